This design comes from an exercise in tuning for small area, a short achievable clock period and few clock cycles on the open sky130 flow, not from production work. Where RTL was checked, it was by simulation tests only, not by an equivalence proof against the original. Runs are listed by start time; runs that overlapped did not see each other's results, and the first one shown may already differ from the original design. Some runs may be left out. An edit can pass the tests and still lose a function that they never use. Function not checked in runs 4, 9, 17 to 19 and 21: the RTL went through the layout flow alone. Power and IR drop assume default switching activity.

==> flow/design.v <==
module fixed_point_add #(parameter BITSIZE = 16) (
    input [BITSIZE-1:0] A,   
    input [BITSIZE-1:0] B,   
    output [BITSIZE-1:0] C   
);
    wire sign_A = A[BITSIZE-1];          
    wire sign_B = B[BITSIZE-1];          
    wire [BITSIZE-2:0] value_A = A[BITSIZE-2:0];  
    wire [BITSIZE-2:0] value_B = B[BITSIZE-2:0];  
    wire [BITSIZE-1:0] sum;
    wire result_sign;
    wire [BITSIZE-2:0] result_value;
    assign sum = (sign_A == sign_B) ? (value_A + value_B) : 
                 (value_A > value_B ? (value_A - value_B) : (value_B - value_A));
    assign result_sign = (sign_A == sign_B) ? sign_A : (value_A > value_B ? sign_A : sign_B);
    wire overflow = (sign_A == sign_B) && ((sum[BITSIZE-1]));
    assign result_value = overflow ? {BITSIZE-1{1'b1}} : sum[BITSIZE-2:0];
    assign C = {result_sign, result_value};
endmodule
module fixed_point_multiply #(parameter BITSIZE = 16, parameter FRAC = 11 ) (
    input  [BITSIZE-1:0] A,   
    input  [BITSIZE-1:0] B,   
    output [BITSIZE-1:0] C    
);
    wire sign_A = A[BITSIZE-1];
    wire sign_B = B[BITSIZE-1];
    wire [BITSIZE-2:0] mag_A = A[BITSIZE-2:0];
    wire [BITSIZE-2:0] mag_B = B[BITSIZE-2:0];
    wire [(2*BITSIZE)-3:0] product_unsigned = mag_A * mag_B;
    wire [BITSIZE-2:0] normalized_product = product_unsigned[25:11];
    wire result_sign = sign_A ^ sign_B;  
    wire [6:0] overflow = 7'b1111111 & product_unsigned[(2*BITSIZE)-3:26];
    assign C = overflow ? {result_sign, 15'b111_1111_1111_1111} : {result_sign, normalized_product[BITSIZE-2:0]};  
endmodule
module compare_8float (
    input wire [15:0] data, x1, x2, x3, x4, x5, x6, x7, x8,  
    input wire [15:0] m1, m2, m3, m4, m5, m6, m7, m8, m9,
    input wire [15:0] c1, c2, c3, c4, c5, c6, c7, c8, c9,
    input wire clk,
    input wire reset,
    output reg [15:0] m, c
);
    reg [7:0] flag;
    wire data_sign = data[15];
    wire [14:0] data_mag = data[14:0];
    wire x1_sign = x1[15];
    wire [14:0] x1_mag = x1[14:0];
    wire x2_sign = x2[15];
    wire [14:0] x2_mag = x2[14:0];
    wire x3_sign = x3[15];
    wire [14:0] x3_mag = x3[14:0];
    wire x4_sign = x4[15];
    wire [14:0] x4_mag = x4[14:0];
    wire x5_sign = x5[15];
    wire [14:0] x5_mag = x5[14:0];
    wire x6_sign = x6[15];
    wire [14:0] x6_mag = x6[14:0];
    wire x7_sign = x7[15];
    wire [14:0] x7_mag = x7[14:0];
    wire x8_sign = x8[15];
    wire [14:0] x8_mag = x8[14:0];
    function compare_sign_mag;
        input sign_a, sign_b;
        input [14:0] mag_a, mag_b;
        begin
            if (sign_a != sign_b) begin
                compare_sign_mag = (sign_a > sign_b);   
            end else begin
                if (sign_a == 1'b1) begin
                    compare_sign_mag = (mag_a > mag_b);
                end else begin
                    compare_sign_mag = (mag_a < mag_b);
                end
            end
        end
    endfunction
    always @(posedge clk or posedge reset) begin
        if (reset) begin
            flag <= 8'b0;
        end else begin
            flag[0] <= compare_sign_mag(data_sign, x1_sign, data_mag, x1_mag);  
            flag[1] <= compare_sign_mag(data_sign, x2_sign, data_mag, x2_mag);  
            flag[2] <= compare_sign_mag(data_sign, x3_sign, data_mag, x3_mag);  
            flag[3] <= compare_sign_mag(data_sign, x4_sign, data_mag, x4_mag);  
            flag[4] <= compare_sign_mag(data_sign, x5_sign, data_mag, x5_mag);  
            flag[5] <= compare_sign_mag(data_sign, x6_sign, data_mag, x6_mag);  
            flag[6] <= compare_sign_mag(data_sign, x7_sign, data_mag, x7_mag);  
            flag[7] <= compare_sign_mag(data_sign, x8_sign, data_mag, x8_mag);  
        end
    end
    always @(posedge clk or posedge reset) begin
        if (reset) begin
            m <= 16'h0000;
            c <= 16'h0000;
        end else begin
            if (flag[3]) begin
                if (flag[1]) begin
                    if (flag[0]) begin
                        m <= m1;
                        c <= c1;
                    end else begin
                        m <= m2;
                        c <= c2;
                    end
                end else begin
                    if (flag[2]) begin
                        m <= m3;
                        c <= c3;
                    end else begin
                        m <= m4;
                        c <= c4;
                    end
                end
            end else begin
                if (flag[5]) begin
                    if(flag[4]) begin
                        m <= m5;
                        c <= c5;
                    end else begin
                        m <= m6;
                        c <= c6;
                    end
                end else begin
                    if(flag[6]) begin
                        m <= m7;
                        c <= c7;
                    end else begin
                        if (flag[7]) begin
                            m <= m8;
                            c <= c8;
                        end else begin
                            m <= m9;
                            c <= c9;
                        end
                    end
                end
            end
        end
    end
endmodule
module enc_1 #(parameter BITSIZE = 16) (
    input wire  clk,
    input wire  reset,
    input wire  [BITSIZE*10-1:0]   x,   
    input wire  [BITSIZE*6*10-1:0] w,   
    input wire  [BITSIZE*6-1:0]    b,   
    output wire [BITSIZE*6-1:0]    y    
);
wire [BITSIZE-1:0] in_mul_1    [5:0];
wire [BITSIZE-1:0] in_mul_2    [5:0];
wire [BITSIZE-1:0] out_mul     [5:0];  
reg  [BITSIZE-1:0] out_mul_reg [5:0];
wire [BITSIZE-1:0] in_add      [5:0];  
reg  [BITSIZE-1:0] in_add_reg  [5:0];
wire [BITSIZE-1:0] out_add     [5:0];  
reg  [3:0] j;                          
reg  done;
always @(posedge clk or posedge reset) begin
    if (reset) begin
        j <= 0;
        done <= 0;
        out_mul_reg[0] <= 0; out_mul_reg[1] <= 0; out_mul_reg[2] <= 0; out_mul_reg[3] <= 0; out_mul_reg[4] <= 0; out_mul_reg[5] <= 0;  
        in_add_reg[0]  <= 0; in_add_reg[1]  <= 0; in_add_reg[2]  <= 0; in_add_reg[3]  <= 0; in_add_reg[4]  <= 0; in_add_reg[5]  <= 0;
    end else begin
        if (!done) begin
            out_mul_reg[0] <= out_mul[0];
            out_mul_reg[1] <= out_mul[1];
            out_mul_reg[2] <= out_mul[2];
            out_mul_reg[3] <= out_mul[3];
            out_mul_reg[4] <= out_mul[4];
            out_mul_reg[5] <= out_mul[5];
            in_add_reg[0] <= in_add[0];
            in_add_reg[1] <= in_add[1];
            in_add_reg[2] <= in_add[2];
            in_add_reg[3] <= in_add[3];
            in_add_reg[4] <= in_add[4];
            in_add_reg[5] <= in_add[5];
            if (j < 10) begin
                j <= j + 1;
            end else begin
                done <= 1;
            end
        end
    end
end
genvar idx;
generate
    for (idx = 0; idx < 6; idx = idx + 1) begin : multiplier
        assign in_mul_1 [idx] = (j == 0) ? x[(BITSIZE*0) +: BITSIZE] :
                                (j == 1) ? x[(BITSIZE*1) +: BITSIZE] :
                                (j == 2) ? x[(BITSIZE*2) +: BITSIZE] :
                                (j == 3) ? x[(BITSIZE*3) +: BITSIZE] :
                                (j == 4) ? x[(BITSIZE*4) +: BITSIZE] :
                                (j == 5) ? x[(BITSIZE*5) +: BITSIZE] :
                                (j == 6) ? x[(BITSIZE*6) +: BITSIZE] :
                                (j == 7) ? x[(BITSIZE*7) +: BITSIZE] :
                                (j == 8) ? x[(BITSIZE*8) +: BITSIZE] : x[(BITSIZE*9) +: BITSIZE];
        assign in_mul_2 [idx] = (j == 0) ? w[(BITSIZE*6*9) + (BITSIZE*idx) +: BITSIZE] :
                                (j == 1) ? w[(BITSIZE*6*8) + (BITSIZE*idx) +: BITSIZE] :
                                (j == 2) ? w[(BITSIZE*6*7) + (BITSIZE*idx) +: BITSIZE] :
                                (j == 3) ? w[(BITSIZE*6*6) + (BITSIZE*idx) +: BITSIZE] :
                                (j == 4) ? w[(BITSIZE*6*5) + (BITSIZE*idx) +: BITSIZE] :
                                (j == 5) ? w[(BITSIZE*6*4) + (BITSIZE*idx) +: BITSIZE] :
                                (j == 6) ? w[(BITSIZE*6*3) + (BITSIZE*idx) +: BITSIZE] :
                                (j == 7) ? w[(BITSIZE*6*2) + (BITSIZE*idx) +: BITSIZE] :
                                (j == 8) ? w[(BITSIZE*6*1) + (BITSIZE*idx) +: BITSIZE] : w[(BITSIZE*6*0) + (BITSIZE*idx) +: BITSIZE];
        fixed_point_multiply mul (
            .A(in_mul_1[idx]),  
            .B(in_mul_2[idx]),  
            .C(out_mul [idx])
        );
    end
endgenerate
generate
    for (idx = 0; idx < 6; idx = idx + 1) begin : adder
        assign in_add[idx] = (j == 0) ? b[BITSIZE*idx +: BITSIZE] : out_add[idx];
        fixed_point_add add (
            .A(out_mul_reg[idx]),
            .B(in_add_reg [idx]),
            .C(out_add    [idx])
        );
        assign y[BITSIZE*idx +: BITSIZE] = in_add_reg[idx];
    end
endgenerate
endmodule
module enc_2 #(parameter BITSIZE = 16) (
    input wire  clk,
    input wire  reset,
    input wire  [BITSIZE*6-1:0]   x,   
    input wire  [BITSIZE*1*6-1:0] w,   
    input wire  [BITSIZE*1-1:0]    b,   
    output wire [BITSIZE*1-1:0]    y    
);
wire [BITSIZE-1:0] in_mul_1;
wire [BITSIZE-1:0] in_mul_2;
wire [BITSIZE-1:0] out_mul;    
reg  [BITSIZE-1:0] out_mul_reg;
wire [BITSIZE-1:0] in_add;     
reg  [BITSIZE-1:0] in_add_reg;
wire [BITSIZE-1:0] out_add;    
reg  [2:0] j;                  
reg  done;                     
assign  in_add =   (j == 0) ? b : out_add;
assign  in_mul_1 = (j == 0) ? x[(BITSIZE*1*0) +: BITSIZE] :
                   (j == 1) ? x[(BITSIZE*1*1) +: BITSIZE] :
                   (j == 2) ? x[(BITSIZE*1*2) +: BITSIZE] :
                   (j == 3) ? x[(BITSIZE*1*3) +: BITSIZE] :
                   (j == 4) ? x[(BITSIZE*1*4) +: BITSIZE] : x[(BITSIZE*1*5) +: BITSIZE];
assign  in_mul_2 = (j == 0) ? w[(BITSIZE*1*0) +: BITSIZE] :
                   (j == 1) ? w[(BITSIZE*1*1) +: BITSIZE] :
                   (j == 2) ? w[(BITSIZE*1*2) +: BITSIZE] :
                   (j == 3) ? w[(BITSIZE*1*3) +: BITSIZE] :
                   (j == 4) ? w[(BITSIZE*1*4) +: BITSIZE] : w[(BITSIZE*1*5) +: BITSIZE];
always @(posedge clk or posedge reset) begin
    if (reset) begin
        j <= 0;
        done <= 0;
        in_add_reg <= 0;
        out_mul_reg <= 0;
    end else begin
        if (!done) begin
            out_mul_reg <= out_mul;
            in_add_reg <= in_add;
            if (j < 6) begin
                j <= j + 1;
            end else begin
                done <= 1;
            end
        end
    end
end
fixed_point_multiply mul (
    .A(in_mul_1),  
    .B(in_mul_2),  
    .C(out_mul)
);
fixed_point_add add (
    .A(out_mul_reg),
    .B(in_add_reg),
    .C(out_add)
);
assign y = in_add_reg;
endmodule
module lambda_layer_v2 (
    input  wire clk,                                   
    input  wire reset,                                 
    input  wire [15:0] mean,                           
    input  wire [15:0] vare,                            
    output wire [15:0] lambda_out                      
);
    wire [15:0] sigma_sqrt;                            
    wire [15:0] prng_out;                              
    wire [15:0] product_var;                           
    wire [15:0] delayed_mean;                          
    wire [15:0] delayed_mean_2;                          
    wire [15:0] softplus_var;                          
    wire [15:0] lambda_result;                         
    wire [4:0] seedprng = 5'b11010;
    delay_3_cycle_v2 delay (
        .clk(clk),
        .in_data(mean),
        .out_data(delayed_mean)
    );
    delay_3_cycle_v2 delay2 (
        .clk(clk),
        .in_data(delayed_mean),
        .out_data(delayed_mean_2)
    );
    softplus_8slice_piped_v2 softplus_lambda (
        .clk(clk),
        .reset(reset),
        .data_in(vare),
        .data_out(softplus_var)
    );
    squareroot_piped_v2 sqrt (
        .clk(clk),
        .reset(reset),
        .data_in(softplus_var),
        .data_out(sigma_sqrt)
    );
    PRNG prng_instance (
        .clk(clk),
        .rst(reset),
        .seed(seedprng),
        .random_out(prng_out),
        .statee()
    );
    reg [15:0] prng_out_reg;
    reg [15:0] sigma_sqrt_reg;
    reg [15:0] delayed_mean_2ke3;
    always @(posedge clk) begin
        if (reset) begin
            prng_out_reg <= 16'b0;
            sigma_sqrt_reg <= 16'b0;
            delayed_mean_2ke3 <= 16'b0;
        end else begin
            prng_out_reg <= prng_out;
            sigma_sqrt_reg <= sigma_sqrt;
            delayed_mean_2ke3 <= delayed_mean_2;        
        end
    end
    fixed_point_multiply mult (
        .A(sigma_sqrt_reg),
        .B(prng_out_reg),
        .C(product_var)
    );
    reg [15:0] product_var_reg;
    reg [15:0] delayed_mean_3;
    always @(posedge clk) begin
        if (reset) begin
            product_var_reg <= 16'b0;
            delayed_mean_3 <= 16'b0;
        end else begin
            product_var_reg <= product_var;
            delayed_mean_3 <= delayed_mean_2ke3;
        end
    end
    fixed_point_add add (
        .A(delayed_mean_3),
        .B(product_var_reg),
        .C(lambda_result)
    );
    reg [15:0] output_reg;
    always @(posedge clk) begin
        if (reset) begin
            output_reg <= 16'b0;
        end else begin
            output_reg <= lambda_result;
        end
    end
    assign lambda_out = output_reg;
endmodule
module delay_3_cycle_v2 (
    input  wire clk,                      
    input  wire [15:0] in_data,           
    output reg  [15:0] out_data           
);
    reg [15:0] shift_reg [0:2];
    always @(posedge clk) begin
        shift_reg[0] <= in_data;
        shift_reg[1] <= shift_reg[0];
        out_data <= shift_reg[1];
    end
endmodule
module squareroot_piped_v2 #(
    parameter BITSIZE = 16         
)(
    input wire clk,                               
    input wire reset,                               
    input wire [BITSIZE-1:0] data_in,             
    output wire [BITSIZE-1:0] data_out            
);
wire [BITSIZE-1:0] m1 = 16'b0101001110001101;  
wire [BITSIZE-1:0] c1 = 16'b0000000000000000;  
wire [BITSIZE-1:0] m2 = 16'b0001001111100011;  
wire [BITSIZE-1:0] c2 = 16'b0000000010010101;  
wire [BITSIZE-1:0] m3 = 16'b0000100011001001;  
wire [BITSIZE-1:0] c3 = 16'b0000000110100000;  
wire [BITSIZE-1:0] m4 = 16'b0000010100110111;  
wire [BITSIZE-1:0] c4 = 16'b0000001011101101;  
wire [BITSIZE-1:0] m5 = 16'b0000001110001101;  
wire [BITSIZE-1:0] c5 = 16'b0000010001011101;  
wire [BITSIZE-1:0] m6 = 16'b0000001010101001;  
wire [BITSIZE-1:0] c6 = 16'b0000010111101101;  
wire [BITSIZE-1:0] m7 = 16'b0000001000011111;  
wire [BITSIZE-1:0] c7 = 16'b0000011101110011;  
wire [BITSIZE-1:0] m8 = 16'b0000000110111111;  
wire [BITSIZE-1:0] c8 = 16'b0000100100010100;  
wire [BITSIZE-1:0] m9 = 16'b0000000110000000;  
wire [BITSIZE-1:0] c9 = 16'b0000101010011011;  
wire [BITSIZE-1:0] x1 = 16'b0000000000010010;  
wire [BITSIZE-1:0] x2 = 16'b0000000011000000;  
wire [BITSIZE-1:0] x3 = 16'b0000001011101011;  
wire [BITSIZE-1:0] x4 = 16'b0000011011100111;  
wire [BITSIZE-1:0] x5 = 16'b0000110111111000;  
wire [BITSIZE-1:0] x6 = 16'b0001011010111001;  
wire [BITSIZE-1:0] x7 = 16'b0010001010110011;  
wire [BITSIZE-1:0] x8 = 16'b0011000111001110;  
wire signed [BITSIZE-1:0] m_out;
wire signed [BITSIZE-1:0] c_out;
compare_8float custom_mux (
    .data  (data_in),
    .x1    (x1),
    .x2    (x2),
    .x3    (x3),
    .x4    (x4),
    .x5    (x5),
    .x6    (x6),
    .x7    (x7),
    .x8    (x8),
    .m1    (m1),
    .m2    (m2),
    .m3    (m3),
    .m4    (m4),
    .m5    (m5),
    .m6    (m6),
    .m7    (m7),
    .m8    (m8),
    .m9    (m9),
    .c1    (c1),
    .c2    (c2),
    .c3    (c3),
    .c4    (c4),
    .c5    (c5),
    .c6    (c6),
    .c7    (c7),
    .c8    (c8),
    .c9    (c9),
    .clk(clk),
    .reset(reset),
    .m     (m_out),
    .c     (c_out)
);
reg [BITSIZE-1:0] data_in_2;
reg [BITSIZE-1:0] data_in_3;
always @(posedge clk or posedge reset) begin
    if (reset) begin
        data_in_2 <= {BITSIZE{1'b0}};   
        data_in_3 <= {BITSIZE{1'b0}};   
    end else begin
        data_in_2 <= data_in;   
        data_in_3 <= data_in_2;   
    end
end
wire signed [BITSIZE-1:0] out_mul;
fixed_point_multiply #(
    .BITSIZE(BITSIZE)   
) custom_mul (
    .A  (data_in_3),  
    .B  (m_out),      
    .C  (out_mul)     
);
 reg [BITSIZE-1:0] c_out2;  
 reg [BITSIZE-1:0] out_mul_reg;  
 always @(posedge clk or posedge reset) begin
     if (reset) begin
         out_mul_reg <= {BITSIZE{1'b0}};   
         c_out2 <= {BITSIZE{1'b0}};        
     end else begin
         out_mul_reg <= out_mul;   
         c_out2 <= c_out;
     end
 end
fixed_point_add #(
    .BITSIZE(BITSIZE)   
) custom_add (
    .A (out_mul_reg),    
    .B (c_out2),         
    .C (data_out)        
);
endmodule
module PRNG
(
    input wire clk,           
    input wire rst,           
    input wire [4:0] seed,   
    output reg [15:0] random_out,  
    output reg [4:0] statee
);
reg [4:0] state;
wire [32*16-1:0] epsilon_LUT;
    assign epsilon_LUT = {
        16'b0000000000000000,  
        16'b0000000000000000,  
        16'b0000000001110001,  
        16'b0000000001110001,  
        16'b0000000011100011,  
        16'b0000000011100011,  
        16'b0000000011100011,  
        16'b0000000101010101,  
        16'b0000000101010101,  
        16'b0000000101010101,  
        16'b0000000101010101,  
        16'b0000000111000111,  
        16'b0000000111000111,  
        16'b0000000111000111,  
        16'b0000000111000111,  
        16'b0000000111000111,  
        16'b0000001000111000,  
        16'b0000001000111000,  
        16'b0000001000111000,  
        16'b0000001000111000,  
        16'b0000001000111000,  
        16'b0000001010101010,  
        16'b0000001010101010,  
        16'b0000001010101010,  
        16'b0000001010101010,  
        16'b0000001100011100,  
        16'b0000001100011100,  
        16'b0000001100011100,  
        16'b0000001110001110,  
        16'b0000001110001110,  
        16'b0000010000000000,  
        16'b0000010000000000   
    };
always @(posedge clk or posedge rst) begin
    if (rst) begin
        random_out <= 0;
    end else begin
        random_out <= epsilon_LUT[state*16 +: 16];
    end
end
always @(posedge clk or posedge rst) begin
    if (rst) begin
        state <= seed;  
    end else begin
        state <= (state ^ (state << 4)) + 3;
    end
end
always @(*) statee = state;
endmodule
module enc_3 #(parameter BITSIZE = 16) (
    input wire  clk,
    input wire  reset,
    input wire  [BITSIZE*1-1:0]    x,   
    input wire  [BITSIZE*6*1-1:0]  w,   
    input wire  [BITSIZE*6-1:0]    b,   
    output wire [BITSIZE*6-1:0]    y    
);
wire [BITSIZE-1:0] in_mul_1    [5:0];
wire [BITSIZE-1:0] in_mul_2    [5:0];
wire [BITSIZE-1:0] out_mul     [5:0];  
reg  [BITSIZE-1:0] out_mul_reg [5:0];
wire [BITSIZE-1:0] in_add      [5:0];  
reg  [BITSIZE-1:0] in_add_reg  [5:0];
wire [BITSIZE-1:0] out_add     [5:0];  
reg  [3:0] j;
reg  done;
always @(posedge clk or posedge reset) begin
    if (reset) begin
        j <= 0;
        done <= 0;
        out_mul_reg[0] <= 0; out_mul_reg[1] <= 0; out_mul_reg[2] <= 0; out_mul_reg[3] <= 0; out_mul_reg[4] <= 0; out_mul_reg[5] <= 0;  
        in_add_reg[0]  <= 0; in_add_reg[1]  <= 0; in_add_reg[2]  <= 0; in_add_reg[3]  <= 0; in_add_reg[4]  <= 0; in_add_reg[5]  <= 0;
    end else begin
        if (!done) begin
            out_mul_reg[0] <= out_mul[0];
            out_mul_reg[1] <= out_mul[1];
            out_mul_reg[2] <= out_mul[2];
            out_mul_reg[3] <= out_mul[3];
            out_mul_reg[4] <= out_mul[4];
            out_mul_reg[5] <= out_mul[5];
            in_add_reg[0] <= in_add[0];
            in_add_reg[1] <= in_add[1];
            in_add_reg[2] <= in_add[2];
            in_add_reg[3] <= in_add[3];
            in_add_reg[4] <= in_add[4];
            in_add_reg[5] <= in_add[5];
            if (j < 1) begin
                j <= j + 1;
            end else begin
                done <= 1;
            end
        end
    end
end
genvar idx;
generate
    for (idx = 0; idx < 6; idx = idx + 1) begin : multiplier
        assign in_mul_1 [idx] = x[(BITSIZE*0) +: BITSIZE];
        assign in_mul_2 [idx] = w[(BITSIZE*idx) +: BITSIZE];
        fixed_point_multiply mul (
            .A(in_mul_1[idx]),
            .B(in_mul_2[idx]),
            .C(out_mul [idx])
        );
    end
endgenerate
generate
    for (idx = 0; idx < 6; idx = idx + 1) begin : adder
        assign in_add[idx] = (j == 0) ? b[BITSIZE*idx +: BITSIZE] : out_add[idx];
        fixed_point_add add (
            .A(out_mul_reg[idx]),
            .B(in_add_reg [idx]),
            .C(out_add    [idx])
        );
        assign y[BITSIZE*idx +: BITSIZE] = in_add_reg[idx];
    end
endgenerate
endmodule
module enc_4 #(parameter BITSIZE = 16) (
    input wire  clk,
    input wire  reset,
    input wire  [BITSIZE*6-1:0]   x,   
    input wire  [BITSIZE*2*6-1:0] w,   
    input wire  [BITSIZE*2-1:0]    b,   
    output wire [BITSIZE*2-1:0]    y    
);
wire [BITSIZE-1:0] in_mul_1    [1:0];
wire [BITSIZE-1:0] in_mul_2    [1:0];
wire [BITSIZE-1:0] out_mul     [1:0];  
reg  [BITSIZE-1:0] out_mul_reg [1:0];
wire [BITSIZE-1:0] in_add      [1:0];  
reg  [BITSIZE-1:0] in_add_reg  [1:0];
wire [BITSIZE-1:0] out_add     [1:0];  
reg  [3:0] j;                          
reg  done;
always @(posedge clk or posedge reset) begin
    if (reset) begin
        j <= 0;
        done <= 0;
        out_mul_reg[0] <= 0; out_mul_reg[1] <= 0;  
        in_add_reg[0]  <= 0; in_add_reg[1]  <= 0;
    end else begin
        if (!done) begin
            out_mul_reg[0] <= out_mul[0];
            out_mul_reg[1] <= out_mul[1];
            in_add_reg[0] <= in_add[0];
            in_add_reg[1] <= in_add[1];
            if (j < 6) begin
                j <= j + 1;
            end else begin
                done <= 1;
            end
        end
    end
end
genvar idx;
generate
    for (idx = 0; idx < 2; idx = idx + 1) begin : multiplier
        assign in_mul_1 [idx] = (j == 0) ? x[(BITSIZE*0) +: BITSIZE] :
                                (j == 1) ? x[(BITSIZE*1) +: BITSIZE] :
                                (j == 2) ? x[(BITSIZE*2) +: BITSIZE] :
                                (j == 3) ? x[(BITSIZE*3) +: BITSIZE] :
                                (j == 4) ? x[(BITSIZE*4) +: BITSIZE] : x[(BITSIZE*5) +: BITSIZE];
        assign in_mul_2 [idx] = (j == 0) ? w[(BITSIZE*2*5) + (BITSIZE*idx) +: BITSIZE] :
                                (j == 1) ? w[(BITSIZE*2*4) + (BITSIZE*idx) +: BITSIZE] :
                                (j == 2) ? w[(BITSIZE*2*3) + (BITSIZE*idx) +: BITSIZE] :
                                (j == 3) ? w[(BITSIZE*2*2) + (BITSIZE*idx) +: BITSIZE] :
                                (j == 4) ? w[(BITSIZE*2*1) + (BITSIZE*idx) +: BITSIZE] : w[(BITSIZE*2*0) + (BITSIZE*idx) +: BITSIZE];
        fixed_point_multiply mul (
            .A(in_mul_1[idx]),
            .B(in_mul_2[idx]),
            .C(out_mul [idx])
        );
    end
endgenerate
generate
    for (idx = 0; idx < 2; idx = idx + 1) begin : adder
        assign in_add[idx] = (j == 0) ? b[BITSIZE*idx +: BITSIZE] : out_add[idx];
        fixed_point_add add (
            .A(out_mul_reg[idx]),
            .B(in_add_reg [idx]),
            .C(out_add    [idx])
        );
        assign y[BITSIZE*idx +: BITSIZE] = in_add_reg[idx];
    end
endgenerate
endmodule
module enc_control (
    input  wire clk,
    input  wire reset,
    output wire [5:0] debug_cc,
    output reg  enc1_start,
    output reg  enc2_start,
    output reg  lambda_start,
    output reg  enc3_start,
    output reg  enc4_start,
    output reg  done_flag
);
    localparam offset    = 2;
    localparam enc1_cc   = 12;
    localparam softplus1 = 3;
    localparam enc2_cc   = 8;
    localparam softplus2 = 3;
    localparam lambda    = 8;
    localparam enc3_cc   = 3;
    localparam softplus3 = 3;
    localparam enc4_cc   = 8;
    localparam sigmoid   = 3;
    reg [6:0] cc;
    assign debug_cc = cc;
    always @(posedge clk or posedge reset) begin
        if (reset) begin
            cc          <= 0;
            enc1_start  <= 1;
            enc2_start  <= 1;
            lambda_start <= 1;
            enc3_start  <= 1;
            enc4_start  <= 1;
            done_flag   <= 0;
        end else begin
            if (!done_flag) begin
                cc <= cc + 1;
                case (cc)
                    offset: 
                        enc1_start <= 0;
                    offset + enc1_cc + softplus1:
                        enc2_start <= 0;
                    offset + enc1_cc + softplus1 + enc2_cc:
                        lambda_start <= 0;
                    offset + enc1_cc + softplus1 + enc2_cc + softplus2 + lambda:
                        enc3_start <= 0;
                    offset + enc1_cc + softplus1 + enc2_cc + softplus2 + lambda + enc3_cc + softplus3:
                        enc4_start <= 0;
                    offset + enc1_cc + softplus1 + enc2_cc + softplus2 + lambda + enc3_cc + softplus3 + enc4_cc + sigmoid:
                        done_flag <= 1;
                    default: begin
                        enc1_start   <= enc1_start;
                        enc2_start   <= enc2_start;
                        lambda_start <= lambda_start;
                        enc3_start   <= enc3_start;
                        enc4_start   <= enc4_start;
                        done_flag    <= done_flag;
                    end
                endcase
            end
        end
    end
endmodule
module sigmoid8_piped 
#(
    parameter BITSIZE = 16  
)
(
    input clk, reset,
    input wire signed [BITSIZE-1:0] data_in,  
    output wire signed [BITSIZE-1:0] data_out
);
wire [15:0] m1 = 16'b0000000000000110;  
wire [15:0] c1 = 16'b0000000000110100;  
wire [15:0] m2 = 16'b0000000000110100;  
wire [15:0] c2 = 16'b0000000100000010;  
wire [15:0] m3 = 16'b0000000010011100;  
wire [15:0] c3 = 16'b0000001000110011;  
wire [15:0] m4 = 16'b0000000100110110;  
wire [15:0] c4 = 16'b0000001101011001;  
wire [15:0] m5 = 16'b0000000111010110;  
wire [15:0] c5 = 16'b0000001111111111;  
wire [15:0] m6 = 16'b0000000100110110;  
wire [15:0] c6 = 16'b0000010010100110;  
wire [15:0] m7 = 16'b0000000010011100;  
wire [15:0] c7 = 16'b0000010111001100;  
wire [15:0] m8 = 16'b0000000000110100;  
wire [15:0] c8 = 16'b0000011011111101;  
wire [15:0] m9 = 16'b0000000000000110;  
wire [15:0] c9 = 16'b0000011111001011;  
wire [15:0] x1 = 16'b1010001110001010;  
wire [15:0] x2 = 16'b1001011101111001;  
wire [15:0] x3 = 16'b1000111101001101;  
wire [15:0] x4 = 16'b1000100001011001;  
wire [15:0] x5 = 16'b0000100001011001;  
wire [15:0] x6 = 16'b0000111101001101;  
wire [15:0] x7 = 16'b0001011101111001;  
wire [15:0] x8 = 16'b0010001110001010;  
wire signed [BITSIZE-1:0] m_out;
wire signed [BITSIZE-1:0] c_out;
compare_8float custom_mux (
    .data  (data_in),
    .x1    (x1),
    .x2    (x2),
    .x3    (x3),
    .x4    (x4),
    .x5    (x5),
    .x6    (x6),
    .x7    (x7),
    .x8    (x8),
    .m1    (m1),
    .m2    (m2),
    .m3    (m3),
    .m4    (m4),
    .m5    (m5),
    .m6    (m6),
    .m7    (m7),
    .m8    (m8),
    .m9    (m9),
    .c1    (c1),
    .c2    (c2),
    .c3    (c3),
    .c4    (c4),
    .c5    (c5),
    .c6    (c6),
    .c7    (c7),
    .c8    (c8),
    .c9    (c9),
    .clk(clk),
    .reset(reset),
    .m     (m_out),
    .c     (c_out)
);
reg [BITSIZE-1:0] data_in_2;
reg [BITSIZE-1:0] data_in_3;
always @(posedge clk or posedge reset) begin
    if (reset) begin
        data_in_2 <= {BITSIZE{1'b0}};   
        data_in_3 <= {BITSIZE{1'b0}};   
    end else begin
        data_in_2 <= data_in;   
        data_in_3 <= data_in_2;   
    end
end
wire signed [BITSIZE-1:0] out_mul;
fixed_point_multiply #(
    .BITSIZE(BITSIZE)   
) custom_mul (
    .A  (data_in_3),  
    .B  (m_out),      
    .C  (out_mul)     
);
 reg [BITSIZE-1:0] c_out2;  
 reg [BITSIZE-1:0] out_mul_reg;  
 always @(posedge clk or posedge reset) begin
     if (reset) begin
         out_mul_reg <= {BITSIZE{1'b0}};   
         c_out2 <= {BITSIZE{1'b0}};        
     end else begin
         out_mul_reg <= out_mul;   
         c_out2 <= c_out;
     end
 end
fixed_point_add #(
    .BITSIZE(BITSIZE)   
) custom_add (
    .A (out_mul_reg),    
    .B (c_out2),         
    .C (data_out)        
);
endmodule
module softplus_8slice_piped_v2
#(parameter BITSIZE = 16)
(
    input clk,
    input reset,
    input wire  [15:0] data_in,
    output wire [15:0] data_out
);
    wire [15:0] m1 = 16'b0000000000000001;
    wire [15:0] m2 = 16'b0000000001100011;
    wire [15:0] m3 = 16'b0000000100111000;
    wire [15:0] m4 = 16'b0000001001111110;
    wire [15:0] m5 = 16'b0000001111111111;
    wire [15:0] m6 = 16'b0000010110000001;
    wire [15:0] m7 = 16'b0000001110001110;
    wire [15:0] m8 = 16'b0000000110101001;
    wire [15:0] m9 = 16'b0000011111110101;
    wire [15:0] c1 = 16'b0000000000011000;
    wire [15:0] c2 = 16'b0000000110101010;
    wire [15:0] c3 = 16'b0000001110001111;
    wire [15:0] c4 = 16'b0000010100011100;
    wire [15:0] c5 = 16'b0000010110110001;
    wire [15:0] c6 = 16'b0000010100011100;
    wire [15:0] c7 = 16'b0000101010100111;
    wire [15:0] c8 = 16'b0000110001111011;
    wire [15:0] c9 = 16'b0000000001010001;
    wire [15:0] x1 = 16'b1001111100000000;
    wire [15:0] x2 = 16'b1001001000101001;
    wire [15:0] x3 = 16'b1000100110111111;
    wire [15:0] x4 = 16'b1000001100011011;
    wire [15:0] x5 = 16'b0000001100010100;
    wire [15:0] x6 = 16'b0000100111000101;
    wire [15:0] x7 = 16'b0001001000110101;
    wire [15:0] x8 = 16'b0001111011111000;
    wire signed [BITSIZE-1:0] m_out;
    wire signed [BITSIZE-1:0] c_out;
compare_8float custom_mux (
    .data  (data_in),
    .x1    (x1),
    .x2    (x2),
    .x3    (x3),
    .x4    (x4),
    .x5    (x5),
    .x6    (x6),
    .x7    (x7),
    .x8    (x8),
    .m1    (m1),
    .m2    (m2),
    .m3    (m3),
    .m4    (m4),
    .m5    (m5),
    .m6    (m6),
    .m7    (m7),
    .m8    (m8),
    .m9    (m9),
    .c1    (c1),
    .c2    (c2),
    .c3    (c3),
    .c4    (c4),
    .c5    (c5),
    .c6    (c6),
    .c7    (c7),
    .c8    (c8),
    .c9    (c9),
    .clk(clk),
    .reset(reset),
    .m     (m_out),
    .c     (c_out)
);
reg [BITSIZE-1:0] data_in_2;
reg [BITSIZE-1:0] data_in_3;
always @(posedge clk or posedge reset) begin
    if (reset) begin
        data_in_2 <= {BITSIZE{1'b0}};   
        data_in_3 <= {BITSIZE{1'b0}};   
    end else begin
        data_in_2 <= data_in;   
        data_in_3 <= data_in_2;   
    end
end
wire signed [BITSIZE-1:0] out_mul;
fixed_point_multiply #(
    .BITSIZE(BITSIZE)   
) custom_mul (
    .A  (data_in_3),  
    .B  (m_out),      
    .C  (out_mul)     
);
 reg [BITSIZE-1:0] c_out2;  
 reg [BITSIZE-1:0] out_mul_reg;  
 always @(posedge clk or posedge reset) begin
     if (reset) begin
         out_mul_reg <= {BITSIZE{1'b0}};   
         c_out2 <= {BITSIZE{1'b0}};        
     end else begin
         out_mul_reg <= out_mul;   
         c_out2 <= c_out;
     end
 end
fixed_point_add #(
    .BITSIZE(BITSIZE)   
) custom_add (
    .A (out_mul_reg),    
    .B (c_out2),         
    .C (data_out)        
);
endmodule
module top_arrhythmia #(parameter BITSIZE = 16) (
    input wire  clk,
    input wire  reset,
    input wire  [BITSIZE*10-1:0]   x,   
    output wire [BITSIZE*6-1:0]    out_intermediate,
    output wire [BITSIZE*1-1:0] out_zvar,
    output wire [BITSIZE*1-1:0] out_zmean,
    output wire [BITSIZE*1-1:0] out_sampling,
    output wire [BITSIZE*6-1:0]    out_hidden_classifier,
    output wire [BITSIZE*2-1:0]    y,    
    output wire done_flag_out
);
    wire signed[BITSIZE*10*6-1:0] w_enc_1;
    wire signed[BITSIZE*6-1:0] b_enc_1;
    wire signed[BITSIZE*6-1:0] w_enc_2_mean;
    wire signed[BITSIZE*1-1:0] b_enc_2_mean;
    wire signed[BITSIZE*6-1:0] w_enc_2_var;
    wire signed[BITSIZE*1-1:0] b_enc_2_var;
    wire signed[BITSIZE*6-1:0] w_enc_3;
    wire signed[BITSIZE*6-1:0] b_enc_3;
    wire signed[BITSIZE*2*6-1:0] w_enc_4;
    wire signed[BITSIZE*2-1:0] b_enc_4;
        assign w_enc_1 = {
16'b1000000101101100,
16'b0000000000000111,
16'b0000000110011111,
16'b0000001110000100,
16'b0000001000001000,
16'b0000011000110101,
16'b0000011100011111,
16'b0000000101111011,
16'b1000010000110101,
16'b0000001100000011,
16'b1000001001011001,
16'b0000001010101000,
16'b1000011011110001,
16'b1000001110100011,
16'b0000011000000111,
16'b0000001000011001,
16'b0000000001010010,
16'b0000010000110011,
16'b0000001110100011,
16'b0000001000011100,
16'b1000010101111011,
16'b0000001110010000,
16'b0000001111000011,
16'b0000000101110000,
16'b0000001001110001,
16'b1000000000000110,
16'b0000010101110111,
16'b1000000000110000,
16'b1000100011000110,
16'b0000000000110100,
16'b1000010100111011,
16'b0000001011000111,
16'b1000010010001000,
16'b0000000110111001,
16'b0000000100011010,
16'b0000011100100101,
16'b0000001110001101,
16'b1000011011011110,
16'b0000001011011010,
16'b0000001101101110,
16'b0000001111101011,
16'b0000001110011111,
16'b1000011001100000,
16'b0000100010001011,
16'b1000000000000010,
16'b0000100001011110,
16'b1000000011001011,
16'b0000001100000100,
16'b0000001001110111,
16'b1000100100111100,
16'b1000000010011110,
16'b1000011001110011,
16'b1000001100011000,
16'b0000011110101000,
16'b0000001101010111,
16'b0000010100001101,
16'b0000000010001000,
16'b0000011001001011,
16'b0000010000001111,
16'b1000001001110110
};
assign b_enc_1 = {
16'b1000001000001011,
16'b1000000001001000,
16'b1000000100111010,
16'b1000000010001011,
16'b1000000001110111,
16'b0000010111100100
};
assign w_enc_2_mean = {
16'b1000101101001101,
16'b1001000101000010,
16'b1001010010010011,
16'b0000011111001111,
16'b1001000000000011,
16'b1000010000100000
};
assign b_enc_2_mean = {
16'b1000000001000101
};
assign w_enc_2_var = {
16'b0000000001100111,
16'b1000100101101101,
16'b1000001110001000,
16'b1001010101110010,
16'b1000110110110110,
16'b1010001101000001
};
assign b_enc_2_var = {
16'b1001100101001010
};
assign w_enc_3 = {
16'b1000011110110001,
16'b1000110000001011,
16'b0000001110011110,
16'b0000101111001101,
16'b0001001100000110,
16'b1000100110011001
};
assign b_enc_3 = {
16'b0000000101001100,
16'b0000001000000101,
16'b1000000111011001,
16'b0000001110110110,
16'b0000010100010001,
16'b0000000110011101
};
assign w_enc_4 = {
16'b0000011011101011,
16'b1000100001010010,
16'b0000000101101011,
16'b1000011100111010,
16'b1000000110001000,
16'b1000010000101101,
16'b1000011110001010,
16'b0000111000010011,
16'b1000001110110000,
16'b0000110111010000,
16'b0000011111001110,
16'b1000001110001010
};
assign b_enc_4 = {
16'b1000010011110011,
16'b0000010011110011
};
    wire  enc1_start;
    wire  enc2_start;
    wire  lambda_start;
    wire  enc3_start;
    wire  enc4_start;
    wire  done_flag;
    assign done_flag_out = done_flag;
    enc_control enc_control_1(
    .clk(clk),
    .reset(reset),
    .debug_cc(),
    .enc1_start(enc1_start),
    .enc2_start(enc2_start),
    .lambda_start(lambda_start),
    .enc3_start(enc3_start),
    .enc4_start(enc4_start),
    .done_flag(done_flag)
    );
    wire [BITSIZE*6-1:0] enc_1_out;
    enc_1 #(.BITSIZE(BITSIZE)) 
    intermediate_layer(
        .clk(clk),
        .reset(enc1_start),
        .x(x),
        .w(w_enc_1),
        .b(b_enc_1),
        .y(enc_1_out)
    );
    wire [BITSIZE*6-1:0] softplus_enc_1_out;
    genvar i;
    generate
        for (i = 0; i < 6; i = i + 1) begin : relu_layer_enc_1
            assign softplus_enc_1_out[BITSIZE*i +: BITSIZE] = enc_1_out[BITSIZE*(i+1)-1] ? {BITSIZE{1'b0}} : enc_1_out[BITSIZE*i +: BITSIZE];
        end
    endgenerate
    assign out_intermediate = softplus_enc_1_out;                    
    reg [BITSIZE*6-1:0] softplus_enc_1_out_reg;
    always @(posedge clk or posedge reset) begin
     if (reset) begin
         softplus_enc_1_out_reg <= {BITSIZE*6{1'b0}};   
     end else begin
         softplus_enc_1_out_reg <= softplus_enc_1_out;   
     end
    end
    wire [BITSIZE*1-1:0] enc_2_mean_out;
    wire [BITSIZE*1-1:0] enc_2_var_out;
    enc_2 #(.BITSIZE(BITSIZE)) 
    mean (
        .clk(clk),
        .reset(enc2_start),
        .x(softplus_enc_1_out_reg),
        .w(w_enc_2_mean),
        .b(b_enc_2_mean),
        .y(enc_2_mean_out)
    );
    assign out_zmean = enc_2_mean_out;                               
    enc_2 #(.BITSIZE(BITSIZE)) 
    ivar (
        .clk(clk),
        .reset(enc2_start),
        .x(softplus_enc_1_out_reg),
        .w(w_enc_2_var),
        .b(b_enc_2_var),
        .y(enc_2_var_out)
    );
    assign out_zvar = enc_2_var_out;                                 
    wire [BITSIZE*1-1:0] lambda_out;
    lambda_layer_v2
    lambda (
    .clk(clk),
    .reset(lambda_start),
    .mean(enc_2_mean_out),
    .vare(enc_2_var_out),
    .lambda_out(lambda_out)
    );
    reg enc3_start_d;
    reg [BITSIZE-1:0] z_sample_reg;
    always @(posedge clk or posedge reset) begin
     if (reset) begin
         enc3_start_d <= 1'b1;
         z_sample_reg <= {BITSIZE{1'b0}};
     end else begin
         enc3_start_d <= enc3_start;
         if (enc3_start_d && !enc3_start)
             z_sample_reg <= lambda_out;
     end
    end
    assign out_sampling = z_sample_reg;                               
    wire [BITSIZE*6-1:0] enc_3_out;
    enc_3 #(.BITSIZE(BITSIZE))
    hidden_classifier(
        .clk(clk),
        .reset(enc3_start),
        .x(lambda_out),
        .w(w_enc_3),
        .b(b_enc_3),
        .y(enc_3_out)
    );
    wire [BITSIZE*6-1:0] softplus_enc_3_out;
    generate
        for (i = 0; i < 6; i = i + 1) begin : relu_layer_enc_3
            assign softplus_enc_3_out[BITSIZE*i +: BITSIZE] = enc_3_out[BITSIZE*(i+1)-1] ? {BITSIZE-1{1'b0}} : enc_3_out[BITSIZE*i +: BITSIZE];
        end
    endgenerate
    assign out_hidden_classifier = softplus_enc_3_out;                                 
    reg [BITSIZE*6-1:0] softplus_enc_3_out_reg;
    always @(posedge clk or posedge reset) begin
     if (reset) begin
         softplus_enc_3_out_reg <= {BITSIZE*6{1'b0}};   
     end else begin
         softplus_enc_3_out_reg [BITSIZE*0 +: BITSIZE] <= softplus_enc_3_out [BITSIZE*5 +: BITSIZE];
         softplus_enc_3_out_reg [BITSIZE*1 +: BITSIZE] <= softplus_enc_3_out [BITSIZE*4 +: BITSIZE];
         softplus_enc_3_out_reg [BITSIZE*2 +: BITSIZE] <= softplus_enc_3_out [BITSIZE*3 +: BITSIZE];
         softplus_enc_3_out_reg [BITSIZE*3 +: BITSIZE] <= softplus_enc_3_out [BITSIZE*2 +: BITSIZE];
         softplus_enc_3_out_reg [BITSIZE*4 +: BITSIZE] <= softplus_enc_3_out [BITSIZE*1 +: BITSIZE];
         softplus_enc_3_out_reg [BITSIZE*5 +: BITSIZE] <= softplus_enc_3_out [BITSIZE*0 +: BITSIZE];
     end
    end
    wire [BITSIZE*2-1:0] enc_4_out;
    enc_4 #(.BITSIZE(BITSIZE))
    classifier_output (
        .clk(clk),
        .reset(enc4_start),
        .x(softplus_enc_3_out_reg),
        .w(w_enc_4),
        .b(b_enc_4),
        .y(enc_4_out)
    );
    wire [BITSIZE*2-1:0] enc_4_out_reverse; 
    assign enc_4_out_reverse[BITSIZE*0 +: BITSIZE] = enc_4_out[BITSIZE*1 +: BITSIZE];
    assign enc_4_out_reverse[BITSIZE*1 +: BITSIZE] = enc_4_out[BITSIZE*0 +: BITSIZE];
    wire [BITSIZE*2-1:0] sigmoid_enc_4_out;
    generate
        for (i = 0; i < 2; i = i + 1) begin : sigmoid_layer_enc_4
            sigmoid8_piped sigmoid_enc_4 (
                .clk(clk),
                .reset(reset),
                .data_in(enc_4_out[BITSIZE*i +: BITSIZE]),
                .data_out(sigmoid_enc_4_out[BITSIZE*i +: BITSIZE])
            );
        end
    endgenerate
    assign y = enc_4_out_reverse;
endmodule
==> flow/run.sh <==
#!/bin/bash
# synth_recipe.tcl (not shown) runs the flow's synth.tcl, then flattens the netlist and writes it again
# the make line also repeats each setting of config.mk as NAME=value (left out here)
make -C /OpenROAD-flow-scripts/flow DESIGN_CONFIG=/design/flow/config.mk WORK_HOME=/design/flow/orfs CLKGATE_MAP_FILE= SYNTH_SCRIPT=/design/flow/synth_recipe.tcl finish
==> flow/config.mk <==
export PLATFORM = sky130hd
export DESIGN_NAME = top_arrhythmia
export DESIGN_NICKNAME = top_arrhythmia
export VERILOG_FILES = /design/flow/design.v
export SDC_FILE = /design/flow/constraint.sdc
export NUM_CORES = 4
export LEC_CHECK = 0
export CAP_MARGIN = 20
export CORE_MARGIN = 2
export CORE_UTILIZATION = 40
export PLACE_DENSITY = 0.6
export SLEW_MARGIN = 20
==> flow/constraint.sdc <==
create_clock -name core_clock -period 12.0 [get_ports {clk}]
set_input_delay 2.4000 -clock core_clock [delete_from_list [all_inputs] [get_ports {clk}]]
set_output_delay 2.4000 -clock core_clock [all_outputs]
set_load 0.01 [all_outputs]
==> impl_metrics.py, run 1 <==
metrics = {
    "die": {
        "core-area_mm2": 0.413,
        "fp.dieW_um": 648,
        "die_h_um": 648,
        "die_area_mm2": 0.420,
        "core.rowCount": 236,
        "start_util_pct": 40.2,
        "io_pins": 435,
    },
    "clock_tree": {
        "clkLatencyLatePin_ns": 0.87,
        "cts_setup_buffers": 0,
        "cts_sinks": 1119,
        "clkTransAtPathRegs_ns": 0.06,
        "cts_buffer_depth": 4,
        "cts_resized": 0,
        "ctsHoldBuffers": 0,
        "htree_levels": 4,
        "cts_tree": "done",
        "cts.root.buffer_cell": "clkbuf_16",
        "cts_buffers": 147,
    },
    "place": {
        "port_buffers": 422,
        "dp_hpwl_um": 463000,
        "post_dp_cell_area_mm2": 0.177,
        "gp_congestion": 1.02,
    },
    "synth": {
        "syn_area_mm2": 0.166,
        "ys_dominant_reg_cell": "dfrtp_1",
        "synth_edf_count": 0,
        "async_flop_share_pct": 83.6,
        "yosysTopAreaCellShare_pct": 23.4,
        "synth_top_area_cell": "fa_1",
        "avgSynthCellArea_um2": 8.64,
        "ys_seq_elements": 1119,
        "synth_area_leaders": "fa_1 (23%), ha_1 (18%), dfrtp_1 (14%)",
        "netlist_instances": 19200,
        "yosysSeqAreaShare_pct": 16.3,
        "ys_warn_count": 27,
        "synth_cell_types": 100,
    },
    "timing": {
        "setup_tns_ns": 0,
        "hold_violations": 0,
        "tightest_slew_ns": 1.30,
        "min_period_over_period_pct": 92.6,
        "slew-limit-headroom_pct": 13.3,
        "rsz0062_at_grt": "no",
        "slew_viol_final": 0,
        "setup_viol": 0,
        "min_period_ns": 11.11,
        "fmax_ghz": 0.0900,
        "skew_ns": 0.0812,
    },
    "grt": {
        "grt_overflow_total": 0,
        "grt.total_usage_pct": 26.9,
        "grt_pass1_wl_um": 865000,
        "grt_max_degree": 140,
        "grt_pass1_vias": 139000,
        "antenna_found_initial": 22,
    },
    "cells_and_area": {
        "drive_above_1_share_pct": 4.49,
        "nFillCells": 40900,
        "syn_to_final_growth_pct": 9.54,
        "nNetsFinal": 23800,
        "final_common_cell": "inv_1",
        "final_cell_mix": "inv_1 (3455), ha_1 (2439), fa_1 (1938)",
        "final_area_mm2": 0.182,
    },
    "detailed_routing": {
        "drt_wl_total_um": 570000,
        "wl_per_cell_um": 22.9,
        "via_per_inst": 5.48,
        "firstDrtPassIters": 8,
        "post-route-drc-count": 0,
        "route.vias.total": 136000,
        "first_iter_violations": 11300,
        "ant_nets": 0,
    },
    "setup_path": {
        "cp_common_cell": "fa_1",
        "max_stage_delay_ns": 0.86,
        "cpMaxStageDelayCell": "a21oi_1",
        "crit_fanout": 14,
        "cp-end-kind": "flip-flop",
        "worst_ep_required_time_ns": 12.64,
        "crit_type": "reg2reg",
        "cp-start-kind": "flip-flop",
        "critPathArrivalTime_ns": 11.75,
        "critical_path.top_delay_family": "adder cells",
        "crit_buf_inv": 8,
    },
    "min_path": {
        "hold_class": "reg2async",
    },
    "status": {
        "run_status": "no timing/DRC/antenna violations",
    },
    "run": {
        "drv_cap": 0,
    },
}
==> path summary, 6_finish.rpt <==
path	startpoint	to	slack [ns]	cells after the start
worst max-delay path	intermediate_layer.j[1]$_DFFE_PP0P_	intermediate_layer.out_mul_reg[0][10]$_DFFE_PP0N_	0.89	32
worst min-delay path	enc_control_1.enc4_start$_DFFE_PP1P_	classifier_output.j[2]$_DFFE_PP0P_	0.26	1
worst max register to register	intermediate_layer.j[1]$_DFFE_PP0P_	intermediate_layer.out_mul_reg[0][10]$_DFFE_PP0N_	0.89	32
worst min register to register	enc_control_1.enc4_start$_DFFE_PP1P_	classifier_output.j[2]$_DFFE_PP0P_	0.26	1
max in group asynchronous	reset	softplus_enc_3_out_reg[28]$_DFF_PP0_	8.65	3
min in group core_clock	lambda.delay.shift_reg[1][2]$_DFF_P_	lambda.delay.out_data[2]$_DFF_P_	0.31	0
==> per-layer routing <==
layer / track usage (%) / share of wire (%) / vias up
met5: 0 / 0.013 / -
met4: 12.5 / 5.6 / 10
met3: 4.07 / 6.9 / 1205
met2: 44.3 / 46 / 5065
met1: 34.8 / 41 / 67600
li1: - / - / 62600
==> cell type report <==
type	count	area, µm²	area share [%]
multi-input cells	13800	123000	67.7
flip-flops and latches	1119	27100	14.9
inverters	3470	13100	7.18
well taps	5474	6850	3.77
repair buffers	741	6650	3.65
clock buffers	184	4080	2.25
clock inverters	80	905	0.498
diodes	14	35.0	0.0193
==> worst reg2reg max path, delay by kind of cell (launching register included) <==
| family | cells | cell delay (ns) |
|---|---|---|
| compound gates | 11 | 3.42 |
| buf+inv | 8 | 1.31 |
| fa+ha+maj | 8 | 4.11 |
| flops | 1 | 0.45 |
| simple gates | 5 | 1.61 |
==> synth_stat cells, drive strengths merged, types with 46 or more instances <==
master   number
mux2i       177
nor3        222
nand2      1607
ha         2439
buf          93
nor2b       234
a21o        284
o31ai        68
o41ai        46
dfxtp       183
xnor2       308
a211oi       99
nand4       111
a2bb2oi      48
and3         67
or2          66
nor4         55
a21oi      1058
xor2        196
o22ai        68
and2        304
o21bai      194
clkbuf      714
mux2         91
o21ai       769
a31oi       103
a221oi       76
nand2b      174
a22oi       208
dfrtp       927
inv        3465
or3          77
o211ai      116
nand3       160
nor2       1819
o21a         99
fa         1938
==> stage by stage <==
step                instances  hold WS (ns)  setup WS (ns)  util [%]
global route            24900         0.284          0.639      44.0
global placement        24600         0.199          0.688      42.8
CTS                     24900         0.271           1.13      44.0
finish                  24900         0.262          0.888      44.0
detailed placement      24600         0.201          0.652      42.8
floorplan               19200         0.310           2.25         -
==> cell families (layout without fill, tap and decap cells) <==
group           count (synthesis)  count (layout)  share of synthesized area (%)
simple gates                 5004            5004                           13.5
fa+ha+maj                    4377            4377                           41.8
buf+inv                      4277            4475                           9.73
compound gates               3664            3664                           14.3
flops                        1119            1119                           16.3
xor+xnor                      504             504                           2.66
mux                           268             268                           1.68
other cells                     1              26                        0.00226
Testbench counts, summed over its fixed seeds: cycles 66,000.
Power of run 1 is left out: the tool's default activity adds up to more than one toggle a clock period on the data nets, which glitch-free logic cannot reach.
==> run 2: changes to the inputs <==
==> flow/design.v (replaced) <==
module top_arrhythmia #(parameter BITSIZE = 16) (
    input wire  clk,
    input wire  reset,
    input wire  [BITSIZE*10-1:0]   x,
    output wire [BITSIZE*6-1:0]    out_intermediate,
    output wire [BITSIZE*1-1:0] out_zvar,
    output wire [BITSIZE*1-1:0] out_zmean,
    output wire [BITSIZE*1-1:0] out_sampling,
    output wire [BITSIZE*6-1:0]    out_hidden_classifier,
    output wire [BITSIZE*2-1:0]    y,
    output wire done_flag_out
);
    reg [5:0] tr;
    reg       done;
    reg [22:0] osel;
    function [22:0] srcdec(input [5:0] t);
        begin
            srcdec = 23'd0;
            case (t)
                6'd0: srcdec[0] = 1'b1;
                6'd1: srcdec[1] = 1'b1;
                6'd2: srcdec[2] = 1'b1;
                6'd3: srcdec[3] = 1'b1;
                6'd4: srcdec[4] = 1'b1;
                6'd5: srcdec[5] = 1'b1;
                6'd6: srcdec[6] = 1'b1;
                6'd7: srcdec[7] = 1'b1;
                6'd8: srcdec[8] = 1'b1;
                6'd9: srcdec[9] = 1'b1;
                6'd10: srcdec[0] = 1'b1;
                6'd11: srcdec[1] = 1'b1;
                6'd12: srcdec[2] = 1'b1;
                6'd13: srcdec[3] = 1'b1;
                6'd14: srcdec[4] = 1'b1;
                6'd15: srcdec[5] = 1'b1;
                6'd16: srcdec[6] = 1'b1;
                6'd17: srcdec[7] = 1'b1;
                6'd18: srcdec[8] = 1'b1;
                6'd19: srcdec[9] = 1'b1;
                6'd20: srcdec[0] = 1'b1;
                6'd21: srcdec[1] = 1'b1;
                6'd22: srcdec[2] = 1'b1;
                6'd23: srcdec[3] = 1'b1;
                6'd24: srcdec[4] = 1'b1;
                6'd25: srcdec[5] = 1'b1;
                6'd26: srcdec[6] = 1'b1;
                6'd27: srcdec[7] = 1'b1;
                6'd28: srcdec[8] = 1'b1;
                6'd29: srcdec[9] = 1'b1;
                6'd30: srcdec[10] = 1'b1;
                6'd31: srcdec[11] = 1'b1;
                6'd32: srcdec[12] = 1'b1;
                6'd33: srcdec[13] = 1'b1;
                6'd34: srcdec[14] = 1'b1;
                6'd35: srcdec[15] = 1'b1;
                6'd39: srcdec[22] = 1'b1;
                6'd40: srcdec[22] = 1'b1;
                6'd41: srcdec[22] = 1'b1;
                6'd43: srcdec[21] = 1'b1;
                6'd44: srcdec[20] = 1'b1;
                6'd45: srcdec[19] = 1'b1;
                6'd46: srcdec[18] = 1'b1;
                6'd47: srcdec[17] = 1'b1;
                6'd48: srcdec[16] = 1'b1;
                default: ;
            endcase
        end
    endfunction
    reg preload, acc_en, ylast, zwe, h1we0, h1we1, h1we2, h3we0, h3we1, h3we2;
    function [9:0] ctldec(input [5:0] t);
        begin
            ctldec = {t == 6'd2 | t == 6'd12 | t == 6'd22 | t == 6'd32 | t == 6'd41 | t == 6'd42 | t == 6'd43 | t == 6'd45,
                      (t >= 6'd2) && (t <= 6'd51),
                      t == 6'd51, t == 6'd38,
                      t == 6'd12, t == 6'd22, t == 6'd32,
                      t == 6'd42, t == 6'd43, t == 6'd44};
        end
    endfunction
    always @(posedge clk or posedge reset) begin
        if (reset) begin
            tr   <= 6'd0;
            done <= 1'b0;
            osel <= srcdec(6'd0);
            {preload, acc_en, ylast, zwe, h1we0, h1we1, h1we2, h3we0, h3we1, h3we2} <= ctldec(6'd0);
        end else if (!done) begin
            tr   <= tr + 6'd1;
            osel <= srcdec(tr + 6'd1);
            {preload, acc_en, ylast, zwe, h1we0, h1we1, h1we2, h3we0, h3we1, h3we2} <= ctldec(tr + 6'd1);
            if (tr == 6'd51) done <= 1'b1;
        end
    end
    assign done_flag_out = done;
    reg [14:0] h1_0, h1_1, h1_2, h1_3, h1_4, h1_5;
    reg [14:0] h3_0, h3_1, h3_2, h3_3, h3_4, h3_5;
    reg [15:0] zmean_r, zvar_r;
    reg        zsign_r;
    reg [15:0] accA, accB;
    reg        accfA, accfB;
    wire [15:0] opa_n =
        ({16{osel[0]}} & x[0 +: 16]) |
        ({16{osel[1]}} & x[16 +: 16]) |
        ({16{osel[2]}} & x[32 +: 16]) |
        ({16{osel[3]}} & x[48 +: 16]) |
        ({16{osel[4]}} & x[64 +: 16]) |
        ({16{osel[5]}} & x[80 +: 16]) |
        ({16{osel[6]}} & x[96 +: 16]) |
        ({16{osel[7]}} & x[112 +: 16]) |
        ({16{osel[8]}} & x[128 +: 16]) |
        ({16{osel[9]}} & x[144 +: 16]) |
        ({16{osel[10]}} & {1'b0, h1_0}) |
        ({16{osel[11]}} & {1'b0, h1_1}) |
        ({16{osel[12]}} & {1'b0, h1_2}) |
        ({16{osel[13]}} & {1'b0, h1_3}) |
        ({16{osel[14]}} & {1'b0, h1_4}) |
        ({16{osel[15]}} & {1'b0, h1_5}) |
        ({16{osel[16]}} & {1'b0, h3_0}) |
        ({16{osel[17]}} & {1'b0, h3_1}) |
        ({16{osel[18]}} & {1'b0, h3_2}) |
        ({16{osel[19]}} & {1'b0, h3_3}) |
        ({16{osel[20]}} & {1'b0, h3_4}) |
        ({16{osel[21]}} & {1'b0, h3_5}) |
        ({16{osel[22]}} & zmean_r);
    reg [21:0] romA_sel;
    always @(*) begin
        case (tr)
            6'd0: romA_sel = 22'h0507b0;
            6'd1: romA_sel = 22'h071c06;
            6'd2: romA_sel = 22'h015780;
            6'd3: romA_sel = 22'h010a08;
            6'd4: romA_sel = 22'h010700;
            6'd5: romA_sel = 22'h050da4;
            6'd6: romA_sel = 22'h02508c;
            6'd7: romA_sel = 22'h041900;
            6'd8: romA_sel = 22'h030426;
            6'd9: romA_sel = 22'h251319;
            6'd10: romA_sel = 22'h021108;
            6'd11: romA_sel = 22'h045980;
            6'd12: romA_sel = 22'h049096;
            6'd13: romA_sel = 22'h021208;
            6'd14: romA_sel = 22'h210600;
            6'd15: romA_sel = 22'h028492;
            6'd16: romA_sel = 22'h059b09;
            6'd17: romA_sel = 22'h08a525;
            6'd18: romA_sel = 22'h2543b8;
            6'd19: romA_sel = 22'h04c7b0;
            6'd20: romA_sel = 22'h004082;
            6'd21: romA_sel = 22'h00c988;
            6'd22: romA_sel = 22'h235584;
            6'd23: romA_sel = 22'h049114;
            6'd24: romA_sel = 22'h200101;
            6'd25: romA_sel = 22'h065c82;
            6'd26: romA_sel = 22'h268d25;
            6'd27: romA_sel = 22'h0aeba8;
            6'd28: romA_sel = 22'h28ad20;
            6'd29: romA_sel = 22'h009b80;
            6'd30: romA_sel = 22'h201004;
            6'd31: romA_sel = 22'h206180;
            6'd32: romA_sel = 22'h0246a0;
            6'd33: romA_sel = 22'h227b88;
            6'd34: romA_sel = 22'h202c01;
            6'd35: romA_sel = 22'h2cbf80;
            6'd39: romA_sel = 22'h2306a0;
            6'd40: romA_sel = 22'h02910d;
            6'd41: romA_sel = 22'h043901;
            6'd43: romA_sel = 22'h282621;
            6'd44: romA_sel = 22'h248c23;
            6'd45: romA_sel = 22'h219780;
            6'd46: romA_sel = 22'h046390;
            6'd47: romA_sel = 22'h0a3610;
            6'd48: romA_sel = 22'h22920b;
            default: romA_sel = 22'h000000;
        endcase
    end
    reg [21:0] romB_sel;
    always @(*) begin
        case (tr)
            6'd0: romB_sel = 22'h041012;
            6'd1: romB_sel = 22'h249496;
            6'd2: romB_sel = 22'h000601;
            6'd3: romB_sel = 22'h025580;
            6'd4: romB_sel = 22'h2a2d21;
            6'd5: romB_sel = 22'h008807;
            6'd6: romB_sel = 22'h01d380;
            6'd7: romB_sel = 22'h22cf80;
            6'd8: romB_sel = 22'h241a02;
            6'd9: romB_sel = 22'h005280;
            6'd10: romB_sel = 22'h02409c;
            6'd11: romB_sel = 22'h211780;
            6'd12: romB_sel = 22'h0440b2;
            6'd13: romB_sel = 22'h20d988;
            6'd14: romB_sel = 22'h015a8a;
            6'd15: romB_sel = 22'h22180a;
            6'd16: romB_sel = 22'h069c07;
            6'd17: romB_sel = 22'h200001;
            6'd18: romB_sel = 22'h22890d;
            6'd19: romB_sel = 22'h02080a;
            6'd20: romB_sel = 22'h218b08;
            6'd21: romB_sel = 22'h0448a4;
            6'd22: romB_sel = 22'h250aa0;
            6'd23: romB_sel = 22'h035584;
            6'd24: romB_sel = 22'h051298;
            6'd25: romB_sel = 22'h20dd80;
            6'd26: romB_sel = 22'h029388;
            6'd27: romB_sel = 22'h240434;
            6'd28: romB_sel = 22'h05529a;
            6'd29: romB_sel = 22'h045e82;
            6'd30: romB_sel = 22'h241cc0;
            6'd31: romB_sel = 22'h2b3711;
            6'd32: romB_sel = 22'h213a09;
            6'd33: romB_sel = 22'h22100a;
            6'd34: romB_sel = 22'h29aba8;
            6'd35: romB_sel = 22'h01408e;
            6'd39: romB_sel = 22'h28f380;
            6'd40: romB_sel = 22'h0ab780;
            6'd41: romB_sel = 22'h2aa0be;
            6'd43: romB_sel = 22'h05cba0;
            6'd44: romB_sel = 22'h01cb88;
            6'd45: romB_sel = 22'h22001a;
            6'd46: romB_sel = 22'h22822b;
            6'd47: romB_sel = 22'h231600;
            6'd48: romB_sel = 22'h028721;
            default: romB_sel = 22'h000000;
        endcase
    end
    reg [15:0] opa;
    reg [21:0] romA, romB;
    always @(posedge clk) begin
        opa  <= opa_n;
        romA <= romA_sel;
        romB <= romB_sel;
    end
    wire [29:0] svA_n, cvA_n, svB_n, cvB_n;
    booth_pp ppA (.m(opa[14:0]), .r(romA[20:0]), .sv(svA_n), .cv(cvA_n));
    booth_pp ppB (.m(opa[14:0]), .r(romB[20:0]), .sv(svB_n), .cv(cvB_n));
    reg [29:0] svA, cvA, svB, cvB;
    reg        sgA2, sgB2;
    always @(posedge clk) begin
        svA <= svA_n; cvA <= cvA_n;
        svB <= svB_n; cvB <= cvB_n;
        sgA2 <= opa[15] ^ romA[21];
        sgB2 <= opa[15] ^ romB[21];
    end
    wire [15:0] qA_n, qB_n;
    booth_fin finA (.sv(svA), .cv(cvA), .sg(sgA2), .q(qA_n));
    booth_fin finB (.sv(svB), .cv(cvB), .sg(sgB2), .q(qB_n));
    reg [15:0] qA, qB;
    reg        qcA, qcB;
    always @(posedge clk) begin
        qA <= qA_n;
        qB <= qB_n;
        qcA <= sgA2;
        qcB <= sgB2;
    end
    reg [15:0] biasA; reg biasA_s;
    always @(*) begin
        case (tr)
            6'd2: begin biasA = 16'h05e4; biasA_s = 1'b0; end
            6'd12: begin biasA = 16'hff75; biasA_s = 1'b1; end
            6'd22: begin biasA = 16'hffb8; biasA_s = 1'b1; end
            6'd32: begin biasA = 16'hffbb; biasA_s = 1'b1; end
            6'd41: begin biasA = 16'h014c; biasA_s = 1'b0; end
            6'd42: begin biasA = 16'hfe27; biasA_s = 1'b1; end
            6'd43: begin biasA = 16'h0511; biasA_s = 1'b0; end
            6'd45: begin biasA = 16'h04f3; biasA_s = 1'b0; end
            default: begin biasA = 16'h0000; biasA_s = 1'b0; end
        endcase
    end
    reg [15:0] biasB; reg biasB_s;
    always @(*) begin
        case (tr)
            6'd2: begin biasB = 16'hff89; biasB_s = 1'b1; end
            6'd12: begin biasB = 16'hfec6; biasB_s = 1'b1; end
            6'd22: begin biasB = 16'hfdf5; biasB_s = 1'b1; end
            6'd32: begin biasB = 16'he6b6; biasB_s = 1'b1; end
            6'd41: begin biasB = 16'h0205; biasB_s = 1'b0; end
            6'd42: begin biasB = 16'h03b6; biasB_s = 1'b0; end
            6'd43: begin biasB = 16'h019d; biasB_s = 1'b0; end
            6'd45: begin biasB = 16'hfb0d; biasB_s = 1'b1; end
            default: begin biasB = 16'h0000; biasB_s = 1'b0; end
        endcase
    end
    wire [15:0] vA, vB;
    wire        sA, sB;
    wire [14:0] mA, mB, rA, rB;
    sat_acc accuA (.acc(accA), .accf(accfA), .q(qA), .qc(qcA), .v(vA), .s(sA), .mag(mA), .relu(rA));
    sat_acc accuB (.acc(accB), .accf(accfB), .q(qB), .qc(qcB), .v(vB), .s(sB), .mag(mB), .relu(rB));
    always @(posedge clk) begin
        if (acc_en) begin
            accA  <= preload ? biasA : ylast ? {sA, mA} : vA;
            accB  <= preload ? biasB : ylast ? {sB, mB} : vB;
            accfA <= preload ? biasA_s : sA;
            accfB <= preload ? biasB_s : sB;
        end
        if (h1we0) begin h1_0 <= rA; h1_1 <= rB; end
        if (h1we1) begin h1_2 <= rA; h1_3 <= rB; end
        if (h1we2) begin h1_4 <= rA; h1_5 <= rB; end
        if (zwe) begin
            zmean_r <= {sA, mA};
            zsign_r <= vA[15];
            zvar_r  <= {sB, mB};
        end
        if (h3we0) begin h3_5 <= rA; h3_4 <= rB; end
        if (h3we1) begin h3_3 <= rA; h3_2 <= rB; end
        if (h3we2) begin h3_1 <= rA; h3_0 <= rB; end
    end
    assign out_intermediate = {1'b0, h1_5, 1'b0, h1_4, 1'b0, h1_3, 1'b0, h1_2, 1'b0, h1_1, 1'b0, h1_0};
    assign out_hidden_classifier = {1'b0, h3_5, 1'b0, h3_4, 1'b0, h3_3, 1'b0, h3_2, 1'b0, h3_1, 1'b0, h3_0};
    assign out_zmean = zmean_r;
    assign out_zvar = zvar_r;
    assign out_sampling = {zsign_r, zmean_r[14:0]};
    assign y = {accA, accB};
endmodule
module booth_pp (
    input  wire [14:0] m,
    input  wire [20:0] r,
    output wire [29:0] sv,
    output wire [29:0] cv
);
    wire [6:0] ng  = r[20:14];
    wire [6:0] one = r[13:7];
    wire [6:0] two = r[6:0];
    wire [16:0] x0 = (({17{one[0]}} & {2'b00, m}) | ({17{two[0]}} & {1'b0, m, 1'b0})) ^ {17{ng[0]}};
    wire [16:0] x1 = (({17{one[1]}} & {2'b00, m}) | ({17{two[1]}} & {1'b0, m, 1'b0})) ^ {17{ng[1]}};
    wire [16:0] x2 = (({17{one[2]}} & {2'b00, m}) | ({17{two[2]}} & {1'b0, m, 1'b0})) ^ {17{ng[2]}};
    wire [16:0] x3 = (({17{one[3]}} & {2'b00, m}) | ({17{two[3]}} & {1'b0, m, 1'b0})) ^ {17{ng[3]}};
    wire [16:0] x4 = (({17{one[4]}} & {2'b00, m}) | ({17{two[4]}} & {1'b0, m, 1'b0})) ^ {17{ng[4]}};
    wire [16:0] x5 = (({17{one[5]}} & {2'b00, m}) | ({17{two[5]}} & {1'b0, m, 1'b0})) ^ {17{ng[5]}};
    wire [15:0] x6 = ({16{one[6]}} & {1'b0, m}) | ({16{two[6]}} & {m, 1'b0});
    wire w1 = x0[10] ^ x1[8];
    wire w2 = x0[10] & x1[8];
    wire w3 = x0[11] ^ x1[9];
    wire w4 = x0[11] & x1[9];
    wire w5 = x0[12] ^ x1[10] ^ x2[8];
    wire w6 = (x0[12] & x1[10]) | (x0[12] & x2[8]) | (x1[10] & x2[8]);
    wire w7 = x0[13] ^ x1[11] ^ x2[9];
    wire w8 = (x0[13] & x1[11]) | (x0[13] & x2[9]) | (x1[11] & x2[9]);
    wire w9 = x0[14] ^ x1[12] ^ x2[10];
    wire w10 = (x0[14] & x1[12]) | (x0[14] & x2[10]) | (x1[12] & x2[10]);
    wire w11 = x0[15] ^ x1[13] ^ x2[11];
    wire w12 = (x0[15] & x1[13]) | (x0[15] & x2[11]) | (x1[13] & x2[11]);
    wire w13 = ~x0[16] ^ x1[14] ^ x2[12];
    wire w14 = (~x0[16] & x1[14]) | (~x0[16] & x2[12]) | (x1[14] & x2[12]);
    wire w15 = x3[10] ^ x4[8];
    wire w16 = x3[10] & x4[8];
    wire w17 = x1[15] ^ x2[13] ^ x3[11];
    wire w18 = (x1[15] & x2[13]) | (x1[15] & x3[11]) | (x2[13] & x3[11]);
    wire w19 = x4[9] ^ x5[7];
    wire w20 = x4[9] & x5[7];
    wire w21 = ~x1[16] ^ x2[14] ^ x3[12];
    wire w22 = (~x1[16] & x2[14]) | (~x1[16] & x3[12]) | (x2[14] & x3[12]);
    wire w23 = x2[15] ^ x3[13];
    wire w24 = x2[15] & x3[13];
    wire w25 = x0[6] ^ x1[4];
    wire w26 = x0[6] & x1[4];
    wire w27 = x0[7] ^ x1[5];
    wire w28 = x0[7] & x1[5];
    wire w29 = x0[8] ^ x1[6] ^ x2[4];
    wire w30 = (x0[8] & x1[6]) | (x0[8] & x2[4]) | (x1[6] & x2[4]);
    wire w31 = x3[2] ^ x4[0];
    wire w32 = x3[2] & x4[0];
    wire w33 = x0[9] ^ x1[7] ^ x2[5];
    wire w34 = (x0[9] & x1[7]) | (x0[9] & x2[5]) | (x1[7] & x2[5]);
    wire w35 = x3[3] ^ x4[1];
    wire w36 = x3[3] & x4[1];
    wire w37 = w1 ^ x2[6] ^ x3[4];
    wire w38 = (w1 & x2[6]) | (w1 & x3[4]) | (x2[6] & x3[4]);
    wire w39 = x4[2] ^ x5[0] ^ ng[5];
    wire w40 = (x4[2] & x5[0]) | (x4[2] & ng[5]) | (x5[0] & ng[5]);
    wire w41 = w2 ^ w3 ^ x2[7];
    wire w42 = (w2 & w3) | (w2 & x2[7]) | (w3 & x2[7]);
    wire w43 = x3[5] ^ x4[3] ^ x5[1];
    wire w44 = (x3[5] & x4[3]) | (x3[5] & x5[1]) | (x4[3] & x5[1]);
    wire w45 = w4 ^ w5 ^ x3[6];
    wire w46 = (w4 & w5) | (w4 & x3[6]) | (w5 & x3[6]);
    wire w47 = x4[4] ^ x5[2] ^ x6[0];
    wire w48 = (x4[4] & x5[2]) | (x4[4] & x6[0]) | (x5[2] & x6[0]);
    wire w49 = w6 ^ w7 ^ x3[7];
    wire w50 = (w6 & w7) | (w6 & x3[7]) | (w7 & x3[7]);
    wire w51 = x4[5] ^ x5[3] ^ x6[1];
    wire w52 = (x4[5] & x5[3]) | (x4[5] & x6[1]) | (x5[3] & x6[1]);
    wire w53 = w8 ^ w9 ^ x3[8];
    wire w54 = (w8 & w9) | (w8 & x3[8]) | (w9 & x3[8]);
    wire w55 = x4[6] ^ x5[4] ^ x6[2];
    wire w56 = (x4[6] & x5[4]) | (x4[6] & x6[2]) | (x5[4] & x6[2]);
    wire w57 = w10 ^ w11 ^ x3[9];
    wire w58 = (w10 & w11) | (w10 & x3[9]) | (w11 & x3[9]);
    wire w59 = x4[7] ^ x5[5] ^ x6[3];
    wire w60 = (x4[7] & x5[5]) | (x4[7] & x6[3]) | (x5[5] & x6[3]);
    wire w61 = w12 ^ w13 ^ w15;
    wire w62 = (w12 & w13) | (w12 & w15) | (w13 & w15);
    wire w63 = x5[6] ^ x6[4] ^ 1'b1;
    wire w64 = (x5[6] & x6[4]) | (x5[6] & 1'b1) | (x6[4] & 1'b1);
    wire w65 = w14 ^ w16 ^ w17;
    wire w66 = (w14 & w16) | (w14 & w17) | (w16 & w17);
    wire w67 = w19 ^ x6[5] ^ 1'b1;
    wire w68 = (w19 & x6[5]) | (w19 & 1'b1) | (x6[5] & 1'b1);
    wire w69 = w18 ^ w20 ^ w21;
    wire w70 = (w18 & w20) | (w18 & w21) | (w20 & w21);
    wire w71 = x4[10] ^ x5[8] ^ x6[6];
    wire w72 = (x4[10] & x5[8]) | (x4[10] & x6[6]) | (x5[8] & x6[6]);
    wire w73 = w22 ^ w23 ^ x4[11];
    wire w74 = (w22 & w23) | (w22 & x4[11]) | (w23 & x4[11]);
    wire w75 = x5[9] ^ x6[7] ^ 1'b1;
    wire w76 = (x5[9] & x6[7]) | (x5[9] & 1'b1) | (x6[7] & 1'b1);
    wire w77 = w24 ^ ~x2[16] ^ x3[14];
    wire w78 = (w24 & ~x2[16]) | (w24 & x3[14]) | (~x2[16] & x3[14]);
    wire w79 = x4[12] ^ x5[10] ^ x6[8];
    wire w80 = (x4[12] & x5[10]) | (x4[12] & x6[8]) | (x5[10] & x6[8]);
    wire w81 = x3[15] ^ x4[13] ^ x5[11];
    wire w82 = (x3[15] & x4[13]) | (x3[15] & x5[11]) | (x4[13] & x5[11]);
    wire w83 = x6[9] ^ 1'b1;
    wire w84 = x6[9] & 1'b1;
    wire w85 = ~x3[16] ^ x4[14] ^ x5[12];
    wire w86 = (~x3[16] & x4[14]) | (~x3[16] & x5[12]) | (x4[14] & x5[12]);
    wire w87 = x4[15] ^ x5[13];
    wire w88 = x4[15] & x5[13];
    wire w89 = x0[4] ^ x1[2];
    wire w90 = x0[4] & x1[2];
    wire w91 = x0[5] ^ x1[3];
    wire w92 = x0[5] & x1[3];
    wire w93 = w25 ^ x2[2] ^ x3[0];
    wire w94 = (w25 & x2[2]) | (w25 & x3[0]) | (x2[2] & x3[0]);
    wire w95 = w26 ^ w27 ^ x2[3];
    wire w96 = (w26 & w27) | (w26 & x2[3]) | (w27 & x2[3]);
    wire w97 = w28 ^ w29 ^ w31;
    wire w98 = (w28 & w29) | (w28 & w31) | (w29 & w31);
    wire w99 = w30 ^ w32 ^ w33;
    wire w100 = (w30 & w32) | (w30 & w33) | (w32 & w33);
    wire w101 = w34 ^ w36 ^ w37;
    wire w102 = (w34 & w36) | (w34 & w37) | (w36 & w37);
    wire w103 = w38 ^ w40 ^ w41;
    wire w104 = (w38 & w40) | (w38 & w41) | (w40 & w41);
    wire w105 = w42 ^ w44 ^ w45;
    wire w106 = (w42 & w44) | (w42 & w45) | (w44 & w45);
    wire w107 = w46 ^ w48 ^ w49;
    wire w108 = (w46 & w48) | (w46 & w49) | (w48 & w49);
    wire w109 = w50 ^ w52 ^ w53;
    wire w110 = (w50 & w52) | (w50 & w53) | (w52 & w53);
    wire w111 = w54 ^ w56 ^ w57;
    wire w112 = (w54 & w56) | (w54 & w57) | (w56 & w57);
    wire w113 = w58 ^ w60 ^ w61;
    wire w114 = (w58 & w60) | (w58 & w61) | (w60 & w61);
    wire w115 = w62 ^ w64 ^ w65;
    wire w116 = (w62 & w64) | (w62 & w65) | (w64 & w65);
    wire w117 = w66 ^ w68 ^ w69;
    wire w118 = (w66 & w68) | (w66 & w69) | (w68 & w69);
    wire w119 = w70 ^ w72 ^ w73;
    wire w120 = (w70 & w72) | (w70 & w73) | (w72 & w73);
    wire w121 = w74 ^ w76 ^ w77;
    wire w122 = (w74 & w76) | (w74 & w77) | (w76 & w77);
    wire w123 = w78 ^ w80 ^ w81;
    wire w124 = (w78 & w80) | (w78 & w81) | (w80 & w81);
    wire w125 = w82 ^ w84 ^ w85;
    wire w126 = (w82 & w84) | (w82 & w85) | (w84 & w85);
    wire w127 = w86 ^ w87 ^ x6[11];
    wire w128 = (w86 & w87) | (w86 & x6[11]) | (w87 & x6[11]);
    wire w129 = w88 ^ ~x4[16] ^ x5[14];
    wire w130 = (w88 & ~x4[16]) | (w88 & x5[14]) | (~x4[16] & x5[14]);
    wire w131 = x5[15] ^ x6[13];
    wire w132 = x5[15] & x6[13];
    wire w133 = x0[2] ^ x1[0];
    wire w134 = x0[2] & x1[0];
    wire w135 = x0[3] ^ x1[1];
    wire w136 = x0[3] & x1[1];
    wire w137 = w89 ^ x2[0] ^ ng[2];
    wire w138 = (w89 & x2[0]) | (w89 & ng[2]) | (x2[0] & ng[2]);
    wire w139 = w90 ^ w91 ^ x2[1];
    wire w140 = (w90 & w91) | (w90 & x2[1]) | (w91 & x2[1]);
    wire w141 = w92 ^ w93 ^ ng[3];
    wire w142 = (w92 & w93) | (w92 & ng[3]) | (w93 & ng[3]);
    wire w143 = w94 ^ w95 ^ x3[1];
    wire w144 = (w94 & w95) | (w94 & x3[1]) | (w95 & x3[1]);
    wire w145 = w96 ^ w97 ^ ng[4];
    wire w146 = (w96 & w97) | (w96 & ng[4]) | (w97 & ng[4]);
    wire w147 = w98 ^ w99 ^ w35;
    wire w148 = (w98 & w99) | (w98 & w35) | (w99 & w35);
    wire w149 = w100 ^ w101 ^ w39;
    wire w150 = (w100 & w101) | (w100 & w39) | (w101 & w39);
    wire w151 = w102 ^ w103 ^ w43;
    wire w152 = (w102 & w103) | (w102 & w43) | (w103 & w43);
    wire w153 = w104 ^ w105 ^ w47;
    wire w154 = (w104 & w105) | (w104 & w47) | (w105 & w47);
    wire w155 = w106 ^ w107 ^ w51;
    wire w156 = (w106 & w107) | (w106 & w51) | (w107 & w51);
    wire w157 = w108 ^ w109 ^ w55;
    wire w158 = (w108 & w109) | (w108 & w55) | (w109 & w55);
    wire w159 = w110 ^ w111 ^ w59;
    wire w160 = (w110 & w111) | (w110 & w59) | (w111 & w59);
    wire w161 = w112 ^ w113 ^ w63;
    wire w162 = (w112 & w113) | (w112 & w63) | (w113 & w63);
    wire w163 = w114 ^ w115 ^ w67;
    wire w164 = (w114 & w115) | (w114 & w67) | (w115 & w67);
    wire w165 = w116 ^ w117 ^ w71;
    wire w166 = (w116 & w117) | (w116 & w71) | (w117 & w71);
    wire w167 = w118 ^ w119 ^ w75;
    wire w168 = (w118 & w119) | (w118 & w75) | (w119 & w75);
    wire w169 = w120 ^ w121 ^ w79;
    wire w170 = (w120 & w121) | (w120 & w79) | (w121 & w79);
    wire w171 = w122 ^ w123 ^ w83;
    wire w172 = (w122 & w123) | (w122 & w83) | (w123 & w83);
    wire w173 = w124 ^ w125 ^ x6[10];
    wire w174 = (w124 & w125) | (w124 & x6[10]) | (w125 & x6[10]);
    wire w175 = w126 ^ w127 ^ 1'b1;
    wire w176 = (w126 & w127) | (w126 & 1'b1) | (w127 & 1'b1);
    wire w177 = w128 ^ w129 ^ x6[12];
    wire w178 = (w128 & w129) | (w128 & x6[12]) | (w129 & x6[12]);
    wire w179 = w130 ^ w131 ^ 1'b1;
    wire w180 = (w130 & w131) | (w130 & 1'b1) | (w131 & 1'b1);
    wire w181 = w132 ^ ~x5[16] ^ x6[14];
    wire w182 = (w132 & ~x5[16]) | (w132 & x6[14]) | (~x5[16] & x6[14]);
    wire w183 = x6[15] ^ 1'b1;
    wire w184 = x6[15] & 1'b1;
    assign sv[0] = x0[0];
    assign cv[0] = ng[0];
    assign sv[1] = x0[1];
    assign cv[1] = 1'b0;
    assign sv[2] = w133;
    assign cv[2] = ng[1];
    assign sv[3] = w134;
    assign cv[3] = w135;
    assign sv[4] = w136;
    assign cv[4] = w137;
    assign sv[5] = w138;
    assign cv[5] = w139;
    assign sv[6] = w140;
    assign cv[6] = w141;
    assign sv[7] = w142;
    assign cv[7] = w143;
    assign sv[8] = w144;
    assign cv[8] = w145;
    assign sv[9] = w146;
    assign cv[9] = w147;
    assign sv[10] = w148;
    assign cv[10] = w149;
    assign sv[11] = w150;
    assign cv[11] = w151;
    assign sv[12] = w152;
    assign cv[12] = w153;
    assign sv[13] = w154;
    assign cv[13] = w155;
    assign sv[14] = w156;
    assign cv[14] = w157;
    assign sv[15] = w158;
    assign cv[15] = w159;
    assign sv[16] = w160;
    assign cv[16] = w161;
    assign sv[17] = w162;
    assign cv[17] = w163;
    assign sv[18] = w164;
    assign cv[18] = w165;
    assign sv[19] = w166;
    assign cv[19] = w167;
    assign sv[20] = w168;
    assign cv[20] = w169;
    assign sv[21] = w170;
    assign cv[21] = w171;
    assign sv[22] = w172;
    assign cv[22] = w173;
    assign sv[23] = w174;
    assign cv[23] = w175;
    assign sv[24] = w176;
    assign cv[24] = w177;
    assign sv[25] = w178;
    assign cv[25] = w179;
    assign sv[26] = w180;
    assign cv[26] = w181;
    assign sv[27] = w182;
    assign cv[27] = w183;
    assign sv[28] = w184;
    assign cv[28] = 1'b1;
    assign sv[29] = 1'b1;
    assign cv[29] = 1'b0;
endmodule
module booth_fin (
    input  wire [29:0] sv,
    input  wire [29:0] cv,
    input  wire        sg,
    output wire [15:0] q
);
    wire [29:0] p = sv + cv;
    wire [15:0] qs = (|p[29:26]) ? 16'h7fff : {1'b0, p[25:11]};
    assign q = qs ^ {16{sg}};
endmodule
module sat_acc (
    input  wire [15:0] acc,
    input  wire        accf,
    input  wire [15:0] q,
    input  wire        qc,
    output wire [15:0] v,
    output wire        s,
    output wire [14:0] mag,
    output wire [14:0] relu
);
    wire [16:0] a17 = {acc[15], acc};
    wire [16:0] b17 = {q[15], q};
    wire [16:0] sum = a17 + b17 + {16'd0, qc};
    wire [16:0] nsum = ~a17 + ~b17 + {16'd0, ~qc} + 17'd1;
    wire [16:0] ax = a17 ^ b17;
    wire [16:0] ao = {a17[15:0] | b17[15:0], 1'b0};
    wire zero  = qc ? (&ax) : (ax == ao);
    wire zlow  = qc ? (&ax[14:0]) : (ax[14:0] == ao[14:0]);
    wire pos_ovf = ~sum[16] & sum[15];
    wire neg_ovf = sum[16] & (~sum[15] | zlow);
    assign v = pos_ovf ? 16'h7fff : neg_ovf ? 16'h8001 : sum[15:0];
    assign s = zero ? accf : sum[16];
    wire big = sum[16] ? nsum[15] : sum[15];
    assign mag  = big ? 15'h7fff : sum[16] ? nsum[14:0] : sum[14:0];
    assign relu = sum[16] ? 15'd0 : sum[15] ? 15'h7fff : sum[14:0];
endmodule
==> flow/flow/run.sh (new file) <==
#!/bin/bash
# The standard layout (standard synthesis, floorplan, placement, CTS,
# routing), with ORFS's setup repair aiming at a shorter period than the
# constraint's: repair_timing gets a setup margin of MARGIN ns. The SDC,
# the synthesis and every other step are the standard flow's own.
set -euo pipefail
export SETUP_SLACK_MARGIN=$(cat flow/margin)
bash standard.sh > flow_standard.log 2>&1
==> flow/flow/margin (new file) <==
8.5
==> flow/standard.sh (new file) <==
#!/bin/bash
# synth_recipe.tcl (not shown) runs the flow's synth.tcl, then flattens the netlist and writes it again
# the make line also repeats each setting of config.mk as NAME=value (left out here)
make -C /OpenROAD-flow-scripts/flow DESIGN_CONFIG=/design/flow/config.mk WORK_HOME=/design/flow/orfs CLKGATE_MAP_FILE= SYNTH_SCRIPT=/design/flow/synth_recipe.tcl "${@:-finish}"
--- a/flow/config.mk
+++ b/flow/config.mk
@@ -6,4 +6,5 @@
 export NUM_CORES = 4
 export LEC_CHECK = 0
+export ABC_CLOCK_PERIOD_IN_PS = 3000
 export CAP_MARGIN = 20
 export CORE_MARGIN = 2
removed: flow/run.sh
==> impl_metrics.py, run 2 <==
metrics = {
    "status": {
        "run_status": "no timing/DRC/antenna violations",
    },
    "setup_path": {
        "worst_ep_required_time_ns": 9.60,
        "crit_type": "reg2out",
        "cp_common_cell": "buf_6",
        "cpMaxStageDelayCell": "edfxtp_1",
        "max_stage_delay_ns": 0.49,
        "r2r_end": "accB[4]$_DFFE_PP_",
        "r2r_cells": 15,
        "path_depth": 2,
        "crit_fanout": 2,
        "crit_chain": "buf_6 > buf_6",
        "cp-end-kind": "primary output",
        "crit_buf_inv": 2,
        "critical_path.top_delay_family": "flip-flops",
        "reg2reg_slack_ns": 8.42,
        "cp-start-kind": "flip-flop",
        "r2r-start": "accB[0]$_DFFE_PP_",
        "critPathArrivalTime_ns": 1.42,
    },
    "detailed_routing": {
        "route.vias.total": 30800,
        "post-route-drc-count": 0,
        "ant_nets": 0,
        "wl_per_cell_um": 29.0,
        "first_iter_violations": 4502,
        "drt_wl_total_um": 146000,
        "firstDrtPassIters": 6,
        "via_per_inst": 6.13,
    },
    "cells_and_area": {
        "drive_above_1_share_pct": 22.7,
        "nNetsFinal": 4413,
        "final_common_cell": "a22oi_1",
        "syn_to_final_growth_pct": 28.8,
        "utilization_pct": 51.9,
        "final_cell_mix": "a22oi_1 (310), buf_4 (275), inv_1 (266)",
        "stdcell_count": 5029,
        "top_register": "svB",
        "nFillCells": 7492,
        "largest_reg_flops": 29,
        "final_area_mm2": 0.0425,
    },
    "min_path": {
        "hold_class": "reg2reg",
        "hold-path-endpoint": "sgB2$_DFF_P_",
        "hold_path_depth": 1,
        "hp-start": "romB[21]$_DFF_P_",
    },
    "synth": {
        "yosysSeqAreaShare_pct": 37.7,
        "synth_edf_count": 247,
        "ys_dominant_reg_cell": "edfxtp_1",
        "syn_area_mm2": 0.0330,
        "netlist_instances": 3382,
        "synth_area_leaders": "edfxtp_1 (22%), dfxtp_1 (12%), fa_1 (8.3%)",
        "yosysTopAreaCellShare_pct": 22.5,
        "synth_cell_types": 93,
        "synth_most_common_cell": "a22oi_1",
        "synthTopCellsByCount": "a22oi_1 (310), inv_1 (271), xnor2_1 (258)",
        "avgSynthCellArea_um2": 9.75,
        "async_flop_share_pct": 8.20,
        "synth_top_area_cell": "edfxtp_1",
        "ys_seq_elements": 488,
        "ys_warn_count": 1,
    },
    "clock_tree": {
        "ctsHoldBuffers": 0,
        "clkLatencyLatePin_ns": 0.64,
        "htree_levels": 2,
        "cts_buffers": 55,
        "clkTransAtPathRegs_ns": 0.06,
        "cts_tree": "done",
        "cts.root.buffer_cell": "clkbuf_16",
        "cts_buffer_depth": 3,
        "cts_sinks": 488,
    },
    "timing": {
        "setup_tns_ns": 0,
        "skew_ns": 0.0297,
        "hold_violations": 0,
        "min_period_over_period_pct": 31.8,
        "tightest_slew_ns": 1.24,
        "rsz0062_at_grt": "yes",
        "slew_viol_final": 0,
        "fmax_ghz": 0.262,
        "setup_viol": 0,
        "min_period_ns": 3.82,
        "slew-limit-headroom_pct": 17.6,
    },
    "grt": {
        "grtUsageMet3_pct": 9.25,
        "antenna_found_initial": 8,
        "grt-busiest-layer": "met2",
        "met1_usage_pct": 46.5,
        "grt_pass1_vias": 28500,
        "grt_overflow_total": 0,
        "grt_max_degree": 85,
        "grt.total_usage_pct": 32.8,
        "met2_usage_pct": 48.9,
        "grt_pass1_wl_um": 205000,
    },
    "die": {
        "core-area_mm2": 0.0818,
        "fp.dieW_um": 291,
        "die_area_mm2": 0.0848,
        "start_util_pct": 40.3,
        "die_h_um": 291,
        "core.rowCount": 105,
        "io_pins": 435,
    },
    "place": {
        "dp_cells": 4670,
        "gp_congestion": 1.00,
        "dp_hpwl_um": 106000,
        "post_dp_cell_area_mm2": 0.0379,
        "port_buffers": 422,
    },
    "run": {
        "drv_cap": 0,
    },
}
==> run 2: repair_timing <==
action,in CTS,in global routing
hold endpoints to repair,0,0
gates cloned,1,5
pin swaps,19,50
setup endpoints to repair,452,472
resized for setup,1327,192
buffers inserted,154,94
==> run 2: how the worst max path moves through the flow <==
stage          slack, ns            startpoint                         to
2_1_floorplan       8.51      romB[15]$_DFF_P_            cvB[17]$_DFF_P_
3_3_place_gp        7.51     accA[0]$_DFFE_PP_          accA[4]$_DFFE_PP_
3_5_place_dp        7.53     accA[0]$_DFFE_PP_          accA[4]$_DFFE_PP_
4_1_cts             8.19  zmean_r[9]$_DFFE_PP_            out_sampling[9]
5_1_grt             8.18     h3_4[7]$_DFFE_PP_  out_hidden_classifier[71]
6_report            8.18  zmean_r[9]$_DFFE_PP_            out_sampling[9]
==> run 2: logic make-up after synthesis <==
logic type / count (synthesis) / synth area share, %
xor+xnor: 319 / 8.54
compound gates: 999 / 21.1
flops: 488 / 37.7
other cells: 1 / 0.0114
mux: 24 / 0.801
simple gates: 645 / 8.93
fa+ha+maj: 343 / 16.1
buf+inv: 563 / 6.81
==> run 2: final cells by class <==
cell class,instances,area (µm²),area share [%]
clock buffer,75,1590,3.73
tap,1070,1340,3.15
timing repair inverter,1,8.76,0.0206
inverter,283,1090,2.57
timing repair buffer,737,6260,14.7
multi-input combinational,2345,19300,45.4
antenna,2,5.00,0.0118
clock inverter,28,430,1.01
sequential,488,12500,29.4
==> run 2: worst register-to-register path: cells and delay by family, from the launching register on <==
family                   cells  cell delay (ns)
AND/OR/NAND/NOR              2             0.25
AO/OA/AOI/OAI                7             1.57
flip-flops                   1             0.43
buffers and inverters        4             0.44
adder cells (fa/ha/maj)      2             0.62
==> run 2: layer usage <==
layer / up-vias / wire length [µm]
met2: 2027 / 62800
met1: 15300 / 59100
met4: 8 / 5470
met3: 357 / 18300
li1: 13200 / -
met5: - / 47
==> run 2: metrics by stage <==
stage | hold slack [ns] | worst slack [ns]
floorplan | 0.329 | 8.51
CTS | 0.421 | 8.19
finish | 0.418 | 8.18
global placement | 0.411 | 7.51
global route | 0.442 | 8.18
detailed placement | 0.413 | 7.53
Testbench counts for the RTL of run 2, summed over its fixed seeds: cycles 63,600.
Power of run 2 is not shown: the default activity estimate is doubtful for this run.
==> run 3: changes to the inputs <==
==> flow/run.sh (new file) <==
#!/bin/bash
# synth_recipe.tcl (not shown) runs the flow's synth.tcl, then flattens the netlist and writes it again
# the make line also repeats each setting of config.mk as NAME=value (left out here)
make -C /OpenROAD-flow-scripts/flow DESIGN_CONFIG=/design/flow/config.mk WORK_HOME=/design/flow/orfs CLKGATE_MAP_FILE= SYNTH_SCRIPT=/design/flow/synth_recipe.tcl finish
--- a/flow/config.mk
+++ b/flow/config.mk
@@ -11,3 +11,4 @@
 export CORE_UTILIZATION = 40
 export PLACE_DENSITY = 0.6
+export SETUP_SLACK_MARGIN = 5
 export SLEW_MARGIN = 20
removed: flow/flow/run.sh
removed: flow/flow/margin
removed: flow/standard.sh
==> impl_metrics.py, run 3 <==
metrics = {
    "detailed_routing": {
        "first_iter_violations": 4173,
        "route.vias.total": 29400,
        "wl_per_cell_um": 29.6,
        "via_per_inst": 6.15,
        "ant_nets": 0,
        "drt_wl_total_um": 141000,
        "firstDrtPassIters": 7,
        "post-route-drc-count": 0,
    },
    "min_path": {
        "hold_path_depth": 1,
        "hold_class": "reg2reg",
    },
    "timing": {
        "hold_violations": 0,
        "min_period_ns": 4.74,
        "fmax_ghz": 0.211,
        "setup_tns_ns": 0,
        "setup_viol": 0,
        "slew_viol_final": 0,
        "slew-limit-headroom_pct": 18.0,
        "min_period_over_period_pct": 39.5,
        "rsz0062_at_grt": "no",
        "tightest_slew_ns": 1.23,
        "skew_ns": 0.0283,
    },
    "synth": {
        "ys_dominant_reg_cell": "edfxtp_1",
        "synth_top_area_cell": "edfxtp_1",
        "yosysSeqAreaShare_pct": 37.7,
        "synthTopCellsByCount": "a22oi_1 (310), inv_1 (271), xnor2_1 (258)",
        "muxShareOfSynthArea_pct": 0.801,
        "synth_area_leaders": "edfxtp_1 (22%), dfxtp_1 (12%), fa_1 (8.3%)",
        "ys_warn_count": 1,
        "synthSimpleGateAreaFrac_pct": 8.93,
        "synth_top_family_by_area": "compound AO/OA/AOI/OAI gates",
        "syn_area_mm2": 0.0330,
        "synthAdderAreaFrac_pct": 16.1,
        "synth_edf_count": 247,
        "netlist_instances": 3382,
        "avgSynthCellArea_um2": 9.75,
        "synth_compound_area_share_pct": 21.1,
        "synth_cell_types": 93,
        "async_flop_share_pct": 8.20,
        "synth_most_common_cell": "a22oi_1",
        "ys_seq_elements": 488,
        "yosysTopAreaCellShare_pct": 22.5,
        "synth-xor-area-share_pct": 8.54,
    },
    "status": {
        "run_status": "no timing/DRC/antenna violations",
    },
    "grt": {
        "grt_max_degree": 85,
        "antenna_found_initial": 4,
        "grt_pass1_wl_um": 201000,
        "grt.total_usage_pct": 32.3,
        "grt_overflow_total": 0,
        "grt_pass1_vias": 27600,
    },
    "cells_and_area": {
        "final_cell_mix": "clkdlybuf4s50_1 (422), a22oi_1 (310), inv_1 (270)",
        "final_common_cell": "clkdlybuf4s50_1",
        "top_register": "svB",
        "nNetsFinal": 4160,
        "drive_above_1_share_pct": 5.75,
        "largest_reg_flops": 29,
        "syn_to_final_growth_pct": 21.1,
    },
    "setup_path": {
        "cpMaxStageDelayCell": "dfrtp_2",
        "cp-end-kind": "primary output",
        "path_depth": 1,
        "crit_type": "reg2out",
        "r2r_cells": 14,
        "critPathArrivalTime_ns": 2.34,
        "max_stage_delay_ns": 0.98,
        "crit_buf_inv": 1,
        "cp-start-kind": "flip-flop",
        "crit_chain": "clkdlybuf4s50_1",
        "worst_ep_required_time_ns": 9.60,
        "crit_fanout": 56,
        "critical_path.top_delay_family": "flip-flops",
    },
    "place": {
        "port_buffers": 422,
        "dp_hpwl_um": 106000,
        "gp_congestion": 1.00,
    },
    "clock_tree": {
        "cts_setup_buffers": 0,
        "clkTransAtPathRegs_ns": 0.06,
        "clkLatencyLatePin_ns": 0.64,
        "htree_levels": 2,
        "cts_tree": "done",
        "cts_buffers": 55,
        "cts_buffer_depth": 3,
        "cts_sinks": 488,
        "cts.root.buffer_cell": "clkbuf_16",
        "ctsHoldBuffers": 0,
        "cts_resized": 0,
    },
    "die": {
        "core.rowCount": 105,
        "core-area_mm2": 0.0818,
        "io_pins": 435,
        "die_area_mm2": 0.0848,
        "start_util_pct": 40.3,
        "fp.dieW_um": 291,
        "die_h_um": 291,
    },
    "run": {
        "drv_cap": 0,
    },
}
[run 3: cell types whose count changed in the layout (fill, tap and decap cells not counted), sizes merged, moves of 2 or more]
cell | previous run | this run
clkinv | 22 | 24
clkdlybuf4s50 | 161 | 422
clkinvlp | 5 | 3
buf | 575 | 66
[run 3: through the flow]
stage	instance area [µm²]	utilization [%]	cells	setup slack (ns)	hold WS (ns)
after CTS	39900	48.8	4773	7.25	0.421
after detailed placement	37900	46.3	4670	7.53	0.413
after global placement	37900	46.3	4670	7.51	0.411
after global routing	39900	48.8	4774	7.07	0.442
final	39900	48.8	4776	7.26	0.418
after floorplan	33000	-	3393	8.51	0.329
[run 3: final timing paths]
check | end | slack [ns] | start
max | done_flag_out | 7.26 | done$_DFF_PP0_
min | sgB2$_DFF_P_ | 0.42 | romB[21]$_DFF_P_
max reg2reg | accA[4]$_DFFE_PP_ | 7.31 | accA[0]$_DFFE_PP_
min reg2reg | sgB2$_DFF_P_ | 0.42 | romB[21]$_DFF_P_
max in group asynchronous | done$_DFF_PP0_ | 9.41 | reset
min in group asynchronous | h3we0$_DFFE_PP0N_ | 2.20 | reset
[run 3: metal layers]
metal | up-vias | part of all wire, % | routed length, µm | global-route usage, %
met5 | - | 0 | 0 | 0
met4 | 0 | 3.0 | 4290 | 7.60
met3 | 281 | 12 | 17300 | 9.35
met2 | 1851 | 43 | 60800 | 48.1
met1 | 14600 | 42 | 58800 | 46.0
li1 | 12600 | - | - | -
[run 3: layout make-up]
| type | count | area (µm²) |
|---|---|---|
| fillers | 7638 | 41900 |
| multi-input cells | 2342 | 18300 |
| flip-flops and latches | 488 | 12500 |
| repair buffers | 488 | 4720 |
| clock buffers | 75 | 1590 |
| well taps | 1070 | 1340 |
| inverters | 283 | 1060 |
| clock inverters | 28 | 430 |
| diodes | 2 | 5.00 |
[run 3: logic make-up after synthesis]
group | after synthesis
fa+ha+maj | 343
mux | 24
other cells | 1
buf+inv | 563
simple gates | 645
compound gates | 999
xor+xnor | 319
flops | 488
Power of run 3 is not shown: the default activity estimate is doubtful for this run.
==> run 4: changes to the inputs <==
--- a/flow/design.v
+++ b/flow/design.v
@@ -13,8 +13,8 @@
     reg [5:0] tr;
     reg       done;
-    reg [22:0] osel;
-    function [22:0] srcdec(input [5:0] t);
+    reg [24:0] osel;
+    function [24:0] srcdec(input [5:0] t);
         begin
-            srcdec = 23'd0;
+            srcdec = 25'd0;
             case (t)
                 6'd0: srcdec[0] = 1'b1;
@@ -54,13 +54,13 @@
                 6'd34: srcdec[14] = 1'b1;
                 6'd35: srcdec[15] = 1'b1;
+                6'd38: srcdec[23] = 1'b1;
                 6'd39: srcdec[22] = 1'b1;
                 6'd40: srcdec[22] = 1'b1;
-                6'd41: srcdec[22] = 1'b1;
-                6'd43: srcdec[21] = 1'b1;
-                6'd44: srcdec[20] = 1'b1;
-                6'd45: srcdec[19] = 1'b1;
-                6'd46: srcdec[18] = 1'b1;
-                6'd47: srcdec[17] = 1'b1;
-                6'd48: srcdec[16] = 1'b1;
+                6'd41: srcdec[24] = 1'b1;
+                6'd42: srcdec[20] = 1'b1;
+                6'd43: srcdec[19] = 1'b1;
+                6'd44: srcdec[18] = 1'b1;
+                6'd45: srcdec[17] = 1'b1;
+                6'd46: srcdec[16] = 1'b1;
                 default: ;
             endcase
@@ -70,9 +70,9 @@
     function [9:0] ctldec(input [5:0] t);
         begin
-            ctldec = {t == 6'd2 | t == 6'd12 | t == 6'd22 | t == 6'd32 | t == 6'd41 | t == 6'd42 | t == 6'd43 | t == 6'd45,
-                      (t >= 6'd2) && (t <= 6'd51),
-                      t == 6'd51, t == 6'd38,
+            ctldec = {t == 6'd2 | t == 6'd12 | t == 6'd22 | t == 6'd32 | t == 6'd40 | t == 6'd41 | t == 6'd42 | t == 6'd43,
+                      (t >= 6'd2) && (t <= 6'd49),
+                      t == 6'd49, t == 6'd38,
                       t == 6'd12, t == 6'd22, t == 6'd32,
-                      t == 6'd42, t == 6'd43, t == 6'd44};
+                      t == 6'd41, t == 6'd42, t == 6'd43};
         end
     endfunction
@@ -87,5 +87,5 @@
             osel <= srcdec(tr + 6'd1);
             {preload, acc_en, ylast, zwe, h1we0, h1we1, h1we2, h3we0, h3we1, h3we2} <= ctldec(tr + 6'd1);
-            if (tr == 6'd51) done <= 1'b1;
+            if (tr == 6'd49) done <= 1'b1;
         end
     end
@@ -97,4 +97,7 @@
     reg [15:0] accA, accB;
     reg        accfA, accfB;
+    wire [15:0] vA, vB;
+    wire        sA, sB;
+    wire [14:0] mA, mB, rA, rB;
     wire [15:0] opa_n =
         ({16{osel[0]}} & x[0 +: 16]) |
@@ -120,5 +123,7 @@
         ({16{osel[20]}} & {1'b0, h3_4}) |
         ({16{osel[21]}} & {1'b0, h3_5}) |
-        ({16{osel[22]}} & zmean_r);
+        ({16{osel[22]}} & zmean_r) |
+        ({16{osel[23]}} & {sA, mA}) |
+        ({16{osel[24]}} & {1'b0, rA});
     reg [21:0] romA_sel;
     always @(*) begin
@@ -160,13 +165,13 @@
             6'd34: romA_sel = 22'h202c01;
             6'd35: romA_sel = 22'h2cbf80;
-            6'd39: romA_sel = 22'h2306a0;
-            6'd40: romA_sel = 22'h02910d;
-            6'd41: romA_sel = 22'h043901;
-            6'd43: romA_sel = 22'h282621;
-            6'd44: romA_sel = 22'h248c23;
-            6'd45: romA_sel = 22'h219780;
-            6'd46: romA_sel = 22'h046390;
-            6'd47: romA_sel = 22'h0a3610;
-            6'd48: romA_sel = 22'h22920b;
+            6'd38: romA_sel = 22'h2306a0;
+            6'd39: romA_sel = 22'h02910d;
+            6'd40: romA_sel = 22'h043901;
+            6'd41: romA_sel = 22'h282621;
+            6'd42: romA_sel = 22'h248c23;
+            6'd43: romA_sel = 22'h219780;
+            6'd44: romA_sel = 22'h046390;
+            6'd45: romA_sel = 22'h0a3610;
+            6'd46: romA_sel = 22'h22920b;
             default: romA_sel = 22'h000000;
         endcase
@@ -211,13 +216,13 @@
             6'd34: romB_sel = 22'h29aba8;
             6'd35: romB_sel = 22'h01408e;
-            6'd39: romB_sel = 22'h28f380;
-            6'd40: romB_sel = 22'h0ab780;
-            6'd41: romB_sel = 22'h2aa0be;
-            6'd43: romB_sel = 22'h05cba0;
-            6'd44: romB_sel = 22'h01cb88;
-            6'd45: romB_sel = 22'h22001a;
-            6'd46: romB_sel = 22'h22822b;
-            6'd47: romB_sel = 22'h231600;
-            6'd48: romB_sel = 22'h028721;
+            6'd38: romB_sel = 22'h28f380;
+            6'd39: romB_sel = 22'h0ab780;
+            6'd40: romB_sel = 22'h2aa0be;
+            6'd41: romB_sel = 22'h05cba0;
+            6'd42: romB_sel = 22'h01cb88;
+            6'd43: romB_sel = 22'h22001a;
+            6'd44: romB_sel = 22'h22822b;
+            6'd45: romB_sel = 22'h231600;
+            6'd46: romB_sel = 22'h028721;
             default: romB_sel = 22'h000000;
         endcase
@@ -259,8 +264,8 @@
             6'd22: begin biasA = 16'hffb8; biasA_s = 1'b1; end
             6'd32: begin biasA = 16'hffbb; biasA_s = 1'b1; end
-            6'd41: begin biasA = 16'h014c; biasA_s = 1'b0; end
-            6'd42: begin biasA = 16'hfe27; biasA_s = 1'b1; end
-            6'd43: begin biasA = 16'h0511; biasA_s = 1'b0; end
-            6'd45: begin biasA = 16'h04f3; biasA_s = 1'b0; end
+            6'd40: begin biasA = 16'h014c; biasA_s = 1'b0; end
+            6'd41: begin biasA = 16'hfe27; biasA_s = 1'b1; end
+            6'd42: begin biasA = 16'h0511; biasA_s = 1'b0; end
+            6'd43: begin biasA = 16'h04f3; biasA_s = 1'b0; end
             default: begin biasA = 16'h0000; biasA_s = 1'b0; end
         endcase
@@ -273,14 +278,11 @@
             6'd22: begin biasB = 16'hfdf5; biasB_s = 1'b1; end
             6'd32: begin biasB = 16'he6b6; biasB_s = 1'b1; end
-            6'd41: begin biasB = 16'h0205; biasB_s = 1'b0; end
-            6'd42: begin biasB = 16'h03b6; biasB_s = 1'b0; end
-            6'd43: begin biasB = 16'h019d; biasB_s = 1'b0; end
-            6'd45: begin biasB = 16'hfb0d; biasB_s = 1'b1; end
+            6'd40: begin biasB = 16'h0205; biasB_s = 1'b0; end
+            6'd41: begin biasB = 16'h03b6; biasB_s = 1'b0; end
+            6'd42: begin biasB = 16'h019d; biasB_s = 1'b0; end
+            6'd43: begin biasB = 16'hfb0d; biasB_s = 1'b1; end
             default: begin biasB = 16'h0000; biasB_s = 1'b0; end
         endcase
     end
-    wire [15:0] vA, vB;
-    wire        sA, sB;
-    wire [14:0] mA, mB, rA, rB;
     sat_acc accuA (.acc(accA), .accf(accfA), .q(qA), .qc(qcA), .v(vA), .s(sA), .mag(mA), .relu(rA));
     sat_acc accuB (.acc(accB), .accf(accfB), .q(qB), .qc(qcB), .v(vB), .s(sB), .mag(mB), .relu(rB));
==> flow/flow/run.sh (new file) <==
#!/bin/bash
# The standard layout (standard synthesis, floorplan, placement, CTS,
# routing), with ORFS's setup repair aiming at a shorter period than the
# constraint's: repair_timing gets a setup margin of MARGIN ns. The SDC,
# the synthesis and every other step are the standard flow's own.
set -euo pipefail
export SETUP_SLACK_MARGIN=$(cat flow/margin)
bash standard.sh > flow_standard.log 2>&1
==> flow/flow/margin (new file) <==
8.7
==> flow/standard.sh (new file) <==
#!/bin/bash
# synth_recipe.tcl (not shown) runs the flow's synth.tcl, then flattens the netlist and writes it again
# the make line also repeats each setting of config.mk as NAME=value (left out here)
make -C /OpenROAD-flow-scripts/flow DESIGN_CONFIG=/design/flow/config.mk WORK_HOME=/design/flow/orfs CLKGATE_MAP_FILE= SYNTH_SCRIPT=/design/flow/synth_recipe.tcl "${@:-finish}"
--- a/flow/config.mk
+++ b/flow/config.mk
@@ -11,4 +11,3 @@
 export CORE_UTILIZATION = 40
 export PLACE_DENSITY = 0.6
-export SETUP_SLACK_MARGIN = 5
 export SLEW_MARGIN = 20
removed: flow/run.sh
==> impl_metrics.py, run 4 <==
metrics = {
    "status": {
        "run_status": "no timing/DRC/antenna violations",
    },
    "run": {
        "drv_cap": 0,
    },
    "die": {
        "die_h_um": 295,
        "start_util_pct": 40.4,
        "fp.dieW_um": 295,
        "core.rowCount": 106,
        "core-area_mm2": 0.0837,
        "io_pins": 435,
        "die_area_mm2": 0.0868,
    },
    "cells_and_area": {
        "final_cell_mix": "a22oi_1 (299), buf_4 (280), inv_1 (257)",
        "drive_above_1_share_pct": 26.1,
        "top_register": "svB",
        "syn_to_final_growth_pct": 34.0,
        "nNetsFinal": 4622,
        "final_common_cell": "a22oi_1",
        "largest_reg_flops": 29,
    },
    "setup_path": {
        "cp-end-kind": "primary output",
        "cp-start-kind": "flip-flop",
        "crit_type": "reg2out",
        "critPathArrivalTime_ns": 1.46,
        "worst_ep_required_time_ns": 9.60,
        "crit_fanout": 2,
    },
    "timing": {
        "min_period_ns": 3.86,
        "rsz0062_at_grt": "yes",
        "tightest_slew_ns": 1.30,
        "setup_tns_ns": 0,
        "slew_viol_final": 0,
        "setup_viol": 0,
        "fmax_ghz": 0.259,
        "slew-limit-headroom_pct": 13.3,
        "min_period_over_period_pct": 32.1,
        "skew_ns": 0.0578,
        "hold_violations": 0,
    },
    "synth": {
        "ys_seq_elements": 489,
        "synth_most_common_cell": "a22oi_1",
        "yosysTopAreaCellShare_pct": 22.0,
        "synth_area_leaders": "edfxtp_1 (22%), dfxtp_1 (12%), fa_1 (8.1%)",
        "ys_warn_count": 1,
        "synth_edf_count": 247,
        "synthTopCellsByCount": "a22oi_1 (315), inv_1 (273), xnor2_1 (253)",
        "avgSynthCellArea_um2": 9.59,
        "ys_dominant_reg_cell": "edfxtp_1",
        "synth_top_area_cell": "edfxtp_1",
        "syn_area_mm2": 0.0338,
        "yosysSeqAreaShare_pct": 36.9,
        "async_flop_share_pct": 8.38,
        "synth_cell_types": 96,
        "netlist_instances": 3524,
    },
    "detailed_routing": {
        "drt_wl_total_um": 152000,
        "via_per_inst": 6.08,
        "first_iter_violations": 4325,
        "ant_nets": 0,
        "wl_per_cell_um": 28.7,
        "firstDrtPassIters": 6,
        "post-route-drc-count": 0,
        "route.vias.total": 32300,
    },
    "clock_tree": {
        "cts_tree": "done",
        "htree_levels": 2,
        "cts_buffers": 57,
        "clkTransAtPathRegs_ns": 0.07,
        "cts.root.buffer_cell": "clkbuf_16",
        "ctsHoldBuffers": 0,
        "cts_buffer_depth": 3,
        "clkLatencyLatePin_ns": 0.67,
        "cts_sinks": 489,
    },
    "grt": {
        "grt_pass1_wl_um": 212000,
        "grt_overflow_total": 0,
        "grt_pass1_vias": 29900,
        "grt_max_degree": 76,
        "grt.total_usage_pct": 33.3,
        "antenna_found_initial": 13,
    },
    "place": {
        "dp_hpwl_um": 107000,
        "port_buffers": 422,
        "gp_congestion": 1.02,
    },
    "min_path": {
        "hold_class": "reg2reg",
    },
}
[run 4: changes by cell type in the layout (fill, tap and decap cells not counted), sizes merged, moves of 10 or more]
cell           previous run  this run
o21a                     24        35
o21ai                   141       184
clkdlybuf4s50           422       147
o22ai                    20        31
xor2                     59        46
buf                      66       631
a222oi                   16         1
nor3                     41        53
o31ai                    20        10
dlygate4sd2               0        13
nand3                    47        68
[run 4: layer usage]
layer / part of all wire, % / vias to the layer above / global-route usage, % / routed length [µm]
li1: - / 13900 / - / -
met2: 43 / 2059 / 50.9 / 65700
met1: 40 / 15900 / 45.6 / 61500
met3: 11 / 442 / 7.86 / 16600
met5: 0.018 / - / 0 / 27
met4: 5.6 / 4 / 12.5 / 8590
[run 4: final timing paths]
check | end | start | slack (ns) | depth (start not counted)
hold reg to reg | sgA2$_DFF_P_ | romA[21]$_DFF_P_ | 0.43 | 1
hold / removal | sgA2$_DFF_P_ | romA[21]$_DFF_P_ | 0.43 | 1
min in group asynchronous | osel[1]$_DFFE_PP0N_ | reset | 2.28 | 2
max in group asynchronous | tr[3]$_DFFE_PP0N_ | reset | 9.15 | 2
setup / recovery | out_sampling[5] | zmean_r[5]$_DFFE_PP_ | 8.14 | 2
setup reg to reg | accB[10]$_DFFE_PP_ | accB[7]$_DFFE_PP_ | 8.31 | 15
[run 4: cell families (layout without fill, tap and decap cells)]
kind of cell	after synthesis	after routing	synth area share [%]
multiplexers	25	25	0.815
adder cells (fa/ha/maj)	344	344	15.7
AND/OR/NAND/NOR	740	745	10.4
buffers and inverters	568	1193	6.75
other	1	20	0.0111
flip-flops	489	489	36.9
XOR/XNOR	300	301	7.83
AO/OA/AOI/OAI	1057	1059	21.6
[run 4: repair_timing]
action	4_1_cts	5_1_grt
gates resized for setup	1536	255
setup buffers	210	93
pin swaps	89	100
endpoints found under the setup margin	588	515
cloned	9	6
[run 4: through the flow]
stage,cells,instance area [µm²],hold WS [ns],worst slack (ns),util (%)
finish,5310,45300,0.429,8.14,54.1
global route,5308,45300,0.444,8.12,54.1
CTS,5203,43200,0.435,8.14,51.6
detailed placement,4877,38800,0.422,7.40,46.4
global placement,4877,38800,0.412,7.51,46.4
floorplan,3535,33900,0.329,8.62,-
[run 4: final cells by class]
class | instances | area [µm²]
fillers | 7431 | 38400
multi-input cells | 2486 | 20900
flip-flops and latches | 489 | 12600
repair buffers | 797 | 7120
clock buffers | 67 | 1500
well taps | 1134 | 1420
inverters | 286 | 1120
clock inverters | 40 | 533
repair inverters | 3 | 38.8
diodes | 8 | 20.0
[run 4: worst max-delay path, cell delays in order (launching register included)]
cell      delay [ns]
edfxtp_1        0.51
buf_6           0.17
buf_6           0.11
Power of run 4 is not shown: the default activity estimate is doubtful for this run.
==> run 5: changes to the inputs <==
--- a/flow/design.v
+++ b/flow/design.v
@@ -288,21 +288,28 @@
     sat_acc accuB (.acc(accB), .accf(accfB), .q(qB), .qc(qcB), .v(vB), .s(sB), .mag(mB), .relu(rB));
     always @(posedge clk) begin
-        if (acc_en) begin
-            accA  <= preload ? biasA : ylast ? {sA, mA} : vA;
-            accB  <= preload ? biasB : ylast ? {sB, mB} : vB;
-            accfA <= preload ? biasA_s : sA;
-            accfB <= preload ? biasB_s : sB;
+        if (reset) begin
+            accA <= 16'h0000; accB <= 16'h0000; accfA <= 1'b0; accfB <= 1'b0;
+            zmean_r <= 16'h0000; zvar_r <= 16'h0000; zsign_r <= 1'b0;
+            h1_0 <= 15'd0; h1_1 <= 15'd0; h1_2 <= 15'd0; h1_3 <= 15'd0; h1_4 <= 15'd0; h1_5 <= 15'd0;
+            h3_0 <= 15'd0; h3_1 <= 15'd0; h3_2 <= 15'd0; h3_3 <= 15'd0; h3_4 <= 15'd0; h3_5 <= 15'd0;
+        end else begin
+            if (acc_en) begin
+                accA  <= preload ? biasA : ylast ? {sA, mA} : vA;
+                accB  <= preload ? biasB : ylast ? {sB, mB} : vB;
+                accfA <= preload ? biasA_s : sA;
+                accfB <= preload ? biasB_s : sB;
+            end
+            if (h1we0) begin h1_0 <= rA; h1_1 <= rB; end
+            if (h1we1) begin h1_2 <= rA; h1_3 <= rB; end
+            if (h1we2) begin h1_4 <= rA; h1_5 <= rB; end
+            if (zwe) begin
+                zmean_r <= {sA, mA};
+                zsign_r <= vA[15];
+                zvar_r  <= {sB, mB};
+            end
+            if (h3we0) begin h3_5 <= rA; h3_4 <= rB; end
+            if (h3we1) begin h3_3 <= rA; h3_2 <= rB; end
+            if (h3we2) begin h3_1 <= rA; h3_0 <= rB; end
         end
-        if (h1we0) begin h1_0 <= rA; h1_1 <= rB; end
-        if (h1we1) begin h1_2 <= rA; h1_3 <= rB; end
-        if (h1we2) begin h1_4 <= rA; h1_5 <= rB; end
-        if (zwe) begin
-            zmean_r <= {sA, mA};
-            zsign_r <= vA[15];
-            zvar_r  <= {sB, mB};
-        end
-        if (h3we0) begin h3_5 <= rA; h3_4 <= rB; end
-        if (h3we1) begin h3_3 <= rA; h3_2 <= rB; end
-        if (h3we2) begin h3_1 <= rA; h3_0 <= rB; end
     end
     assign out_intermediate = {1'b0, h1_5, 1'b0, h1_4, 1'b0, h1_3, 1'b0, h1_2, 1'b0, h1_1, 1'b0, h1_0};
==> impl_metrics.py, run 5 <==
metrics = {
    "status": {
        "run_status": "no timing/DRC/antenna violations",
    },
    "setup_path": {
        "cp-end-kind": "primary output",
        "crit_type": "reg2out",
        "cpMaxStageDelayCell": "dfxtp_4",
        "r2r_cells": 16,
        "r2r_end": "accB[3]$_SDFFE_PP0P_",
        "max_stage_delay_ns": 0.37,
        "critPathArrivalTime_ns": 1.29,
        "worst_ep_required_time_ns": 9.60,
        "cp-start-kind": "flip-flop",
        "crit_chain": "buf_12 > buf_6",
        "r2r-start": "accB[9]$_SDFFE_PP0P_",
        "crit_fanout": 3,
        "reg2reg_slack_ns": 8.56,
    },
    "timing": {
        "hold_violations": 0,
        "slew-limit-headroom_pct": 15.5,
        "min_period_over_period_pct": 30.7,
        "tightest_slew_ns": 1.27,
        "rsz0062_at_grt": "yes",
        "setup_tns_ns": 0,
        "fmax_ghz": 0.271,
        "slew_viol_final": 0,
        "skew_ns": 0.0717,
        "hold_ws_ns": 0.427,
        "setup_viol": 0,
        "min_period_ns": 3.69,
    },
    "die": {
        "core.rowCount": 107,
        "start_util_pct": 40.2,
        "io_pins": 435,
        "fp.dieW_um": 296,
        "die_area_mm2": 0.0875,
        "die_h_um": 296,
        "core-area_mm2": 0.0847,
    },
    "run": {
        "drv_cap": 0,
    },
    "place": {
        "dp_hpwl_um": 112000,
        "dp_cells": 5260,
        "port_buffers": 422,
        "post_dp_cell_area_mm2": 0.0390,
        "gp_congestion": 1.03,
    },
    "grt": {
        "grt_pass1_vias": 32900,
        "antenna_found_initial": 11,
        "grt.total_usage_pct": 35.7,
        "grt_max_degree": 95,
        "grt_overflow_total": 0,
        "grt_pass1_wl_um": 230000,
    },
    "clock_tree": {
        "cts_sinks": 489,
        "cts.root.buffer_cell": "clkbuf_16",
        "clkLatencyLatePin_ns": 0.67,
        "cts_tree": "done",
        "ctsHoldBuffers": 0,
        "htree_levels": 2,
        "cts_buffer_depth": 3,
        "clkTransAtPathRegs_ns": 0.08,
        "cts_buffers": 56,
    },
    "synth": {
        "synth_top_area_cell": "dfxtp_1",
        "ys_seq_elements": 489,
        "synth_area_leaders": "dfxtp_1 (26%), fa_1 (8.0%), ha_1 (7.5%)",
        "yosysTopAreaCellShare_pct": 26.3,
        "ys_dominant_reg_cell": "dfxtp_1",
        "synthTopCellsByCount": "dfxtp_1 (448), nor2_1 (401), a22oi_1 (337)",
        "ys_warn_count": 1,
        "async_flop_share_pct": 8.38,
        "netlist_instances": 3944,
        "avgSynthCellArea_um2": 8.64,
        "synth_cell_types": 95,
        "yosysSeqAreaShare_pct": 29.3,
        "synth_most_common_cell": "dfxtp_1",
        "syn_area_mm2": 0.0341,
        "synth_edf_count": 0,
    },
    "cells_and_area": {
        "final_common_cell": "buf_4",
        "final_cell_mix": "buf_4 (381), nor2_1 (377), a22oi_1 (312)",
        "nNetsFinal": 5062,
        "largest_reg_flops": 29,
        "top_register": "svB",
        "stdcell_count": 5756,
        "final_area_mm2": 0.0477,
        "drive_above_1_share_pct": 32.2,
        "syn_to_final_growth_pct": 40.0,
    },
    "detailed_routing": {
        "drt_wl_total_um": 165000,
        "post-route-drc-count": 0,
        "firstDrtPassIters": 6,
        "wl_per_cell_um": 28.7,
        "route.vias.total": 35000,
        "first_iter_violations": 4386,
        "via_per_inst": 6.08,
        "ant_nets": 0,
    },
    "power_and_ir_drop": {
        "irDropWorstVdd_mv": 0.242,
        "p_leak_nw": 19.7,
        "pwr_density_cell_mw_per_mm2": 214,
    },
    "min_path": {
        "hold-path-endpoint": "sgA2$_DFF_P_",
        "hold_class": "reg2reg",
        "hold_path_depth": 1,
        "hp-start": "romA[21]$_DFF_P_",
    },
}
-- run 5: cell count changes after synthesis, sizes merged, moves of 25 or more --
cell and delta:
clkbuf +35, dfxtp +247, edfxtp -247, mux2i +178
nor2 +210, o21ai -25
-- run 5: worst max-delay path by stage --
stage / start / endpoint / slack, ns / cells past startpoint
CTS: done$_DFF_PP0_ / done_flag_out / 8.29 / 1
global route: done$_DFF_PP0_ / done_flag_out / 8.30 / 1
finish: zmean_r[1]$_SDFFE_PP0P_ / out_sampling[1] / 8.31 / 2
global placement: x[86] / opa[6]$_DFF_P_ / 7.71 / 6
floorplan: x[62] / opa[14]$_DFF_P_ / 8.60 / 6
detailed placement: x[86] / opa[6]$_DFF_P_ / 7.67 / 6
-- run 5: metrics by stage --
stage,worst slack (ns),total power (W),utilization (%)
after floorplan,8.60,0.00442,-
after global placement,7.71,0.00591,46.0
after detailed placement,7.67,0.00590,46.0
after CTS,8.29,0.00873,53.5
after global routing,8.30,0.0105,56.3
final,8.31,0.0102,56.3
-- run 5: kinds of logic after synthesis --
| family | after synthesis | synth area share, % |
|---|---|---|
| AO/OA/AOI/OAI | 1072 | 21.9 |
| XOR/XNOR | 318 | 8.24 |
| multiplexers | 203 | 5.99 |
| adder cells (fa/ha/maj) | 344 | 15.6 |
| other | 1 | 0.0110 |
| buffers and inverters | 620 | 7.19 |
| AND/OR/NAND/NOR | 897 | 11.7 |
| flip-flops | 489 | 29.3 |
-- run 5: layout make-up --
cell class              instances  area [µm²]
repair buffers                875        8560
fillers                      7492       37100
flip-flops and latches        489       10700
multi-input cells            2852       23800
clock buffers                  71        1570
diodes                          7        17.5
clock inverters                32         510
well taps                    1144        1430
inverters                     286        1100
-- run 5: repair_timing --
item	CTS	global route
pin swaps	64	149
endpoints found under the setup margin	582	539
gates cloned	8	6
buffers inserted	267	105
gates resized for setup	2034	321
-- run 5: metal layers --
layer	part of all wire, %	global-route usage, %
met5	0.032	0
met4	7.3	20.1
met3	12	9.37
met2	42	53.5
met1	39	46.6
-- run 5: critical path: cells and delay by family, from the launching register on --
| family | cells | cell delay [ns] |
|---|---|---|
| flip-flops | 1 | 0.37 |
| buffers and inverters | 2 | 0.25 |
-- run 5: power by group --
part | switching, W | internal (W) | leakage [nW] | total (W)
registers | 0.000105 | 0.00172 | 4.33 | 0.00183
clock network | 0.000773 | 0.00117 | 1.02 | 0.00194
logic | 0.00375 | 0.00269 | 14.3 | 0.00645
Testbench counts for the RTL of run 5, summed over its fixed seeds: cycles 61,200.
==> run 6: changes to the inputs <==
==> flow/flow/margin (replaced) <==
8.3
==> impl_metrics.py, run 6 <==
metrics = {
    "setup_path": {
        "worst_ep_required_time_ns": 12.52,
        "crit_end": "accA[7]$_SDFFE_PP0P_",
        "startpoint": "tr[0]$_DFFE_PP0N_",
        "r2r_end": "accA[7]$_SDFFE_PP0P_",
        "cp-end-kind": "flip-flop",
        "critical_path.top_delay_family": "simple AND/OR/NAND/NOR gates",
        "r2r_cells": 9,
        "cp-start-kind": "flip-flop",
        "reg2reg_slack_ns": 8.29,
        "path_depth": 9,
        "r2r-start": "tr[0]$_DFFE_PP0N_",
        "crit_type": "reg2reg",
        "max_stage_delay_ns": 0.76,
        "crit_chain": "inv_1 > ha_2 > nand2b_1 > o22a_1 > nor3_1 > or2_2 > a21oi_1 > and4_1 > a2111oi_2",
        "cpMaxStageDelayCell": "nor3_1",
        "critPathArrivalTime_ns": 4.23,
        "crit_buf_inv": 1,
        "crit_fanout": 19,
    },
    "cells_and_area": {
        "drive_above_1_share_pct": 17.7,
        "utilization_pct": 49.0,
        "top_register": "svB",
        "final_cell_mix": "nor2_1 (395), a22oi_1 (337), inv_1 (273)",
        "largest_reg_flops": 29,
        "nNetsFinal": 4726,
        "final_common_cell": "nor2_1",
        "syn_to_final_growth_pct": 22.0,
    },
    "grt": {
        "grt_overflow_total": 0,
        "grt_pass1_wl_um": 211000,
        "grt.total_usage_pct": 32.6,
        "grt_pass1_vias": 30500,
        "antenna_found_initial": 7,
        "grt_max_degree": 84,
    },
    "synth": {
        "synthSimpleGateAreaFrac_pct": 11.7,
        "ys_warn_count": 1,
        "synthAdderAreaFrac_pct": 15.6,
        "yosysSeqAreaShare_pct": 29.3,
        "async_flop_share_pct": 8.38,
        "synth_area_leaders": "dfxtp_1 (26%), fa_1 (8.0%), ha_1 (7.5%)",
        "syn_area_mm2": 0.0341,
        "avgSynthCellArea_um2": 8.64,
        "netlist_instances": 3944,
        "synth_cell_types": 95,
        "synth_compound_area_share_pct": 21.9,
        "ys_dominant_reg_cell": "dfxtp_1",
        "synthTopCellsByCount": "dfxtp_1 (448), nor2_1 (401), a22oi_1 (337)",
        "synth-xor-area-share_pct": 8.24,
        "muxShareOfSynthArea_pct": 5.99,
        "synth_most_common_cell": "dfxtp_1",
        "synth_edf_count": 0,
        "yosysTopAreaCellShare_pct": 26.3,
        "synth_top_family_by_area": "compound AO/OA/AOI/OAI gates",
        "ys_seq_elements": 489,
        "synth_top_area_cell": "dfxtp_1",
    },
    "timing": {
        "fmax_ghz": 0.270,
        "min_period_ns": 3.71,
        "setup_viol": 0,
        "hold_violations": 0,
        "slew-limit-headroom_pct": 19.5,
        "tightest_slew_ns": 1.21,
        "skew_ns": 0.0756,
        "slew_viol_final": 0,
        "min_period_over_period_pct": 30.9,
        "rsz0062_at_grt": "yes",
        "setup_tns_ns": 0,
        "hold_ws_ns": 0.439,
    },
    "die": {
        "die_h_um": 296,
        "die_area_mm2": 0.0875,
        "core.rowCount": 107,
        "core-area_mm2": 0.0847,
        "start_util_pct": 40.2,
        "fp.dieW_um": 296,
        "io_pins": 435,
    },
    "run": {
        "drv_cap": 0,
    },
    "detailed_routing": {
        "wl_per_cell_um": 27.3,
        "firstDrtPassIters": 6,
        "via_per_inst": 6.02,
        "ant_nets": 0,
        "first_iter_violations": 3967,
        "drt_wl_total_um": 148000,
        "route.vias.total": 32600,
        "post-route-drc-count": 0,
    },
    "status": {
        "run_status": "no timing/DRC/antenna violations",
    },
    "power_and_ir_drop": {
        "p_leak_nw": 16.8,
        "pwr_density_cell_mw_per_mm2": 196,
        "irDropWorstVdd_mv": 0.210,
    },
    "min_path": {
        "hold_class": "reg2reg",
        "hp-start": "romA[21]$_DFF_P_",
        "hold_path_depth": 1,
    },
    "clock_tree": {
        "cts_tree": "done",
        "clkLatencyLatePin_ns": 0.67,
        "clkTransAtPathRegs_ns": 0.07,
        "htree_levels": 2,
        "cts.root.buffer_cell": "clkbuf_16",
        "cts_buffer_depth": 3,
        "cts_buffers": 57,
        "cts_sinks": 489,
    },
    "place": {
        "gp_congestion": 1.03,
        "dp_hpwl_um": 109000,
        "port_buffers": 422,
    },
}
-- run 6: cells by family (layout without fill, tap and decap cells) --
family	count (synthesis)	count (layout)
adders and majority gates	344	344
buffers and inverters	620	933
AOI/OAI and AO/OA	1072	1075
other	1	15
DFF	489	489
muxes	203	203
xor gates and xnor gates	318	318
and+or+nand+nor	897	898
-- run 6: through the flow --
| stage | std cells | power [W] | instance area, µm² | setup WS (ns) |
|---|---|---|---|---|
| after CTS | 5390 | 0.00777 | 41300 | 8.11 |
| after floorplan | 3955 | 0.00442 | 34100 | 8.31 |
| after global placement | 5249 | 0.00588 | 38900 | 7.13 |
| after detailed placement | 5249 | 0.00586 | 38900 | 7.12 |
| after global routing | 5417 | 0.00845 | 41600 | 8.23 |
| final | 5419 | 0.00814 | 41600 | 8.29 |
-- run 6: worst min-delay path by stage --
stage                     slack, ns        endpoint
after floorplan                0.33  cvA[0]$_DFF_P_
after global placement         0.41    sgA2$_DFF_P_
after detailed placement       0.43    sgA2$_DFF_P_
after CTS                      0.44    sgA2$_DFF_P_
after global routing           0.45    sgA2$_DFF_P_
final                          0.44    sgA2$_DFF_P_
-- run 6: layout make-up --
type,count,area [µm²]
clock inverter,29,342
timing repair buffer,540,4590
tap,1144,1430
antenna,3,7.51
clock buffer,78,1620
fill,8286,43200
inverter,286,1080
multi-input combinational,2850,22100
sequential,489,10400
-- run 6: power by group --
group,internal (W),switching (W)
Clock,0.00102,0.000764
Sequential,0.00173,0.000124
Combinational,0.00160,0.00290
Total,0.00435,0.00379
-- run 6: timing repair --
item	CTS	global route
setup buffers	34	22
cloned	0	4
hold buffers	0	0
gates resized for setup	1113	134
pin swaps	2	15
endpoints found under the setup margin	488	222
-- run 6: worst reg2reg max path, stage by stage, from the launching register on --
cell       delay, ns
dfrtp_2         0.56
inv_1           0.38
ha_2            0.42
nand2b_1        0.30
o22a_1          0.26
nor3_1          0.76
or2_2           0.24
a21oi_1         0.09
and4_1          0.24
a2111oi_2       0.33
-- run 6: routing by layer --
layer	up-vias	track usage (%)	share of wire, %
met4	4	13.3	5.0
li1	14400	-	-
met5	-	0	0.015
met2	1928	50.2	43
met3	400	6.98	10
met1	15900	44.2	41
==> run 7: changes to the inputs <==
--- a/flow/design.v
+++ b/flow/design.v
@@ -68,4 +68,10 @@
     endfunction
     reg preload, acc_en, ylast, zwe, h1we0, h1we1, h1we2, h3we0, h3we1, h3we2;
+    reg [7:0] bsel;    
+    function [7:0] bdec(input [5:0] t);
+        begin
+            bdec = {t == 6'd43, t == 6'd42, t == 6'd41, t == 6'd40, t == 6'd32, t == 6'd22, t == 6'd12, t == 6'd2};
+        end
+    endfunction
     function [9:0] ctldec(input [5:0] t);
         begin
@@ -83,8 +89,10 @@
             osel <= srcdec(6'd0);
             {preload, acc_en, ylast, zwe, h1we0, h1we1, h1we2, h3we0, h3we1, h3we2} <= ctldec(6'd0);
+            bsel <= bdec(6'd0);
         end else if (!done) begin
             tr   <= tr + 6'd1;
             osel <= srcdec(tr + 6'd1);
             {preload, acc_en, ylast, zwe, h1we0, h1we1, h1we2, h3we0, h3we1, h3we2} <= ctldec(tr + 6'd1);
+            bsel <= bdec(tr + 6'd1);
             if (tr == 6'd49) done <= 1'b1;
         end
@@ -257,32 +265,22 @@
         qcB <= sgB2;
     end
-    reg [15:0] biasA; reg biasA_s;
-    always @(*) begin
-        case (tr)
-            6'd2: begin biasA = 16'h05e4; biasA_s = 1'b0; end
-            6'd12: begin biasA = 16'hff75; biasA_s = 1'b1; end
-            6'd22: begin biasA = 16'hffb8; biasA_s = 1'b1; end
-            6'd32: begin biasA = 16'hffbb; biasA_s = 1'b1; end
-            6'd40: begin biasA = 16'h014c; biasA_s = 1'b0; end
-            6'd41: begin biasA = 16'hfe27; biasA_s = 1'b1; end
-            6'd42: begin biasA = 16'h0511; biasA_s = 1'b0; end
-            6'd43: begin biasA = 16'h04f3; biasA_s = 1'b0; end
-            default: begin biasA = 16'h0000; biasA_s = 1'b0; end
-        endcase
-    end
-    reg [15:0] biasB; reg biasB_s;
-    always @(*) begin
-        case (tr)
-            6'd2: begin biasB = 16'hff89; biasB_s = 1'b1; end
-            6'd12: begin biasB = 16'hfec6; biasB_s = 1'b1; end
-            6'd22: begin biasB = 16'hfdf5; biasB_s = 1'b1; end
-            6'd32: begin biasB = 16'he6b6; biasB_s = 1'b1; end
-            6'd40: begin biasB = 16'h0205; biasB_s = 1'b0; end
-            6'd41: begin biasB = 16'h03b6; biasB_s = 1'b0; end
-            6'd42: begin biasB = 16'h019d; biasB_s = 1'b0; end
-            6'd43: begin biasB = 16'hfb0d; biasB_s = 1'b1; end
-            default: begin biasB = 16'h0000; biasB_s = 1'b0; end
-        endcase
-    end
+    wire [15:0] biasA = ({16{bsel[0]}} & 16'h05e4) |
+        ({16{bsel[1]}} & 16'hff75) |
+        ({16{bsel[2]}} & 16'hffb8) |
+        ({16{bsel[3]}} & 16'hffbb) |
+        ({16{bsel[4]}} & 16'h014c) |
+        ({16{bsel[5]}} & 16'hfe27) |
+        ({16{bsel[6]}} & 16'h0511) |
+        ({16{bsel[7]}} & 16'h04f3);
+    wire biasA_s = bsel[1] | bsel[2] | bsel[3] | bsel[5];
+    wire [15:0] biasB = ({16{bsel[0]}} & 16'hff89) |
+        ({16{bsel[1]}} & 16'hfec6) |
+        ({16{bsel[2]}} & 16'hfdf5) |
+        ({16{bsel[3]}} & 16'he6b6) |
+        ({16{bsel[4]}} & 16'h0205) |
+        ({16{bsel[5]}} & 16'h03b6) |
+        ({16{bsel[6]}} & 16'h019d) |
+        ({16{bsel[7]}} & 16'hfb0d);
+    wire biasB_s = bsel[0] | bsel[1] | bsel[2] | bsel[3] | bsel[7];
     sat_acc accuA (.acc(accA), .accf(accfA), .q(qA), .qc(qcA), .v(vA), .s(sA), .mag(mA), .relu(rA));
     sat_acc accuB (.acc(accB), .accf(accfB), .q(qB), .qc(qcB), .v(vB), .s(sB), .mag(mB), .relu(rB));
==> flow/flow/run.sh (replaced) <==
#!/bin/bash
# The standard layout (standard synthesis, floorplan, placement, CTS,
# routing) with two changes to how it is made; the SDC, the synthesis and
# every other step are the standard flow's own:
#  - ORFS's setup repair aims at a shorter period than the constraint's:
#    repair_timing gets a setup margin of flow/margin ns;
#  - the port buffers that buffer_ports inserts on every input and output
#    are sky130_fd_sc_hd__buf_1 (resized later as timing needs).
set -euo pipefail
export SETUP_SLACK_MARGIN=$(cat flow/margin)
export BUFFER_PORTS_ARGS="-buffer_cell sky130_fd_sc_hd__buf_1"
bash standard.sh > flow_standard.log 2>&1
==> impl_metrics.py, run 7 <==
metrics = {
    "clock_tree": {
        "cts.root.buffer_cell": "clkbuf_16",
        "cts_buffer_depth": 3,
        "cts_sinks": 491,
        "htree_levels": 2,
        "cts_tree": "done",
        "clkTransAtPathRegs_ns": 0.07,
        "cts_buffers": 55,
        "ctsHoldBuffers": 0,
        "clkLatencyLatePin_ns": 0.68,
    },
    "synth": {
        "netlist_instances": 4034,
        "synth_top_family_by_area": "compound AO/OA/AOI/OAI gates",
        "synthTopCellsByCount": "dfxtp_1 (448), nor2_1 (397), a22oi_1 (326)",
        "ys_seq_elements": 491,
        "synth_most_common_cell": "dfxtp_1",
        "synth_edf_count": 0,
        "ys_warn_count": 1,
        "async_flop_share_pct": 8.76,
        "yosysTopAreaCellShare_pct": 25.7,
        "yosysSeqAreaShare_pct": 28.8,
        "synth_top_area_cell": "dfxtp_1",
        "syn_area_mm2": 0.0348,
        "avgSynthCellArea_um2": 8.64,
        "synth_area_leaders": "dfxtp_1 (26%), fa_1 (7.8%), ha_1 (7.3%)",
        "synth_cell_types": 98,
        "muxShareOfSynthArea_pct": 5.83,
        "synthAdderAreaFrac_pct": 15.3,
        "ys_dominant_reg_cell": "dfxtp_1",
        "synth-xor-area-share_pct": 7.61,
        "synthSimpleGateAreaFrac_pct": 12.5,
        "synth_compound_area_share_pct": 22.7,
    },
    "place": {
        "dp_cells": 5346,
        "port_buffers": 422,
        "dp_hpwl_um": 106000,
        "gp_congestion": 1.00,
    },
    "cells_and_area": {
        "stdcell_count": 5478,
        "largest_reg_flops": 29,
        "final_cell_mix": "nor2_1 (385), dfxtp_1 (372), buf_1 (348)",
        "multi_input_area_mm2": 0.0228,
        "regArea_mm2": 0.0102,
        "nFillCells": 8608,
        "top_register": "svB",
        "final_common_cell": "nor2_1",
        "nNetsFinal": 4775,
        "syn_to_final_growth_pct": 14.4,
        "utilization_pct": 46.1,
        "drive_above_1_share_pct": 11.3,
    },
    "power_and_ir_drop": {
        "pwr-share-clk_pct": 24.4,
        "p_leak_nw": 15.5,
        "p_int_w": 0.00400,
        "p_seq_share_pct": 25.2,
        "switching_share_pct": 45.0,
        "pwr-share-comb_pct": 50.3,
        "p_sw_w": 0.00328,
        "pwr_density_cell_mw_per_mm2": 183,
        "irDropWorstVdd_mv": 0.152,
    },
    "setup_path": {
        "worst_ep_required_time_ns": 9.60,
        "crit_chain": "buf_1",
        "reg2reg_slack_ns": 8.37,
        "cp-end-kind": "primary output",
        "cpMaxStageDelayCell": "dfxtp_1",
        "cp-start-kind": "flip-flop",
        "crit_fanout": 4,
        "crit_buf_inv": 1,
        "max_stage_delay_ns": 0.40,
        "crit_type": "reg2out",
        "critical_path.top_delay_family": "flip-flops",
        "critPathArrivalTime_ns": 1.29,
    },
    "timing": {
        "hold_violations": 0,
        "rsz0062_at_grt": "yes",
        "slew_viol_final": 0,
        "hold_ws_ns": 0.420,
        "min_period_ns": 3.69,
        "min_period_over_period_pct": 30.8,
        "setup_tns_ns": 0,
        "skew_ns": 0.0923,
        "fmax_ghz": 0.271,
        "setup_viol": 0,
        "slew-limit-headroom_pct": 17.7,
        "tightest_slew_ns": 1.23,
    },
    "die": {
        "start_util_pct": 40.3,
        "core.rowCount": 108,
        "die_h_um": 299,
        "core-area_mm2": 0.0865,
        "fp.dieW_um": 299,
        "io_pins": 435,
        "die_area_mm2": 0.0895,
    },
    "detailed_routing": {
        "via_per_inst": 6.05,
        "wl_per_cell_um": 26.2,
        "post-route-drc-count": 0,
        "firstDrtPassIters": 7,
        "route.vias.total": 33100,
        "drt_wl_total_um": 143000,
        "ant_nets": 0,
        "first_iter_violations": 4253,
    },
    "grt": {
        "grt_pass1_vias": 30900,
        "antenna_found_initial": 7,
        "grt_overflow_total": 0,
        "grt_pass1_wl_um": 210000,
        "grt.total_usage_pct": 30.7,
        "grt_max_degree": 215,
    },
    "run": {
        "drv_cap": 0,
    },
    "min_path": {
        "hold_class": "reg2reg",
    },
    "status": {
        "run_status": "no timing/DRC/antenna violations",
    },
}
## run 7: changes by cell type after synthesis, sizes merged, moves of 11 or more
cell,change
a21o,-20
o31ai,+11
a22o,+26
nand4,+14
clkbuf,+24
xor2,-11
buf,-11
## run 7: cell type report
cell class                      instances  share of cell area (%)
Clock inverter                         29                   0.907
Clock buffer                           73                    3.90
Sequential cell                       491                    25.6
Timing Repair Buffer                  517                    6.17
Antenna cell                            5                  0.0314
Inverter                              283                    2.68
Tap cell                             1155                    3.63
Multi-Input combinational cell       2925                    57.1
## run 7: kinds of logic (layout without fill, tap and decap cells)
family	after synthesis	count (layout)
compound gates	1112	1113
simple gates	952	952
buf+inv	630	902
flops	491	491
fa+ha+maj	344	344
xor+xnor	302	302
mux	202	202
other cells	1	17
## run 7: timing repair
action                                  CTS  global route
setup buffers                            11            13
hold endpoints to repair                  0             0
gates resized for setup                 180            87
gates cloned                              1             0
endpoints found under the setup margin  230           243
pin swaps                                 6             9
## run 7: per-layer routing
layer | global-route usage (%) | part of all wire, %
met1 | 41.2 | 41
met2 | 48.7 | 45
met3 | 5.41 | 9.5
met4 | 12.9 | 5.0
met5 | 0 | 0.016
## run 7: worst paths after layout
check                                      from              endpoint  cells past startpoint
max reg2reg                      qA[15]$_DFF_P_  accA[8]$_SDFFE_PP0P_                     14
min in group asynchronous                 reset   bsel[1]$_DFFE_PP0N_                      3
min                            romA[21]$_DFF_P_          sgA2$_DFF_P_                      1
max in group asynchronous                 reset        done$_DFF_PP0_                      3
min reg2reg                    romA[21]$_DFF_P_          sgA2$_DFF_P_                      1
max                        accB[0]$_SDFFE_PP0P_                  y[0]                      1
## run 7: metrics by stage
step / setup WS (ns) / instance area [µm²] / total power [W]
after floorplan: 8.42 / 34900 / 0.00393
after global placement: 7.89 / 37000 / 0.00507
after detailed placement: 7.89 / 37000 / 0.00504
after CTS: 8.22 / 39400 / 0.00697
after global routing: 8.22 / 39800 / 0.00756
final: 8.31 / 39800 / 0.00728
## run 7: power groups by stage
stage          Combinational, W  Clock, W  Sequential [W]
5_1_grt                 0.00385   0.00186         0.00184
3_5_place_dp            0.00318         0         0.00186
6_report                0.00367   0.00178         0.00184
3_3_place_gp            0.00320         0         0.00186
2_1_floorplan           0.00210         0         0.00183
4_1_cts                 0.00334   0.00179         0.00183
Testbench counts for the RTL of run 7, summed over its fixed seeds: cycles 61,200.
==> run 8: changes to the inputs <==
--- a/flow/config.mk
+++ b/flow/config.mk
@@ -10,4 +10,6 @@
 export CORE_MARGIN = 2
 export CORE_UTILIZATION = 40
+export CTS_CLUSTER_DIAMETER = 60
+export CTS_CLUSTER_SIZE = 30
 export PLACE_DENSITY = 0.6
 export SLEW_MARGIN = 20
==> impl_metrics.py, run 8 <==
metrics = {
    "place": {
        "port_buffers": 422,
        "gp_congestion": 1.00,
        "dp_hpwl_um": 106000,
        "post_dp_cell_area_mm2": 0.0370,
    },
    "power_and_ir_drop": {
        "p_seq_share_pct": 25.6,
        "pwr-share-clk_pct": 23.2,
        "switching_share_pct": 46.7,
        "power_w": 0.00716,
        "pwr_density_cell_mw_per_mm2": 181,
        "p_sw_w": 0.00334,
        "p_leak_nw": 15.4,
        "p_int_w": 0.00382,
        "irDropWorstVdd_mv": 0.149,
        "pwr-share-comb_pct": 51.2,
    },
    "clock_tree": {
        "clkLatencyLatePin_ns": 0.68,
        "cts_buffer_depth": 3,
        "cts_buffers": 48,
        "cts_tree": "done",
        "cts.root.buffer_cell": "clkbuf_16",
        "ctsHoldBuffers": 0,
        "htree_levels": 2,
        "cts_sinks": 491,
        "clkTransAtPathRegs_ns": 0.08,
    },
    "die": {
        "fp.dieW_um": 299,
        "start_util_pct": 40.3,
        "die_area_mm2": 0.0895,
        "die_h_um": 299,
        "core.rowCount": 108,
        "io_pins": 435,
        "core-area_mm2": 0.0865,
    },
    "synth": {
        "yosysSeqAreaShare_pct": 28.8,
        "synth_area_leaders": "dfxtp_1 (26%), fa_1 (7.8%), ha_1 (7.3%)",
        "ys_seq_elements": 491,
        "yosysTopAreaCellShare_pct": 25.7,
        "synth_top_area_cell": "dfxtp_1",
        "ys_warn_count": 1,
        "async_flop_share_pct": 8.76,
        "syn_area_mm2": 0.0348,
        "synth_edf_count": 0,
        "ys_dominant_reg_cell": "dfxtp_1",
        "synthTopCellsByCount": "dfxtp_1 (448), nor2_1 (397), a22oi_1 (326)",
        "netlist_instances": 4034,
        "synth_most_common_cell": "dfxtp_1",
        "synth_cell_types": 98,
        "avgSynthCellArea_um2": 8.64,
    },
    "timing": {
        "slew_viol_final": 0,
        "hold_ws_ns": 0.420,
        "hold_violations": 0,
        "fmax_ghz": 0.269,
        "rsz0062_at_grt": "yes",
        "min_period_over_period_pct": 31.0,
        "skew_ns": 0.0786,
        "setup_viol": 0,
        "slew-limit-headroom_pct": 11.3,
        "tightest_slew_ns": 1.33,
        "min_period_ns": 3.72,
        "setup_tns_ns": 0,
    },
    "detailed_routing": {
        "via_per_inst": 6.10,
        "firstDrtPassIters": 8,
        "post-route-drc-count": 0,
        "ant_nets": 0,
        "wl_per_cell_um": 26.3,
        "first_iter_violations": 4385,
        "drt_wl_total_um": 144000,
        "route.vias.total": 33400,
    },
    "cells_and_area": {
        "largest_reg_flops": 29,
        "final_common_cell": "nor2_1",
        "syn_to_final_growth_pct": 13.9,
        "nFillCells": 8621,
        "drive_above_1_share_pct": 11.2,
        "regArea_mm2": 0.0102,
        "final_cell_mix": "nor2_1 (388), dfxtp_1 (375), buf_1 (349)",
        "multi_input_area_mm2": 0.0228,
        "top_register": "svB",
        "nNetsFinal": 4772,
        "final_area_mm2": 0.0397,
    },
    "setup_path": {
        "crit_type": "reg2reg",
        "cp-end-kind": "flip-flop",
        "cp-start-kind": "flip-flop",
        "critPathArrivalTime_ns": 4.26,
        "worst_ep_required_time_ns": 12.53,
        "crit_fanout": 20,
    },
    "status": {
        "run_status": "no timing/DRC/antenna violations",
    },
    "run": {
        "drv_cap": 0,
    },
    "grt": {
        "antenna_found_initial": 6,
        "grt.total_usage_pct": 30.7,
        "grt_overflow_total": 0,
        "grt_max_degree": 215,
        "grt_pass1_wl_um": 210000,
        "grt_pass1_vias": 30900,
    },
    "min_path": {
        "hold_class": "reg2reg",
    },
}
[run 8: cell count changes in the layout (fill, tap and decap cells not counted), sizes merged, moves of 3 or more]
cell	before	now
clkbuf	84	61
inv	279	297
buf	506	511
clkinv	25	19
bufinv	4	1
[run 8: cells by family (layout without fill, tap and decap cells)]
family                     Yosys count  after routing  share of synthesized area, %
adders and majority gates          344            344                          15.3
AOI/OAI and AO/OA                 1112           1114                          22.7
xor gates and xnor gates           302            302                          7.61
DFF                                491            491                          28.8
and+or+nand+nor                    952            952                          12.5
other                                1             16                        0.0108
buffers and inverters              630            893                          7.22
muxes                              202            202                          5.83
[run 8: routing by layer]
| metal | vias to the layer above | track usage, % | routed length (µm) |
|---|---|---|---|
| met3 | 385 | 5.33 | 14700 |
| li1 | 14800 | - | - |
| met5 | - | 0 | 15 |
| met4 | 2 | 12.3 | 7160 |
| met1 | 16200 | 41.3 | 57800 |
| met2 | 2062 | 49.0 | 64300 |
[run 8: final timing paths]
kind	startpoint	slack (ns)	depth (start not counted)	to
worst max-delay path	qA[15]$_DFF_P_	8.28	14	accA[8]$_SDFFE_PP0P_
worst min-delay path	romA[21]$_DFF_P_	0.42	1	sgA2$_DFF_P_
worst max register to register	qA[15]$_DFF_P_	8.28	14	accA[8]$_SDFFE_PP0P_
worst min register to register	romA[21]$_DFF_P_	0.42	1	sgA2$_DFF_P_
max in group asynchronous	reset	9.00	3	tr[1]$_DFFE_PP0N_
min in group asynchronous	reset	2.46	3	bsel[1]$_DFFE_PP0N_
[run 8: worst max-delay path: stages, from the launching register on]
cell and delay, ns:
dfxtp_1 0.41, inv_1 0.12, fa_1 0.21, inv_1 0.06
fa_1 0.43, a211oi_1 0.24, o21bai_1 0.13, a21o_1 0.22
a211o_1 0.41, a21oi_2 0.19, buf_8 0.25, o31ai_1 0.11
nor2b_2 0.23, a221o_1 0.38, a211oi_2 0.21
[run 8: layout make-up]
class | instances | area share [%]
Antenna cell | 4 | 0.0252
Clock buffer | 52 | 3.09
Clock inverter | 38 | 1.31
Inverter | 283 | 2.70
Multi-Input combinational cell | 2926 | 57.4
Sequential cell | 491 | 25.6
Tap cell | 1155 | 3.64
Timing Repair Buffer | 520 | 6.23
[run 8: power groups by stage]
| stage | Sequential (W) | Clock (W) | Combinational, W |
|---|---|---|---|
| floorplan | 0.00183 | 0 | 0.00210 |
| global placement | 0.00186 | 0 | 0.00320 |
| detailed placement | 0.00186 | 0 | 0.00318 |
| CTS | 0.00183 | 0.00168 | 0.00334 |
| global route | 0.00184 | 0.00174 | 0.00385 |
| finish | 0.00183 | 0.00166 | 0.00366 |
[run 8: stage by stage]
step,worst slack [ns],util [%],cells
final,8.28,45.9,5469
after global routing,8.20,45.9,5468
after CTS,8.19,45.4,5450
after detailed placement,7.89,42.8,5346
after global placement,7.89,42.8,5346
after floorplan,8.42,-,4045
[run 8: what timing repair did]
action / in CTS / in global routing
resized for setup: 180 / 75
setup buffers: 13 / 14
pin swaps: 2 / 8
gates cloned: 1 / 1
endpoints found under the setup margin: 227 / 208
==> run 9: changes to the inputs <==
--- a/flow/design.v
+++ b/flow/design.v
@@ -85,9 +85,9 @@
     always @(posedge clk or posedge reset) begin
         if (reset) begin
-            tr   <= 6'd0;
+            tr   <= 6'd1;
             done <= 1'b0;
-            osel <= srcdec(6'd0);
-            {preload, acc_en, ylast, zwe, h1we0, h1we1, h1we2, h3we0, h3we1, h3we2} <= ctldec(6'd0);
-            bsel <= bdec(6'd0);
+            osel <= srcdec(6'd1);
+            {preload, acc_en, ylast, zwe, h1we0, h1we1, h1we2, h3we0, h3we1, h3we2} <= ctldec(6'd1);
+            bsel <= bdec(6'd1);
         end else if (!done) begin
             tr   <= tr + 6'd1;
@@ -239,7 +239,7 @@
     reg [21:0] romA, romB;
     always @(posedge clk) begin
-        opa  <= opa_n;
-        romA <= romA_sel;
-        romB <= romB_sel;
+        opa  <= reset ? x[15:0] : opa_n;
+        romA <= reset ? 22'h0507b0 : romA_sel;
+        romB <= reset ? 22'h041012 : romB_sel;
     end
     wire [29:0] svA_n, cvA_n, svB_n, cvB_n;
--- a/flow/config.mk
+++ b/flow/config.mk
@@ -10,6 +10,4 @@
 export CORE_MARGIN = 2
 export CORE_UTILIZATION = 40
-export CTS_CLUSTER_DIAMETER = 60
-export CTS_CLUSTER_SIZE = 30
 export PLACE_DENSITY = 0.6
 export SLEW_MARGIN = 20
==> impl_metrics.py, run 9 <==
metrics = {
    "detailed_routing": {
        "ant_nets": 0,
        "first_iter_violations": 4338,
        "route.vias.total": 32700,
        "via_per_inst": 6.03,
        "drt_wl_total_um": 149000,
        "post-route-drc-count": 0,
        "firstDrtPassIters": 7,
        "wl_per_cell_um": 27.4,
    },
    "setup_path": {
        "worst_ep_required_time_ns": 12.49,
        "reg2reg_slack_ns": 8.24,
        "crit_type": "reg2reg",
        "cp-start-kind": "flip-flop",
        "critPathArrivalTime_ns": 4.26,
        "crit_fanout": 6,
        "cp-end-kind": "flip-flop",
    },
    "timing": {
        "min_period_ns": 3.76,
        "setup_viol": 0,
        "min_period_over_period_pct": 31.4,
        "slew-limit-headroom_pct": 15.7,
        "tightest_slew_ns": 1.26,
        "slew_viol_final": 0,
        "setup_tns_ns": 0,
        "fmax_ghz": 0.266,
        "skew_ns": 0.0688,
        "rsz0062_at_grt": "yes",
        "hold_violations": 0,
    },
    "place": {
        "dp_cells": 5289,
        "port_buffers": 422,
        "dp_hpwl_um": 111000,
        "gp_congestion": 1.06,
    },
    "clock_tree": {
        "clkLatencyLatePin_ns": 0.67,
        "cts_buffer_depth": 3,
        "clkTransAtPathRegs_ns": 0.07,
        "ctsHoldBuffers": 0,
        "cts.root.buffer_cell": "clkbuf_16",
        "cts_buffers": 56,
        "htree_levels": 2,
        "cts_sinks": 491,
        "cts_tree": "done",
    },
    "cells_and_area": {
        "largest_reg_flops": 29,
        "syn_to_final_growth_pct": 15.9,
        "final_cell_mix": "nor2_1 (410), dfxtp_1 (366), buf_1 (358)",
        "drive_above_1_share_pct": 11.1,
        "final_common_cell": "nor2_1",
        "stdcell_count": 5431,
        "nNetsFinal": 4740,
        "top_register": "svB",
    },
    "synth": {
        "yosysSeqAreaShare_pct": 29.3,
        "synth_top_area_cell": "dfxtp_1",
        "synth_cell_types": 86,
        "synth_most_common_cell": "dfxtp_1",
        "synth_edf_count": 0,
        "synth_area_leaders": "dfxtp_1 (26%), fa_1 (7.9%), ha_1 (7.5%)",
        "netlist_instances": 3983,
        "ys_warn_count": 1,
        "ys_seq_elements": 491,
        "ys_dominant_reg_cell": "dfxtp_1",
        "avgSynthCellArea_um2": 8.60,
        "async_flop_share_pct": 8.76,
        "synthTopCellsByCount": "dfxtp_1 (448), nor2_1 (426), inv_1 (270)",
        "syn_area_mm2": 0.0343,
        "yosysTopAreaCellShare_pct": 26.2,
    },
    "grt": {
        "grt_pass1_wl_um": 212000,
        "grt_overflow_total": 0,
        "antenna_found_initial": 12,
        "grt_pass1_vias": 30000,
        "grt.total_usage_pct": 32.8,
        "grt_max_degree": 108,
    },
    "die": {
        "fp.dieW_um": 297,
        "io_pins": 435,
        "die_h_um": 297,
        "core-area_mm2": 0.0850,
        "die_area_mm2": 0.0880,
        "start_util_pct": 40.3,
        "core.rowCount": 107,
    },
    "power_and_ir_drop": {
        "irDropWorstVdd_mv": 0.201,
        "pwr_density_cell_mw_per_mm2": 250,
        "p_leak_nw": 15.6,
    },
    "status": {
        "run_status": "no timing/DRC/antenna violations",
    },
    "min_path": {
        "hold_class": "reg2reg",
    },
    "run": {
        "drv_cap": 0,
    },
}
run 9: where the power goes:
part	leakage (nW)	total [W]	internal, W	switching, W
registers	4.27	0.00203	0.00185	0.000186
clock network	0.938	0.00181	0.00106	0.000752
logic	10.4	0.00607	0.00221	0.00386
total	15.6	0.00991	0.00511	0.00480
run 9: cell type report:
type / instances / area [µm²]
diodes: 6 / 15.0
clock buffers: 76 / 1580
repair buffers: 527 / 2630
flip-flops and latches: 491 / 10200
fillers: 8423 / 45300
multi-input cells: 2879 / 22400
inverters: 283 / 1070
clock inverters: 25 / 364
well taps: 1144 / 1430
run 9: cell families (layout without fill, tap and decap cells):
family | count (synthesis) | count (layout) | share of synthesized area, %
adders and majority gates | 344 | 344 | 15.5
other | 1 | 18 | 0.0109
xor gates and xnor gates | 326 | 326 | 8.33
buffers and inverters | 624 | 911 | 7.21
AOI/OAI and AO/OA | 1053 | 1053 | 21.4
DFF | 491 | 491 | 29.3
muxes | 213 | 213 | 6.24
and+or+nand+nor | 931 | 931 | 11.9
run 9: what timing repair did:
item | 4_1_cts | 5_1_grt
cloned | 0 | 0
resized for setup | 208 | 128
endpoints found under the setup margin | 405 | 263
pin swaps | 5 | 31
buffers inserted | 15 | 20
run 9: worst max-delay path: stages (launching register included):
cell and delay (ns):
dfxtp_4 0.36, inv_2 0.06, fa_2 0.22, inv_2 0.05, fa_2 0.40, a21o_1 0.17, a21o_1 0.19, a2111oi_4 0.42
o31a_1 0.28, o2111ai_4 0.18, buf_12 0.20, nor3b_1 0.13, a311o_2 0.43, or2_4 0.29, a21oi_2 0.13, o21ai_1 0.08
run 9: path summary, 6_finish.rpt:
path | start | end | cells past startpoint
max in group asynchronous | reset | tr[3]$_DFFE_PP0N_ | 3
max | qA[15]$_DFF_P_ | accA[4]$_SDFFE_PP0P_ | 15
min reg2reg | romA[21]$_SDFF_PP0_ | sgA2$_DFF_P_ | 1
max reg2reg | qA[15]$_DFF_P_ | accA[4]$_SDFFE_PP0P_ | 15
min in group asynchronous | reset | bsel[4]$_DFFE_PP0N_ | 2
min | romA[21]$_SDFF_PP0_ | sgA2$_DFF_P_ | 1
run 9: metal layers:
metal,global-route usage (%),part of all wire (%)
met1,46.0,42
met2,47.2,41
met3,9.78,12
met4,11.9,4.1
met5,0,0.032
run 9: through the flow:
stage | power [W] | area (µm²) | setup WS, ns | utilization (%) | hold slack [ns]
final | 0.00991 | 39700 | 8.24 | 46.7 | 0.431
after global routing | 0.0104 | 39700 | 8.13 | 46.7 | 0.452
after CTS | 0.00934 | 39100 | 8.23 | 46.0 | 0.430
after detailed placement | 0.00713 | 36500 | 6.77 | 42.9 | 0.420
after global placement | 0.00713 | 36500 | 6.77 | 42.9 | 0.410
after floorplan | 0.00538 | 34300 | 8.40 | - | 0.329
==> run 10: changes to the inputs <==
--- a/flow/design.v
+++ b/flow/design.v
@@ -243,18 +243,20 @@
         romB <= reset ? 22'h041012 : romB_sel;
     end
-    wire [29:0] svA_n, cvA_n, svB_n, cvB_n;
-    booth_pp ppA (.m(opa[14:0]), .r(romA[20:0]), .sv(svA_n), .cv(cvA_n));
-    booth_pp ppB (.m(opa[14:0]), .r(romB[20:0]), .sv(svB_n), .cv(cvB_n));
-    reg [29:0] svA, cvA, svB, cvB;
+    wire [29:11] svA_n, cvA_n, svB_n, cvB_n;
+    wire        clA_n, clB_n;
+    booth_pp ppA (.m(opa[14:0]), .r(romA[20:0]), .sv(svA_n), .cv(cvA_n), .cl(clA_n));
+    booth_pp ppB (.m(opa[14:0]), .r(romB[20:0]), .sv(svB_n), .cv(cvB_n), .cl(clB_n));
+    reg [29:11] svA, cvA, svB, cvB;
+    reg         clA, clB;
     reg        sgA2, sgB2;
     always @(posedge clk) begin
-        svA <= svA_n; cvA <= cvA_n;
-        svB <= svB_n; cvB <= cvB_n;
+        svA <= svA_n; cvA <= cvA_n; clA <= clA_n;
+        svB <= svB_n; cvB <= cvB_n; clB <= clB_n;
         sgA2 <= opa[15] ^ romA[21];
         sgB2 <= opa[15] ^ romB[21];
     end
     wire [15:0] qA_n, qB_n;
-    booth_fin finA (.sv(svA), .cv(cvA), .sg(sgA2), .q(qA_n));
-    booth_fin finB (.sv(svB), .cv(cvB), .sg(sgB2), .q(qB_n));
+    booth_fin finA (.sv(svA), .cv(cvA), .cl(clA), .sg(sgA2), .q(qA_n));
+    booth_fin finB (.sv(svB), .cv(cvB), .cl(clB), .sg(sgB2), .q(qB_n));
     reg [15:0] qA, qB;
     reg        qcA, qcB;
@@ -321,6 +323,7 @@
     input  wire [14:0] m,
     input  wire [20:0] r,
-    output wire [29:0] sv,
-    output wire [29:0] cv
+    output wire [29:11] sv,
+    output wire [29:11] cv,
+    output wire        cl
 );
     wire [6:0] ng  = r[20:14];
@@ -518,26 +521,27 @@
     wire w183 = x6[15] ^ 1'b1;
     wire w184 = x6[15] & 1'b1;
-    assign sv[0] = x0[0];
-    assign cv[0] = ng[0];
-    assign sv[1] = x0[1];
-    assign cv[1] = 1'b0;
-    assign sv[2] = w133;
-    assign cv[2] = ng[1];
-    assign sv[3] = w134;
-    assign cv[3] = w135;
-    assign sv[4] = w136;
-    assign cv[4] = w137;
-    assign sv[5] = w138;
-    assign cv[5] = w139;
-    assign sv[6] = w140;
-    assign cv[6] = w141;
-    assign sv[7] = w142;
-    assign cv[7] = w143;
-    assign sv[8] = w144;
-    assign cv[8] = w145;
-    assign sv[9] = w146;
-    assign cv[9] = w147;
-    assign sv[10] = w148;
-    assign cv[10] = w149;
+    wire [10:0] sl, cvl;
+    assign sl[0] = x0[0];
+    assign cvl[0] = ng[0];
+    assign sl[1] = x0[1];
+    assign cvl[1] = 1'b0;
+    assign sl[2] = w133;
+    assign cvl[2] = ng[1];
+    assign sl[3] = w134;
+    assign cvl[3] = w135;
+    assign sl[4] = w136;
+    assign cvl[4] = w137;
+    assign sl[5] = w138;
+    assign cvl[5] = w139;
+    assign sl[6] = w140;
+    assign cvl[6] = w141;
+    assign sl[7] = w142;
+    assign cvl[7] = w143;
+    assign sl[8] = w144;
+    assign cvl[8] = w145;
+    assign sl[9] = w146;
+    assign cvl[9] = w147;
+    assign sl[10] = w148;
+    assign cvl[10] = w149;
     assign sv[11] = w150;
     assign cv[11] = w151;
@@ -578,12 +582,108 @@
     assign sv[29] = 1'b1;
     assign cv[29] = 1'b0;
+    wire [10:0] g0 = sl & cvl;
+    wire [10:0] p0 = sl | cvl;
+    wire [10:0] g1, p1;
+    assign g1[0] = g0[0];
+    assign p1[0] = p0[0];
+    assign g1[1] = g0[1] | (p0[1] & g0[0]);
+    assign p1[1] = p0[1] & p0[0];
+    assign g1[2] = g0[2] | (p0[2] & g0[1]);
+    assign p1[2] = p0[2] & p0[1];
+    assign g1[3] = g0[3] | (p0[3] & g0[2]);
+    assign p1[3] = p0[3] & p0[2];
+    assign g1[4] = g0[4] | (p0[4] & g0[3]);
+    assign p1[4] = p0[4] & p0[3];
+    assign g1[5] = g0[5] | (p0[5] & g0[4]);
+    assign p1[5] = p0[5] & p0[4];
+    assign g1[6] = g0[6] | (p0[6] & g0[5]);
+    assign p1[6] = p0[6] & p0[5];
+    assign g1[7] = g0[7] | (p0[7] & g0[6]);
+    assign p1[7] = p0[7] & p0[6];
+    assign g1[8] = g0[8] | (p0[8] & g0[7]);
+    assign p1[8] = p0[8] & p0[7];
+    assign g1[9] = g0[9] | (p0[9] & g0[8]);
+    assign p1[9] = p0[9] & p0[8];
+    assign g1[10] = g0[10] | (p0[10] & g0[9]);
+    assign p1[10] = p0[10] & p0[9];
+    wire [10:0] g2, p2;
+    assign g2[0] = g1[0];
+    assign p2[0] = p1[0];
+    assign g2[1] = g1[1];
+    assign p2[1] = p1[1];
+    assign g2[2] = g1[2] | (p1[2] & g1[0]);
+    assign p2[2] = p1[2] & p1[0];
+    assign g2[3] = g1[3] | (p1[3] & g1[1]);
+    assign p2[3] = p1[3] & p1[1];
+    assign g2[4] = g1[4] | (p1[4] & g1[2]);
+    assign p2[4] = p1[4] & p1[2];
+    assign g2[5] = g1[5] | (p1[5] & g1[3]);
+    assign p2[5] = p1[5] & p1[3];
+    assign g2[6] = g1[6] | (p1[6] & g1[4]);
+    assign p2[6] = p1[6] & p1[4];
+    assign g2[7] = g1[7] | (p1[7] & g1[5]);
+    assign p2[7] = p1[7] & p1[5];
+    assign g2[8] = g1[8] | (p1[8] & g1[6]);
+    assign p2[8] = p1[8] & p1[6];
+    assign g2[9] = g1[9] | (p1[9] & g1[7]);
+    assign p2[9] = p1[9] & p1[7];
+    assign g2[10] = g1[10] | (p1[10] & g1[8]);
+    assign p2[10] = p1[10] & p1[8];
+    wire [10:0] g3, p3;
+    assign g3[0] = g2[0];
+    assign p3[0] = p2[0];
+    assign g3[1] = g2[1];
+    assign p3[1] = p2[1];
+    assign g3[2] = g2[2];
+    assign p3[2] = p2[2];
+    assign g3[3] = g2[3];
+    assign p3[3] = p2[3];
+    assign g3[4] = g2[4] | (p2[4] & g2[0]);
+    assign p3[4] = p2[4] & p2[0];
+    assign g3[5] = g2[5] | (p2[5] & g2[1]);
+    assign p3[5] = p2[5] & p2[1];
+    assign g3[6] = g2[6] | (p2[6] & g2[2]);
+    assign p3[6] = p2[6] & p2[2];
+    assign g3[7] = g2[7] | (p2[7] & g2[3]);
+    assign p3[7] = p2[7] & p2[3];
+    assign g3[8] = g2[8] | (p2[8] & g2[4]);
+    assign p3[8] = p2[8] & p2[4];
+    assign g3[9] = g2[9] | (p2[9] & g2[5]);
+    assign p3[9] = p2[9] & p2[5];
+    assign g3[10] = g2[10] | (p2[10] & g2[6]);
+    assign p3[10] = p2[10] & p2[6];
+    wire [10:0] g4, p4;
+    assign g4[0] = g3[0];
+    assign p4[0] = p3[0];
+    assign g4[1] = g3[1];
+    assign p4[1] = p3[1];
+    assign g4[2] = g3[2];
+    assign p4[2] = p3[2];
+    assign g4[3] = g3[3];
+    assign p4[3] = p3[3];
+    assign g4[4] = g3[4];
+    assign p4[4] = p3[4];
+    assign g4[5] = g3[5];
+    assign p4[5] = p3[5];
+    assign g4[6] = g3[6];
+    assign p4[6] = p3[6];
+    assign g4[7] = g3[7];
+    assign p4[7] = p3[7];
+    assign g4[8] = g3[8] | (p3[8] & g3[0]);
+    assign p4[8] = p3[8] & p3[0];
+    assign g4[9] = g3[9] | (p3[9] & g3[1]);
+    assign p4[9] = p3[9] & p3[1];
+    assign g4[10] = g3[10] | (p3[10] & g3[2]);
+    assign p4[10] = p3[10] & p3[2];
+    assign cl = g4[10];
 endmodule
 module booth_fin (
-    input  wire [29:0] sv,
-    input  wire [29:0] cv,
+    input  wire [29:11] sv,
+    input  wire [29:11] cv,
+    input  wire        cl,
     input  wire        sg,
     output wire [15:0] q
 );
-    wire [29:0] p = sv + cv;
+    wire [29:11] p = sv + cv + {18'd0, cl};
     wire [15:0] qs = (|p[29:26]) ? 16'h7fff : {1'b0, p[25:11]};
     assign q = qs ^ {16{sg}};
--- a/flow/config.mk
+++ b/flow/config.mk
@@ -6,5 +6,5 @@
 export NUM_CORES = 4
 export LEC_CHECK = 0
-export ABC_CLOCK_PERIOD_IN_PS = 3000
+export ABC_CLOCK_PERIOD_IN_PS = 4500
 export CAP_MARGIN = 20
 export CORE_MARGIN = 2
==> impl_metrics.py, run 10 <==
metrics = {
    "setup_path": {
        "cp-start-kind": "flip-flop",
        "cp-end-kind": "primary output",
        "crit_fanout": 3,
        "crit_buf_inv": 1,
        "max_stage_delay_ns": 0.48,
        "crit_chain": "buf_2",
        "critical_path.top_delay_family": "flip-flops",
        "crit_type": "reg2out",
        "cpMaxStageDelayCell": "dfxtp_1",
        "path_depth": 1,
        "worst_ep_required_time_ns": 9.60,
        "critPathArrivalTime_ns": 1.33,
        "r2r_cells": 12,
    },
    "clock_tree": {
        "clkTransAtPathRegs_ns": 0.06,
        "cts.root.buffer_cell": "clkbuf_16",
        "cts_sinks": 451,
        "htree_levels": 2,
        "cts_buffer_depth": 3,
        "cts_buffers": 52,
        "clkLatencyLatePin_ns": 0.64,
        "cts_tree": "done",
        "ctsHoldBuffers": 0,
    },
    "synth": {
        "yosysSeqAreaShare_pct": 27.1,
        "synth_top_area_cell": "dfxtp_1",
        "synth_cell_types": 106,
        "async_flop_share_pct": 9.53,
        "ys_warn_count": 1,
        "avgSynthCellArea_um2": 8.46,
        "synth_area_leaders": "dfxtp_1 (24%), fa_1 (8.2%), ha_1 (6.7%)",
        "synthTopCellsByCount": "dfxtp_1 (408), nor2_1 (373), inv_1 (291)",
        "ys_dominant_reg_cell": "dfxtp_1",
        "synth_edf_count": 0,
        "netlist_instances": 4034,
        "syn_area_mm2": 0.0341,
        "ys_seq_elements": 451,
        "yosysTopAreaCellShare_pct": 23.9,
        "synth_most_common_cell": "dfxtp_1",
    },
    "cells_and_area": {
        "final_cell_mix": "buf_1 (389), nor2_1 (371), dfxtp_1 (340)",
        "top_register": "osel",
        "nFillCells": 8428,
        "drive_above_1_share_pct": 10.2,
        "nNetsFinal": 4781,
        "regArea_mm2": 0.00938,
        "multi_input_area_mm2": 0.0227,
        "final_area_mm2": 0.0392,
        "final_common_cell": "buf_1",
        "largest_reg_flops": 24,
        "syn_to_final_growth_pct": 14.7,
    },
    "min_path": {
        "hold_class": "reg2reg",
        "hold_path_depth": 2,
    },
    "timing": {
        "rsz0062_at_grt": "yes",
        "slew_viol_final": 0,
        "slew-limit-headroom_pct": 28.6,
        "hold_violations": 0,
        "tightest_slew_ns": 1.06,
        "fmax_ghz": 0.268,
        "min_period_ns": 3.73,
        "min_period_over_period_pct": 31.1,
        "setup_viol": 0,
        "skew_ns": 0.0411,
        "setup_tns_ns": 0,
    },
    "status": {
        "run_status": "no timing/DRC/antenna violations",
    },
    "power_and_ir_drop": {
        "power_w": 0.0101,
        "irDropWorstVdd_mv": 0.253,
        "p_leak_nw": 14.9,
        "pwr_density_cell_mw_per_mm2": 257,
    },
    "place": {
        "post_dp_cell_area_mm2": 0.0364,
        "dp_hpwl_um": 112000,
        "gp_congestion": 1.04,
        "port_buffers": 422,
    },
    "grt": {
        "grt_max_degree": 137,
        "grt_overflow_total": 0,
        "antenna_found_initial": 12,
        "grt_pass1_wl_um": 214000,
        "grt_pass1_vias": 31000,
        "grt.total_usage_pct": 32.9,
    },
    "detailed_routing": {
        "ant_nets": 0,
        "firstDrtPassIters": 7,
        "post-route-drc-count": 0,
        "drt_wl_total_um": 152000,
        "first_iter_violations": 4705,
        "via_per_inst": 6.20,
        "route.vias.total": 34000,
        "wl_per_cell_um": 27.7,
    },
    "die": {
        "die_h_um": 296,
        "core-area_mm2": 0.0849,
        "core.rowCount": 107,
        "io_pins": 435,
        "start_util_pct": 40.2,
        "die_area_mm2": 0.0877,
        "fp.dieW_um": 296,
    },
    "run": {
        "drv_cap": 0,
    },
}
-- run 10: cell count changes after synthesis, sizes merged, moves of 26 or more --
| cell | previous run | this run |
|---|---|---|
| nand2b | 14 | 48 |
| a21oi | 214 | 243 |
| nor2 | 427 | 374 |
| inv | 272 | 298 |
| o211ai | 13 | 44 |
| dfxtp | 448 | 408 |
| nand3 | 33 | 65 |
| a21o | 48 | 22 |
-- run 10: timing repair --
item                                    CTS  global route
gates cloned                              1             6
pin swaps                                 2            11
endpoints found under the setup margin  235           137
gates resized for setup                 120           101
setup buffers                             9            19
-- run 10: cell type report --
cell class / count / area share, %
Sequential cell: 451 / 24.0
Clock buffer: 75 / 3.82
Timing Repair Buffer: 539 / 7.02
Antenna cell: 10 / 0.0639
Inverter: 301 / 2.90
Multi-Input combinational cell: 2950 / 57.9
Clock inverter: 19 / 0.725
Tap cell: 1144 / 3.65
-- run 10: cell families after synthesis --
group                      after synthesis  share of synthesized area [%]
AOI/OAI and AO/OA                     1146                           23.7
and+or+nand+nor                        960                           12.8
buffers and inverters                  645                           7.62
DFF                                    451                           27.1
adders and majority gates              332                           15.2
xor gates and xnor gates               306                           7.87
muxes                                  193                           5.73
other                                    1                         0.0110
-- run 10: worst paths after layout --
| path | start | endpoint | slack (ns) |
|---|---|---|---|
| setup / recovery | h1_4[6]$_SDFFE_PP0P_ | out_intermediate[70] | 8.27 |
| hold / removal | zvar_r[10]$_SDFFE_PP0P_ | zvar_r[10]$_SDFFE_PP0P_ | 0.47 |
| setup reg to reg | accB[1]$_SDFFE_PP0P_ | zvar_r[6]$_SDFFE_PP0P_ | 8.33 |
| hold reg to reg | zvar_r[10]$_SDFFE_PP0P_ | zvar_r[10]$_SDFFE_PP0P_ | 0.47 |
| max in group asynchronous | reset | bsel[1]$_DFFE_PP0N_ | 9.09 |
| min in group asynchronous | reset | tr[5]$_DFFE_PP0N_ | 2.10 |
-- run 10: per-layer routing --
metal,routed length [µm],vias to the layer above,share of wire [%],track usage [%]
met4,7030,12,4.6,11.9
met3,20600,458,14,11.5
li1,-,14800,-,-
met5,333,-,0.22,1.11
met2,62300,2312,41,47.5
met1,61900,16500,41,44.9
-- run 10: per-stage QoR --
step | setup WS, ns | hold WS, ns | utilization (%) | std cells
after floorplan | 8.28 | 0.329 | - | 4045
after global placement | 7.16 | 0.457 | 42.9 | 5350
after detailed placement | 7.15 | 0.458 | 42.9 | 5350
after CTS | 8.26 | 0.473 | 45.5 | 5454
after global routing | 8.14 | 0.499 | 46.1 | 5481
final | 8.27 | 0.471 | 46.1 | 5489
-- run 10: power by group --
group | internal (W) | total [W] | switching (W) | leakage, nW
clock network | 0.000979 | 0.00169 | 0.000711 | 0.856
logic | 0.00221 | 0.00650 | 0.00430 | 10.1
registers | 0.00170 | 0.00187 | 0.000171 | 3.93
Testbench counts for the RTL of run 10, summed over its fixed seeds: cycles 60,000.
==> run 11: changes to the inputs <==
--- a/flow/config.mk
+++ b/flow/config.mk
@@ -6,5 +6,5 @@
 export NUM_CORES = 4
 export LEC_CHECK = 0
-export ABC_CLOCK_PERIOD_IN_PS = 4500
+export ABC_CLOCK_PERIOD_IN_PS = 3000
 export CAP_MARGIN = 20
 export CORE_MARGIN = 2
==> impl_metrics.py, run 11 <==
metrics = {
    "status": {
        "run_status": "no timing/DRC/antenna violations",
    },
    "synth": {
        "synth_most_common_cell": "dfxtp_1",
        "synth_cell_types": 106,
        "yosysSeqAreaShare_pct": 27.1,
        "synthTopCellsByCount": "dfxtp_1 (408), nor2_1 (373), inv_1 (291)",
        "synth_top_area_cell": "dfxtp_1",
        "ys_dominant_reg_cell": "dfxtp_1",
        "synth_edf_count": 0,
        "synth_area_leaders": "dfxtp_1 (24%), fa_1 (8.2%), ha_1 (6.7%)",
        "yosysTopAreaCellShare_pct": 23.9,
        "avgSynthCellArea_um2": 8.46,
        "ys_warn_count": 1,
        "async_flop_share_pct": 9.53,
        "netlist_instances": 4034,
        "ys_seq_elements": 451,
        "syn_area_mm2": 0.0341,
    },
    "power_and_ir_drop": {
        "p_leak_nw": 14.9,
        "p_seq_share_pct": 18.6,
        "power_w": 0.0101,
        "pwr_density_cell_mw_per_mm2": 257,
        "pwr-share-comb_pct": 64.6,
        "p_sw_w": 0.00518,
        "irDropWorstVdd_mv": 0.253,
        "switching_share_pct": 51.5,
        "pwr-share-clk_pct": 16.8,
        "p_int_w": 0.00489,
    },
    "timing": {
        "fmax_ghz": 0.268,
        "setup_tns_ns": 0,
        "skew_ns": 0.0411,
        "setup_viol": 0,
        "tightest_slew_ns": 1.06,
        "min_period_ns": 3.73,
        "hold_ws_ns": 0.471,
        "slew_viol_final": 0,
        "slew-limit-headroom_pct": 28.6,
        "hold_violations": 0,
        "rsz0062_at_grt": "yes",
        "min_period_over_period_pct": 31.1,
    },
    "setup_path": {
        "worst_ep_required_time_ns": 9.60,
        "crit_chain": "buf_2",
        "critical_path.top_delay_family": "flip-flops",
        "crit_buf_inv": 1,
        "startpoint": "h1_4[6]$_SDFFE_PP0P_",
        "reg2reg_slack_ns": 8.33,
        "critPathArrivalTime_ns": 1.33,
        "r2r-start": "accB[1]$_SDFFE_PP0P_",
        "cp-end-kind": "primary output",
        "max_stage_delay_ns": 0.48,
        "cp-start-kind": "flip-flop",
        "crit_type": "reg2out",
        "cpMaxStageDelayCell": "dfxtp_1",
        "crit_fanout": 3,
    },
    "cells_and_area": {
        "drive_above_1_share_pct": 10.2,
        "top_register": "osel",
        "nNetsFinal": 4781,
        "largest_reg_flops": 24,
        "regArea_mm2": 0.00938,
        "final_area_mm2": 0.0392,
        "final_common_cell": "buf_1",
        "syn_to_final_growth_pct": 14.7,
        "final_cell_mix": "buf_1 (389), nor2_1 (371), dfxtp_1 (340)",
        "nFillCells": 8428,
        "multi_input_area_mm2": 0.0227,
    },
    "grt": {
        "grt.total_usage_pct": 32.9,
        "grt_overflow_total": 0,
        "grt_max_degree": 137,
        "grt_pass1_wl_um": 214000,
        "antenna_found_initial": 12,
        "grt_pass1_vias": 31000,
    },
    "detailed_routing": {
        "first_iter_violations": 4705,
        "ant_nets": 0,
        "wl_per_cell_um": 27.7,
        "via_per_inst": 6.20,
        "route.vias.total": 34000,
        "post-route-drc-count": 0,
        "firstDrtPassIters": 7,
        "drt_wl_total_um": 152000,
    },
    "clock_tree": {
        "cts_buffer_depth": 3,
        "ctsHoldBuffers": 0,
        "clkLatencyLatePin_ns": 0.64,
        "cts.root.buffer_cell": "clkbuf_16",
        "cts_buffers": 52,
        "cts_sinks": 451,
        "clkTransAtPathRegs_ns": 0.06,
        "htree_levels": 2,
        "cts_tree": "done",
    },
    "place": {
        "port_buffers": 422,
        "gp_congestion": 1.04,
        "post_dp_cell_area_mm2": 0.0364,
        "dp_hpwl_um": 112000,
    },
    "die": {
        "start_util_pct": 40.2,
        "die_h_um": 296,
        "core-area_mm2": 0.0849,
        "core.rowCount": 107,
        "die_area_mm2": 0.0877,
        "fp.dieW_um": 296,
        "io_pins": 435,
    },
    "min_path": {
        "hold_class": "reg2reg",
        "hp-start": "zvar_r[10]$_SDFFE_PP0P_",
    },
    "run": {
        "drv_cap": 0,
    },
}
-- run 11: through the flow --
step	util, %	std cells	setup slack (ns)
floorplan	-	4045	8.28
CTS	45.5	5454	8.26
detailed placement	42.9	5350	7.15
global placement	42.9	5350	7.16
finish	46.1	5489	8.27
global route	46.1	5481	8.14
-- run 11: area by class of cell --
class	count	area share [%]
multi-input combinational	2950	57.9
sequential	451	24.0
timing repair buffer	539	7.02
clock buffer	75	3.82
tap	1144	3.65
inverter	301	2.90
clock inverter	19	0.725
antenna	10	0.0639
-- run 11: logic make-up after synthesis --
group                      count (synthesis)  share of synthesized area (%)
muxes                                    193                           5.73
AOI/OAI and AO/OA                       1146                           23.7
other                                      1                         0.0110
xor gates and xnor gates                 306                           7.87
and+or+nand+nor                          960                           12.8
DFF                                      451                           27.1
adders and majority gates                332                           15.2
buffers and inverters                    645                           7.62
-- run 11: layer usage --
metal | wire, µm | global-route usage [%] | up-vias
met5 | 333 | 1.11 | -
met3 | 20600 | 11.5 | 458
li1 | - | - | 14800
met4 | 7030 | 11.9 | 12
met2 | 62300 | 47.5 | 2312
met1 | 61900 | 44.9 | 16500
-- run 11: final timing paths --
kind                       cells after the start                       to
min in group asynchronous                      2        tr[5]$_DFFE_PP0N_
hold reg to reg                                2  zvar_r[10]$_SDFFE_PP0P_
setup / recovery                               1     out_intermediate[70]
setup reg to reg                              12   zvar_r[6]$_SDFFE_PP0P_
hold / removal                                 2  zvar_r[10]$_SDFFE_PP0P_
max in group asynchronous                      3      bsel[1]$_DFFE_PP0N_
-- run 11: repair_timing --
| action | in CTS | in global routing |
|---|---|---|
| resized for setup | 120 | 101 |
| setup endpoints to repair | 235 | 137 |
| gates cloned | 1 | 6 |
| pin swaps | 2 | 11 |
| setup buffers | 9 | 19 |
-- run 11: power by group through the flow --
stage | clock, W | combinational (W) | sequential [W]
2_1_floorplan | 0 | 0.00383 | 0.00184
5_1_grt | 0.00177 | 0.00679 | 0.00189
4_1_cts | 0.00170 | 0.00607 | 0.00186
3_5_place_dp | 0 | 0.00578 | 0.00189
6_report | 0.00169 | 0.00650 | 0.00187
3_3_place_gp | 0 | 0.00579 | 0.00189
==> run 12: changes to the inputs <==
--- a/flow/config.mk
+++ b/flow/config.mk
@@ -6,5 +6,5 @@
 export NUM_CORES = 4
 export LEC_CHECK = 0
-export ABC_CLOCK_PERIOD_IN_PS = 3000
+export ABC_AREA = 1
 export CAP_MARGIN = 20
 export CORE_MARGIN = 2
==> impl_metrics.py, run 12 <==
metrics = {
    "status": {
        "run_status": "no timing/DRC/antenna violations",
    },
    "setup_path": {
        "r2r_cells": 11,
        "crit_fanout": 3,
        "cp-start-kind": "flip-flop",
        "max_stage_delay_ns": 0.36,
        "worst_ep_required_time_ns": 9.60,
        "crit_chain": "buf_1",
        "path_depth": 1,
        "critical_path.top_delay_family": "flip-flops",
        "crit_buf_inv": 1,
        "critPathArrivalTime_ns": 1.31,
        "cpMaxStageDelayCell": "dfxtp_1",
        "crit_type": "reg2out",
        "cp-end-kind": "primary output",
    },
    "die": {
        "start_util_pct": 40.3,
        "io_pins": 435,
        "die_h_um": 297,
        "core.rowCount": 107,
        "fp.dieW_um": 297,
        "core-area_mm2": 0.0850,
        "die_area_mm2": 0.0881,
    },
    "synth": {
        "syn_area_mm2": 0.0343,
        "ys_warn_count": 1,
        "synthTopCellsByCount": "nand2_1 (970), inv_1 (605), dfxtp_1 (408)",
        "yosysTopAreaCellShare_pct": 23.8,
        "yosysSeqAreaShare_pct": 27.0,
        "ys_dominant_reg_cell": "dfxtp_1",
        "synth_area_leaders": "dfxtp_1 (24%), nand2_1 (11%), fa_1 (8.2%)",
        "netlist_instances": 4812,
        "synth_most_common_cell": "nand2_1",
        "synth_edf_count": 0,
        "avgSynthCellArea_um2": 7.13,
        "synth_cell_types": 70,
        "ys_seq_elements": 451,
        "async_flop_share_pct": 9.53,
        "synth_top_area_cell": "dfxtp_1",
    },
    "place": {
        "dp_hpwl_um": 117000,
        "port_buffers": 422,
        "post_dp_cell_area_mm2": 0.0364,
        "gp_congestion": 1.03,
    },
    "cells_and_area": {
        "largest_reg_flops": 24,
        "drive_above_1_share_pct": 7.40,
        "final_common_cell": "nand2_1",
        "nFillCells": 8879,
        "top_register": "osel",
        "final_cell_mix": "nand2_1 (967), inv_1 (596), buf_1 (389)",
        "final_area_mm2": 0.0388,
        "syn_to_final_growth_pct": 13.2,
        "nNetsFinal": 5564,
    },
    "clock_tree": {
        "cts_sinks": 451,
        "htree_levels": 2,
        "cts_tree": "done",
        "cts_buffers": 53,
        "cts.root.buffer_cell": "clkbuf_16",
        "clkTransAtPathRegs_ns": 0.06,
        "cts_buffer_depth": 3,
        "clkLatencyLatePin_ns": 0.65,
    },
    "grt": {
        "met2_usage_pct": 51.2,
        "grtUsageMet3_pct": 6.99,
        "grt_pass1_vias": 33100,
        "met1_usage_pct": 44.4,
        "grt-busiest-layer": "met2",
        "grt_pass1_wl_um": 222000,
        "antenna_found_initial": 5,
        "grt.total_usage_pct": 33.2,
        "grt_overflow_total": 0,
        "grt_max_degree": 198,
    },
    "timing": {
        "slew_viol_final": 0,
        "tightest_slew_ns": 1.13,
        "min_period_ns": 3.71,
        "skew_ns": 0.0720,
        "slew-limit-headroom_pct": 24.6,
        "rsz0062_at_grt": "yes",
        "setup_tns_ns": 0,
        "min_period_over_period_pct": 30.9,
        "setup_viol": 0,
        "hold_violations": 0,
        "fmax_ghz": 0.270,
    },
    "detailed_routing": {
        "wl_per_cell_um": 24.3,
        "via_per_inst": 5.68,
        "first_iter_violations": 3781,
        "route.vias.total": 35600,
        "drt_wl_total_um": 152000,
        "ant_nets": 0,
        "firstDrtPassIters": 6,
        "post-route-drc-count": 0,
    },
    "min_path": {
        "hold_class": "reg2reg",
        "hold_path_depth": 2,
    },
    "power_and_ir_drop": {
        "power_w": 0.00885,
        "p_leak_nw": 18.1,
        "pwr_density_cell_mw_per_mm2": 228,
        "irDropWorstVdd_mv": 0.145,
    },
    "run": {
        "drv_cap": 0,
    },
}
-- run 12: final timing paths --
check | slack [ns] | to | start
worst max-delay path | 8.29 | out_hidden_classifier[4] | h3_0[4]$_SDFFE_PP0P_
worst min-delay path | 0.49 | zvar_r[14]$_SDFFE_PP0P_ | zvar_r[14]$_SDFFE_PP0P_
worst max register to register | 8.41 | cvA[7]$_DFF_P_ | opa[14]$_DFF_P_
worst min register to register | 0.49 | zvar_r[14]$_SDFFE_PP0P_ | zvar_r[14]$_SDFFE_PP0P_
max in group asynchronous | 8.89 | tr[0]$_DFFE_PP1N_ | reset
min in group asynchronous | 2.20 | osel[24]$_DFFE_PP0N_ | reset
-- run 12: metal layers --
| layer | vias up | wire (µm) |
|---|---|---|
| li1 | 16400 | - |
| met1 | 16900 | 62600 |
| met2 | 1969 | 66200 |
| met3 | 376 | 14900 |
| met4 | 0 | 8730 |
| met5 | - | 0 |
-- run 12: kinds of logic after synthesis --
kind of cell	Yosys count	synth area share (%)
mux	3	0.0949
buf+inv	949	11.0
flops	451	27.0
other cells	1	0.0109
compound gates	1172	19.6
fa+ha+maj	328	15.0
simple gates	1651	20.7
xor+xnor	257	6.62
-- run 12: final cells by class --
class | instances | area, µm² | area share [%]
clock inverter | 27 | 347 | 0.893
timing repair buffer | 510 | 2410 | 6.22
inverter | 639 | 2480 | 6.39
tap | 1144 | 1430 | 3.69
sequential | 451 | 9330 | 24.0
antenna | 4 | 10.0 | 0.0258
multi-input combinational | 3423 | 21300 | 55.0
clock buffer | 72 | 1470 | 3.78
-- run 12: metrics by stage --
| stage | setup slack (ns) | util, % | instances | hold slack (ns) |
|---|---|---|---|---|
| after floorplan | 8.46 | - | 4823 | 0.329 |
| after global placement | 7.14 | 42.8 | 6131 | 0.468 |
| after detailed placement | 7.18 | 42.8 | 6131 | 0.475 |
| after CTS | 8.26 | 45.2 | 6239 | 0.489 |
| after global routing | 8.23 | 45.7 | 6268 | 0.509 |
| final | 8.29 | 45.7 | 6270 | 0.486 |
-- run 12: worst register-to-register path, stage by stage, from the launching register on --
cell and delay (ns):
dfxtp_1 0.34, buf_6 0.23, clkinvlp_4 0.31, o22ai_1 0.26, xor2_1 0.12, fa_1 0.49, inv_1 0.06, fa_1 0.54
inv_1 0.06, fa_1 0.53, inv_1 0.05, fa_1 0.46
-- run 12: repair_timing --
item	4_1_cts	5_1_grt
resized for setup	82	61
buffers inserted	8	25
hold buffers	0	0
gates cloned	1	1
pin swaps	0	5
endpoints found under the setup margin	140	91
-- run 12: where the power goes --
group	leakage [nW]	internal [W]	switching, W
sequential	3.92	0.00168	0.000168
combinational	13.3	0.00148	0.00383
clock	0.882	0.000977	0.000721
==> run 13: changes to the inputs <==
==> flow/flow/margin (replaced) <==
8.1
--- a/flow/config.mk
+++ b/flow/config.mk
@@ -6,5 +6,5 @@
 export NUM_CORES = 4
 export LEC_CHECK = 0
-export ABC_AREA = 1
+export ABC_CLOCK_PERIOD_IN_PS = 3000
 export CAP_MARGIN = 20
 export CORE_MARGIN = 2
==> impl_metrics.py, run 13 <==
metrics = {
    "timing": {
        "fmax_ghz": 0.252,
        "tightest_slew_ns": 1.17,
        "min_period_over_period_pct": 33.0,
        "setup_tns_ns": 0,
        "skew_ns": 0.0349,
        "setup_viol": 0,
        "min_period_ns": 3.96,
        "hold_violations": 0,
        "slew_viol_final": 0,
        "rsz0062_at_grt": "no",
        "slew-limit-headroom_pct": 22.2,
    },
    "grt": {
        "antenna_found_initial": 7,
        "grt_pass1_vias": 30900,
        "grt_max_degree": 89,
        "grt_overflow_total": 0,
        "grt.total_usage_pct": 32.5,
        "grt_pass1_wl_um": 212000,
    },
    "cells_and_area": {
        "syn_to_final_growth_pct": 13.2,
        "final_cell_mix": "buf_1 (421), dfxtp_1 (395), nor2_1 (371)",
        "largest_reg_flops": 24,
        "drive_above_1_share_pct": 7.37,
        "nNetsFinal": 4760,
        "final_common_cell": "buf_1",
        "nFillCells": 8515,
        "top_register": "osel",
        "regArea_mm2": 0.00928,
        "utilization_pct": 45.5,
        "multi_input_area_mm2": 0.0226,
    },
    "clock_tree": {
        "clkTransAtPathRegs_ns": 0.07,
        "cts.root.buffer_cell": "clkbuf_16",
        "cts_buffers": 52,
        "ctsHoldBuffers": 0,
        "clkLatencyLatePin_ns": 0.65,
        "htree_levels": 2,
        "cts_sinks": 451,
        "cts_tree": "done",
        "cts_buffer_depth": 3,
    },
    "status": {
        "run_status": "no timing/DRC/antenna violations",
    },
    "synth": {
        "synth_most_common_cell": "dfxtp_1",
        "muxShareOfSynthArea_pct": 5.73,
        "netlist_instances": 4034,
        "synth_top_area_cell": "dfxtp_1",
        "async_flop_share_pct": 9.53,
        "synthAdderAreaFrac_pct": 15.2,
        "synthTopCellsByCount": "dfxtp_1 (408), nor2_1 (373), inv_1 (291)",
        "synth_top_family_by_area": "compound AO/OA/AOI/OAI gates",
        "synth_area_leaders": "dfxtp_1 (24%), fa_1 (8.2%), ha_1 (6.7%)",
        "synth-xor-area-share_pct": 7.87,
        "ys_warn_count": 1,
        "ys_dominant_reg_cell": "dfxtp_1",
        "synth_cell_types": 106,
        "avgSynthCellArea_um2": 8.46,
        "synth_edf_count": 0,
        "yosysTopAreaCellShare_pct": 23.9,
        "yosysSeqAreaShare_pct": 27.1,
        "ys_seq_elements": 451,
        "syn_area_mm2": 0.0341,
        "synth_compound_area_share_pct": 23.7,
        "synthSimpleGateAreaFrac_pct": 12.8,
    },
    "power_and_ir_drop": {
        "p_sw_w": 0.00506,
        "irDropWorstVdd_mv": 0.260,
        "switching_share_pct": 51.2,
        "p_leak_nw": 14.6,
        "pwr_density_cell_mw_per_mm2": 256,
        "pwr-share-clk_pct": 17.5,
        "p_seq_share_pct": 19.0,
        "p_int_w": 0.00482,
        "pwr-share-comb_pct": 63.5,
    },
    "setup_path": {
        "critPathArrivalTime_ns": 1.56,
        "cp-end-kind": "primary output",
        "critical_path.top_delay_family": "flip-flops",
        "worst_ep_required_time_ns": 9.60,
        "cp-start-kind": "flip-flop",
        "cpMaxStageDelayCell": "dfxtp_1",
        "crit_fanout": 4,
        "crit_type": "reg2out",
        "crit_buf_inv": 1,
        "crit_chain": "buf_1",
        "max_stage_delay_ns": 0.70,
    },
    "die": {
        "io_pins": 435,
        "die_area_mm2": 0.0877,
        "core.rowCount": 107,
        "start_util_pct": 40.2,
        "fp.dieW_um": 296,
        "core-area_mm2": 0.0849,
        "die_h_um": 296,
    },
    "detailed_routing": {
        "drt_wl_total_um": 147000,
        "first_iter_violations": 4647,
        "ant_nets": 0,
        "post-route-drc-count": 0,
        "firstDrtPassIters": 9,
        "wl_per_cell_um": 26.9,
        "route.vias.total": 33700,
        "via_per_inst": 6.17,
    },
    "min_path": {
        "hold_class": "reg2reg",
    },
    "place": {
        "port_buffers": 422,
        "dp_hpwl_um": 109000,
        "gp_congestion": 1.03,
    },
    "run": {
        "drv_cap": 0,
    },
}
## run 13: final timing paths
path | start | to | slack, ns | cells past startpoint
min in group asynchronous | reset | tr[2]$_DFFE_PP0N_ | 2.15 | 2
worst min-delay path | zvar_r[13]$_SDFFE_PP0P_ | zvar_r[13]$_SDFFE_PP0P_ | 0.47 | 2
worst max register to register | accA[14]$_SDFFE_PP0P_ | accA[15]$_SDFFE_PP0P_ | 8.16 | 12
worst max-delay path | zmean_r[10]$_SDFFE_PP0P_ | out_sampling[10] | 8.04 | 1
worst min register to register | zvar_r[13]$_SDFFE_PP0P_ | zvar_r[13]$_SDFFE_PP0P_ | 0.47 | 2
max in group asynchronous | reset | done$_DFF_PP0_ | 8.68 | 3
## run 13: cell type report
cell class	instances	area share, %
clock buffer	77	4.13
timing repair buffer	517	6.16
antenna	6	0.0388
clock inverter	19	0.634
tap	1144	3.70
multi-input combinational	2951	58.4
inverter	301	2.93
sequential	451	24.0
## run 13: power groups by stage
stage / registers, W / clock network [W] / logic [W]
floorplan: 0.00184 / 0 / 0.00383
detailed placement: 0.00190 / 0 / 0.00571
CTS: 0.00187 / 0.00174 / 0.00587
global placement: 0.00190 / 0 / 0.00570
global route: 0.00189 / 0.00180 / 0.00662
finish: 0.00188 / 0.00173 / 0.00628
## run 13: repair_timing
item,in CTS,in global routing
gates cloned,2,1
buffers inserted,4,18
setup endpoints to repair,78,91
resized for setup,20,48
pin swaps,1,4
## run 13: metal layers
layer	vias up	track usage, %	share of wire (%)
met1	16300	45.6	42
li1	14700	-	-
met5	-	0.998	0.13
met4	8	12.4	4.6
met3	438	9.41	12
met2	2252	46.5	41
## run 13: metrics by stage
stage | std cells | cell area (µm²) | setup WS (ns) | power, W | hold slack, ns
after floorplan | 4045 | 34200 | 8.18 | 0.00567 | 0.329
after global placement | 5339 | 36300 | 6.85 | 0.00760 | 0.457
after detailed placement | 5339 | 36300 | 6.87 | 0.00761 | 0.466
after CTS | 5441 | 38300 | 8.04 | 0.00948 | 0.478
after global routing | 5460 | 38600 | 8.08 | 0.0103 | 0.507
final | 5466 | 38700 | 8.04 | 0.00988 | 0.472
## run 13: cells by family (layout without fill, tap and decap cells)
family	count (synthesis)	after routing
AO/OA/AOI/OAI	1146	1146
XOR/XNOR	306	306
buffers and inverters	645	914
flip-flops	451	451
other	1	18
adder cells (fa/ha/maj)	332	332
AND/OR/NAND/NOR	960	961
multiplexers	193	194
## run 13: worst reg2reg max path: stages (launching register included)
cell      delay, ns
dfxtp_1        0.49
inv_1          0.13
ha_1           0.42
ha_1           0.44
nand3_1        0.16
or2_2          0.37
nor4_4         0.33
nor2b_1        0.23
a21oi_1        0.08
o21ai_0        0.23
nand3_2        0.28
a221oi_2       0.45
nor3_1         0.09
==> run 14: changes to the inputs <==
==> flow/flow/margin (replaced) <==
8.4
--- a/flow/config.mk
+++ b/flow/config.mk
@@ -6,5 +6,5 @@
 export NUM_CORES = 4
 export LEC_CHECK = 0
-export ABC_CLOCK_PERIOD_IN_PS = 3000
+export ABC_AREA = 1
 export CAP_MARGIN = 20
 export CORE_MARGIN = 2
==> impl_metrics.py, run 14 <==
metrics = {
    "setup_path": {
        "crit_type": "reg2out",
        "crit_end": "done_flag_out",
        "startpoint": "done$_DFF_PP0_",
        "critPathArrivalTime_ns": 1.31,
        "path_depth": 2,
        "reg2reg_slack_ns": 8.48,
        "cpMaxStageDelayCell": "dfrtp_1",
        "crit_fanout": 2,
        "max_stage_delay_ns": 0.41,
        "cp-start-kind": "flip-flop",
        "crit_buf_inv": 2,
        "cp-end-kind": "primary output",
        "r2r_cells": 10,
        "r2r_end": "romB[11]$_SDFF_PP0_",
        "critical_path.top_delay_family": "flip-flops",
        "worst_ep_required_time_ns": 9.60,
        "crit_chain": "buf_12 > buf_6",
        "r2r-start": "tr[0]$_DFFE_PP1N_",
    },
    "timing": {
        "setup_tns_ns": 0,
        "setup_viol": 0,
        "min_period_over_period_pct": 30.9,
        "tightest_slew_ns": 1.14,
        "slew-limit-headroom_pct": 24.2,
        "hold_violations": 0,
        "min_period_ns": 3.71,
        "skew_ns": 0.0750,
        "rsz0062_at_grt": "yes",
        "fmax_ghz": 0.270,
        "slew_viol_final": 0,
    },
    "place": {
        "post_dp_cell_area_mm2": 0.0364,
        "dp_cells": 6131,
        "gp_congestion": 1.03,
        "port_buffers": 422,
        "dp_hpwl_um": 117000,
    },
    "power_and_ir_drop": {
        "p_leak_nw": 19.0,
        "pwr_density_cell_mw_per_mm2": 224,
        "irDropWorstVdd_mv": 0.147,
    },
    "synth": {
        "yosysTopAreaCellShare_pct": 23.8,
        "synth_top_area_cell": "dfxtp_1",
        "syn_area_mm2": 0.0343,
        "synth_most_common_cell": "nand2_1",
        "synthTopCellsByCount": "nand2_1 (970), inv_1 (605), dfxtp_1 (408)",
        "avgSynthCellArea_um2": 7.13,
        "ys_dominant_reg_cell": "dfxtp_1",
        "synth_area_leaders": "dfxtp_1 (24%), nand2_1 (11%), fa_1 (8.2%)",
        "ys_seq_elements": 451,
        "yosysSeqAreaShare_pct": 27.0,
        "netlist_instances": 4812,
        "synth_edf_count": 0,
        "async_flop_share_pct": 9.53,
        "ys_warn_count": 1,
        "synth_cell_types": 70,
    },
    "grt": {
        "antenna_found_initial": 8,
        "grt.total_usage_pct": 33.4,
        "grt_max_degree": 198,
        "grt_pass1_wl_um": 223000,
        "grt_overflow_total": 0,
        "grt_pass1_vias": 33300,
    },
    "run": {
        "drv_cap": 0,
    },
    "die": {
        "start_util_pct": 40.3,
        "fp.dieW_um": 297,
        "core.rowCount": 107,
        "die_area_mm2": 0.0881,
        "core-area_mm2": 0.0850,
        "die_h_um": 297,
        "io_pins": 435,
    },
    "cells_and_area": {
        "largest_reg_flops": 24,
        "regArea_mm2": 0.00954,
        "drive_above_1_share_pct": 13.3,
        "stdcell_count": 6289,
        "final_common_cell": "nand2_1",
        "syn_to_final_growth_pct": 15.8,
        "nNetsFinal": 5583,
        "final_area_mm2": 0.0397,
        "final_cell_mix": "nand2_1 (965), inv_1 (591), a21oi_1 (381)",
        "multi_input_area_mm2": 0.0214,
        "nFillCells": 8822,
        "top_register": "osel",
    },
    "detailed_routing": {
        "route.vias.total": 35700,
        "drt_wl_total_um": 153000,
        "firstDrtPassIters": 8,
        "ant_nets": 0,
        "post-route-drc-count": 0,
        "first_iter_violations": 3987,
        "via_per_inst": 5.67,
        "wl_per_cell_um": 24.4,
    },
    "clock_tree": {
        "cts_buffers": 53,
        "cts_buffer_depth": 3,
        "clkLatencyLatePin_ns": 0.65,
        "htree_levels": 2,
        "clkTransAtPathRegs_ns": 0.06,
        "cts.root.buffer_cell": "clkbuf_16",
        "cts_sinks": 451,
        "cts_tree": "done",
        "ctsHoldBuffers": 0,
    },
    "status": {
        "run_status": "no timing/DRC/antenna violations",
    },
    "min_path": {
        "hold_class": "reg2reg",
    },
}
## run 14: changes by cell type after synthesis, moves of 170 or more
cell / change
nand2_1: +721
mux2i_1: -183
a22oi_1: -267
inv_1: +314
o22ai_1: +170
xor2_1: +171
xnor2_1: -220
o21ai_0: +230
## run 14: power by group
group          internal [W]  switching (W)
Combinational       0.00150        0.00385
Sequential          0.00169       0.000169
Clock              0.000977       0.000721
Total               0.00417        0.00474
## run 14: cells by family (layout without fill, tap and decap cells)
group / Yosys count / after routing / synth area share [%]
AND/OR/NAND/NOR: 1651 / 1651 / 20.7
buffers and inverters: 949 / 1267 / 11.0
AO/OA/AOI/OAI: 1172 / 1172 / 19.6
adder cells (fa/ha/maj): 328 / 328 / 15.0
flip-flops: 451 / 451 / 27.0
XOR/XNOR: 257 / 257 / 6.62
multiplexers: 3 / 3 / 0.0949
other: 1 / 16 / 0.0109
## run 14: tightest hold or removal path: cells and delay by family, from the launching register on
kind	cells	cell delay, ns
buffers and inverters	1	0.05
DFF	1	0.33
AOI/OAI and AO/OA	1	0.08
## run 14: layout make-up
cell class	count	share of cell area, %
multi-input cells	3423	53.9
inverters	639	6.30
well taps	1144	3.60
diodes	4	0.0252
repair buffers	529	7.53
clock inverters	27	0.873
clock buffers	72	3.70
flip-flops and latches	451	24.0
## run 14: repair_timing
item                                    CTS  global route
endpoints found under the setup margin  335           189
pin swaps                                 1            10
setup buffers                            24            28
cloned                                    1             2
gates resized for setup                 386           147
## run 14: how the worst min path moves through the flow
stage | to | from | cells past startpoint
CTS | zvar_r[13]$_SDFFE_PP0P_ | zvar_r[13]$_SDFFE_PP0P_ | 2
global placement | zvar_r[13]$_SDFFE_PP0P_ | zvar_r[13]$_SDFFE_PP0P_ | 2
floorplan | qA[15]$_DFF_P_ | sgA2$_DFF_P_ | 0
global route | zvar_r[13]$_SDFFE_PP0P_ | zvar_r[13]$_SDFFE_PP0P_ | 2
detailed placement | zvar_r[14]$_SDFFE_PP0P_ | zvar_r[14]$_SDFFE_PP0P_ | 2
finish | zvar_r[14]$_SDFFE_PP0P_ | zvar_r[14]$_SDFFE_PP0P_ | 2
## run 14: routing by layer
metal | track usage, % | vias up | share of wire (%)
li1 | - | 16400 | -
met1 | 44.4 | 17000 | 41
met2 | 51.4 | 1919 | 44
met3 | 7.13 | 393 | 9.4
met4 | 15.8 | 4 | 5.8
met5 | 0 | - | 0.018
## run 14: stage by stage
stage | setup slack [ns] | utilization (%) | power [W] | hold WS (ns)
after global routing | 8.25 | 46.7 | 0.00944 | 0.509
after detailed placement | 7.18 | 42.8 | 0.00699 | 0.475
after CTS | 8.26 | 46.0 | 0.00875 | 0.489
after floorplan | 8.46 | - | 0.00526 | 0.329
final | 8.29 | 46.7 | 0.00892 | 0.488
after global placement | 7.14 | 42.8 | 0.00699 | 0.468
==> run 15: changes to the inputs <==
==> flow/flow/margin (replaced) <==
8.3
--- a/flow/config.mk
+++ b/flow/config.mk
@@ -9,5 +9,5 @@
 export CAP_MARGIN = 20
 export CORE_MARGIN = 2
-export CORE_UTILIZATION = 40
-export PLACE_DENSITY = 0.6
+export CORE_UTILIZATION = 50
+export PLACE_DENSITY = 0.7
 export SLEW_MARGIN = 20
==> impl_metrics.py, run 15 <==
metrics = {
    "status": {
        "run_status": "no timing/DRC/antenna violations",
    },
    "cells_and_area": {
        "largest_reg_flops": 24,
        "top_register": "osel",
        "final_common_cell": "nand2_1",
        "syn_to_final_growth_pct": 12.1,
        "utilization_pct": 56.3,
        "drive_above_1_share_pct": 6.97,
        "final_cell_mix": "nand2_1 (965), inv_1 (596), buf_1 (398)",
        "stdcell_count": 5999,
        "nNetsFinal": 5553,
    },
    "die": {
        "die_area_mm2": 0.0707,
        "die_h_um": 266,
        "fp.dieW_um": 266,
        "start_util_pct": 50.3,
        "core.rowCount": 96,
        "core-area_mm2": 0.0682,
        "io_pins": 435,
    },
    "setup_path": {
        "critical_path.top_delay_family": "flip-flops",
        "path_depth": 1,
        "critPathArrivalTime_ns": 1.32,
        "crit_chain": "buf_1",
        "reg2reg_slack_ns": 8.37,
        "crit_buf_inv": 1,
        "r2r-start": "romB[14]$_SDFF_PP0_",
        "r2r_cells": 9,
        "cp-start-kind": "flip-flop",
        "cpMaxStageDelayCell": "dfxtp_1",
        "crit_type": "reg2out",
        "max_stage_delay_ns": 0.41,
        "crit_fanout": 3,
        "cp-end-kind": "primary output",
        "r2r_end": "cvB[2]$_DFF_P_",
        "worst_ep_required_time_ns": 9.60,
    },
    "timing": {
        "slew_viol_final": 0,
        "min_period_over_period_pct": 31.0,
        "skew_ns": 0.0872,
        "tightest_slew_ns": 1.17,
        "setup_viol": 0,
        "slew-limit-headroom_pct": 21.4,
        "hold_violations": 0,
        "min_period_ns": 3.72,
        "rsz0062_at_grt": "no",
        "setup_tns_ns": 0,
        "fmax_ghz": 0.269,
    },
    "min_path": {
        "hp-start": "zvar_r[11]$_SDFFE_PP0P_",
        "hold_path_depth": 2,
        "hold-path-endpoint": "zvar_r[11]$_SDFFE_PP0P_",
        "hold_class": "reg2reg",
    },
    "clock_tree": {
        "htree_levels": 2,
        "cts_sinks": 451,
        "clkLatencyLatePin_ns": 0.65,
        "cts_buffer_depth": 3,
        "cts.root.buffer_cell": "clkbuf_16",
        "cts_buffers": 50,
        "cts_tree": "done",
        "clkTransAtPathRegs_ns": 0.07,
        "ctsHoldBuffers": 0,
    },
    "synth": {
        "syn_area_mm2": 0.0343,
        "ys_dominant_reg_cell": "dfxtp_1",
        "yosysTopAreaCellShare_pct": 23.8,
        "synthTopCellsByCount": "nand2_1 (970), inv_1 (605), dfxtp_1 (408)",
        "ys_seq_elements": 451,
        "synth_area_leaders": "dfxtp_1 (24%), nand2_1 (11%), fa_1 (8.2%)",
        "synth_top_area_cell": "dfxtp_1",
        "async_flop_share_pct": 9.53,
        "synth_most_common_cell": "nand2_1",
        "netlist_instances": 4812,
        "synth_edf_count": 0,
        "synth_cell_types": 70,
        "yosysSeqAreaShare_pct": 27.0,
        "ys_warn_count": 1,
        "avgSynthCellArea_um2": 7.13,
    },
    "place": {
        "dp_cells": 5866,
        "port_buffers": 422,
        "dp_hpwl_um": 110000,
        "gp_congestion": 1.07,
    },
    "grt": {
        "antenna_found_initial": 16,
        "grt_pass1_wl_um": 214000,
        "grt_overflow_total": 0,
        "grt_pass1_vias": 33000,
        "grt_max_degree": 81,
        "grt.total_usage_pct": 40.1,
    },
    "detailed_routing": {
        "first_iter_violations": 5439,
        "via_per_inst": 6.02,
        "ant_nets": 0,
        "post-route-drc-count": 0,
        "wl_per_cell_um": 24.5,
        "route.vias.total": 36100,
        "firstDrtPassIters": 8,
        "drt_wl_total_um": 147000,
    },
    "power_and_ir_drop": {
        "pwr_density_cell_mw_per_mm2": 230,
        "power_w": 0.00883,
        "p_leak_nw": 18.1,
        "irDropWorstVdd_mv": 0.212,
    },
    "run": {
        "drv_cap": 0,
    },
}
-- run 15: how the worst max path moves through the flow --
stage | to | slack (ns) | startpoint
finish | out_hidden_classifier[27] | 8.28 | h3_1[11]$_SDFFE_PP0P_
global route | accB[11]$_SDFFE_PP0P_ | 8.30 | qB[15]$_DFF_P_
CTS | opa[1]$_DFF_P_ | 8.19 | reset
detailed placement | opa[1]$_DFF_P_ | 6.20 | reset
global placement | opa[1]$_DFF_P_ | 6.29 | reset
floorplan | zmean_r[2]$_SDFFE_PP0P_ | 8.46 | reset
-- run 15: logic make-up after synthesis --
kind of cell,after synthesis,share of synthesized area [%]
simple gates,1651,20.7
flops,451,27.0
compound gates,1172,19.6
buf+inv,949,11.0
other cells,1,0.0109
fa+ha+maj,328,15.0
mux,3,0.0949
xor+xnor,257,6.62
-- run 15: where the power goes --
part	total, W	switching (W)	internal [W]
sequential	0.00184	0.000165	0.00168
clock	0.00165	0.000684	0.000962
combinational	0.00535	0.00386	0.00148
total	0.00883	0.00471	0.00412
-- run 15: area by class of cell --
type | count | area (µm²)
Tap cell | 882 | 1100
Clock inverter | 22 | 308
Antenna cell | 10 | 25.0
Multi-Input combinational cell | 3423 | 21400
Fill cell | 6687 | 29800
Timing Repair Buffer | 498 | 2340
Sequential cell | 451 | 9320
Timing Repair inverter | 4 | 30.0
Inverter | 639 | 2490
Clock buffer | 70 | 1460
-- run 15: layer usage --
layer	GRT usage (%)	share of wire [%]	vias to the layer above
li1	-	-	16400
met1	52.3	39	16900
met2	59.9	42	2359
met3	11.1	12	536
met4	22.7	6.8	4
met5	0	0.019	-
-- run 15: metrics by stage --
step,worst slack (ns),hold slack [ns],instance area [µm²]
3_3_place_gp,6.29,0.463,36000
5_1_grt,8.30,0.491,38400
2_1_floorplan,8.46,0.329,34300
3_5_place_dp,6.20,0.468,36000
4_1_cts,8.19,0.481,38000
6_report,8.28,0.476,38400
-- run 15: what timing repair did --
action,4_1_cts,5_1_grt
pin swaps,0,2
gates cloned,2,4
setup endpoints to repair,264,55
endpoints found under the hold margin,0,0
buffers inserted,5,19
gates resized for setup,73,59
==> run 16: changes to the inputs <==
--- a/flow/config.mk
+++ b/flow/config.mk
@@ -9,5 +9,5 @@
 export CAP_MARGIN = 20
 export CORE_MARGIN = 2
-export CORE_UTILIZATION = 50
-export PLACE_DENSITY = 0.7
+export CORE_UTILIZATION = 60
+export PLACE_DENSITY = 0.8
 export SLEW_MARGIN = 20
==> impl_metrics.py, run 16 <==
metrics = {
    "timing": {
        "fmax_ghz": 0.265,
        "slew_viol_final": 0,
        "slew-limit-headroom_pct": 14.9,
        "rsz0062_at_grt": "yes",
        "min_period_ns": 3.78,
        "hold_violations": 0,
        "skew_ns": 0.0414,
        "setup_viol": 0,
        "setup_tns_ns": 0,
        "tightest_slew_ns": 1.28,
        "hold_ws_ns": 0.484,
        "min_period_over_period_pct": 31.5,
    },
    "cells_and_area": {
        "syn_to_final_growth_pct": 11.1,
        "multi_input_area_mm2": 0.0213,
        "regArea_mm2": 0.00932,
        "nNetsFinal": 5547,
        "nFillCells": 4994,
        "final_common_cell": "nand2_1",
        "stdcell_count": 5860,
        "top_register": "osel",
        "final_cell_mix": "nand2_1 (968), inv_1 (596), buf_1 (387)",
        "largest_reg_flops": 24,
        "drive_above_1_share_pct": 6.97,
    },
    "setup_path": {
        "critical_path.top_delay_family": "buffers and inverters",
        "cpMaxStageDelayCell": "buf_1",
        "crit_chain": "buf_1",
        "startpoint": "h3_2[1]$_SDFFE_PP0P_",
        "worst_ep_required_time_ns": 9.60,
        "critPathArrivalTime_ns": 1.38,
        "max_stage_delay_ns": 0.39,
        "cp-start-kind": "flip-flop",
        "cp-end-kind": "primary output",
        "crit_fanout": 3,
        "crit_buf_inv": 1,
        "r2r-start": "qB[15]$_DFF_P_",
        "crit_type": "reg2out",
    },
    "synth": {
        "synth_cell_types": 70,
        "avgSynthCellArea_um2": 7.13,
        "synth_most_common_cell": "nand2_1",
        "synth_edf_count": 0,
        "yosysSeqAreaShare_pct": 27.0,
        "syn_area_mm2": 0.0343,
        "synth_area_leaders": "dfxtp_1 (24%), nand2_1 (11%), fa_1 (8.2%)",
        "netlist_instances": 4812,
        "async_flop_share_pct": 9.53,
        "synthTopCellsByCount": "nand2_1 (970), inv_1 (605), dfxtp_1 (408)",
        "synth_top_area_cell": "dfxtp_1",
        "ys_seq_elements": 451,
        "yosysTopAreaCellShare_pct": 23.8,
        "ys_dominant_reg_cell": "dfxtp_1",
        "ys_warn_count": 1,
    },
    "detailed_routing": {
        "post-route-drc-count": 0,
        "drt_wl_total_um": 147000,
        "firstDrtPassIters": 10,
        "ant_nets": 0,
        "wl_per_cell_um": 25.1,
        "via_per_inst": 6.32,
        "first_iter_violations": 5453,
        "route.vias.total": 37100,
    },
    "die": {
        "core.rowCount": 87,
        "fp.dieW_um": 243,
        "die_h_um": 243,
        "die_area_mm2": 0.0591,
        "io_pins": 435,
        "core-area_mm2": 0.0565,
        "start_util_pct": 60.7,
    },
    "grt": {
        "grt_pass1_wl_um": 214000,
        "antenna_found_initial": 10,
        "grt-busiest-layer": "met2",
        "met1_usage_pct": 59.6,
        "grt.total_usage_pct": 47.8,
        "grt_max_degree": 109,
        "grt_overflow_total": 0,
        "met2_usage_pct": 70.1,
        "grt_pass1_vias": 33700,
        "grtUsageMet3_pct": 17.3,
    },
    "clock_tree": {
        "cts_tree": "done",
        "cts_buffers": 50,
        "clkTransAtPathRegs_ns": 0.06,
        "htree_levels": 2,
        "clkLatencyLatePin_ns": 0.64,
        "cts_sinks": 451,
        "cts_buffer_depth": 3,
        "ctsHoldBuffers": 0,
        "cts.root.buffer_cell": "clkbuf_16",
    },
    "power_and_ir_drop": {
        "irDropWorstVdd_mv": 0.170,
        "p_leak_nw": 18.0,
        "pwr_density_cell_mw_per_mm2": 231,
    },
    "run": {
        "drv_cap": 0,
    },
    "place": {
        "gp_congestion": 1.10,
        "dp_cells": 5733,
        "dp_hpwl_um": 109000,
        "port_buffers": 422,
    },
    "min_path": {
        "hold_class": "reg2reg",
        "hp-start": "zvar_r[13]$_SDFFE_PP0P_",
    },
    "status": {
        "run_status": "no timing/DRC/antenna violations",
    },
}
## run 16: cell types whose count changed in the layout (fill, tap and decap cells not counted), sizes merged
cell and change:
buf -6, clkinv -2, inv +5, diode -1
clkbuf -8, bufinv -1
## run 16: repair_timing
item                                    in CTS  in global routing
cloned                                       2                  4
pin swaps                                    0                  3
resized for setup                           79                 66
endpoints found under the setup margin     229                 66
setup buffers                                5                 21
## run 16: kinds of logic (layout without fill, tap and decap cells)
group / after synthesis / in the layout / synth area share (%)
fa+ha+maj: 328 / 328 / 15.0
xor+xnor: 257 / 257 / 6.62
flops: 451 / 451 / 27.0
mux: 3 / 3 / 0.0949
simple gates: 1651 / 1651 / 20.7
compound gates: 1172 / 1172 / 19.6
buf+inv: 949 / 1221 / 11.0
other cells: 1 / 21 / 0.0109
## run 16: final cells by class
| class | instances | area share, % |
|---|---|---|
| repair inverters | 4 | 0.0690 |
| clock inverters | 24 | 0.835 |
| flip-flops and latches | 451 | 24.5 |
| multi-input cells | 3423 | 56.1 |
| repair buffers | 492 | 6.00 |
| inverters | 639 | 6.52 |
| diodes | 9 | 0.0591 |
| well taps | 756 | 2.48 |
| clock buffers | 62 | 3.51 |
## run 16: per-stage QoR
step,cell area (µm²),setup WS (ns),utilization (%),total power (W)
3_3_place_gp,35800,6.75,63.4,0.00687
6_report,38100,8.22,67.4,0.00881
5_1_grt,38100,8.16,67.4,0.00923
2_1_floorplan,34300,8.46,-,0.00526
3_5_place_dp,35800,6.76,63.4,0.00692
4_1_cts,37700,8.27,66.7,0.00851
## run 16: worst paths after layout
kind | endpoint | slack, ns | cells after the start
min in group asynchronous | osel[22]$_DFFE_PP0N_ | 2.29 | 3
min reg2reg | zvar_r[13]$_SDFFE_PP0P_ | 0.48 | 2
min | zvar_r[13]$_SDFFE_PP0P_ | 0.48 | 2
max | out_hidden_classifier[33] | 8.22 | 1
max in group asynchronous | bsel[1]$_DFFE_PP0N_ | 9.14 | 3
max reg2reg | accB[5]$_SDFFE_PP0P_ | 8.24 | 18
## run 16: per-layer routing
metal | vias up | routed length (µm)
li1 | 16300 | -
met1 | 17000 | 52900
met2 | 2956 | 60100
met3 | 711 | 21800
met4 | 8 | 12200
met5 | - | 139
## run 16: report_power, final
| part | internal [W] | switching, W | leakage (nW) |
|---|---|---|---|
| clock network | 0.000888 | 0.000694 | 0.811 |
| logic | 0.00148 | 0.00391 | 13.3 |
| registers | 0.00168 | 0.000159 | 3.92 |
| total | 0.00405 | 0.00477 | 18.0 |
==> run 17: changes to the inputs <==
--- a/flow/design.v
+++ b/flow/design.v
@@ -13,5 +13,5 @@
     reg [5:0] tr;
     reg       done;
-    reg [24:0] osel;
+    wire [24:0] osel = srcdec(tr);
     function [24:0] srcdec(input [5:0] t);
         begin
@@ -67,6 +67,6 @@
         end
     endfunction
-    reg preload, acc_en, ylast, zwe, h1we0, h1we1, h1we2, h3we0, h3we1, h3we2;
-    reg [7:0] bsel;    
+    wire preload, acc_en, ylast, zwe, h1we0, h1we1, h1we2, h3we0, h3we1, h3we2;
+    wire [7:0] bsel;    
     function [7:0] bdec(input [5:0] t);
         begin
@@ -87,16 +87,12 @@
             tr   <= 6'd1;
             done <= 1'b0;
-            osel <= srcdec(6'd1);
-            {preload, acc_en, ylast, zwe, h1we0, h1we1, h1we2, h3we0, h3we1, h3we2} <= ctldec(6'd1);
-            bsel <= bdec(6'd1);
         end else if (!done) begin
             tr   <= tr + 6'd1;
-            osel <= srcdec(tr + 6'd1);
-            {preload, acc_en, ylast, zwe, h1we0, h1we1, h1we2, h3we0, h3we1, h3we2} <= ctldec(tr + 6'd1);
-            bsel <= bdec(tr + 6'd1);
             if (tr == 6'd49) done <= 1'b1;
         end
     end
     assign done_flag_out = done;
+    assign {preload, acc_en, ylast, zwe, h1we0, h1we1, h1we2, h3we0, h3we1, h3we2} = ctldec(tr);
+    assign bsel = bdec(tr);
     reg [14:0] h1_0, h1_1, h1_2, h1_3, h1_4, h1_5;
     reg [14:0] h3_0, h3_1, h3_2, h3_3, h3_4, h3_5;
--- a/flow/config.mk
+++ b/flow/config.mk
@@ -9,5 +9,5 @@
 export CAP_MARGIN = 20
 export CORE_MARGIN = 2
-export CORE_UTILIZATION = 60
-export PLACE_DENSITY = 0.8
+export CORE_UTILIZATION = 50
+export PLACE_DENSITY = 0.7
 export SLEW_MARGIN = 20
==> impl_metrics.py, run 17 <==
metrics = {
    "place": {
        "port_buffers": 422,
        "gp_congestion": 1.06,
        "dp_hpwl_um": 113000,
        "post_dp_cell_area_mm2": 0.0355,
    },
    "cells_and_area": {
        "drive_above_1_share_pct": 7.56,
        "syn_to_final_growth_pct": 11.1,
        "nNetsFinal": 5669,
        "final_common_cell": "nand2_1",
        "final_area_mm2": 0.0376,
        "top_register": "romB",
        "largest_reg_flops": 21,
        "final_cell_mix": "nand2_1 (1161), inv_1 (639), buf_1 (388)",
    },
    "clock_tree": {
        "cts.root.buffer_cell": "clkbuf_16",
        "htree_levels": 2,
        "clkLatencyLatePin_ns": 0.65,
        "cts_tree": "done",
        "clkTransAtPathRegs_ns": 0.06,
        "cts_sinks": 415,
        "cts_buffers": 46,
        "cts_buffer_depth": 3,
        "ctsHoldBuffers": 0,
    },
    "synth": {
        "avgSynthCellArea_um2": 6.88,
        "synth_edf_count": 0,
        "synth_compound_area_share_pct": 17.0,
        "synth_most_common_cell": "nand2_1",
        "synth_top_area_cell": "dfxtp_1",
        "synthAdderAreaFrac_pct": 15.1,
        "ys_warn_count": 1,
        "ys_dominant_reg_cell": "dfxtp_1",
        "synthSimpleGateAreaFrac_pct": 24.9,
        "yosysTopAreaCellShare_pct": 24.2,
        "synth_top_family_by_area": "simple AND/OR/NAND/NOR gates",
        "yosysSeqAreaShare_pct": 24.7,
        "syn_area_mm2": 0.0338,
        "synth-xor-area-share_pct": 6.60,
        "synth_area_leaders": "dfxtp_1 (24%), nand2_1 (13%), fa_1 (8.3%)",
        "ys_seq_elements": 415,
        "async_flop_share_pct": 1.69,
        "netlist_instances": 4915,
        "synthTopCellsByCount": "nand2_1 (1165), inv_1 (645), dfxtp_1 (408)",
        "synth_cell_types": 68,
        "muxShareOfSynthArea_pct": 0.0666,
    },
    "timing": {
        "fmax_ghz": 0.268,
        "slew-limit-headroom_pct": 26.7,
        "skew_ns": 0.0788,
        "min_period_ns": 3.72,
        "hold_violations": 0,
        "setup_viol": 0,
        "rsz0062_at_grt": "yes",
        "slew_viol_final": 0,
        "tightest_slew_ns": 1.10,
        "min_period_over_period_pct": 31.0,
        "setup_tns_ns": 0,
    },
    "setup_path": {
        "r2r_cells": 9,
        "critical_path.top_delay_family": "flip-flops",
        "r2r_end": "accA[10]$_SDFFE_PP0P_",
        "worst_ep_required_time_ns": 9.60,
        "cp-end-kind": "primary output",
        "crit_fanout": 3,
        "reg2reg_slack_ns": 8.30,
        "crit_buf_inv": 1,
        "cp-start-kind": "flip-flop",
        "r2r-start": "tr[0]$_DFFE_PP1N_",
        "critPathArrivalTime_ns": 1.32,
        "max_stage_delay_ns": 0.37,
        "crit_chain": "buf_1",
        "cpMaxStageDelayCell": "dfxtp_1",
        "crit_type": "reg2out",
    },
    "detailed_routing": {
        "ant_nets": 0,
        "route.vias.total": 36500,
        "via_per_inst": 5.98,
        "wl_per_cell_um": 24.2,
        "firstDrtPassIters": 7,
        "drt_wl_total_um": 148000,
        "first_iter_violations": 4733,
        "post-route-drc-count": 0,
    },
    "min_path": {
        "hp-start": "romA[21]$_SDFF_PP0_",
        "hold_path_depth": 1,
        "hold-path-endpoint": "sgA2$_DFF_P_",
        "hold_class": "reg2reg",
    },
    "die": {
        "io_pins": 435,
        "core-area_mm2": 0.0670,
        "fp.dieW_um": 264,
        "start_util_pct": 50.4,
        "die_area_mm2": 0.0697,
        "die_h_um": 264,
        "core.rowCount": 95,
    },
    "grt": {
        "grt.total_usage_pct": 40.4,
        "grt_max_degree": 101,
        "grt_overflow_total": 0,
        "grt_pass1_vias": 32900,
        "grt_pass1_wl_um": 213000,
        "antenna_found_initial": 17,
    },
    "power_and_ir_drop": {
        "p_leak_nw": 17.9,
        "pwr_density_cell_mw_per_mm2": 236,
        "irDropWorstVdd_mv": 0.150,
    },
    "run": {
        "drv_cap": 0,
    },
    "status": {
        "run_status": "no timing/DRC/antenna violations",
    },
}
run 17: cell count changes in the layout (fill, tap and decap cells not counted), sizes merged, moves of 13 or more:
cell and change:
a21oi -63, a221oi -13, a22o -35, a31oi +17, buf -16, dfrtp -35, inv +55, nand2 +197
nand3 +52, nand3b +13, nor2 +28, o21ai -28, o22ai +13
run 17: area by class of cell:
cell class | instances | area, µm²
clock inverter | 26 | 255
sequential | 415 | 8420
fill | 6744 | 29500
timing repair buffer | 478 | 2120
multi-input combinational | 3546 | 21700
inverter | 692 | 2720
clock buffer | 59 | 1250
timing repair inverter | 7 | 38.8
antenna | 12 | 30.0
tap | 873 | 1090
run 17: logic make-up (layout without fill, tap and decap cells):
kind of cell | after synthesis | after routing
and+or+nand+nor | 1929 | 1929
other | 1 | 24
muxes | 2 | 2
xor gates and xnor gates | 253 | 253
buffers and inverters | 965 | 1262
adders and majority gates | 325 | 325
DFF | 415 | 415
AOI/OAI and AO/OA | 1025 | 1025
run 17: worst register-to-register path, delay by kind of cell, from the launching register on:
family / cells / cell delay [ns]
buffers and inverters: 3 / 1.22
AND/OR/NAND/NOR: 4 / 1.03
flip-flops: 1 / 0.74
adder cells (fa/ha/maj): 1 / 0.46
AO/OA/AOI/OAI: 1 / 0.12
run 17: worst max-delay path by stage:
| stage | from | to | slack [ns] | depth (start not counted) |
|---|---|---|---|---|
| detailed placement | reset | h3_4[2]$_SDFFE_PP0P_ | 6.33 | 6 |
| floorplan | reset | accB[10]$_SDFFE_PP0P_ | 8.45 | 6 |
| finish | h3_0[12]$_SDFFE_PP0P_ | out_hidden_classifier[12] | 8.28 | 1 |
| global placement | reset | h3_4[2]$_SDFFE_PP0P_ | 6.36 | 6 |
| CTS | accA[14]$_SDFFE_PP0P_ | y[30] | 8.30 | 1 |
| global route | romA[8]$_SDFF_PP1_ | clA$_DFF_P_ | 8.24 | 13 |
run 17: repair_timing:
item / in CTS / in global routing
buffers inserted: 10 / 14
gates resized for setup: 103 / 48
endpoints found under the setup margin: 210 / 73
pin swaps: 1 / 0
cloned: 2 / 6
run 17: per-layer routing:
| metal | vias up | GRT usage (%) | wire length [µm] |
|---|---|---|---|
| met3 | 495 | 9.37 | 18300 |
| li1 | 16500 | - | - |
| met2 | 2562 | 59.8 | 61600 |
| met5 | - | 0 | 61 |
| met4 | 10 | 23.6 | 10500 |
| met1 | 16900 | 53.8 | 57400 |
run 17: power breakdown:
part / switching [W] / internal (W) / total, W
registers: 0.000199 / 0.00157 / 0.00177
logic: 0.00400 / 0.00167 / 0.00567
clock network: 0.000652 / 0.000773 / 0.00142
total: 0.00485 / 0.00401 / 0.00886
run 17: through the flow:
stage,cells,hold slack (ns),total power [W],setup WS [ns],util (%)
final,6108,0.432,0.00886,8.28,56.1
after global routing,6107,0.451,0.00940,8.24,56.1
after CTS,6076,0.438,0.00864,8.30,55.6
after detailed placement,5979,0.429,0.00718,6.33,52.9
after global placement,5979,0.423,0.00717,6.36,52.9
after floorplan,4926,0.329,0.00549,8.45,-
==> run 18: changes to the inputs <==
--- a/flow/flow/run.sh
+++ b/flow/flow/run.sh
@@ -6,7 +6,7 @@
 #    repair_timing gets a setup margin of flow/margin ns;
 #  - the port buffers that buffer_ports inserts on every input and output
-#    are sky130_fd_sc_hd__buf_1 (resized later as timing needs).
+#    are sky130_fd_sc_hd__buf_2 (resized later as timing needs).
 set -euo pipefail
 export SETUP_SLACK_MARGIN=$(cat flow/margin)
-export BUFFER_PORTS_ARGS="-buffer_cell sky130_fd_sc_hd__buf_1"
+export BUFFER_PORTS_ARGS="-buffer_cell sky130_fd_sc_hd__buf_2"
 bash standard.sh > flow_standard.log 2>&1
==> impl_metrics.py, run 18 <==
metrics = {
    "status": {
        "run_status": "no timing/DRC/antenna violations",
    },
    "clock_tree": {
        "cts_buffers": 46,
        "cts_buffer_depth": 3,
        "cts_sinks": 415,
        "clkTransAtPathRegs_ns": 0.06,
        "cts.root.buffer_cell": "clkbuf_16",
        "cts_tree": "done",
        "ctsHoldBuffers": 0,
        "clkLatencyLatePin_ns": 0.64,
        "htree_levels": 2,
    },
    "synth": {
        "ys_seq_elements": 415,
        "yosysTopAreaCellShare_pct": 24.2,
        "netlist_instances": 4915,
        "synth_most_common_cell": "nand2_1",
        "synth_cell_types": 68,
        "async_flop_share_pct": 1.69,
        "synth_top_area_cell": "dfxtp_1",
        "synth_area_leaders": "dfxtp_1 (24%), nand2_1 (13%), fa_1 (8.3%)",
        "yosysSeqAreaShare_pct": 24.7,
        "synthTopCellsByCount": "nand2_1 (1165), inv_1 (645), dfxtp_1 (408)",
        "syn_area_mm2": 0.0338,
        "synth_edf_count": 0,
        "avgSynthCellArea_um2": 6.88,
        "ys_warn_count": 1,
        "ys_dominant_reg_cell": "dfxtp_1",
    },
    "timing": {
        "slew-limit-headroom_pct": 18.4,
        "min_period_ns": 3.74,
        "skew_ns": 0.0607,
        "setup_tns_ns": 0,
        "fmax_ghz": 0.268,
        "hold_violations": 0,
        "slew_viol_final": 0,
        "min_period_over_period_pct": 31.1,
        "rsz0062_at_grt": "yes",
        "tightest_slew_ns": 1.22,
        "setup_viol": 0,
    },
    "detailed_routing": {
        "via_per_inst": 5.99,
        "post-route-drc-count": 0,
        "wl_per_cell_um": 24.3,
        "ant_nets": 0,
        "first_iter_violations": 5142,
        "firstDrtPassIters": 8,
        "route.vias.total": 36600,
        "drt_wl_total_um": 148000,
    },
    "power_and_ir_drop": {
        "switching_share_pct": 54.5,
        "pwr-share-clk_pct": 16.3,
        "p_int_w": 0.00409,
        "p_sw_w": 0.00490,
        "irDropWorstVdd_mv": 0.168,
        "pwr_density_cell_mw_per_mm2": 236,
        "p_leak_nw": 19.3,
        "pwr-share-comb_pct": 63.9,
        "p_seq_share_pct": 19.8,
        "power_w": 0.00899,
    },
    "cells_and_area": {
        "final_cell_mix": "nand2_1 (1159), inv_1 (639), buf_2 (420)",
        "drive_above_1_share_pct": 15.0,
        "syn_to_final_growth_pct": 12.8,
        "nFillCells": 6633,
        "nNetsFinal": 5672,
        "top_register": "romB",
        "final_common_cell": "nand2_1",
        "largest_reg_flops": 21,
    },
    "grt": {
        "grt_pass1_vias": 33200,
        "grt_overflow_total": 0,
        "grt_max_degree": 96,
        "grt_pass1_wl_um": 214000,
        "antenna_found_initial": 18,
        "grt.total_usage_pct": 40.7,
    },
    "die": {
        "fp.dieW_um": 264,
        "die_h_um": 264,
        "die_area_mm2": 0.0697,
        "start_util_pct": 50.4,
        "core.rowCount": 95,
        "io_pins": 435,
        "core-area_mm2": 0.0670,
    },
    "setup_path": {
        "reg2reg_slack_ns": 8.30,
        "worst_ep_required_time_ns": 12.51,
        "cp-start-kind": "primary input",
        "r2r-start": "tr[0]$_DFFE_PP1N_",
        "crit_fanout": 67,
        "critPathArrivalTime_ns": 4.25,
        "crit_end": "zmean_r[11]$_SDFFE_PP0N_",
        "r2r_cells": 15,
        "r2r_end": "opa[5]$_DFF_P_",
        "cp-end-kind": "flip-flop",
        "startpoint": "reset",
        "crit_type": "in2reg",
    },
    "place": {
        "port_buffers": 422,
        "dp_hpwl_um": 115000,
        "gp_congestion": 1.05,
    },
    "run": {
        "drv_cap": 0,
    },
    "min_path": {
        "hold_class": "reg2reg",
    },
}
==> run 18: changes by cell type in the layout (fill, tap and decap cells not counted), moves of 4 or more <==
cell	previous run	this run
buf_1	388	0
clkbuf_1	8	4
clkbuf_2	12	0
buf_2	19	420
clkinv_4	13	8
clkinv_2	18	14
==> run 18: critical path, stage by stage <==
cell,delay (ns)
clkbuf_4,0.24
buf_8,0.32
nor2_1,0.63
buf_4,0.30
inv_1,0.15
o22ai_1,0.18
==> run 18: worst min path at each step <==
stage / startpoint / endpoint / slack, ns / cells after the start
6_report: romA[21]$_SDFF_PP0_ / sgA2$_DFF_P_ / 0.43 / 1
5_1_grt: romA[21]$_SDFF_PP0_ / sgA2$_DFF_P_ / 0.44 / 1
4_1_cts: romA[21]$_SDFF_PP0_ / sgA2$_DFF_P_ / 0.43 / 1
3_5_place_dp: romA[21]$_SDFF_PP0_ / sgA2$_DFF_P_ / 0.42 / 1
3_3_place_gp: romA[21]$_SDFF_PP0_ / sgA2$_DFF_P_ / 0.42 / 1
2_1_floorplan: sgA2$_DFF_P_ / qA[15]$_DFF_P_ / 0.33 / 0
==> run 18: logic make-up after synthesis <==
logic type      count (synthesis)  synth area share (%)
simple gates                 1929                  24.9
compound gates               1025                  17.0
buf+inv                       965                  11.6
flops                         415                  24.7
fa+ha+maj                     325                  15.1
xor+xnor                      253                  6.60
mux                             2                0.0666
other cells                     1                0.0111
==> run 18: stage by stage <==
stage | util [%] | instances | instance area, µm² | hold WS [ns] | setup WS [ns]
2_1_floorplan | - | 4926 | 33900 | 0.329 | 8.45
3_3_place_gp | 53.7 | 5980 | 36000 | 0.416 | 6.71
3_5_place_dp | 53.7 | 5980 | 36000 | 0.418 | 6.69
4_1_cts | 56.4 | 6078 | 37800 | 0.426 | 8.30
5_1_grt | 56.9 | 6108 | 38100 | 0.436 | 8.24
6_report | 56.9 | 6110 | 38100 | 0.426 | 8.26
==> run 18: area by class of cell <==
| cell class | instances | area, µm² | area share (%) |
|---|---|---|---|
| tap | 873 | 1090 | 2.86 |
| timing repair buffer | 485 | 2660 | 6.98 |
| multi-input combinational | 3546 | 21700 | 56.8 |
| antenna | 15 | 37.5 | 0.0984 |
| sequential | 415 | 8420 | 22.1 |
| inverter | 692 | 2700 | 7.09 |
| clock inverter | 24 | 292 | 0.764 |
| clock buffer | 57 | 1260 | 3.31 |
| timing repair inverter | 3 | 15.0 | 0.0394 |
==> run 18: power groups by stage <==
stage               sequential [W]  combinational, W  clock (W)
finish                     0.00178           0.00575    0.00147
global route               0.00179           0.00623    0.00152
CTS                        0.00177           0.00551    0.00147
detailed placement         0.00179           0.00543          0
global placement           0.00179           0.00542          0
floorplan                  0.00170           0.00379          0
==> run 18: timing repair <==
| item | CTS | global route |
|---|---|---|
| endpoints found under the setup margin | 232 | 78 |
| setup buffers | 17 | 13 |
| gates resized for setup | 64 | 48 |
| gates cloned | 0 | 4 |
| pin swaps | 1 | 0 |
==> run 18: routing by layer <==
layer	up-vias	part of all wire [%]	global-route usage [%]
li1	16500	-	-
met1	17000	39	54.5
met2	2520	41	59.4
met3	517	12	9.25
met4	8	7.3	24.8
met5	-	0.040	0
==> run 19: changes to the inputs <==
--- a/flow/flow/run.sh
+++ b/flow/flow/run.sh
@@ -6,7 +6,7 @@
 #    repair_timing gets a setup margin of flow/margin ns;
 #  - the port buffers that buffer_ports inserts on every input and output
-#    are sky130_fd_sc_hd__buf_2 (resized later as timing needs).
+#    are sky130_fd_sc_hd__buf_1 (resized later as timing needs).
 set -euo pipefail
 export SETUP_SLACK_MARGIN=$(cat flow/margin)
-export BUFFER_PORTS_ARGS="-buffer_cell sky130_fd_sc_hd__buf_2"
+export BUFFER_PORTS_ARGS="-buffer_cell sky130_fd_sc_hd__buf_1"
 bash standard.sh > flow_standard.log 2>&1
==> flow/flow/margin (replaced) <==
8.4
==> impl_metrics.py, run 19 <==
metrics = {
    "clock_tree": {
        "clkTransAtPathRegs_ns": 0.06,
        "clkLatencyLatePin_ns": 0.65,
        "ctsHoldBuffers": 0,
        "cts_buffer_depth": 3,
        "htree_levels": 2,
        "cts_buffers": 46,
        "cts_tree": "done",
        "cts_sinks": 415,
        "cts.root.buffer_cell": "clkbuf_16",
    },
    "die": {
        "start_util_pct": 50.4,
        "fp.dieW_um": 264,
        "die_area_mm2": 0.0697,
        "io_pins": 435,
        "die_h_um": 264,
        "core.rowCount": 95,
        "core-area_mm2": 0.0670,
    },
    "synth": {
        "synth_edf_count": 0,
        "async_flop_share_pct": 1.69,
        "synth_most_common_cell": "nand2_1",
        "syn_area_mm2": 0.0338,
        "avgSynthCellArea_um2": 6.88,
        "ys_warn_count": 1,
        "netlist_instances": 4915,
        "yosysSeqAreaShare_pct": 24.7,
        "ys_seq_elements": 415,
        "yosysTopAreaCellShare_pct": 24.2,
        "ys_dominant_reg_cell": "dfxtp_1",
        "synthTopCellsByCount": "nand2_1 (1165), inv_1 (645), dfxtp_1 (408)",
        "synth_top_area_cell": "dfxtp_1",
        "synth_cell_types": 68,
        "synth_area_leaders": "dfxtp_1 (24%), nand2_1 (13%), fa_1 (8.3%)",
    },
    "cells_and_area": {
        "nNetsFinal": 5729,
        "syn_to_final_growth_pct": 14.4,
        "drive_above_1_share_pct": 13.3,
        "utilization_pct": 57.7,
        "final_common_cell": "nand2_1",
        "final_cell_mix": "nand2_1 (1159), inv_1 (629), o21ai_0 (353)",
        "largest_reg_flops": 21,
        "stdcell_count": 6166,
        "top_register": "romB",
    },
    "timing": {
        "slew_viol_final": 0,
        "hold_ws_ns": 0.432,
        "tightest_slew_ns": 1.12,
        "setup_viol": 0,
        "hold_violations": 0,
        "skew_ns": 0.0775,
        "fmax_ghz": 0.273,
        "min_period_over_period_pct": 30.5,
        "setup_tns_ns": 0,
        "slew-limit-headroom_pct": 25.2,
        "min_period_ns": 3.66,
        "rsz0062_at_grt": "yes",
    },
    "detailed_routing": {
        "firstDrtPassIters": 7,
        "wl_per_cell_um": 24.4,
        "first_iter_violations": 5029,
        "post-route-drc-count": 0,
        "via_per_inst": 6.00,
        "drt_wl_total_um": 150000,
        "route.vias.total": 37000,
        "ant_nets": 0,
    },
    "grt": {
        "grt_pass1_wl_um": 215000,
        "antenna_found_initial": 16,
        "grt_pass1_vias": 33200,
        "grt_overflow_total": 0,
        "grt_max_degree": 70,
        "met1_usage_pct": 54.2,
        "grt.total_usage_pct": 40.7,
        "grt-busiest-layer": "met2",
        "grtUsageMet3_pct": 9.23,
        "met2_usage_pct": 60.4,
    },
    "power_and_ir_drop": {
        "p_leak_nw": 18.8,
        "power_w": 0.00894,
        "pwr_density_cell_mw_per_mm2": 231,
        "irDropWorstVdd_mv": 0.153,
    },
    "status": {
        "run_status": "no timing/DRC/antenna violations",
    },
    "min_path": {
        "hold_class": "reg2reg",
        "hold_path_depth": 1,
    },
    "setup_path": {
        "worst_ep_required_time_ns": 12.51,
        "cp-start-kind": "flip-flop",
        "r2r_cells": 11,
        "crit_type": "reg2reg",
        "cp-end-kind": "flip-flop",
        "critPathArrivalTime_ns": 4.17,
        "crit_fanout": 16,
    },
    "place": {
        "gp_congestion": 1.06,
        "dp_cells": 5979,
        "port_buffers": 422,
        "dp_hpwl_um": 113000,
    },
    "run": {
        "drv_cap": 0,
    },
}
run 19: worst paths after layout:
path / startpoint / endpoint / slack [ns]
setup / recovery: tr[0]$_DFFE_PP1N_ / opa[11]$_DFF_P_ / 8.34
hold / removal: romA[21]$_SDFF_PP0_ / sgA2$_DFF_P_ / 0.43
setup reg to reg: tr[0]$_DFFE_PP1N_ / opa[11]$_DFF_P_ / 8.34
hold reg to reg: romA[21]$_SDFF_PP0_ / sgA2$_DFF_P_ / 0.43
max in group asynchronous: reset / tr[0]$_DFFE_PP1N_ / 9.63
min in group asynchronous: reset / tr[2]$_DFFE_PP0N_ / 2.05
run 19: critical path: stages (launching register included):
cell and delay, ns:
dfstp_4 0.55, inv_1 0.24, ha_1 0.46, nand2_1 0.38, nor2_1 0.46, nand2_2 0.33
o21ai_0 0.53, nand3b_1 0.18, nor2_1 0.07, nand2_1 0.06, nor2_1 0.04, a31oi_1 0.23
run 19: cells by family after synthesis:
family	count (synthesis)	share of synthesized area, %
buffers and inverters	965	11.6
muxes	2	0.0666
and+or+nand+nor	1929	24.9
adders and majority gates	325	15.1
DFF	415	24.7
AOI/OAI and AO/OA	1025	17.0
other	1	0.0111
xor gates and xnor gates	253	6.60
run 19: what timing repair did:
action,in CTS,in global routing
buffers inserted,23,56
hold endpoints to repair,0,0
resized for setup,367,134
endpoints found under the setup margin,422,144
pin swaps,1,10
cloned,6,7
run 19: through the flow:
stage	worst slack, ns	area, µm²
2_1_floorplan	8.45	33900
3_3_place_gp	6.36	35500
3_5_place_dp	6.33	35500
4_1_cts	8.39	37900
5_1_grt	8.30	38700
6_report	8.34	38700
run 19: area by class of cell:
| type | instances | area [µm²] |
|---|---|---|
| diodes | 10 | 25.0 |
| repair inverters | 10 | 56.3 |
| inverters | 692 | 2780 |
| repair buffers | 534 | 2920 |
| clock buffers | 59 | 1250 |
| well taps | 873 | 1090 |
| flip-flops and latches | 415 | 8620 |
| fillers | 6600 | 28300 |
| clock inverters | 26 | 255 |
| multi-input cells | 3547 | 21700 |
run 19: metal layers:
layer / wire, µm / part of all wire, %
met1: 57800 / 38
met2: 62300 / 41
met3: 18900 / 13
met4: 11300 / 7.5
met5: 69 / 0.046
run 19: where the power goes:
group | switching [W] | leakage [nW] | internal (W)
combinational | 0.00404 | 14.5 | 0.00170
clock | 0.000649 | 0.741 | 0.000773
sequential | 0.000200 | 3.49 | 0.00158
total | 0.00489 | 18.8 | 0.00405
==> run 20: changes to the inputs <==
--- a/flow/design.v
+++ b/flow/design.v
@@ -13,5 +13,5 @@
     reg [5:0] tr;
     reg       done;
-    wire [24:0] osel = srcdec(tr);
+    reg [24:0] osel;
     function [24:0] srcdec(input [5:0] t);
         begin
@@ -67,6 +67,6 @@
         end
     endfunction
-    wire preload, acc_en, ylast, zwe, h1we0, h1we1, h1we2, h3we0, h3we1, h3we2;
-    wire [7:0] bsel;    
+    reg preload, acc_en, ylast, zwe, h1we0, h1we1, h1we2, h3we0, h3we1, h3we2;
+    reg [7:0] bsel;    
     function [7:0] bdec(input [5:0] t);
         begin
@@ -87,12 +87,16 @@
             tr   <= 6'd1;
             done <= 1'b0;
+            osel <= srcdec(6'd1);
+            {preload, acc_en, ylast, zwe, h1we0, h1we1, h1we2, h3we0, h3we1, h3we2} <= ctldec(6'd1);
+            bsel <= bdec(6'd1);
         end else if (!done) begin
             tr   <= tr + 6'd1;
+            osel <= srcdec(tr + 6'd1);
+            {preload, acc_en, ylast, zwe, h1we0, h1we1, h1we2, h3we0, h3we1, h3we2} <= ctldec(tr + 6'd1);
+            bsel <= bdec(tr + 6'd1);
             if (tr == 6'd49) done <= 1'b1;
         end
     end
     assign done_flag_out = done;
-    assign {preload, acc_en, ylast, zwe, h1we0, h1we1, h1we2, h3we0, h3we1, h3we2} = ctldec(tr);
-    assign bsel = bdec(tr);
     reg [14:0] h1_0, h1_1, h1_2, h1_3, h1_4, h1_5;
     reg [14:0] h3_0, h3_1, h3_2, h3_3, h3_4, h3_5;
--- a/flow/flow/run.sh
+++ b/flow/flow/run.sh
@@ -6,7 +6,7 @@
 #    repair_timing gets a setup margin of flow/margin ns;
 #  - the port buffers that buffer_ports inserts on every input and output
-#    are sky130_fd_sc_hd__buf_1 (resized later as timing needs).
+#    are sky130_fd_sc_hd__buf_2 (resized later as timing needs).
 set -euo pipefail
 export SETUP_SLACK_MARGIN=$(cat flow/margin)
-export BUFFER_PORTS_ARGS="-buffer_cell sky130_fd_sc_hd__buf_1"
+export BUFFER_PORTS_ARGS="-buffer_cell sky130_fd_sc_hd__buf_2"
 bash standard.sh > flow_standard.log 2>&1
==> flow/flow/margin (replaced) <==
8.3
==> impl_metrics.py, run 20 <==
metrics = {
    "status": {
        "run_status": "no timing/DRC/antenna violations",
    },
    "die": {
        "die_area_mm2": 0.0707,
        "die_h_um": 266,
        "core-area_mm2": 0.0682,
        "core.rowCount": 96,
        "fp.dieW_um": 266,
        "start_util_pct": 50.3,
        "io_pins": 435,
    },
    "timing": {
        "min_period_ns": 3.72,
        "fmax_ghz": 0.269,
        "setup_viol": 0,
        "timing.final.ws_setup_ns": 8.28,
        "setup_tns_ns": 0,
        "hold_violations": 0,
        "rsz0062_at_grt": "yes",
        "skew_ns": 0.0473,
        "slew_viol_final": 0,
        "slew-limit-headroom_pct": 18.7,
        "min_period_over_period_pct": 31.0,
        "tightest_slew_ns": 1.19,
    },
    "synth": {
        "ys_warn_count": 1,
        "async_flop_share_pct": 9.53,
        "yosysTopAreaCellShare_pct": 23.8,
        "synth_cell_types": 70,
        "synthTopCellsByCount": "nand2_1 (970), inv_1 (605), dfxtp_1 (408)",
        "syn_area_mm2": 0.0343,
        "ys_seq_elements": 451,
        "synth_edf_count": 0,
        "synth_top_area_cell": "dfxtp_1",
        "synth_most_common_cell": "nand2_1",
        "yosysSeqAreaShare_pct": 27.0,
        "netlist_instances": 4812,
        "ys_dominant_reg_cell": "dfxtp_1",
        "avgSynthCellArea_um2": 7.13,
        "synth_area_leaders": "dfxtp_1 (24%), nand2_1 (11%), fa_1 (8.2%)",
    },
    "clock_tree": {
        "cts_sinks": 451,
        "clkTransAtPathRegs_ns": 0.06,
        "clkLatencyLatePin_ns": 0.65,
        "cts_tree": "done",
        "ctsHoldBuffers": 0,
        "htree_levels": 2,
        "cts_buffer_depth": 3,
        "cts.root.buffer_cell": "clkbuf_16",
        "cts_buffers": 51,
    },
    "cells_and_area": {
        "stdcell_count": 5988,
        "nFillCells": 6637,
        "syn_to_final_growth_pct": 13.1,
        "final_area_mm2": 0.0388,
        "largest_reg_flops": 24,
        "final_common_cell": "nand2_1",
        "nNetsFinal": 5545,
        "top_register": "osel",
        "utilization_pct": 56.9,
        "multi_input_area_mm2": 0.0213,
        "final_cell_mix": "nand2_1 (966), inv_1 (598), buf_2 (418)",
        "regArea_mm2": 0.00932,
        "drive_above_1_share_pct": 14.5,
    },
    "detailed_routing": {
        "post-route-drc-count": 0,
        "ant_nets": 0,
        "firstDrtPassIters": 6,
        "wl_per_cell_um": 25.0,
        "drt_wl_total_um": 149000,
        "via_per_inst": 6.04,
        "first_iter_violations": 4891,
        "route.vias.total": 36200,
    },
    "place": {
        "dp_cells": 5864,
        "dp_hpwl_um": 113000,
        "port_buffers": 422,
        "gp_congestion": 1.06,
        "post_dp_cell_area_mm2": 0.0365,
        "pre_cts_ws_ns": 6.30,
    },
    "grt": {
        "grt_pass1_wl_um": 216000,
        "antenna_found_initial": 11,
        "grt_max_degree": 84,
        "grt.total_usage_pct": 40.8,
        "grt_pass1_vias": 32900,
        "grt_overflow_total": 0,
    },
    "setup_path": {
        "worst_ep_required_time_ns": 9.60,
        "critPathArrivalTime_ns": 1.32,
        "cp-end-kind": "primary output",
        "crit_type": "reg2out",
        "crit_buf_inv": 1,
        "cp-start-kind": "flip-flop",
        "crit_chain": "buf_2",
        "critical_path.top_delay_family": "flip-flops",
        "crit_fanout": 3,
        "max_stage_delay_ns": 0.48,
        "cpMaxStageDelayCell": "dfxtp_1",
    },
    "power_and_ir_drop": {
        "p_leak_nw": 19.5,
        "pwr_density_cell_mw_per_mm2": 226,
        "irDropWorstVdd_mv": 0.175,
    },
    "run": {
        "drv_cap": 0,
    },
    "min_path": {
        "hold_class": "reg2reg",
    },
}
[run 20: cell types whose count changed after synthesis, sizes merged, moves of 17 or more]
cell / delta
a21oi: +63
clkbuf: +75
nand3: -52
nor2: -28
dfrtp: +35
a22o: +35
nand2: -197
a31oi: -17
buf: -38
o21ai: +28
inv: -57
[run 20: timing repair]
| item | in CTS | in global routing |
|---|---|---|
| gates resized for setup | 60 | 50 |
| buffers inserted | 7 | 11 |
| setup endpoints to repair | 248 | 56 |
| cloned | 3 | 3 |
| pin swaps | 1 | 1 |
[run 20: cell families (layout without fill, tap and decap cells)]
family,Yosys count,in the layout,synth area share (%)
AOI/OAI and AO/OA,1172,1172,19.6
xor gates and xnor gates,257,257,6.62
adders and majority gates,328,328,15.0
buffers and inverters,949,1223,11.0
DFF,451,451,27.0
muxes,3,3,0.0949
other,1,21,0.0109
and+or+nand+nor,1651,1651,20.7
[run 20: per-layer routing]
metal	global-route usage [%]	share of wire [%]	vias to the layer above
met5	0	0.030	-
met4	23.0	6.7	6
met3	10.0	11	482
met2	61.9	43	2338
met1	53.2	39	17000
li1	-	-	16400
[run 20: path summary, 6_finish.rpt]
kind,from,endpoint,slack [ns],cells past startpoint
worst min-delay path,zvar_r[13]$_SDFFE_PP0P_,zvar_r[13]$_SDFFE_PP0P_,0.48,2
min in group asynchronous,reset,osel[18]$_DFFE_PP0N_,2.13,3
max in group asynchronous,reset,bsel[2]$_DFFE_PP0N_,9.47,3
worst min register to register,zvar_r[13]$_SDFFE_PP0P_,zvar_r[13]$_SDFFE_PP0P_,0.48,2
worst max-delay path,h3_1[12]$_SDFFE_PP0P_,out_hidden_classifier[28],8.28,1
worst max register to register,romB[14]$_SDFF_PP0_,cvB[2]$_DFF_P_,8.34,9
[run 20: layout make-up]
class                   count  area share (%)
diodes                      9          0.0580
clock buffers              67            3.57
clock inverters            24           0.758
inverters                 639            6.38
multi-input cells        3423            55.0
flip-flops and latches    451            24.0
well taps                 882            2.84
repair buffers            491            7.30
repair inverters            2          0.0451
[run 20: worst register-to-register path: cells and delay by family, from the launching register on]
kind	cells	cell delay, ns
XOR/XNOR	1	0.29
buffers and inverters	4	0.60
flip-flops	1	0.60
adder cells (fa/ha/maj)	4	2.04
[run 20: power by group]
group	switching, W	internal, W
sequential	0.000161	0.00168
combinational	0.00384	0.00150
clock	0.000695	0.000891
[run 20: per-stage QoR]
stage | power (W) | hold slack [ns]
after floorplan | 0.00526 | 0.329
after global placement | 0.00694 | 0.461
after detailed placement | 0.00697 | 0.471
after CTS | 0.00856 | 0.484
after global routing | 0.00925 | 0.518
final | 0.00876 | 0.482
Testbench counts for the RTL of run 20, summed over its fixed seeds: cycles 60,000.
==> run 21: changes to the inputs <==
--- a/flow/design.v
+++ b/flow/design.v
@@ -13,5 +13,5 @@
     reg [5:0] tr;
     reg       done;
-    reg [24:0] osel;
+    wire [24:0] osel = srcdec(tr);
     function [24:0] srcdec(input [5:0] t);
         begin
@@ -67,6 +67,6 @@
         end
     endfunction
-    reg preload, acc_en, ylast, zwe, h1we0, h1we1, h1we2, h3we0, h3we1, h3we2;
-    reg [7:0] bsel;    
+    wire preload, acc_en, ylast, zwe, h1we0, h1we1, h1we2, h3we0, h3we1, h3we2;
+    wire [7:0] bsel;    
     function [7:0] bdec(input [5:0] t);
         begin
@@ -87,16 +87,12 @@
             tr   <= 6'd1;
             done <= 1'b0;
-            osel <= srcdec(6'd1);
-            {preload, acc_en, ylast, zwe, h1we0, h1we1, h1we2, h3we0, h3we1, h3we2} <= ctldec(6'd1);
-            bsel <= bdec(6'd1);
         end else if (!done) begin
             tr   <= tr + 6'd1;
-            osel <= srcdec(tr + 6'd1);
-            {preload, acc_en, ylast, zwe, h1we0, h1we1, h1we2, h3we0, h3we1, h3we2} <= ctldec(tr + 6'd1);
-            bsel <= bdec(tr + 6'd1);
             if (tr == 6'd49) done <= 1'b1;
         end
     end
     assign done_flag_out = done;
+    assign {preload, acc_en, ylast, zwe, h1we0, h1we1, h1we2, h3we0, h3we1, h3we2} = ctldec(tr);
+    assign bsel = bdec(tr);
     reg [14:0] h1_0, h1_1, h1_2, h1_3, h1_4, h1_5;
     reg [14:0] h3_0, h3_1, h3_2, h3_3, h3_4, h3_5;
==> flow/flow/margin (replaced) <==
8.35
==> impl_metrics.py, run 21 <==
metrics = {
    "timing": {
        "hold_violations": 0,
        "hold_ws_ns": 0.427,
        "setup_viol": 0,
        "setup_tns_ns": 0,
        "skew_ns": 0.0594,
        "slew-limit-headroom_pct": 18.7,
        "tightest_slew_ns": 1.22,
        "slew_viol_final": 0,
        "min_period_over_period_pct": 30.6,
        "rsz0062_at_grt": "yes",
        "fmax_ghz": 0.272,
        "min_period_ns": 3.68,
    },
    "clock_tree": {
        "cts_sinks": 415,
        "cts_buffers": 46,
        "htree_levels": 2,
        "cts.root.buffer_cell": "clkbuf_16",
        "clkTransAtPathRegs_ns": 0.06,
        "cts_buffer_depth": 3,
        "ctsHoldBuffers": 0,
        "clkLatencyLatePin_ns": 0.64,
        "cts_tree": "done",
    },
    "cells_and_area": {
        "final_common_cell": "nand2_1",
        "nNetsFinal": 5683,
        "top_register": "romB",
        "largest_reg_flops": 21,
        "final_cell_mix": "nand2_1 (1160), inv_1 (637), buf_2 (416)",
        "drive_above_1_share_pct": 15.8,
        "utilization_pct": 57.2,
        "syn_to_final_growth_pct": 13.4,
    },
    "power_and_ir_drop": {
        "p_int_w": 0.00410,
        "p_seq_share_pct": 19.8,
        "p_leak_nw": 19.4,
        "irDropWorstVdd_mv": 0.167,
        "pwr-share-comb_pct": 63.9,
        "pwr-share-clk_pct": 16.3,
        "pwr_density_cell_mw_per_mm2": 235,
        "p_sw_w": 0.00491,
        "switching_share_pct": 54.5,
    },
    "detailed_routing": {
        "via_per_inst": 6.00,
        "first_iter_violations": 4839,
        "wl_per_cell_um": 24.3,
        "post-route-drc-count": 0,
        "firstDrtPassIters": 7,
        "ant_nets": 0,
        "drt_wl_total_um": 149000,
        "route.vias.total": 36700,
    },
    "grt": {
        "grt_pass1_wl_um": 215000,
        "grt_max_degree": 96,
        "grt.total_usage_pct": 40.8,
        "grt_overflow_total": 0,
        "grt_pass1_vias": 33200,
        "antenna_found_initial": 18,
    },
    "setup_path": {
        "max_stage_delay_ns": 0.75,
        "cpMaxStageDelayCell": "dfstp_4",
        "worst_ep_required_time_ns": 12.46,
        "cp_common_cell": "nand2_1",
        "cp-end-kind": "flip-flop",
        "reg2reg_slack_ns": 8.32,
        "crit_fanout": 16,
        "cp-start-kind": "flip-flop",
        "crit_chain": "inv_1 > ha_1 > nand2_1 > inv_1 > nand2_2 > clkinvlp_4 > buf_4 > nand2_1 > nand2_1 > nor2_1 > nand4_1 > nor2_2 > nand2_1 > nor2_1 > a31oi_1",
        "crit_type": "reg2reg",
        "critPathArrivalTime_ns": 4.13,
    },
    "synth": {
        "async_flop_share_pct": 1.69,
        "avgSynthCellArea_um2": 6.88,
        "yosysTopAreaCellShare_pct": 24.2,
        "syn_area_mm2": 0.0338,
        "synth_cell_types": 68,
        "synthTopCellsByCount": "nand2_1 (1165), inv_1 (645), dfxtp_1 (408)",
        "synth_most_common_cell": "nand2_1",
        "synth_edf_count": 0,
        "ys_dominant_reg_cell": "dfxtp_1",
        "ys_seq_elements": 415,
        "netlist_instances": 4915,
        "ys_warn_count": 1,
        "synth_area_leaders": "dfxtp_1 (24%), nand2_1 (13%), fa_1 (8.3%)",
        "yosysSeqAreaShare_pct": 24.7,
        "synth_top_area_cell": "dfxtp_1",
    },
    "die": {
        "io_pins": 435,
        "fp.dieW_um": 264,
        "core.rowCount": 95,
        "die_h_um": 264,
        "start_util_pct": 50.4,
        "core-area_mm2": 0.0670,
        "die_area_mm2": 0.0697,
    },
    "status": {
        "run_status": "no timing/DRC/antenna violations",
    },
    "place": {
        "dp_hpwl_um": 115000,
        "port_buffers": 422,
        "gp_congestion": 1.05,
    },
    "min_path": {
        "hold_class": "reg2reg",
    },
    "run": {
        "drv_cap": 0,
    },
}
-- run 21: cell count changes after synthesis, sizes merged, moves of 35 or more --
cell and change:
inv +57, a22o -35, dfrtp -35, a21oi -63, buf +38, nand2 +197, clkbuf -75, nand3 +52
-- run 21: final timing paths --
check                      depth (start not counted)                 from           endpoint
min                                                1  romA[21]$_SDFF_PP0_       sgA2$_DFF_P_
max                                               15    tr[0]$_DFFE_PP1N_     opa[5]$_DFF_P_
min in group asynchronous                          2                reset  tr[4]$_DFFE_PP0N_
min reg2reg                                        1  romA[21]$_SDFF_PP0_       sgA2$_DFF_P_
max reg2reg                                       15    tr[0]$_DFFE_PP1N_     opa[5]$_DFF_P_
max in group asynchronous                          2                reset  tr[0]$_DFFE_PP1N_
-- run 21: power by group through the flow --
stage               clock network, W  registers [W]  logic [W]
floorplan                          0        0.00170    0.00379
global placement                   0        0.00179    0.00542
detailed placement                 0        0.00179    0.00543
CTS                          0.00147        0.00177    0.00551
global route                 0.00152        0.00179    0.00624
finish                       0.00147        0.00178    0.00576
-- run 21: cells by family after synthesis --
| kind of cell | after synthesis | synth area share (%) |
|---|---|---|
| AOI/OAI and AO/OA | 1025 | 17.0 |
| xor gates and xnor gates | 253 | 6.60 |
| adders and majority gates | 325 | 15.1 |
| buffers and inverters | 965 | 11.6 |
| DFF | 415 | 24.7 |
| muxes | 2 | 0.0666 |
| other | 1 | 0.0111 |
| and+or+nand+nor | 1929 | 24.9 |
-- run 21: metal layers --
metal / part of all wire [%] / wire [µm] / track usage [%]
met2: 41 / 61200 / 59.9
met1: 39 / 57900 / 54.2
met3: 12 / 18400 / 9.63
met5: 0.038 / 57 / 0
met4: 7.4 / 11000 / 24.7
-- run 21: area by class of cell --
cell class | count | area [µm²]
fill | 6611 | 28700
clock inverter | 24 | 292
inverter | 692 | 2720
timing repair buffer | 495 | 2780
timing repair inverter | 3 | 15.0
sequential | 415 | 8470
antenna | 14 | 35.0
multi-input combinational | 3547 | 21700
tap | 873 | 1090
clock buffer | 57 | 1260
-- run 21: stage by stage --
step	total power (W)	setup slack [ns]	cells	cell area (µm²)
after CTS	0.00876	8.35	6080	37900
after floorplan	0.00549	8.45	4926	33900
final	0.00901	8.32	6120	38400
after detailed placement	0.00722	6.69	5980	36000
after global routing	0.00956	8.24	6118	38300
after global placement	0.00721	6.71	5980	36000
-- run 21: timing repair --
action	4_1_cts	5_1_grt
pin swaps	1	6
setup buffers	17	22
cloned	2	4
setup endpoints to repair	278	95
gates resized for setup	109	57
-- run 21: critical path: cells and delay by family, from the launching register on --
family	cells	cell delay, ns
flip-flops	1	0.75
AO/OA/AOI/OAI	1	0.10
buffers and inverters	4	0.84
AND/OR/NAND/NOR	9	1.54
adder cells (fa/ha/maj)	1	0.33

afterwards: timing with drivers on the ports:
The results above use ideal ports. As a check the final layouts listed here were re-extracted and re-timed, cells and wires unchanged.
Step 1 (the two cells are an assumption about what drives the block):
set clk [get_ports {clk}]
set_driving_cell -lib_cell sky130_fd_sc_hd__clkbuf_16 $clk
set_driving_cell -lib_cell sky130_fd_sc_hd__buf_2 [delete_from_list [all_inputs] $clk]
Step 2 also shifts input and output timing later by t, the mid clock arrival at the registers, as if the neighbouring blocks saw the same clock.
Slacks: ideal ports / drivers / drivers and shift; pairs: ideal ports / drivers.
| run | t (ns) | setup slack, ns | clock arrival spread, ns | worst register clock-pin slew, ns |
|---|---|---|---|---|
| run 1 | 0.932 | 0.888 / 0.888 / 0.458 | 0.087 / 0.086 | 0.07 / 0.07 |
| run 2 | 0.698 | 8.184 / 8.114 / 7.925 | 0.030 / 0.030 | 0.07 / 0.07 |
| run 3 | 0.690 | 7.260 / 7.191 / 7.314 | 0.031 / 0.031 | 0.07 / 0.07 |
| run 4 | 0.711 | 8.144 / 8.072 / 7.861 | 0.059 / 0.058 | 0.07 / 0.07 |
| run 5 | 0.698 | 8.314 / 8.246 / 7.786 | 0.072 / 0.072 | 0.08 / 0.08 |
| run 6 | 0.699 | 8.292 / 8.236 / 7.705 | 0.077 / 0.076 | 0.07 / 0.07 |
| run 7 | 0.698 | 8.306 / 8.238 / 7.907 | 0.096 / 0.096 | 0.07 / 0.07 |
| run 8 | 0.708 | 8.276 / 8.234 / 7.876 | 0.079 / 0.079 | 0.11 / 0.11 |
| run 9 | 0.701 | 8.238 / 8.206 / 7.689 | 0.071 / 0.071 | 0.07 / 0.07 |
| run 10 | 0.687 | 8.274 / 8.206 / 7.739 | 0.042 / 0.042 | 0.07 / 0.07 |
| run 11 | 0.687 | 8.274 / 8.206 / 7.739 | 0.042 / 0.042 | 0.07 / 0.07 |
| run 12 | 0.681 | 8.293 / 8.226 / 7.698 | 0.074 / 0.073 | 0.07 / 0.07 |
| run 13 | 0.695 | 8.035 / 7.970 / 7.512 | 0.035 / 0.035 | 0.07 / 0.07 |
| run 14 | 0.684 | 8.293 / 8.226 / 7.804 | 0.076 / 0.076 | 0.07 / 0.07 |
| run 15 | 0.675 | 8.284 / 8.219 / 7.695 | 0.087 / 0.087 | 0.07 / 0.07 |
| run 16 | 0.687 | 8.222 / 8.157 / 7.727 | 0.041 / 0.042 | 0.07 / 0.07 |
| run 17 | 0.673 | 8.275 / 8.214 / 7.696 | 0.079 / 0.079 | 0.07 / 0.07 |
| run 18 | 0.671 | 8.263 / 8.221 / 7.624 | 0.065 / 0.065 | 0.07 / 0.07 |
| run 19 | 0.667 | 8.341 / 8.315 / 7.818 | 0.078 / 0.078 | 0.07 / 0.07 |
| run 20 | 0.693 | 8.276 / 8.210 / 7.656 | 0.048 / 0.048 | 0.07 / 0.07 |
| run 21 | 0.681 | 8.324 / 8.261 / 7.810 | 0.065 / 0.064 | 0.07 / 0.07 |
After both steps setup and hold are still met in every run listed. The setup slack of run 18, which loses most, moves by -0.042 ns with the drivers and by -0.639 ns with both steps.
